This design comes from an exercise in tuning for small area on the open sky130 flow, not from production work.
At most, simulation tests tie the RTL to the original design; equivalence was not proved.
Order is by start time. A run may have started before the one above it ended, and the first run may already hold edits.
Not every run is shown, and edits may drop behaviour that the tests do not exercise.
For runs 2 to 5, only the layout was checked, not whether the RTL still works.
In runs 7 to 14 and 16 to 26 the design's own scripts or RTL, not TritonCTS, make the clock network.
The clock port is modelled as an ideal driver, which makes a skipped or thinned clock tree look cheaper than it is; a real chip needs a root buffer or a tree.
Power is estimated from default activity; no workload was simulated.

==> design/flow/design.v <==
module timer #(
    parameter timerBaseAddr = 0,
    parameter timerbits = 16,
    parameter addrWidth = 32
) (
    input sel,
    enable,
    reset,
    clk,
    write,
    input logic [addrWidth-1:0] addr,
    input logic [timerbits-1:0] wdata,
    output logic [timerbits-1:0] rdata,
    output logic ready,
    slverr
);
  localparam STATE_IDLE = 0;
  localparam STATE_SETUP = 1;
  localparam STATE_WRITE = 2;
  localparam STATE_READ = 3;
  localparam CTR_STATUS_ADDR = timerBaseAddr;
  localparam CTR_GOAL_ADDR = timerBaseAddr + 1;
  localparam CTR_CURR_ADDR = timerBaseAddr + 2;
  localparam CTR_STATUS_START = 0;
  localparam CTR_STATUS_PAUSE = 1;
  localparam CTR_STATUS_STATE = 2;
  localparam CTR_STATE_LEN = 2;
  logic [1:0] apb_state;
  logic [timerbits-1:0] current_value;
  logic [timerbits-1:0] max_value;
  localparam CTR_IDLE = 2'b00;
  localparam CTR_RUNNING = 2'b01;
  localparam CTR_COMPLETE = 2'b10;
  logic [3:0] state_bits;
  always @(posedge clk) begin
    if (!reset) begin
      apb_state <= STATE_IDLE;
      current_value <= 0;
      max_value <= 0;
      state_bits <= 0;
      rdata <= 0;
      ready <= 0;
      slverr <= 0;
    end else begin
    if (state_bits[CTR_STATUS_STATE+:CTR_STATE_LEN] == CTR_RUNNING && current_value == max_value)
      state_bits[CTR_STATUS_STATE+:CTR_STATE_LEN] <= CTR_COMPLETE;
    if (state_bits[CTR_STATUS_STATE+:CTR_STATE_LEN] == CTR_RUNNING && !state_bits[CTR_STATUS_PAUSE])
      current_value <= current_value + 8'b00000001;
    if (addr >= timerBaseAddr && addr <= timerBaseAddr + 2) begin
      case (apb_state)
        STATE_IDLE: begin
          rdata  <= 0;
          slverr <= 0;
          ready  <= 0;
          if (sel) apb_state <= STATE_SETUP;
        end
        STATE_SETUP: begin
          if (sel && enable) begin
            if (write) begin
              apb_state <= STATE_WRITE;
            end else begin
              apb_state <= STATE_READ;
            end
          end
        end
        STATE_WRITE: begin
          ready <= 1;
          if (sel && enable) begin
            case (addr)
              CTR_STATUS_ADDR: begin
                state_bits[CTR_STATUS_START] <= wdata[0];
                state_bits[CTR_STATUS_PAUSE] <= wdata[1];
                if (wdata[CTR_STATUS_START] == 1)
                  state_bits[CTR_STATUS_STATE+:CTR_STATE_LEN] <= CTR_RUNNING;
                else begin
                  current_value <= 0;
                  state_bits[CTR_STATUS_STATE+:CTR_STATE_LEN] <= CTR_IDLE;
                end
              end
              CTR_GOAL_ADDR: begin
                max_value <= wdata;
              end
              CTR_CURR_ADDR: begin
                slverr <= 1;
              end
            endcase
          end else apb_state <= STATE_IDLE;
        end
        STATE_READ: begin
          ready <= 1;
          if (sel && enable) begin
            case (addr)
              CTR_STATUS_ADDR: begin
                rdata <= state_bits;
              end
              CTR_GOAL_ADDR: begin
                rdata <= max_value;
              end
              CTR_CURR_ADDR: begin
                rdata <= current_value;
              end
            endcase
          end else apb_state <= STATE_IDLE;
        end
        default: begin
          apb_state <= STATE_IDLE;
        end
      endcase
    end
    end
  end
endmodule
==> design/flow/run.sh <==
#!/bin/bash
# synth_recipe.tcl (not shown) runs the flow's synth.tcl, then flattens the netlist and writes it again
# the make line also repeats each setting of config.mk as NAME=value (left out here)
make -C /OpenROAD-flow-scripts/flow DESIGN_CONFIG=/design/flow/config.mk WORK_HOME=/design/flow/orfs CLKGATE_MAP_FILE= SYNTH_SCRIPT=/design/flow/synth_recipe.tcl finish
==> design/flow/config.mk <==
export PLATFORM = sky130hd
export DESIGN_NAME = timer
export DESIGN_NICKNAME = timer
export VERILOG_FILES = /design/flow/design.v
export SDC_FILE = /design/flow/constraint.sdc
export NUM_CORES = 4
export LEC_CHECK = 0
export CAP_MARGIN = 20
export CORE_MARGIN = 2
export CORE_UTILIZATION = 40
export SLEW_MARGIN = 20
==> design/flow/constraint.sdc <==
create_clock -name core_clock -period 4.0 [get_ports {clk}]
set_input_delay 0.8000 -clock core_clock [delete_from_list [all_inputs] [get_ports {clk}]]
set_output_delay 0.8000 -clock core_clock [all_outputs]
set_load 0.01 [all_outputs]
==> impl_metrics.py, run 1 <==
metrics = {
    "yosys": {
        "yosys-top-cells-area": "dfxtp_1 40%, nand2_1 6.7%, xnor2_1 4.7%",
        "synth_area_um2": 2820,
        "synth_area_per_cell_um2": 8.93,
        "async_reset_ff_share_pct": 0,
        "syn_inst": 316,
        "synth-seq-cells": 56,
        "ys_warn_count": 1,
        "seq_area_frac_synth_pct": 39.7,
        "ys.flop_type": "dfxtp_1",
        "synth_top_area_share_pct": 39.7,
        "syn_nets": 374,
        "synth-edff-count": 0,
        "synth_cell_types": 42,
        "netlist.top_cell.by_area": "dfxtp_1",
    },
    "power": {
        "total_power_mw": 0.936,
        "ir_worst_vdd_mv": 0.141,
        "combPwrFrac_pct": 9.7,
        "net-switching-power_mw": 0.205,
        "netSwitchingFraction_pct": 21.9,
        "p_int_mw": 0.731,
        "power_per_cell_area_nw_per_um2": 255,
        "power_frac_clock_pct": 30.8,
        "p_leak_nw": 1.29,
        "p_seq_share_pct": 59.5,
    },
    "setup_path": {
        "path_max_fanout": 16,
        "crit_path_end_kind": "flip-flop",
        "rr_endpoint": "rdata[3]$_SDFFE_PN0P_",
        "cp.arrival_ns": 3.07,
        "reg2reg_slack_ns": 1.83,
        "reg2reg_from": "apb_state[0]$_SDFFE_PN0P_",
        "reg2reg_depth": 5,
        "path_class": "input pin to flip-flop",
        "critical_path_required_ns": 4.21,
        "cp-start-kind": "input pin",
    },
    "final_layout": {
        "post_layout_nonfiller_instances": 476,
        "diodes": 0,
        "syn2layout_area_growth_pct": 30.3,
        "ff_latch_area_um2": 1120,
        "multi_input_area_um2": 1600,
        "fin_util_pct": 54.1,
        "nNetsFinal": 438,
        "n_fill_cell": 656,
        "finalInstanceArea_um2": 3680,
        "drive_above_1_share_pct": 8.95,
    },
    "clock_network": {
        "cts_root_buffer": "clkbuf_8",
        "hold_buffers": 0,
        "clk_pin_slew_worst_paths_ns": 0.09,
        "postCtsSetupBuffers": 0,
        "ctsResizeCount": 0,
        "cts-buffers-inserted": 5,
        "clkSinkCount": 56,
        "cts_max_path_buffers": 2,
        "cts_tree": "yes",
        "htreeDepth": 2,
        "clock_latency_ns": 0.30,
    },
    "timing": {
        "period_share_pct": 71.4,
        "fin_skew_ns": 0.00540,
        "whs_ns": 0.461,
        "period_needed_ns": 2.86,
        "worst_pin_slew_ns": 0.786,
        "rsz0062_at_grt": "false",
        "slew_violations": 0,
        "hold_violations": 0,
        "setup-tns-final_ns": 0,
        "setup_ws_ns": 1.14,
        "fmax_ghz": 0.350,
        "finalSetupViolCount": 0,
        "max_slew_margin_pct": 47.6,
    },
    "drt": {
        "wirelength_um": 6710,
        "final_antenna_net_count": 0,
        "route.detailed.drc": 0,
        "drt-vias-per-instance": 5.00,
        "vias": 2380,
        "dr.pass1.iters": 4,
        "wl_per_cell_um": 14.1,
        "drt_iter0_markers": 103,
    },
    "floorplanning": {
        "placementRows": 30,
        "fp.dieH_um": 88.0,
        "initial_core_util_pct": 41.5,
        "core_um2": 6790,
        "die_w_um": 88.0,
        "die_area_um2": 7740,
        "io_pins": 71,
    },
    "placed_design": {
        "place_inst": 469,
        "finalWeightedCongestion": 0.812,
        "port_buffers": 70,
        "dp_hpwl_um": 5150,
        "dpl_worst_slack_ns": 0.797,
        "placed_cell_area_um2": 3600,
    },
    "grt": {
        "grt-ovfl-total": 0,
        "grt_use_total_pct": 18.5,
        "grt_pass1_wl_um": 11100,
        "grt.busiest_layer": "met2",
        "antenna_found_initial": 0,
        "grtUsageMet3_pct": 2.92,
        "grt_util_met2_pct": 29.5,
        "grt_pass1_vias": 2286,
        "grt_max_degree": 45,
        "grt_util_met1_pct": 26.4,
    },
    "worst_hold_path": {
        "min_from": "rdata[7]$_SDFFE_PN0P_",
        "hp-class": "flip-flop to flip-flop",
        "whs_endpoint": "rdata[7]$_SDFFE_PN0P_",
        "whs_path_depth": 2,
    },
    "run": {
        "cap_violations": 0,
    },
    "outcome": {
        "status": "no timing/DRC/antenna violations",
    },
}
layout by cell type, fill, tap and decap left out, types with 2 or more instances in the layout:
| cell type | synthesis | routed |
|---|---|---|
| nor4_2 | 3 | 3 |
| nor3_1 | 2 | 2 |
| o21ai_0 | 21 | 21 |
| xnor2_1 | 15 | 15 |
| clkbuf_8 | 0 | 5 |
| a21oi_1 | 2 | 2 |
| buf_4 | 0 | 5 |
| inv_1 | 5 | 5 |
| nor4_4 | 4 | 4 |
| ha_1 | 5 | 5 |
| nor2_1 | 20 | 20 |
| nor4_1 | 4 | 4 |
| or3_1 | 2 | 2 |
| clkdlybuf4s50_1 | 0 | 70 |
| dfxtp_1 | 56 | 56 |
| a22oi_1 | 16 | 16 |
| o211ai_1 | 4 | 4 |
| mux2i_1 | 4 | 4 |
| and4_1 | 2 | 2 |
| nand4_4 | 2 | 2 |
| nand3_1 | 24 | 24 |
| nand4_1 | 5 | 5 |
| nand2_1 | 50 | 50 |
| nor2b_1 | 7 | 7 |
| xor2_1 | 14 | 14 |
| o21ai_2 | 10 | 10 |
| and3_1 | 6 | 6 |
synthesized netlist by cell type, types with 2 or more instances:
cell type   n
dfxtp_1    56
nand2_1    50
nand3_1    24
o21ai_0    21
nor2_1     20
a22oi_1    16
xnor2_1    15
xor2_1     14
clkbuf_1   12
o21ai_2    10
nor2b_1     7
and3_1      6
buf_2       5
ha_1        5
inv_1       5
nand4_1     5
mux2i_1     4
nor4_1      4
nor4_4      4
o211ai_1    4
nor4_2      3
a21oi_1     2
and4_1      2
nand4_4     2
nor3_1      2
or3_1       2
worst max-delay path: stages:
cell             delay, ns
clkdlybuf4s50_1       0.45
nor4_4                0.33
nand4_4               0.23
or4_1                 0.93
o211ai_1              0.32
flip-flops by register name (all words and copies together), names as in the netlist:
| signal | count |
|---|---|
| rdata | 16 |
| max_value | 16 |
| apb_state | 2 |
| slverr | 1 |
| ready | 1 |
| current_value | 16 |
| state_bits | 4 |
power by group through the flow:
| stage | Clock, mW | Combinational [mW] | Sequential, mW |
|---|---|---|---|
| 6_report | 0.288 | 0.0909 | 0.557 |
| 5_1_grt | 0.320 | 0.0977 | 0.557 |
| 3_3_place_gp | 0 | 0.0906 | 0.570 |
| 3_5_place_dp | 0 | 0.0915 | 0.570 |
| 2_1_floorplan | 0 | 0.0259 | 0.570 |
| 4_1_cts | 0.300 | 0.0917 | 0.557 |
worst max path at each step:
stage                   from                     end  slack, ns  cells after the start
floorplan            addr[8]  rdata[10]$_SDFFE_PN0P_       1.68                      6
global placement     addr[4]   rdata[3]$_SDFFE_PN0P_       0.88                      5
detailed placement   addr[7]   rdata[3]$_SDFFE_PN0P_       0.80                      5
CTS                  addr[7]   rdata[0]$_SDFFE_PN0P_       1.12                      5
global route        addr[18]   rdata[3]$_SDFFE_PN0P_       1.01                      5
finish               addr[4]   rdata[3]$_SDFFE_PN0P_       1.14                      5
cells by family after synthesis:
group	Yosys count	share of synthesized area, %
adder cells (fa/ha/maj)	5	2.22
flip-flops	56	39.7
AND/OR/NAND/NOR	136	27.8
AO/OA/AOI/OAI	63	16.3
buffers and inverters	23	3.55
XOR/XNOR	29	9.00
multiplexers	4	1.42
layout make-up:
class / count / area share [%]
multi-input cells: 237 / 43.5
repair buffers: 75 / 20.1
flip-flops and latches: 56 / 30.5
clock inverters: 1 / 0.136
inverters: 5 / 0.511
well taps: 96 / 3.27
clock buffers: 6 / 1.97
routing by layer:
metal	vias to the layer above	wire, um
met5	-	0
met4	0	70
met3	4	225
met2	33	3080
met1	1092	3340
li1	1251	-
==> run 2: changes to the inputs <==
==> design/flow/design.v (replaced) <==
module timer #(
    parameter timerBaseAddr = 0,
    parameter timerbits = 16,
    parameter addrWidth = 32
) (
    input sel,
    enable,
    reset,
    clk,
    write,
    input logic [addrWidth-1:0] addr,
    input logic [timerbits-1:0] wdata,
    output logic [timerbits-1:0] rdata,
    output logic ready,
    slverr
);
  logic [1:0] apb_state;
  logic [timerbits-1:0] current_value;
  logic [timerbits-1:0] max_value;
  logic pause;
  logic running;    
  logic complete;   
  wire [addrWidth-1:0] offs = addr - timerBaseAddr;
  wire in_range = (offs[addrWidth-1:2] == 0) && !(offs[1] && offs[0]);
  wire a_goal = offs[0];   
  wire a_curr = offs[1];   
  wire a_stat = !offs[1] && !offs[0];
  wire se = sel && enable;
  wire is_write = apb_state == 2'b10;
  wire is_read = apb_state == 2'b11;
  wire wr_cycle = reset && in_range && is_write && se;
  wire rd_cycle = reset && in_range && is_read && se;
  wire wr_stat = wr_cycle && a_stat;
  wire wr_goal = wr_cycle && a_goal;
  wire equal = current_value == max_value;
  wire goal_keep = reset && !wr_goal;
  wire [timerbits-1:0] goal_next = ({timerbits{wr_goal}} & wdata) |
                                   ({timerbits{goal_keep}} & max_value);
  wire cnt_keep = reset && !(wr_stat && !wdata[0]);
  wire [timerbits-1:0] carry;
  assign carry[0] = running && !pause;
  genvar i;
  generate
    for (i = 1; i < timerbits; i = i + 1) begin : g_carry
      assign carry[i] = carry[i-1] && current_value[i-1];
    end
  endgenerate
  wire [timerbits-1:0] cnt_next = {timerbits{cnt_keep}} & (current_value ^ carry);
  wire stat_keep = reset && !wr_stat;
  wire pause_next = (wr_stat && wdata[1]) || (stat_keep && pause);
  wire running_next = (wr_stat && wdata[0]) || (stat_keep && running && !equal);
  wire complete_next = stat_keep && (complete || (running && equal));
  wire bus_keep = reset && !in_range;
  wire bus_step = reset && in_range;
  logic [1:0] apb_next;
  always_comb begin
    case (apb_state)
      2'b00: apb_next = sel ? 2'b01 : 2'b00;
      2'b01: apb_next = se ? (write ? 2'b10 : 2'b11) : 2'b01;
      default: apb_next = se ? apb_state : 2'b00;
    endcase
    apb_next = ({2{bus_step}} & apb_next) | ({2{bus_keep}} & apb_state);
  end
  wire ready_next = (bus_step && apb_state[1]) || (bus_keep && ready);
  wire slverr_next = (bus_step && is_write && (slverr || (se && a_curr))) ||
                     (bus_keep && slverr);
  wire rd_keep = bus_keep || (bus_step && is_read && !se);
  wire rd_goal = rd_cycle && a_goal;
  wire rd_curr = rd_cycle && a_curr;
  wire rd_stat = rd_cycle && a_stat;
  wire [3:0] status = {complete, running, pause, running | complete};
  wire [timerbits-1:0] rdata_next = ({timerbits{rd_goal}} & max_value) |
                                    ({timerbits{rd_curr}} & current_value) |
                                    ({timerbits{rd_stat}} & {{(timerbits-4){1'b0}}, status}) |
                                    ({timerbits{rd_keep}} & rdata);
  always @(posedge clk) begin
    apb_state <= apb_next;
    current_value <= cnt_next;
    max_value <= goal_next;
    pause <= pause_next;
    running <= running_next;
    complete <= complete_next;
    rdata <= rdata_next;
    ready <= ready_next;
    slverr <= slverr_next;
  end
endmodule
==> design/flow/flow/run.sh (new file) <==
#!/bin/bash
# Standard layout, but with the smallest buffer on the ports.
export BUFFER_PORTS_ARGS="-buffer_cell sky130_fd_sc_hd__buf_1"
bash standard.sh > standard.log 2>&1
==> design/flow/standard.sh (new file) <==
#!/bin/bash
# synth_recipe.tcl (not shown) runs the flow's synth.tcl, then flattens the netlist and writes it again
# the make line also repeats each setting of config.mk as NAME=value (left out here)
make -C /OpenROAD-flow-scripts/flow DESIGN_CONFIG=/design/flow/config.mk WORK_HOME=/design/flow/orfs CLKGATE_MAP_FILE= SYNTH_SCRIPT=/design/flow/synth_recipe.tcl "${@:-finish}"
removed: design/flow/run.sh
==> run 2 against run 1 <==
Die area fell by 9.6%; combinational power fell by 48%; still clean on timing, DRC and antenna; sequential power fell by 2%; utilization fell by 6.7 points; register-to-register slack got worse by 1.5 ns; synthesized cell count fell by 19%.
==> impl_metrics.py, run 2 <==
metrics = {
    "clock_network": {
        "clock_latency_ns": 0.31,
        "clkSinkCount": 55,
        "cts-buffers-inserted": 5,
        "cts_tree": "yes",
        "hold_buffers": 0,
        "clk_pin_slew_worst_paths_ns": 0.10,
        "cts_max_path_buffers": 2,
        "postCtsSetupBuffers": 0,
        "cts_root_buffer": "clkbuf_8",
        "ctsResizeCount": 0,
        "htreeDepth": 2,
    },
    "timing": {
        "hold_violations": 0,
        "slew_violations": 0,
        "fmax_ghz": 0.276,
        "setup_ws_ns": 0.372,
        "worst_pin_slew_ns": 0.756,
        "period_needed_ns": 3.63,
        "finalSetupViolCount": 0,
        "fin_skew_ns": 0.00766,
        "period_share_pct": 90.7,
        "max_slew_margin_pct": 49.6,
        "rsz0062_at_grt": "false",
        "setup-tns-final_ns": 0,
    },
    "yosys": {
        "syn_nets": 324,
        "synth-edff-count": 0,
        "synth-seq-cells": 55,
        "ys.flop_type": "dfxtp_1",
        "synthTopCellsByCount": "55 x dfxtp_1, 28 x a22o_1, 28 x nand2_1, 18 x and2_1, 18 x inv_1",
        "ys_warn_count": 1,
        "async_reset_ff_share_pct": 0,
        "synth_area_per_cell_um2": 9.92,
        "yosys-top-cells-area": "dfxtp_1 43%, a22o_1 9.7%, ha_1 7.4%",
        "netlist.top_cell.by_area": "dfxtp_1",
        "synth_top_area_share_pct": 43.4,
        "yosysMostFrequentCell": "dfxtp_1",
        "synth_cell_types": 34,
        "seq_area_frac_synth_pct": 43.4,
        "synth_area_um2": 2540,
        "syn_inst": 256,
    },
    "final_layout": {
        "drive_above_1_share_pct": 4.89,
        "final_common_cell": "buf_1",
        "top_regs": "current_value (16), max_value (16), rdata (16)",
        "syn2layout_area_growth_pct": 16.7,
        "n_fill_cell": 635,
        "nNetsFinal": 394,
        "final_cell_mix": "70 x buf_1, 55 x dfxtp_1, 28 x nand2_1, 28 x a22o_1",
        "diodes": 0,
    },
    "power": {
        "netSwitchingFraction_pct": 23.1,
        "power_per_cell_area_nw_per_um2": 311,
        "net-switching-power_mw": 0.213,
        "power_frac_clock_pct": 35.4,
        "p_int_mw": 0.707,
        "p_seq_share_pct": 59.5,
        "p_leak_nw": 1.34,
        "combPwrFrac_pct": 5.1,
        "ir_worst_vdd_mv": 0.162,
    },
    "drt": {
        "route.detailed.drc": 0,
        "wirelength_um": 5220,
        "final_antenna_net_count": 0,
        "dr.pass1.iters": 4,
        "vias": 2019,
        "wl_per_cell_um": 12.9,
        "drt-vias-per-instance": 5.00,
        "drt_iter0_markers": 78,
    },
    "setup_path": {
        "crit_top_cell": "ha_1",
        "reg2reg_slack_ns": 0.37,
        "critical_path_required_ns": 4.21,
        "crit_path_end_kind": "flip-flop",
        "path_class": "flip-flop to flip-flop",
        "cp_slowest_stage_delay_ns": 0.35,
        "slowest_stage": "dfxtp_1",
        "cp.arrival_ns": 3.84,
        "cp-start-kind": "flip-flop",
        "path_max_fanout": 5,
        "cp_cell_sequence": "nor2b_1 > ha_1 > ha_1 > ha_1 > ha_1 > ha_1 > ha_1 > ha_1 > ha_1 > ha_1 > ha_1 > ha_1 > ha_1 > ha_1 > ha_1 > ha_1 > xor2_1 > and2_1",
    },
    "placed_design": {
        "dp_hpwl_um": 3970,
        "dpl_worst_slack_ns": 0.374,
        "finalWeightedCongestion": 0.745,
        "port_buffers": 70,
    },
    "run": {
        "cap_violations": 0,
    },
    "grt": {
        "grt-ovfl-total": 0,
        "grt_pass1_vias": 1871,
        "antenna_found_initial": 0,
        "grt_pass1_wl_um": 8810,
        "grt_use_total_pct": 15.3,
        "grt_max_degree": 21,
    },
    "worst_hold_path": {
        "hp-class": "flip-flop to flip-flop",
    },
    "floorplanning": {
        "io_pins": 71,
        "die_area_um2": 7000,
        "placementRows": 29,
        "initial_core_util_pct": 40.7,
        "core_um2": 6240,
        "fp.dieH_um": 83.7,
        "die_w_um": 83.7,
    },
    "outcome": {
        "status": "no timing/DRC/antenna violations",
    },
}
-- run 2: changes by cell type after synthesis, moves of 13 or more --
cell	delta
a22o_1	+28
and2_1	+17
inv_1	+13
mux2i_1	+13
nand2_1	-22
nand3_1	-21
nor2_1	-16
o21ai_0	-19
xor2_1	-13
-- run 2: cells by family (layout without fill, tap and decap cells) --
group           after synthesis  after routing  share of synthesized area, %
flops                        55             55                          43.4
xor+xnor                     17             17                          5.86
buf+inv                      29            100                          5.22
simple gates                 77             77                          16.6
compound gates               46             46                          14.8
mux                          17             17                          6.70
fa+ha+maj                    15             15                          7.39
-- run 2: worst paths after layout --
path,startpoint,endpoint,cells past startpoint
setup / recovery,running$_DFF_P_,current_value[15]$_DFF_P_,18
hold / removal,rdata[9]$_DFF_P_,rdata[9]$_DFF_P_,1
setup reg to reg,running$_DFF_P_,current_value[15]$_DFF_P_,18
hold reg to reg,rdata[9]$_DFF_P_,rdata[9]$_DFF_P_,1
-- run 2: critical path: cells and delay by family, from the launching register on --
family,cells,cell delay [ns]
flops,1,0.35
fa+ha+maj,15,2.69
simple gates,2,0.31
xor+xnor,1,0.16
-- run 2: area by class of cell --
class	count	area (um2)	share of cell area, %
clock buffer	6	82.6	2.79
clock inverter	2	16.3	0.549
inverter	18	67.6	2.28
multi-input combinational	172	1310	44.1
sequential	55	1100	37.2
tap	77	96.3	3.25
timing repair buffer	74	293	9.89
-- run 2: per-layer routing --
layer	up-vias	GRT usage [%]	routed length (um)
met2	63	23.9	2240
li1	1042	-	-
met3	4	2.77	248
met1	910	21.7	2690
met5	-	0	0
met4	0	3.96	40
-- run 2: power by group through the flow --
stage / clock (mW) / combinational [mW] / sequential (mW)
floorplan: 0 / 0.0200 / 0.560
global placement: 0 / 0.0471 / 0.560
detailed placement: 0 / 0.0475 / 0.560
CTS: 0.338 / 0.0477 / 0.547
global route: 0.353 / 0.0535 / 0.547
finish: 0.326 / 0.0472 / 0.547
-- run 2: through the flow --
stage	hold WS [ns]	util [%]	total power, mW	cells	instance area, um2
floorplan	0.461	-	0.580	256	2540
global placement	0.459	45.9	0.607	396	2860
detailed placement	0.466	45.9	0.607	396	2860
CTS	0.491	47.5	0.933	404	2960
global route	0.502	47.5	0.954	404	2960
finish	0.484	47.5	0.920	404	2960
==> run 3: changes to the inputs <==
==> design/flow/flow/run.sh (replaced) <==
#!/bin/bash
# Layout flow: the standard flow (standard.sh) with three changes:
#  - synthesis is ORFS's synthesis script with an area-oriented ABC script
#    (flow/area.abc) and without the half-adder extraction step;
#  - the ports are buffered with the smallest buffer (buf_1);
#  - CTS uses small clock buffers and no dummy loads.
# Each tool's full output is in the ORFS logs under orfs/logs/, and make's in
# the *.log files here.
set -euo pipefail
HERE=$(pwd)
FLOWDIR=$HERE/flow

# Synthesis script: ORFS's synth.tcl with ABC running flow/area.abc.
sed "s|  log_cmd abc {\*}\$abc_args|  set abc_args [lreplace \$abc_args 1 1 $FLOWDIR/area.abc]\n  log_cmd abc {*}\$abc_args|" \
  "$FLOW_HOME/scripts/synth.tcl" > "$HERE/area_synth.tcl"
grep -q "area.abc" "$HERE/area_synth.tcl"
sed "s|source \$::env(SCRIPTS_DIR)/synth.tcl|source $HERE/area_synth.tcl|" \
  "$HERE/synth_recipe.tcl" > "$HERE/area_synth_recipe.tcl"
grep -q "area_synth.tcl" "$HERE/area_synth_recipe.tcl"

# standard.sh with that synthesis script and no adder mapping.
sed -e "s|SYNTH_SCRIPT=[^ ]*|SYNTH_SCRIPT=$HERE/area_synth_recipe.tcl ADDER_MAP_FILE=|" \
  "$HERE/standard.sh" > "$HERE/area_standard.sh"
grep -q "area_synth_recipe.tcl" "$HERE/area_standard.sh"

export BUFFER_PORTS_ARGS="-buffer_cell sky130_fd_sc_hd__buf_1"
export CTS_ARGS="-sink_clustering_enable -repair_clock_nets -dont_use_dummy_load -buf_list {sky130_fd_sc_hd__clkbuf_4 sky130_fd_sc_hd__clkbuf_8}"

bash "$HERE/area_standard.sh" > "$HERE/flow_make.log" 2>&1
==> design/flow/flow/area.abc (new file) <==
strash
dch -f
amap
strash
dch -f
amap
topo
==> run 3 against run 2 <==
Clock power fell by 14%; sequential power barely moved; final area fell by 12%; sequential share of layout area rose by 5.0 points; die area fell by 14%; power fell by 6.3%; setup slack improved by 0.62 ns; critical path type unchanged; largest cell class is now registers; largest power group unchanged; highest routed layer unchanged.
==> impl_metrics.py, run 3 <==
metrics = {
    "drt": {
        "dr.pass1.iters": 4,
        "drt-vias-per-instance": 5.10,
        "final_antenna_net_count": 0,
        "route.detailed.drc": 0,
        "vias": 2121,
        "wl_per_cell_um": 12.9,
        "wirelength_um": 5360,
        "drt_iter0_markers": 102,
    },
    "worst_hold_path": {
        "whs_endpoint": "ready$_DFF_P_",
        "hp-class": "flip-flop to flip-flop",
        "min_from": "ready$_DFF_P_",
        "whs_path_depth": 1,
    },
    "setup_path": {
        "cp_slowest_stage_delay_ns": 0.34,
        "path_class": "flip-flop to flip-flop",
        "rr_endpoint": "current_value[15]$_DFF_P_",
        "critical_path_buf_inv_count": 1,
        "crit_family": "simple AND/OR/NAND/NOR gates",
        "reg2reg_from": "running$_DFF_P_",
        "cp-start-kind": "flip-flop",
        "reg2reg_depth": 18,
        "crit_path_end_kind": "flip-flop",
        "reg2reg_slack_ns": 0.99,
        "cp_cell_sequence": "clkinv_1 > nor2_1 > nand2_1 > nor2_1 > nand2_1 > nor2_1 > nand2_1 > nor2_1 > nand2_1 > nor2_1 > nand2_1 > nor2_1 > nand2_1 > nor2_1 > nand2_1 > nor2_1 > nand2_1 > a221oi_1",
        "slowest_stage": "dfxtp_1",
        "critical_path_required_ns": 4.22,
        "cp.arrival_ns": 3.23,
        "path_max_fanout": 3,
    },
    "timing": {
        "fin_skew_ns": 0.0131,
        "period_needed_ns": 3.01,
        "rsz0062_at_grt": "false",
        "period_share_pct": 75.3,
        "slew_violations": 0,
        "worst_pin_slew_ns": 0.694,
        "fmax_ghz": 0.332,
        "setup-tns-final_ns": 0,
        "finalSetupViolCount": 0,
        "whs_ns": 0.454,
        "setup_ws_ns": 0.989,
        "hold_violations": 0,
        "max_slew_margin_pct": 53.6,
    },
    "final_layout": {
        "final_common_cell": "buf_1",
        "drive_above_1_share_pct": 2.31,
        "ff_latch_area_um2": 1100,
        "n_fill_cell": 548,
        "diodes": 0,
        "top_regs": "current_value (16), max_value (16), rdata (16)",
        "nNetsFinal": 401,
        "final_cell_mix": "70 x buf_1, 55 x dfxtp_1, 40 x clkinv_1, 35 x nand2_1",
        "finalInstanceArea_um2": 2610,
        "syn2layout_area_growth_pct": 20.3,
        "multi_input_area_um2": 920,
    },
    "placed_design": {
        "port_buffers": 70,
        "finalWeightedCongestion": 0.802,
        "dpl_worst_slack_ns": 0.804,
        "placed_cell_area_um2": 2540,
        "dp_hpwl_um": 4000,
    },
    "clock_network": {
        "clk_pin_slew_worst_paths_ns": 0.09,
        "ctsResizeCount": 0,
        "postCtsSetupBuffers": 0,
        "cts_max_path_buffers": 2,
        "clock_latency_ns": 0.30,
        "htreeDepth": 2,
        "cts-buffers-inserted": 5,
        "clkSinkCount": 55,
        "hold_buffers": 0,
        "cts_tree": "yes",
        "cts_root_buffer": "clkbuf_8",
    },
    "floorplanning": {
        "die_area_um2": 6030,
        "placementRows": 26,
        "core_um2": 5170,
        "fp.dieH_um": 77.7,
        "initial_core_util_pct": 42.0,
        "io_pins": 71,
        "die_w_um": 77.7,
    },
    "yosys": {
        "yosysMostFrequentCell": "dfxtp_1",
        "ys_warn_count": 1,
        "syn_nets": 321,
        "netlist.top_cell.by_area": "dfxtp_1",
        "synth_top_area_share_pct": 50.7,
        "synth-edff-count": 0,
        "ys.flop_type": "dfxtp_1",
        "yosys-top-cells-area": "dfxtp_1 51%, o21ai_0 7.4%, clkinv_1 6.9%",
        "synth_area_um2": 2170,
        "syn_inst": 268,
        "synthTopCellsByCount": "55 x dfxtp_1, 40 x clkinv_1, 35 x nand2_1, 32 x o21ai_0, 31 x nor2_1",
        "synth_area_per_cell_um2": 8.10,
        "synth_cell_types": 21,
        "async_reset_ff_share_pct": 0,
        "synth-seq-cells": 55,
        "seq_area_frac_synth_pct": 50.7,
    },
    "power": {
        "power_per_cell_area_nw_per_um2": 330,
        "p_leak_nw": 0.818,
        "total_power_mw": 0.862,
        "ir_worst_vdd_mv": 0.125,
    },
    "grt": {
        "grt_pass1_wl_um": 9110,
        "grt_max_degree": 17,
        "grt_pass1_vias": 2029,
        "grt_use_total_pct": 19.0,
        "antenna_found_initial": 0,
        "grt-ovfl-total": 0,
    },
    "outcome": {
        "status": "no timing/DRC/antenna violations",
    },
    "run": {
        "cap_violations": 0,
    },
}
## run 3: layer usage
layer  track usage (%)  vias up  part of all wire, %
met5                 0        -                    0
met4              5.36        0                  1.2
met3              3.49        6                  5.3
met2              32.8       66                   47
met1              24.0      924                   46
li1                  -     1125                    -
## run 3: worst max-delay path by stage
stage	depth (start not counted)	endpoint	from	slack, ns
floorplan	10	current_value[15]$_DFF_P_	addr[6]	0.45
detailed placement	12	max_value[10]$_DFF_P_	addr[6]	0.80
CTS	18	current_value[15]$_DFF_P_	running$_DFF_P_	0.95
finish	18	current_value[15]$_DFF_P_	running$_DFF_P_	0.99
global route	18	current_value[15]$_DFF_P_	running$_DFF_P_	0.31
global placement	9	rdata[14]$_DFF_P_	addr[6]	0.84
## run 3: report_power, final
| part | leakage, nW | internal, mW | switching (mW) |
|---|---|---|---|
| Sequential | 0.443 | 0.547 | 0.0000000000102 |
| Clock | 0.0359 | 0.114 | 0.166 |
| Combinational | 0.339 | 0.0154 | 0.0203 |
## run 3: cell type report
cell class	instances	share of cell area, %
well taps	70	3.35
multi-input cells	173	35.2
clock buffers	5	2.63
inverters	40	5.75
repair buffers	73	10.9
flip-flops and latches	55	42.1
## run 3: cells by family (layout without fill, tap and decap cells)
group | Yosys count | in the layout | synth area share [%]
buffers and inverters | 40 | 118 | 6.92
AND/OR/NAND/NOR | 88 | 88 | 17.3
AO/OA/AOI/OAI | 85 | 85 | 25.0
flip-flops | 55 | 55 | 50.7
## run 3: through the flow
stage | util, % | std cells
3_3_place_gp | 49.2 | 411
6_report | 50.5 | 416
3_5_place_dp | 49.2 | 411
4_1_cts | 50.5 | 416
5_1_grt | 50.5 | 416
2_1_floorplan | - | 268
==> run 4: changes to the inputs <==
--- a/design/flow/flow/run.sh
+++ b/design/flow/flow/run.sh
@@ -24,6 +24,6 @@
 grep -q "area_synth_recipe.tcl" "$HERE/area_standard.sh"
 
 export BUFFER_PORTS_ARGS="-buffer_cell sky130_fd_sc_hd__buf_1"
-export CTS_ARGS="-sink_clustering_enable -repair_clock_nets -dont_use_dummy_load -buf_list {sky130_fd_sc_hd__clkbuf_4 sky130_fd_sc_hd__clkbuf_8}"
+export CTS_ARGS="-sink_clustering_enable -repair_clock_nets -dont_use_dummy_load -sink_clustering_size 60 -sink_clustering_max_diameter 500 -buf_list {sky130_fd_sc_hd__clkbuf_16}"
 
 bash "$HERE/area_standard.sh" > "$HERE/flow_make.log" 2>&1
==> run 4 against run 3 <==
Still clean; clock skew down 0.0051 ns; fmax fell by 1.8%; synthesized area unchanged; sequential cell count is the same; combinational power about the same; final area grew 2.2%; setup slack got worse by 0.055 ns; critical path type unchanged; critical endpoint unchanged.
==> impl_metrics.py, run 4 <==
metrics = {
    "outcome": {
        "status": "no timing/DRC/antenna violations",
    },
    "power": {
        "p_int_mw": 0.784,
        "netSwitchingFraction_pct": 19.8,
        "net-switching-power_mw": 0.193,
        "p_seq_share_pct": 56.0,
        "p_leak_nw": 0.843,
        "power_per_cell_area_nw_per_um2": 366,
        "power_frac_clock_pct": 40.3,
        "ir_worst_vdd_mv": 0.196,
        "combPwrFrac_pct": 3.7,
    },
    "yosys": {
        "netlist.top_cell.by_area": "dfxtp_1",
        "synth_compound_area_share_pct": 25.0,
        "synth_area_per_cell_um2": 8.10,
        "ys.flop_type": "dfxtp_1",
        "synth_cell_types": 21,
        "yosys.area_share.simple_pct": 17.3,
        "synth_area_um2": 2170,
        "synth_top_family_by_area": "compound AO/OA/AOI/OAI gates",
        "synth_xor_area_share_pct": 0,
        "synthTopCellsByCount": "55 x dfxtp_1, 40 x clkinv_1, 35 x nand2_1, 32 x o21ai_0, 31 x nor2_1",
        "synth_adder_area_share_pct": 0,
        "syn_nets": 321,
        "async_reset_ff_share_pct": 0,
        "ys_warn_count": 1,
        "syn_inst": 268,
        "seq_area_frac_synth_pct": 50.7,
        "synth-edff-count": 0,
        "muxShareOfSynthArea_pct": 0,
        "yosysMostFrequentCell": "dfxtp_1",
        "synth-seq-cells": 55,
        "yosys-top-cells-area": "dfxtp_1 51%, o21ai_0 7.4%, clkinv_1 6.9%",
        "synth_top_area_share_pct": 50.7,
    },
    "setup_path": {
        "rr_endpoint": "current_value[15]$_DFF_P_",
        "path_max_fanout": 3,
        "slowest_stage": "dfxtp_1",
        "cp_slowest_stage_delay_ns": 0.33,
        "cp_cell_sequence": "clkinv_1 > nor2_1 > nand2_1 > nor2_1 > nand2_1 > nor2_1 > nand2_1 > nor2_1 > nand2_1 > nor2_1 > nand2_1 > nor2_1 > nand2_1 > nor2_1 > nand2_1 > nor2_1 > nand2_1 > a221oi_1",
        "cp.arrival_ns": 3.26,
        "reg2reg_depth": 18,
        "reg2reg_slack_ns": 0.93,
        "cp_num_cells": 18,
        "cp-start-kind": "flip-flop",
        "cp-endpoint": "current_value[15]$_DFF_P_",
        "path_class": "flip-flop to flip-flop",
        "critical_path_buf_inv_count": 1,
        "critical_path.startpoint": "running$_DFF_P_",
        "critical_path_required_ns": 4.19,
        "crit_family": "simple AND/OR/NAND/NOR gates",
        "crit_path_end_kind": "flip-flop",
        "reg2reg_from": "running$_DFF_P_",
    },
    "timing": {
        "period_needed_ns": 3.07,
        "fmax_ghz": 0.326,
        "fin_skew_ns": 0.00804,
        "period_share_pct": 76.7,
        "rsz0062_at_grt": "false",
        "worst_pin_slew_ns": 0.704,
        "setup_ws_ns": 0.934,
        "finalSetupViolCount": 0,
        "setup-tns-final_ns": 0,
        "slew_violations": 0,
        "hold_violations": 0,
        "max_slew_margin_pct": 52.9,
    },
    "run": {
        "cap_violations": 0,
    },
    "worst_hold_path": {
        "hp-class": "flip-flop to flip-flop",
        "whs_path_depth": 1,
    },
    "floorplanning": {
        "io_pins": 71,
        "initial_core_util_pct": 42.0,
        "core_um2": 5170,
        "fp.dieH_um": 77.7,
        "placementRows": 26,
        "die_w_um": 77.7,
        "die_area_um2": 6030,
    },
    "grt": {
        "grt_use_total_pct": 19.1,
        "grt-ovfl-total": 0,
        "grt_max_degree": 17,
        "antenna_found_initial": 0,
        "grt_pass1_wl_um": 9140,
        "grt_pass1_vias": 2037,
    },
    "final_layout": {
        "finalInstanceArea_um2": 2670,
        "diodes": 0,
        "top_regs": "current_value (16), max_value (16), rdata (16)",
        "ff_latch_area_um2": 1100,
        "syn2layout_area_growth_pct": 22.9,
        "n_fill_cell": 544,
        "drive_above_1_share_pct": 2.31,
        "final_cell_mix": "70 x buf_1, 55 x dfxtp_1, 40 x clkinv_1, 35 x nand2_1",
        "multi_input_area_um2": 920,
        "final_common_cell": "buf_1",
        "nNetsFinal": 401,
    },
    "placed_design": {
        "dpl_worst_slack_ns": 0.804,
        "placed_cell_area_um2": 2540,
        "finalWeightedCongestion": 0.802,
        "port_buffers": 70,
        "dp_hpwl_um": 4000,
    },
    "clock_network": {
        "hold_buffers": 0,
        "cts_max_path_buffers": 2,
        "ctsResizeCount": 0,
        "clk_pin_slew_worst_paths_ns": 0.07,
        "cts_root_buffer": "clkbuf_16",
        "cts-buffers-inserted": 5,
        "clkSinkCount": 55,
        "htreeDepth": 2,
        "postCtsSetupBuffers": 0,
        "clock_latency_ns": 0.28,
        "cts_tree": "yes",
    },
    "drt": {
        "route.detailed.drc": 0,
        "drt-vias-per-instance": 5.15,
        "wl_per_cell_um": 12.9,
        "dr.pass1.iters": 4,
        "vias": 2143,
        "drt_iter0_markers": 109,
        "wirelength_um": 5380,
        "final_antenna_net_count": 0,
    },
}
==> run 4: cell counts after synthesis <==
Identical to the previous run, type by type.
==> run 4: how the worst min path moves through the flow <==
stage | start | slack, ns | end
2_1_floorplan | complete$_DFF_P_ | 0.43 | complete$_DFF_P_
3_3_place_gp | ready$_DFF_P_ | 0.45 | ready$_DFF_P_
3_5_place_dp | ready$_DFF_P_ | 0.44 | ready$_DFF_P_
4_1_cts | ready$_DFF_P_ | 0.46 | ready$_DFF_P_
5_1_grt | ready$_DFF_P_ | 0.47 | ready$_DFF_P_
6_report | ready$_DFF_P_ | 0.45 | ready$_DFF_P_
==> run 4: logic make-up after synthesis <==
kind of cell | Yosys count
DFF | 55
buffers and inverters | 40
and+or+nand+nor | 88
AOI/OAI and AO/OA | 85
==> run 4: routing by layer <==
metal  vias to the layer above  track usage, %  wire [um]
met5                         -               0          0
met4                         0            5.36         31
met3                         2            3.49        279
met2                        68            33.2       2580
met1                       948            24.2       2500
li1                       1125               -          -
==> run 4: metrics by stage <==
| stage | total power [mW] | cells | hold slack (ns) | util [%] |
|---|---|---|---|---|
| after global routing | 1.02 | 416 | 0.468 | 51.6 |
| after floorplan | 0.570 | 268 | 0.429 | - |
| after CTS | 0.987 | 416 | 0.456 | 51.6 |
| final | 0.978 | 416 | 0.450 | 51.6 |
| after detailed placement | 0.596 | 411 | 0.442 | 49.2 |
| after global placement | 0.596 | 411 | 0.450 | 49.2 |
==> run 4: layout make-up <==
class	instances	area share [%]
repair buffers	73	10.7
inverters	40	5.63
multi-input cells	173	34.5
well taps	70	3.28
clock buffers	5	4.69
flip-flops and latches	55	41.3
==> run 4: power groups by stage <==
stage / Clock [mW] / Sequential, mW / Combinational [mW]
floorplan: 0 / 0.560 / 0.0100
global placement: 0 / 0.560 / 0.0359
detailed placement: 0 / 0.560 / 0.0361
CTS: 0.403 / 0.547 / 0.0362
global route: 0.431 / 0.547 / 0.0406
finish: 0.394 / 0.547 / 0.0360
==> run 5: changes to the inputs <==
--- a/design/flow/flow/run.sh
+++ b/design/flow/flow/run.sh
@@ -24,6 +24,6 @@
 grep -q "area_synth_recipe.tcl" "$HERE/area_standard.sh"
 
 export BUFFER_PORTS_ARGS="-buffer_cell sky130_fd_sc_hd__buf_1"
-export CTS_ARGS="-sink_clustering_enable -repair_clock_nets -dont_use_dummy_load -sink_clustering_size 60 -sink_clustering_max_diameter 500 -buf_list {sky130_fd_sc_hd__clkbuf_16}"
+export CTS_ARGS="-sink_clustering_enable -repair_clock_nets -dont_use_dummy_load -sink_clustering_size 60 -sink_clustering_max_diameter 500 -buf_list {sky130_fd_sc_hd__clkbuf_8}"
 
 bash "$HERE/area_standard.sh" > "$HERE/flow_make.log" 2>&1
==> run 5 against run 4 <==
Largest cell class unchanged; register-to-register slack better by 0.05 ns; critical endpoint unchanged; synthesized area stayed put; sequential cell count stayed put; count of clock-buffer cells in the layout stayed put.
==> impl_metrics.py, run 5 <==
metrics = {
    "outcome": {
        "status": "no timing/DRC/antenna violations",
    },
    "floorplanning": {
        "core_um2": 5170,
        "initial_core_util_pct": 42.0,
        "fp.dieH_um": 77.7,
        "placementRows": 26,
        "die_area_um2": 6030,
        "io_pins": 71,
        "die_w_um": 77.7,
    },
    "final_layout": {
        "syn2layout_area_growth_pct": 20.3,
        "nNetsFinal": 401,
        "drive_above_1_share_pct": 2.31,
        "fin_util_pct": 50.5,
        "final_common_cell": "buf_1",
        "diodes": 0,
        "post_layout_nonfiller_instances": 416,
        "top_regs": "current_value (16), max_value (16), rdata (16)",
        "final_cell_mix": "70 x buf_1, 55 x dfxtp_1, 40 x clkinv_1, 35 x nand2_1",
    },
    "yosys": {
        "yosys-top-cells-area": "dfxtp_1 51%, o21ai_0 7.4%, clkinv_1 6.9%",
        "synth_area_um2": 2170,
        "synth_cell_types": 21,
        "synth-edff-count": 0,
        "synth_area_per_cell_um2": 8.10,
        "yosysMostFrequentCell": "dfxtp_1",
        "netlist.top_cell.by_area": "dfxtp_1",
        "ys.flop_type": "dfxtp_1",
        "ys_warn_count": 1,
        "synth-seq-cells": 55,
        "syn_nets": 321,
        "syn_inst": 268,
        "synthTopCellsByCount": "55 x dfxtp_1, 40 x clkinv_1, 35 x nand2_1, 32 x o21ai_0, 31 x nor2_1",
        "async_reset_ff_share_pct": 0,
        "seq_area_frac_synth_pct": 50.7,
        "synth_top_area_share_pct": 50.7,
    },
    "placed_design": {
        "port_buffers": 70,
        "dp_hpwl_um": 4000,
        "place_inst": 411,
        "finalWeightedCongestion": 0.802,
    },
    "grt": {
        "grt_use_total_pct": 19.0,
        "grt_pass1_vias": 2029,
        "antenna_found_initial": 0,
        "grt-ovfl-total": 0,
        "grt_pass1_wl_um": 9110,
        "grt_max_degree": 17,
    },
    "setup_path": {
        "reg2reg_from": "running$_DFF_P_",
        "rr_endpoint": "current_value[15]$_DFF_P_",
        "cp.arrival_ns": 3.23,
        "path_max_fanout": 3,
        "crit_path_end_kind": "flip-flop",
        "cp_cell_sequence": "clkinv_1 > nor2_1 > nand2_1 > nor2_1 > nand2_1 > nor2_1 > nand2_1 > nor2_1 > nand2_1 > nor2_1 > nand2_1 > nor2_1 > nand2_1 > nor2_1 > nand2_1 > nor2_1 > nand2_1 > a221oi_1",
        "cp_slowest_stage_delay_ns": 0.34,
        "slowest_stage": "dfxtp_1",
        "reg2reg_slack_ns": 0.99,
        "cp-start-kind": "flip-flop",
        "critical_path_required_ns": 4.22,
        "path_class": "flip-flop to flip-flop",
        "reg2reg_depth": 18,
    },
    "drt": {
        "wl_per_cell_um": 12.9,
        "final_antenna_net_count": 0,
        "drt-vias-per-instance": 5.10,
        "wirelength_um": 5360,
        "dr.pass1.iters": 4,
        "drt_iter0_markers": 102,
        "route.detailed.drc": 0,
        "vias": 2121,
    },
    "timing": {
        "slew_violations": 0,
        "setup-tns-final_ns": 0,
        "hold_violations": 0,
        "fmax_ghz": 0.332,
        "period_share_pct": 75.3,
        "fin_skew_ns": 0.0131,
        "worst_pin_slew_ns": 0.694,
        "max_slew_margin_pct": 53.6,
        "finalSetupViolCount": 0,
        "rsz0062_at_grt": "false",
        "period_needed_ns": 3.01,
        "whs_ns": 0.454,
    },
    "clock_network": {
        "htreeDepth": 2,
        "clock_latency_ns": 0.30,
        "postCtsSetupBuffers": 0,
        "clkSinkCount": 55,
        "cts_root_buffer": "clkbuf_8",
        "ctsResizeCount": 0,
        "clk_pin_slew_worst_paths_ns": 0.09,
        "hold_buffers": 0,
        "cts-buffers-inserted": 5,
        "cts_tree": "yes",
        "cts_max_path_buffers": 2,
    },
    "run": {
        "cap_violations": 0,
    },
    "power": {
        "ir_worst_vdd_mv": 0.125,
        "power_per_cell_area_nw_per_um2": 330,
        "p_leak_nw": 0.818,
    },
    "worst_hold_path": {
        "hp-class": "flip-flop to flip-flop",
        "min_from": "ready$_DFF_P_",
        "whs_endpoint": "ready$_DFF_P_",
        "whs_path_depth": 1,
    },
}
[run 5: kinds of logic (layout without fill, tap and decap cells)]
| family | Yosys count | count (layout) | share of synthesized area (%) |
|---|---|---|---|
| buf+inv | 40 | 118 | 6.92 |
| flops | 55 | 55 | 50.7 |
| compound gates | 85 | 85 | 25.0 |
| simple gates | 88 | 88 | 17.3 |
[run 5: cell type report]
type                            instances  area, um2
Timing Repair Buffer                   73        285
Inverter                               40        150
Fill cell                             548       2560
Tap cell                               70       87.6
Multi-Input combinational cell        173        920
Clock buffer                            5       68.8
Sequential cell                        55       1100
[run 5: routing by layer]
metal  track usage, %  wire [um]  up-vias
met3             3.49        285        6
met5                0          0        -
met1             24.0       2470      924
met2             32.8       2540       66
li1                 -          -     1125
met4             5.36         66        0
[run 5: worst max-delay path by stage]
stage | startpoint | to | slack, ns | cells past startpoint
2_1_floorplan | addr[6] | current_value[15]$_DFF_P_ | 0.45 | 10
3_3_place_gp | addr[6] | rdata[14]$_DFF_P_ | 0.84 | 9
3_5_place_dp | addr[6] | max_value[10]$_DFF_P_ | 0.80 | 12
4_1_cts | running$_DFF_P_ | current_value[15]$_DFF_P_ | 0.95 | 18
5_1_grt | running$_DFF_P_ | current_value[15]$_DFF_P_ | 0.31 | 18
6_report | running$_DFF_P_ | current_value[15]$_DFF_P_ | 0.99 | 18
[run 5: critical path, delay by kind of cell (launching register included)]
family | cells | cell delay, ns
simple gates | 16 | 2.23
flops | 1 | 0.34
compound gates | 1 | 0.27
buf+inv | 1 | 0.09
[run 5: report_power, final]
group / leakage, nW / switching (mW) / internal [mW]
combinational: 0.339 / 0.0203 / 0.0154
sequential: 0.443 / 0.0000000000102 / 0.547
clock: 0.0359 / 0.166 / 0.114
[run 5: through the flow]
step / area [um2] / power [mW] / setup WS [ns]
after global placement: 2540 / 0.596 / 0.839
final: 2610 / 0.862 / 0.989
after CTS: 2610 / 0.867 / 0.951
after global routing: 2610 / 0.895 / 0.307
after floorplan: 2170 / 0.570 / 0.448
after detailed placement: 2540 / 0.596 / 0.804
==> run 6: changes to the inputs <==
--- a/design/flow/design.v
+++ b/design/flow/design.v
@@ -16,7 +16,8 @@
 );
   logic [1:0] apb_state;
   logic [timerbits-1:0] current_value;
-  logic [timerbits-1:0] max_value;
+  logic [timerbits-1:0] max_value_n;   
+  wire [timerbits-1:0] max_value = ~max_value_n;
   logic pause;
   logic running;    
   logic complete;   
@@ -34,8 +35,8 @@
   wire wr_goal = wr_cycle && a_goal;
   wire equal = current_value == max_value;
   wire goal_keep = reset && !wr_goal;
-  wire [timerbits-1:0] goal_next = ({timerbits{wr_goal}} & wdata) |
-                                   ({timerbits{goal_keep}} & max_value);
+  wire [timerbits-1:0] goal_next_n = ~(({timerbits{wr_goal}} & wdata) |
+                                   ({timerbits{goal_keep}} & max_value));
   wire cnt_keep = reset && !(wr_stat && !wdata[0]);
   wire [timerbits-1:0] carry;
   assign carry[0] = running && !pause;
@@ -76,7 +77,7 @@
   always @(posedge clk) begin
     apb_state <= apb_next;
     current_value <= cnt_next;
-    max_value <= goal_next;
+    max_value_n <= goal_next_n;
     pause <= pause_next;
     running <= running_next;
     complete <= complete_next;
--- a/design/flow/flow/run.sh
+++ b/design/flow/flow/run.sh
@@ -24,6 +24,6 @@
 grep -q "area_synth_recipe.tcl" "$HERE/area_standard.sh"
 
 export BUFFER_PORTS_ARGS="-buffer_cell sky130_fd_sc_hd__buf_1"
-export CTS_ARGS="-sink_clustering_enable -repair_clock_nets -dont_use_dummy_load -sink_clustering_size 60 -sink_clustering_max_diameter 500 -buf_list {sky130_fd_sc_hd__clkbuf_8}"
+export CTS_ARGS="-sink_clustering_enable -repair_clock_nets -dont_use_dummy_load -buf_list {sky130_fd_sc_hd__clkbuf_4 sky130_fd_sc_hd__clkbuf_8}"
 
 bash "$HERE/area_standard.sh" > "$HERE/flow_make.log" 2>&1
==> run 6 against run 5 <==
Hold slack better by 0.0067 ns; synthesized cell count is 4.1% lower; critical endpoint unchanged; still clean on timing, DRC and antenna; fmax down 0.85%; highest routed layer unchanged; largest cell class unchanged; first-iteration DRC count rose by 22%; via count is 0.38% higher; non-clock buffer count grew 4; final area hardly changed.
==> impl_metrics.py, run 6 <==
metrics = {
    "final_layout": {
        "diodes": 0,
        "syn2layout_area_growth_pct": 22.1,
        "final_cell_mix": "70 x buf_1, 55 x dfxtp_1, 51 x nor2_1, 31 x nand2_1, 22 x a21oi_1",
        "drive_above_1_share_pct": 3.54,
        "nNetsFinal": 394,
        "final_common_cell": "buf_1",
        "top_regs": "current_value (16), max_value_n (16), rdata (16)",
    },
    "placed_design": {
        "dpl_worst_slack_ns": 0.863,
        "dp_hpwl_um": 3830,
        "finalWeightedCongestion": 0.844,
        "port_buffers": 70,
    },
    "clock_network": {
        "clkSinkCount": 55,
        "hold_buffers": 0,
        "cts_tree": "yes",
        "ctsResizeCount": 0,
        "htreeDepth": 2,
        "cts_root_buffer": "clkbuf_8",
        "cts_max_path_buffers": 2,
        "clock_latency_ns": 0.30,
        "clk_pin_slew_worst_paths_ns": 0.08,
        "postCtsSetupBuffers": 0,
        "cts-buffers-inserted": 5,
    },
    "yosys": {
        "synth_xor_area_share_pct": 0.410,
        "muxShareOfSynthArea_pct": 0,
        "synth-edff-count": 0,
        "yosysMostFrequentCell": "dfxtp_1",
        "synthTopCellsByCount": "55 x dfxtp_1, 51 x nor2_1, 31 x nand2_1, 22 x a21oi_1, 21 x clkinv_1",
        "yosys-top-cells-area": "dfxtp_1 51%, nor2_1 9.0%, nand2_1 5.4%",
        "seq_area_frac_synth_pct": 51.5,
        "netlist.top_cell.by_area": "dfxtp_1",
        "async_reset_ff_share_pct": 0,
        "synth-seq-cells": 55,
        "synth_top_family_by_area": "compound AO/OA/AOI/OAI gates",
        "ys_warn_count": 1,
        "yosys.area_share.simple_pct": 19.5,
        "syn_nets": 310,
        "synth_area_per_cell_um2": 8.32,
        "synth_cell_types": 22,
        "ys.flop_type": "dfxtp_1",
        "synth_adder_area_share_pct": 0,
        "synth_top_area_share_pct": 51.5,
        "synth_area_um2": 2140,
        "syn_inst": 257,
        "synth_compound_area_share_pct": 24.9,
    },
    "grt": {
        "grt_pass1_vias": 1988,
        "grtUsageMet3_pct": 3.65,
        "grt_use_total_pct": 18.8,
        "grt-ovfl-total": 0,
        "grt_pass1_wl_um": 9080,
        "grt.busiest_layer": "met2",
        "antenna_found_initial": 0,
        "grt_max_degree": 17,
        "grt_util_met2_pct": 29.9,
        "grt_util_met1_pct": 25.7,
    },
    "timing": {
        "fmax_ghz": 0.329,
        "slew_violations": 0,
        "rsz0062_at_grt": "false",
        "hold_violations": 0,
        "worst_pin_slew_ns": 0.754,
        "finalSetupViolCount": 0,
        "period_share_pct": 75.9,
        "period_needed_ns": 3.04,
        "setup_ws_ns": 0.963,
        "fin_skew_ns": 0.0191,
        "setup-tns-final_ns": 0,
        "max_slew_margin_pct": 49.6,
    },
    "setup_path": {
        "reg2reg_depth": 18,
        "rr_endpoint": "current_value[15]$_DFF_P_",
        "cp-start-kind": "flip-flop",
        "critical_path_required_ns": 4.21,
        "reg2reg_slack_ns": 0.96,
        "reg2reg_from": "running$_DFF_P_",
        "critical_path.startpoint": "running$_DFF_P_",
        "path_max_fanout": 4,
        "path_class": "flip-flop to flip-flop",
        "cp.arrival_ns": 3.24,
        "crit_path_end_kind": "flip-flop",
    },
    "floorplanning": {
        "placementRows": 26,
        "initial_core_util_pct": 41.6,
        "die_area_um2": 5950,
        "die_w_um": 77.1,
        "core_um2": 5140,
        "io_pins": 71,
        "fp.dieH_um": 77.1,
    },
    "worst_hold_path": {
        "whs_endpoint": "ready$_DFF_P_",
        "hp-class": "flip-flop to flip-flop",
        "whs_path_depth": 1,
        "min_from": "ready$_DFF_P_",
    },
    "outcome": {
        "status": "no timing/DRC/antenna violations",
    },
    "drt": {
        "drt-vias-per-instance": 5.21,
        "drt_iter0_markers": 124,
        "route.detailed.drc": 0,
        "vias": 2129,
        "final_antenna_net_count": 0,
        "wirelength_um": 5170,
        "dr.pass1.iters": 4,
        "wl_per_cell_um": 12.6,
    },
    "power": {
        "ir_worst_vdd_mv": 0.201,
        "power_per_cell_area_nw_per_um2": 329,
        "p_leak_nw": 0.862,
        "total_power_mw": 0.857,
    },
    "run": {
        "cap_violations": 0,
    },
}
-- run 6: cell types whose count changed in the layout (fill, tap and decap cells not counted), sizes merged, moves of 5 or more --
cell    before  now
a21oi        9   22
nor2        31   51
a221o        0    7
o22ai       12    3
a22oi        5    0
clkinv      40   21
o21ai       32   17
-- run 6: area by class of cell --
class	count	area [um2]
timing repair buffer	77	315
sequential	55	1100
fill	549	2530
multi-input combinational	181	958
clock buffer	5	68.8
tap	70	87.6
inverter	21	78.8
-- run 6: power by group --
part	total (mW)	internal, mW	switching [mW]
clock network	0.272	0.113	0.159
logic	0.0380	0.0168	0.0212
registers	0.547	0.547	0.00000000000747
total	0.857	0.677	0.180
-- run 6: critical path: stages (launching register included) --
cell      delay, ns
dfxtp_1        0.34
clkinv_1       0.13
nor2_1         0.16
nand2_1        0.09
nor2_1         0.17
nand2_1        0.11
nor2_1         0.17
nand2_1        0.10
nor2_1         0.18
nand2_1        0.12
nor2_1         0.17
nand2_1        0.11
nor2_1         0.16
nand2_1        0.10
nor2_1         0.16
nand2_1        0.11
nor2_1         0.19
nand2_1        0.10
a221oi_1       0.28
-- run 6: through the flow --
step	area (um2)	hold slack [ns]	util, %	instances
2_1_floorplan	2140	0.433	-	257
3_3_place_gp	2540	0.449	49.4	404
6_report	2610	0.461	50.8	409
5_1_grt	2610	0.495	50.8	409
4_1_cts	2610	0.466	50.8	409
3_5_place_dp	2540	0.449	49.4	404
-- run 6: logic make-up (layout without fill, tap and decap cells) --
group	count (synthesis)	in the layout
and+or+nand+nor	101	101
AOI/OAI and AO/OA	79	79
DFF	55	55
buffers and inverters	21	103
xor gates and xnor gates	1	1
-- run 6: worst max path at each step --
stage          slack (ns)                         to  depth (start not counted)
2_1_floorplan        0.62  current_value[15]$_DFF_P_                         10
6_report             0.96  current_value[15]$_DFF_P_                         18
4_1_cts              0.96  current_value[15]$_DFF_P_                         18
3_3_place_gp         0.84   current_value[3]$_DFF_P_                         12
3_5_place_dp         0.86   current_value[7]$_DFF_P_                         12
5_1_grt              0.35  current_value[15]$_DFF_P_                         18
-- run 6: routing by layer --
| layer | share of wire, % | wire length (um) |
|---|---|---|
| met5 | 0 | 0 |
| met4 | 1.6 | 85 |
| met3 | 4.6 | 240 |
| met2 | 46 | 2360 |
| met1 | 48 | 2480 |
==> run 7: changes to the inputs <==
--- a/design/flow/flow/run.sh
+++ b/design/flow/flow/run.sh
@@ -3,7 +3,8 @@
 #  - synthesis is ORFS's synthesis script with an area-oriented ABC script
 #    (flow/area.abc) and without the half-adder extraction step;
 #  - the ports are buffered with the smallest buffer (buf_1);
-#  - CTS uses small clock buffers and no dummy loads.
+#  - the clock is buffered by flow/cts_hook.tcl (three clkbuf_8, each driving
+#    a nearby group of flip-flops) instead of TritonCTS.
 # Each tool's full output is in the ORFS logs under orfs/logs/, and make's in
 # the *.log files here.
 set -euo pipefail
@@ -24,6 +25,6 @@
 grep -q "area_synth_recipe.tcl" "$HERE/area_standard.sh"
 
 export BUFFER_PORTS_ARGS="-buffer_cell sky130_fd_sc_hd__buf_1"
-export CTS_ARGS="-sink_clustering_enable -repair_clock_nets -dont_use_dummy_load -buf_list {sky130_fd_sc_hd__clkbuf_4 sky130_fd_sc_hd__clkbuf_8}"
+export PRE_CTS_TCL="$FLOWDIR/cts_hook.tcl"
 
 bash "$HERE/area_standard.sh" > "$HERE/flow_make.log" 2>&1
==> design/flow/flow/clkbuf.tcl (new file) <==
# Manual clock buffering: split the flip-flops on net clk into CLKB_N groups by
# k-means on their placed locations, and drive each group from its own
# CLKB_CELL buffer placed at the group's centre; the buffers' inputs are on clk.
proc manual_clock_buffers {n cell} {
  set db [ord::get_db]; set block [[$db getChip] getBlock]
  set net [$block findNet clk]
  set pts {}
  foreach it [$net getITerms] {
    set loc [[$it getInst] getLocation]
    lappend pts [list [lindex $loc 0] [lindex $loc 1] $it]
  }
  set pts [lsort -integer -index 0 $pts]
  set m [llength $pts]
  # initial centres: evenly spaced in x order
  set cs {}
  for {set g 0} {$g < $n} {incr g} {
    set e [lindex $pts [expr {int(($g + 0.5) * $m / $n)}]]
    lappend cs [list [lindex $e 0] [lindex $e 1]]
  }
  set cap [expr {int(ceil(double($m) / $n))}]
  for {set iter 0} {$iter < 30} {incr iter} {
    # balanced assignment: greedy by distance, each group at most cap sinks
    set pairs {}
    set i 0
    foreach p $pts {
      set g 0
      foreach c $cs {
        set d [expr {abs([lindex $p 0] - [lindex $c 0]) + abs([lindex $p 1] - [lindex $c 1])}]
        lappend pairs [list $d $i $g]
        incr g
      }
      incr i
    }
    set pairs [lsort -integer -index 0 $pairs]
    set asg [lrepeat $m -1]; set cnt [lrepeat $n 0]
    foreach pr $pairs {
      lassign $pr d i g
      if {[lindex $asg $i] >= 0} continue
      if {[lindex $cnt $g] >= $cap} continue
      lset asg $i $g; lset cnt $g [expr {[lindex $cnt $g] + 1}]
    }
    set ncs {}
    for {set g 0} {$g < $n} {incr g} {
      set sx 0; set sy 0; set k 0
      for {set i 0} {$i < $m} {incr i} {
        if {[lindex $asg $i] == $g} { set p [lindex $pts $i]; incr sx [lindex $p 0]; incr sy [lindex $p 1]; incr k }
      }
      if {$k > 0} { lappend ncs [list [expr {$sx / $k}] [expr {$sy / $k}]] } else { lappend ncs [lindex $cs $g] }
    }
    set cs $ncs
  }
  set master [$db findMaster $cell]
  for {set g 0} {$g < $n} {incr g} {
    set inst [odb::dbInst_create $block $master clkbuf_manual_$g]
    set nn [odb::dbNet_create $block clk_manual_$g]
    $nn setSigType CLOCK
    for {set i 0} {$i < $m} {incr i} {
      if {[lindex $asg $i] == $g} { set it [lindex [lindex $pts $i] 2]; $it disconnect; $it connect $nn }
    }
    [$inst findITerm A] connect $net
    [$inst findITerm X] connect $nn
    $inst setLocation [lindex [lindex $cs $g] 0] [lindex [lindex $cs $g] 1]
    $inst setPlacementStatus PLACED
    $inst setSourceType TIMING
  }
}
==> design/flow/flow/cts_hook.tcl (new file) <==
# PRE_CTS hook: buffer the clock by hand instead of TritonCTS. The clock port
# drives a few clock buffers; each drives a nearby group of flip-flops.
source [file join [file dirname [info script]] clkbuf.tcl]
manual_clock_buffers 3 sky130_fd_sc_hd__clkbuf_8
set_propagated_clock [all_clocks]
proc clock_tree_synthesis {args} {
  puts "clock_tree_synthesis skipped: the clock was buffered by cts_hook.tcl"
}
==> run 7 against run 6 <==
Via count down 0.75%; hold slack better by 0.012 ns; largest power group unchanged; sequential cell count unchanged; highest routed layer unchanged; sequential power about the same; register-to-register slack worse by 0.03 ns; fmax down 0.85%; synthesized cell count unchanged; final cell count down 0.49%.
==> impl_metrics.py, run 7 <==
metrics = {
    "grt": {
        "grt_use_total_pct": 17.8,
        "grt_max_degree": 20,
        "grt-ovfl-total": 0,
        "grt_pass1_wl_um": 9050,
        "grt_pass1_vias": 1974,
        "antenna_found_initial": 0,
    },
    "yosys": {
        "synth-edff-count": 0,
        "syn_inst": 257,
        "netlist.top_cell.by_area": "dfxtp_1",
        "ys_warn_count": 1,
        "async_reset_ff_share_pct": 0,
        "ys.flop_type": "dfxtp_1",
        "synthTopCellsByCount": "55 x dfxtp_1, 51 x nor2_1, 31 x nand2_1, 22 x a21oi_1, 21 x clkinv_1",
        "yosys-top-cells-area": "dfxtp_1 51%, nor2_1 9.0%, nand2_1 5.4%",
        "syn_nets": 310,
        "synth_top_area_share_pct": 51.5,
        "yosysMostFrequentCell": "dfxtp_1",
        "synth_area_um2": 2140,
        "seq_area_frac_synth_pct": 51.5,
        "synth_area_per_cell_um2": 8.32,
        "synth_cell_types": 22,
        "synth-seq-cells": 55,
    },
    "power": {
        "combPwrFrac_pct": 4.7,
        "power_frac_clock_pct": 26.6,
        "p_int_mw": 0.634,
        "ir_worst_vdd_mv": 0.292,
        "power_per_cell_area_nw_per_um2": 309,
        "netSwitchingFraction_pct": 20.4,
        "p_leak_nw": 0.848,
        "p_seq_share_pct": 68.7,
        "net-switching-power_mw": 0.163,
    },
    "drt": {
        "final_antenna_net_count": 0,
        "wirelength_um": 5130,
        "wl_per_cell_um": 12.6,
        "route.detailed.drc": 0,
        "vias": 2113,
        "drt-vias-per-instance": 5.19,
        "drt_iter0_markers": 131,
        "dr.pass1.iters": 4,
    },
    "timing": {
        "worst_pin_slew_ns": 0.751,
        "setup_ws_ns": 0.937,
        "hold_violations": 0,
        "fmax_ghz": 0.326,
        "period_needed_ns": 3.06,
        "fin_skew_ns": 0.0188,
        "max_slew_margin_pct": 49.8,
        "slew_violations": 0,
        "setup-tns-final_ns": 0,
        "period_share_pct": 76.6,
        "rsz0062_at_grt": "false",
        "finalSetupViolCount": 0,
    },
    "final_layout": {
        "final_cell_mix": "70 x buf_1, 55 x dfxtp_1, 51 x nor2_1, 31 x nand2_1, 22 x a21oi_1",
        "drive_above_1_share_pct": 2.97,
        "ff_latch_area_um2": 1100,
        "diodes": 0,
        "multi_input_area_um2": 958,
        "nNetsFinal": 392,
        "top_regs": "current_value (16), max_value_n (16), rdata (16)",
        "syn2layout_area_growth_pct": 20.8,
        "final_common_cell": "buf_1",
        "n_fill_cell": 554,
    },
    "floorplanning": {
        "placementRows": 26,
        "initial_core_util_pct": 41.6,
        "core_um2": 5140,
        "die_area_um2": 5950,
        "die_w_um": 77.1,
        "fp.dieH_um": 77.1,
        "io_pins": 71,
    },
    "setup_path": {
        "cp.arrival_ns": 3.15,
        "cp-start-kind": "flip-flop",
        "crit_path_end_kind": "flip-flop",
        "path_max_fanout": 4,
        "path_class": "flip-flop to flip-flop",
        "reg2reg_slack_ns": 0.94,
        "critical_path_required_ns": 4.08,
    },
    "worst_hold_path": {
        "hp-class": "flip-flop to flip-flop",
    },
    "clock_network": {
        "ctsResizeCount": 0,
        "clk_pin_slew_worst_paths_ns": 0.12,
        "postCtsSetupBuffers": 0,
        "clock_latency_ns": 0.17,
        "hold_buffers": 0,
    },
    "placed_design": {
        "port_buffers": 70,
        "finalWeightedCongestion": 0.844,
        "dp_hpwl_um": 3830,
        "dpl_worst_slack_ns": 0.863,
    },
    "run": {
        "cap_violations": 0,
    },
    "outcome": {
        "status": "no timing/DRC/antenna violations",
    },
}
## run 7: cell counts after synthesis
Identical to the previous run, type by type.
## run 7: cell type report, without the clock buffers
| class | count | area share, % |
|---|---|---|
| timing repair buffer | 77 | 12.2 |
| sequential | 55 | 42.6 |
| inverter | 21 | 3.05 |
| multi-input combinational | 181 | 37.1 |
| tap | 70 | 3.39 |
## run 7: worst paths after layout
path,startpoint,end,cells after the start
setup / recovery,running$_DFF_P_,current_value[15]$_DFF_P_,18
hold / removal,ready$_DFF_P_,ready$_DFF_P_,1
setup reg to reg,running$_DFF_P_,current_value[15]$_DFF_P_,18
hold reg to reg,ready$_DFF_P_,ready$_DFF_P_,1
## run 7: routing by layer
| layer | track usage [%] | part of all wire (%) | vias up |
|---|---|---|---|
| met5 | 0 | 0 | - |
| met4 | 2.86 | 1.4 | 0 |
| met3 | 0.941 | 4.8 | 6 |
| met2 | 30.0 | 46 | 55 |
| met1 | 25.7 | 48 | 959 |
| li1 | - | - | 1093 |
## run 7: through the flow
step | utilization (%) | hold WS (ns) | total power [mW] | cells | area [um2]
detailed placement | 49.4 | 0.449 | 0.598 | 404 | 2540
global placement | 49.4 | 0.449 | 0.597 | 404 | 2540
finish | 50.2 | 0.473 | 0.797 | 407 | 2580
floorplan | - | 0.433 | 0.570 | 257 | 2140
CTS | 50.2 | 0.476 | 0.803 | 407 | 2580
global route | 50.2 | 0.502 | 0.825 | 407 | 2580
## run 7: power by group through the flow
stage / combinational [mW] / sequential, mW / clock, mW
floorplan: 0.0105 / 0.560 / 0
detailed placement: 0.0381 / 0.560 / 0
CTS: 0.0383 / 0.547 / 0.217
global route: 0.0431 / 0.548 / 0.235
global placement: 0.0375 / 0.560 / 0
finish: 0.0378 / 0.547 / 0.212
## run 7: critical path: stages (launching register included)
cell and delay [ns]:
dfxtp_1 0.36, clkinv_1 0.13, nor2_1 0.16, nand2_1 0.09
nor2_1 0.17, nand2_1 0.11, nor2_1 0.17, nand2_1 0.10
nor2_1 0.17, nand2_1 0.11, nor2_1 0.17, nand2_1 0.11
nor2_1 0.16, nand2_1 0.11, nor2_1 0.16, nand2_1 0.11
nor2_1 0.19, nand2_1 0.10, a221oi_1 0.27
## run 7: cell families after synthesis
kind of cell    after synthesis  synth area share, %
buf+inv                      21                 3.69
compound gates               79                 24.9
xor+xnor                      1                0.410
simple gates                101                 19.5
flops                        55                 51.5
==> run 8: changes to the inputs <==
--- a/design/flow/config.mk
+++ b/design/flow/config.mk
@@ -5,7 +5,7 @@
 export SDC_FILE = /design/flow/constraint.sdc
 export NUM_CORES = 4
 export LEC_CHECK = 0
-export CAP_MARGIN = 20
+export CAP_MARGIN = 0
 export CORE_MARGIN = 2
 export CORE_UTILIZATION = 40
-export SLEW_MARGIN = 20
+export SLEW_MARGIN = 0
==> run 8 against run 7 <==
Clock skew stayed put; die area stayed put; synthesized cell count stayed put; still clean; largest power group unchanged; highest routed layer unchanged; clock power hardly changed; fmax stayed put.
==> impl_metrics.py, run 8 <==
metrics = {
    "outcome": {
        "status": "no timing/DRC/antenna violations",
    },
    "floorplanning": {
        "die_w_um": 77.1,
        "core_um2": 5140,
        "io_pins": 71,
        "die_area_um2": 5950,
        "placementRows": 26,
        "initial_core_util_pct": 41.6,
        "fp.dieH_um": 77.1,
    },
    "final_layout": {
        "n_fill_cell": 554,
        "multi_input_area_um2": 958,
        "finalInstanceArea_um2": 2580,
        "top_regs": "current_value (16), max_value_n (16), rdata (16)",
        "diodes": 0,
        "fin_util_pct": 50.2,
        "final_cell_mix": "70 x buf_1, 55 x dfxtp_1, 51 x nor2_1, 31 x nand2_1, 22 x a21oi_1",
        "final_common_cell": "buf_1",
        "nNetsFinal": 392,
        "post_layout_nonfiller_instances": 407,
        "drive_above_1_share_pct": 2.97,
        "ff_latch_area_um2": 1100,
        "syn2layout_area_growth_pct": 20.8,
    },
    "drt": {
        "wirelength_um": 5130,
        "dr.pass1.iters": 4,
        "final_antenna_net_count": 0,
        "drt-vias-per-instance": 5.19,
        "wl_per_cell_um": 12.6,
        "vias": 2113,
        "drt_iter0_markers": 131,
        "route.detailed.drc": 0,
    },
    "worst_hold_path": {
        "hp-class": "flip-flop to flip-flop",
        "min_from": "ready$_DFF_P_",
    },
    "grt": {
        "grt_pass1_wl_um": 9050,
        "antenna_found_initial": 0,
        "grt_pass1_vias": 1974,
        "grt_use_total_pct": 17.8,
        "grt-ovfl-total": 0,
        "grt_max_degree": 20,
    },
    "timing": {
        "rsz0062_at_grt": "false",
        "whs_ns": 0.473,
        "setup-tns-final_ns": 0,
        "fmax_ghz": 0.326,
        "worst_pin_slew_ns": 0.751,
        "max_slew_margin_pct": 49.8,
        "period_needed_ns": 3.06,
        "slew_violations": 0,
        "hold_violations": 0,
        "period_share_pct": 76.6,
        "finalSetupViolCount": 0,
        "setup_ws_ns": 0.937,
        "fin_skew_ns": 0.0188,
    },
    "setup_path": {
        "path_max_fanout": 4,
        "reg2reg_from": "running$_DFF_P_",
        "crit_path_end_kind": "flip-flop",
        "cp.arrival_ns": 3.15,
        "path_class": "flip-flop to flip-flop",
        "cp-start-kind": "flip-flop",
        "critical_path_required_ns": 4.08,
        "critical_path.startpoint": "running$_DFF_P_",
    },
    "power": {
        "power_per_cell_area_nw_per_um2": 309,
        "ir_worst_vdd_mv": 0.292,
        "p_leak_nw": 0.848,
        "total_power_mw": 0.797,
    },
    "yosys": {
        "synthTopCellsByCount": "55 x dfxtp_1, 51 x nor2_1, 31 x nand2_1, 22 x a21oi_1, 21 x clkinv_1",
        "yosysMostFrequentCell": "dfxtp_1",
        "seq_area_frac_synth_pct": 51.5,
        "synth_top_area_share_pct": 51.5,
        "synth_area_per_cell_um2": 8.32,
        "synth_cell_types": 22,
        "ys.flop_type": "dfxtp_1",
        "netlist.top_cell.by_area": "dfxtp_1",
        "synth_area_um2": 2140,
        "async_reset_ff_share_pct": 0,
        "synth-edff-count": 0,
        "ys_warn_count": 1,
        "yosys-top-cells-area": "dfxtp_1 51%, nor2_1 9.0%, nand2_1 5.4%",
        "syn_nets": 310,
        "syn_inst": 257,
        "synth-seq-cells": 55,
    },
    "clock_network": {
        "clk_pin_slew_worst_paths_ns": 0.12,
        "ctsResizeCount": 0,
        "hold_buffers": 0,
        "postCtsSetupBuffers": 0,
        "clock_latency_ns": 0.17,
    },
    "placed_design": {
        "port_buffers": 70,
        "place_inst": 404,
        "dp_hpwl_um": 3830,
        "placed_cell_area_um2": 2540,
        "dpl_worst_slack_ns": 0.863,
        "finalWeightedCongestion": 0.844,
    },
    "run": {
        "cap_violations": 0,
    },
}
run 8: worst max-delay path, stage by stage, from the launching register on:
cell	delay, ns
dfxtp_1	0.36
clkinv_1	0.13
nor2_1	0.16
nand2_1	0.09
nor2_1	0.17
nand2_1	0.11
nor2_1	0.17
nand2_1	0.10
nor2_1	0.17
nand2_1	0.11
nor2_1	0.17
nand2_1	0.11
nor2_1	0.16
nand2_1	0.11
nor2_1	0.16
nand2_1	0.11
nor2_1	0.19
nand2_1	0.10
a221oi_1	0.27
run 8: cell families after synthesis:
group | count (synthesis) | synth area share, %
AO/OA/AOI/OAI | 79 | 24.9
XOR/XNOR | 1 | 0.410
buffers and inverters | 21 | 3.69
AND/OR/NAND/NOR | 101 | 19.5
flip-flops | 55 | 51.5
run 8: worst paths after layout:
check / end / slack (ns) / cells after the start
max reg2reg: current_value[15]$_DFF_P_ / 0.94 / 18
min: ready$_DFF_P_ / 0.47 / 1
max: current_value[15]$_DFF_P_ / 0.94 / 18
min reg2reg: ready$_DFF_P_ / 0.47 / 1
run 8: power breakdown:
group / switching, mW / total (mW) / leakage (nW) / internal, mW
clock: 0.142 / 0.212 / 0.0216 / 0.0702
combinational: 0.0210 / 0.0378 / 0.383 / 0.0168
sequential: 0.00000000000727 / 0.547 / 0.443 / 0.547
total: 0.163 / 0.797 / 0.848 / 0.634
run 8: layout make-up, without the clock buffers:
class | count | area share [%]
Multi-Input combinational cell | 181 | 37.1
Inverter | 21 | 3.05
Sequential cell | 55 | 42.6
Tap cell | 70 | 3.39
Timing Repair Buffer | 77 | 12.2
run 8: metal layers:
| layer | share of wire, % | wire length (um) | vias to the layer above | track usage [%] |
|---|---|---|---|---|
| met5 | 0 | 0 | - | 0 |
| met4 | 1.4 | 73 | 0 | 2.86 |
| met3 | 4.8 | 244 | 6 | 0.941 |
| met2 | 46 | 2340 | 55 | 30.0 |
| met1 | 48 | 2470 | 959 | 25.7 |
| li1 | - | - | 1093 | - |
==> run 9: changes to the inputs <==
--- a/design/flow/config.mk
+++ b/design/flow/config.mk
@@ -8,4 +8,5 @@
 export CAP_MARGIN = 0
 export CORE_MARGIN = 2
 export CORE_UTILIZATION = 40
+export GPL_TIMING_DRIVEN = 0
 export SLEW_MARGIN = 0
==> run 9 against run 8 <==
Largest cell class unchanged; wire length grew 3.2%; sequential share of layout area up 0.12 points; global-route usage decreased by 0.13 points; utilization shrank 0.15 points; via count decreased by 0.90%; first-iteration DRC count decreased by 24%; sequential cell count is the same; die area unchanged; sequential power is essentially flat; final area fell by 0.29%; setup slack lost 0.21 ns.
==> impl_metrics.py, run 9 <==
metrics = {
    "grt": {
        "grt-ovfl-total": 0,
        "grt_pass1_wl_um": 8860,
        "antenna_found_initial": 0,
        "grt_use_total_pct": 17.6,
        "grt_max_degree": 20,
        "grt_pass1_vias": 1935,
    },
    "yosys": {
        "ys_warn_count": 1,
        "synth_top_area_share_pct": 51.5,
        "synth-seq-cells": 55,
        "seq_area_frac_synth_pct": 51.5,
        "muxShareOfSynthArea_pct": 0,
        "syn_nets": 310,
        "yosys-top-cells-area": "dfxtp_1 51%, nor2_1 9.0%, nand2_1 5.4%",
        "async_reset_ff_share_pct": 0,
        "synth_area_per_cell_um2": 8.32,
        "netlist.top_cell.by_area": "dfxtp_1",
        "yosysMostFrequentCell": "dfxtp_1",
        "ys.flop_type": "dfxtp_1",
        "synth_xor_area_share_pct": 0.410,
        "yosys.area_share.simple_pct": 19.5,
        "synth_cell_types": 22,
        "synth_compound_area_share_pct": 24.9,
        "synth_adder_area_share_pct": 0,
        "synthTopCellsByCount": "55 x dfxtp_1, 51 x nor2_1, 31 x nand2_1, 22 x a21oi_1, 21 x clkinv_1",
        "synth_area_um2": 2140,
        "syn_inst": 257,
        "synth_top_family_by_area": "compound AO/OA/AOI/OAI gates",
        "synth-edff-count": 0,
    },
    "drt": {
        "route.met2.wl_um": 2530,
        "dr_wl_met3_um": 244,
        "vias": 2094,
        "route.detailed.drc": 0,
        "highest_layer": "met4",
        "wirelength_um": 5300,
        "wl_met1_um": 2460,
        "drt-vias-per-instance": 5.18,
        "dr.pass1.iters": 4,
        "wl_per_cell_um": 13.1,
        "final_antenna_net_count": 0,
        "drt_iter0_markers": 100,
    },
    "final_layout": {
        "diodes": 0,
        "final_cell_mix": "70 x buf_1, 55 x dfxtp_1, 51 x nor2_1, 31 x nand2_1, 22 x a21oi_1",
        "n_fill_cell": 529,
        "post_layout_nonfiller_instances": 404,
        "top_regs": "current_value (16), max_value_n (16), rdata (16)",
        "drive_above_1_share_pct": 2.10,
        "syn2layout_area_growth_pct": 20.4,
        "nNetsFinal": 389,
        "final_common_cell": "buf_1",
    },
    "setup_path": {
        "cp-start-kind": "input pin",
        "critical_path_buf_inv_count": 3,
        "critical_path_required_ns": 4.06,
        "cp_cell_sequence": "buf_1 > nor4_1 > nand4_1 > a211oi_1 > nand2_1 > nor3_1 > nand2_1 > nor3_1 > clkinv_1 > o21ai_1 > buf_6 > a211oi_1",
        "path_max_fanout": 10,
        "slowest_stage": "o21ai_1",
        "crit_family": "simple AND/OR/NAND/NOR gates",
        "cp_slowest_stage_delay_ns": 0.51,
        "path_class": "input pin to flip-flop",
        "cp.arrival_ns": 3.33,
        "crit_path_end_kind": "flip-flop",
    },
    "timing": {
        "finalSetupViolCount": 0,
        "worst_pin_slew_ns": 0.751,
        "slew_violations": 0,
        "fin_skew_ns": 0.00777,
        "period_needed_ns": 3.27,
        "rsz0062_at_grt": "false",
        "hold_violations": 0,
        "period_share_pct": 81.7,
        "max_slew_margin_pct": 49.8,
        "setup-tns-final_ns": 0,
        "fmax_ghz": 0.306,
    },
    "run": {
        "cap_violations": 0,
    },
    "outcome": {
        "status": "no timing/DRC/antenna violations",
    },
    "floorplanning": {
        "die_area_um2": 5950,
        "die_w_um": 77.1,
        "core_um2": 5140,
        "initial_core_util_pct": 41.6,
        "io_pins": 71,
        "placementRows": 26,
        "fp.dieH_um": 77.1,
    },
    "clock_network": {
        "hold_buffers": 0,
        "postCtsSetupBuffers": 0,
        "ctsResizeCount": 0,
        "clock_latency_ns": 0.17,
        "clk_pin_slew_worst_paths_ns": 0.11,
    },
    "power": {
        "p_leak_nw": 0.838,
        "power_per_cell_area_nw_per_um2": 308,
        "ir_worst_vdd_mv": 0.286,
    },
    "placed_design": {
        "port_buffers": 70,
        "dp_hpwl_um": 3900,
        "finalWeightedCongestion": 0.749,
        "place_inst": 400,
    },
    "worst_hold_path": {
        "hp-class": "flip-flop to flip-flop",
    },
}
-- run 9: cell counts after synthesis --
No cell type changed its count.
-- run 9: where the power goes --
group | switching, mW | total, mW | leakage, nW | internal, mW
registers | 0.00000000000544 | 0.547 | 0.443 | 0.547
clock network | 0.136 | 0.206 | 0.0216 | 0.0701
logic | 0.0218 | 0.0390 | 0.373 | 0.0172
total | 0.158 | 0.793 | 0.838 | 0.635
-- run 9: worst paths after layout --
kind                                 startpoint                        end  slack, ns  depth (start not counted)
worst max-delay path                   addr[23]  current_value[11]$_DFF_P_       0.73                         12
worst min-delay path              ready$_DFF_P_              ready$_DFF_P_       0.47                          1
worst max register to register  running$_DFF_P_  current_value[15]$_DFF_P_       0.85                         18
worst min register to register    ready$_DFF_P_              ready$_DFF_P_       0.47                          1
-- run 9: layout make-up, without the clock buffers --
type | instances | area [um2] | share of cell area [%]
Sequential cell | 55 | 1100 | 42.8
Inverter | 21 | 78.8 | 3.06
Tap cell | 70 | 87.6 | 3.40
Timing Repair Buffer | 74 | 308 | 12.0
Multi-Input combinational cell | 181 | 958 | 37.2
-- run 9: through the flow --
stage               setup slack (ns)  instance area, um2  hold slack (ns)  util, %  power, mW
floorplan                      0.624                2140            0.433        -      0.570
global placement              -0.356                2490            0.437     48.4      0.595
detailed placement             0.447                2520            0.447     49.1      0.599
CTS                            0.644                2560            0.474     49.9      0.801
global route                   0.355                2570            0.501     50.1      0.823
finish                         0.730                2570            0.468     50.1      0.793
-- run 9: cells by family (layout without fill, tap and decap cells) --
family / count (synthesis) / after routing
compound gates: 79 / 79
buf+inv: 21 / 98
simple gates: 101 / 101
xor+xnor: 1 / 1
flops: 55 / 55
-- run 9: metal layers --
layer / vias to the layer above / global-route usage, %
li1: 1091 / -
met1: 951 / 25.0
met2: 46 / 31.0
met3: 6 / 0.824
met4: 0 / 1.79
met5: - / 0
==> run 10: changes to the inputs <==
--- a/design/flow/flow/run.sh
+++ b/design/flow/flow/run.sh
@@ -3,8 +3,9 @@
 #  - synthesis is ORFS's synthesis script with an area-oriented ABC script
 #    (flow/area.abc) and without the half-adder extraction step;
 #  - the ports are buffered with the smallest buffer (buf_1);
-#  - the clock is buffered by flow/cts_hook.tcl (three clkbuf_8, each driving
-#    a nearby group of flip-flops) instead of TritonCTS.
+#  - the clock is buffered by flow/cts_hook.tcl (four clock buffers, each
+#    driving a nearby group of flip-flops) instead of TritonCTS;
+#  - the repair steps may use only small buffers (flow/small_bufs.tcl).
 # Each tool's full output is in the ORFS logs under orfs/logs/, and make's in
 # the *.log files here.
 set -euo pipefail
@@ -26,5 +27,8 @@
 
 export BUFFER_PORTS_ARGS="-buffer_cell sky130_fd_sc_hd__buf_1"
 export PRE_CTS_TCL="$FLOWDIR/cts_hook.tcl"
+export PRE_GLOBAL_PLACE_TCL="$FLOWDIR/small_bufs.tcl"
+export PRE_RESIZE_TCL="$FLOWDIR/small_bufs.tcl"
+export PRE_GLOBAL_ROUTE_TCL="$FLOWDIR/small_bufs.tcl"
 
 bash "$HERE/area_standard.sh" > "$HERE/flow_make.log" 2>&1
--- a/design/flow/flow/clkbuf.tcl
+++ b/design/flow/flow/clkbuf.tcl
@@ -50,6 +50,7 @@
     set cs $ncs
   }
   set master [$db findMaster $cell]
+  set insts {}
   for {set g 0} {$g < $n} {incr g} {
     set inst [odb::dbInst_create $block $master clkbuf_manual_$g]
     set nn [odb::dbNet_create $block clk_manual_$g]
@@ -62,5 +63,37 @@
     $inst setLocation [lindex [lindex $cs $g] 0] [lindex [lindex $cs $g] 1]
     $inst setPlacementStatus PLACED
     $inst setSourceType TIMING
+    lappend insts $inst
+  }
+  return $insts
+}
+
+# Clock slew at the flip-flops each buffer drives, from placement parasitics.
+proc manual_clock_group_slew {inst} {
+  set mx 0
+  set nn [[$inst findITerm X] getNet]
+  foreach it [$nn getITerms] {
+    if {[$it isOutputSignal]} continue
+    set p [get_pins [[$it getInst] getName]/[[$it getMTerm] getName]]
+    set s [get_property $p slew_max]
+    if {$s > $mx} { set mx $s }
+  }
+  return $mx
+}
+
+# Size each clock buffer up, one step at a time, until the clock slew at its
+# flip-flops is at most max_slew (ns) by the placement estimate.
+proc manual_clock_buffer_sizes {insts sizes max_slew} {
+  foreach inst $insts {
+    set i 0
+    while {1} {
+      estimate_parasitics -placement
+      set s [manual_clock_group_slew $inst]
+      set m [[$inst getMaster] getName]
+      puts "clock buffer [$inst getName] $m: [llength [[[$inst findITerm X] getNet] getITerms]] pins, slew [format %.3f $s]"
+      set i [lsearch $sizes $m]
+      if {$s <= $max_slew || $i < 0 || $i + 1 >= [llength $sizes]} break
+      replace_cell [get_cells [$inst getName]] [lindex $sizes [expr {$i + 1}]]
+    }
   }
 }
==> design/flow/flow/cts_hook.tcl (replaced) <==
# PRE_CTS hook: buffer the clock by hand instead of TritonCTS. The clock port
# drives four clock buffers; each drives a nearby group of flip-flops, and is
# sized up if the clock slew at its flip-flops would be high.
source [file join [file dirname [info script]] small_bufs.tcl]
source [file join [file dirname [info script]] clkbuf.tcl]
set_propagated_clock [all_clocks]
set clock_buffers [manual_clock_buffers 4 sky130_fd_sc_hd__clkbuf_8]
manual_clock_buffer_sizes $clock_buffers \
  {sky130_fd_sc_hd__clkbuf_8 sky130_fd_sc_hd__clkbuf_16} 0.110
proc clock_tree_synthesis {args} {
  puts "clock_tree_synthesis skipped: the clock was buffered by cts_hook.tcl"
}
==> design/flow/flow/small_bufs.tcl (new file) <==
# Hook for the steps that repair slew, capacitance and timing: keep the
# resizer to small buffers, so that an overloaded net gets a small buffer or a
# stronger driver instead of a large buffer.
set_dont_use {sky130_fd_sc_hd__buf_4 sky130_fd_sc_hd__buf_6 sky130_fd_sc_hd__buf_8
  sky130_fd_sc_hd__buf_12 sky130_fd_sc_hd__buf_16 sky130_fd_sc_hd__bufbuf_8
  sky130_fd_sc_hd__bufbuf_16}
--- a/design/flow/config.mk
+++ b/design/flow/config.mk
@@ -5,8 +5,8 @@
 export SDC_FILE = /design/flow/constraint.sdc
 export NUM_CORES = 4
 export LEC_CHECK = 0
-export CAP_MARGIN = 0
+export CAP_MARGIN = 20
 export CORE_MARGIN = 2
 export CORE_UTILIZATION = 40
 export GPL_TIMING_DRIVEN = 0
-export SLEW_MARGIN = 0
+export SLEW_MARGIN = 20
==> run 10 against run 9 <==
Hold slack improved by 0.0022 ns; clock power up 15%; final area fell by 0.29%; highest routed layer unchanged; synthesized area unchanged; global-route usage decreased by 0.095 points; synthesized cell count is the same; largest cell class unchanged; setup slack worse by 0.029 ns; critical path depth shrank 1; die area unchanged; sequential power about the same; final cell count decreased by 0.25%; critical endpoint is now current_value[15]$_DFF_P_; first-iteration DRC count fell by 36%; critical path type unchanged.
==> impl_metrics.py, run 10 <==
metrics = {
    "outcome": {
        "status": "no timing/DRC/antenna violations",
    },
    "timing": {
        "setup-tns-final_ns": 0,
        "max_slew_margin_pct": 45.3,
        "fin_skew_ns": 0.0144,
        "setup_ws_ns": 0.701,
        "period_needed_ns": 3.30,
        "rsz0062_at_grt": "false",
        "slew_violations": 0,
        "period_share_pct": 82.5,
        "fmax_ghz": 0.303,
        "hold_violations": 0,
        "worst_pin_slew_ns": 0.818,
        "finalSetupViolCount": 0,
    },
    "setup_path": {
        "path_class": "input pin to flip-flop",
        "path_max_fanout": 16,
        "critical_path_required_ns": 3.99,
        "crit_path_end_kind": "flip-flop",
        "reg2reg_slack_ns": 0.89,
        "cp.arrival_ns": 3.29,
        "cp_slowest_stage_delay_ns": 0.59,
        "cp_cell_sequence": "buf_1 > nor4_1 > nand4_1 > a211oi_1 > nand2_1 > nor3_1 > nand2_1 > nor3_1 > clkinv_1 > o21ai_2 > a221oi_1",
        "slowest_stage": "o21ai_2",
        "cp-start-kind": "input pin",
    },
    "placed_design": {
        "dp_hpwl_um": 3860,
        "finalWeightedCongestion": 0.749,
        "dpl_worst_slack_ns": 0.517,
        "placed_cell_area_um2": 2510,
        "port_buffers": 70,
    },
    "final_layout": {
        "finalInstanceArea_um2": 2570,
        "syn2layout_area_growth_pct": 20.1,
        "top_regs": "current_value (16), max_value_n (16), rdata (16)",
        "drive_above_1_share_pct": 3.00,
        "final_cell_mix": "70 x buf_1, 55 x dfxtp_1, 50 x nor2_1, 31 x nand2_1, 22 x a21oi_1",
        "diodes": 0,
        "final_common_cell": "buf_1",
        "nNetsFinal": 388,
    },
    "drt": {
        "dr.pass1.iters": 4,
        "wirelength_um": 5310,
        "wl_per_cell_um": 13.2,
        "final_antenna_net_count": 0,
        "drt_iter0_markers": 64,
        "drt-vias-per-instance": 5.15,
        "route.detailed.drc": 0,
        "vias": 2077,
    },
    "yosys": {
        "netlist.top_cell.by_area": "dfxtp_1",
        "syn_inst": 257,
        "ys.flop_type": "dfxtp_1",
        "ys_warn_count": 1,
        "synth_area_um2": 2140,
        "syn_nets": 310,
        "synth-edff-count": 0,
        "async_reset_ff_share_pct": 0,
        "yosysMostFrequentCell": "dfxtp_1",
        "synth_area_per_cell_um2": 8.32,
        "synthTopCellsByCount": "55 x dfxtp_1, 51 x nor2_1, 31 x nand2_1, 22 x a21oi_1, 21 x clkinv_1",
        "synth-seq-cells": 55,
        "synth_cell_types": 22,
        "yosys-top-cells-area": "dfxtp_1 51%, nor2_1 9.0%, nand2_1 5.4%",
        "seq_area_frac_synth_pct": 51.5,
        "synth_top_area_share_pct": 51.5,
    },
    "power": {
        "netSwitchingFraction_pct": 20.2,
        "ir_worst_vdd_mv": 0.258,
        "p_int_mw": 0.655,
        "net-switching-power_mw": 0.166,
        "power_per_cell_area_nw_per_um2": 320,
        "p_leak_nw": 0.832,
        "p_seq_share_pct": 66.7,
        "combPwrFrac_pct": 4.5,
        "power_frac_clock_pct": 28.8,
    },
    "floorplanning": {
        "core_um2": 5140,
        "placementRows": 26,
        "initial_core_util_pct": 41.6,
        "io_pins": 71,
        "die_w_um": 77.1,
        "die_area_um2": 5950,
        "fp.dieH_um": 77.1,
    },
    "clock_network": {
        "clock_latency_ns": 0.16,
        "ctsResizeCount": 0,
        "postCtsSetupBuffers": 0,
        "hold_buffers": 0,
        "clk_pin_slew_worst_paths_ns": 0.10,
    },
    "grt": {
        "antenna_found_initial": 0,
        "grt.busiest_layer": "met2",
        "grtUsageMet3_pct": 1.06,
        "grt_use_total_pct": 17.6,
        "grt_util_met1_pct": 25.1,
        "grt-ovfl-total": 0,
        "grt_util_met2_pct": 30.0,
        "grt_max_degree": 17,
        "grt_pass1_vias": 1916,
        "grt_pass1_wl_um": 8740,
    },
    "worst_hold_path": {
        "hp-class": "flip-flop to flip-flop",
    },
    "run": {
        "cap_violations": 0,
    },
}
run 10: area by class of cell, without the clock buffers:
class,count,area (um2)
multi-input combinational,181,972
inverter,21,78.8
tap,70,87.6
sequential,55,1100
timing repair buffer,72,273
fill,539,2570
run 10: worst paths after layout:
check                                   end  cells past startpoint            start
setup / recovery  current_value[15]$_DFF_P_                     11         addr[23]
hold / removal                ready$_DFF_P_                      1    ready$_DFF_P_
setup reg to reg  current_value[15]$_DFF_P_                     18  running$_DFF_P_
hold reg to reg               ready$_DFF_P_                      1    ready$_DFF_P_
run 10: power groups by stage:
stage / logic (mW) / registers (mW) / clock network, mW
CTS: 0.0374 / 0.547 / 0.245
global route: 0.0415 / 0.547 / 0.266
detailed placement: 0.0372 / 0.560 / 0
global placement: 0.0347 / 0.560 / 0
floorplan: 0.0105 / 0.560 / 0
finish: 0.0370 / 0.547 / 0.237
run 10: cells by family (layout without fill, tap and decap cells):
group | Yosys count | in the layout | share of synthesized area [%]
DFF | 55 | 55 | 51.5
and+or+nand+nor | 101 | 101 | 19.5
xor gates and xnor gates | 1 | 1 | 0.410
AOI/OAI and AO/OA | 79 | 79 | 24.9
buffers and inverters | 21 | 97 | 3.69
run 10: per-stage QoR:
stage	power [mW]	hold WS [ns]	util, %	instances
2_1_floorplan	0.570	0.433	-	257
4_1_cts	0.829	0.475	50.0	403
6_report	0.820	0.470	50.0	403
5_1_grt	0.855	0.502	50.0	403
3_3_place_gp	0.595	0.437	48.4	397
3_5_place_dp	0.597	0.450	48.9	399
run 10: critical path: cells and delay by family:
kind,cells,cell delay [ns]
buffers and inverters,2,0.25
and+or+nand+nor,6,1.25
AOI/OAI and AO/OA,3,0.99
run 10: per-layer routing:
metal | vias up | routed length, um | share of wire (%)
met1 | 930 | 2470 | 47
met3 | 8 | 273 | 5.1
met2 | 49 | 2470 | 47
met5 | - | 0 | 0
li1 | 1090 | - | -
met4 | 0 | 87 | 1.6
==> run 11: changes to the inputs <==
--- a/design/flow/config.mk
+++ b/design/flow/config.mk
@@ -7,6 +7,6 @@
 export LEC_CHECK = 0
 export CAP_MARGIN = 20
 export CORE_MARGIN = 2
-export CORE_UTILIZATION = 40
+export CORE_UTILIZATION = 70
 export GPL_TIMING_DRIVEN = 0
 export SLEW_MARGIN = 20
==> run 11 against run 10 <==
Sequential share of layout area up 0.87 points; via count grew 3.4%; combinational power rose by 2%; global-route usage up 13 points; setup slack lost 0.16 ns; final area shrank 2.0%; clock power is 5% lower; first-iteration DRC count grew to 2.8 times the previous value; final cell count fell by 9.4%; synthesized area stayed put; largest power group unchanged.
==> impl_metrics.py, run 11 <==
metrics = {
    "outcome": {
        "status": "no timing/DRC/antenna violations",
    },
    "final_layout": {
        "syn2layout_area_growth_pct": 17.7,
        "n_fill_cell": 207,
        "diodes": 0,
        "drive_above_1_share_pct": 2.71,
        "top_regs": "current_value (16), max_value_n (16), rdata (16)",
        "final_cell_mix": "70 x buf_1, 55 x dfxtp_1, 50 x nor2_1, 31 x nand2_1, 22 x a21oi_1",
        "nNetsFinal": 387,
        "final_common_cell": "buf_1",
    },
    "timing": {
        "setup_ws_ns": 0.540,
        "worst_pin_slew_ns": 0.785,
        "fmax_ghz": 0.289,
        "hold_violations": 0,
        "finalSetupViolCount": 0,
        "period_needed_ns": 3.46,
        "max_slew_margin_pct": 47.6,
        "rsz0062_at_grt": "false",
        "fin_skew_ns": 0.00960,
        "period_share_pct": 86.5,
        "setup-tns-final_ns": 0,
        "slew_violations": 0,
    },
    "yosys": {
        "synth_area_per_cell_um2": 8.32,
        "seq_area_frac_synth_pct": 51.5,
        "synth_adder_area_share_pct": 0,
        "synth_top_area_share_pct": 51.5,
        "ys_warn_count": 1,
        "synthTopCellsByCount": "55 x dfxtp_1, 51 x nor2_1, 31 x nand2_1, 22 x a21oi_1, 21 x clkinv_1",
        "synth-edff-count": 0,
        "yosys-top-cells-area": "dfxtp_1 51%, nor2_1 9.0%, nand2_1 5.4%",
        "netlist.top_cell.by_area": "dfxtp_1",
        "syn_inst": 257,
        "yosysMostFrequentCell": "dfxtp_1",
        "synth_top_family_by_area": "compound AO/OA/AOI/OAI gates",
        "yosys.area_share.simple_pct": 19.5,
        "synth_area_um2": 2140,
        "muxShareOfSynthArea_pct": 0,
        "synth_xor_area_share_pct": 0.410,
        "synth_cell_types": 22,
        "synth-seq-cells": 55,
        "ys.flop_type": "dfxtp_1",
        "syn_nets": 310,
        "async_reset_ff_share_pct": 0,
        "synth_compound_area_share_pct": 24.9,
    },
    "setup_path": {
        "cp.arrival_ns": 3.50,
        "reg2reg_slack_ns": 0.83,
        "cp-start-kind": "input pin",
        "critical_path.startpoint": "addr[13]",
        "crit_path_end_kind": "flip-flop",
        "path_max_fanout": 10,
        "reg2reg_from": "running$_DFF_P_",
        "path_class": "input pin to flip-flop",
        "critical_path_required_ns": 4.04,
    },
    "grt": {
        "antenna_found_initial": 0,
        "grt_max_degree": 17,
        "grt_pass1_vias": 1911,
        "grt_use_total_pct": 30.1,
        "grt-ovfl-total": 0,
        "grt_pass1_wl_um": 8290,
    },
    "drt": {
        "drt_iter0_markers": 180,
        "final_antenna_net_count": 0,
        "drt-vias-per-instance": 5.88,
        "wirelength_um": 5270,
        "vias": 2148,
        "wl_per_cell_um": 14.4,
        "dr.pass1.iters": 4,
        "route.detailed.drc": 0,
    },
    "placed_design": {
        "dp_hpwl_um": 3820,
        "port_buffers": 70,
        "finalWeightedCongestion": 0.791,
        "dpl_worst_slack_ns": 0.194,
    },
    "floorplanning": {
        "io_pins": 71,
        "die_area_um2": 3510,
        "initial_core_util_pct": 71.8,
        "fp.dieH_um": 59.3,
        "placementRows": 20,
        "core_um2": 2980,
        "die_w_um": 59.3,
    },
    "worst_hold_path": {
        "hp-class": "flip-flop to flip-flop",
        "min_from": "ready$_DFF_P_",
    },
    "power": {
        "p_leak_nw": 0.828,
        "ir_worst_vdd_mv": 0.317,
        "power_per_cell_area_nw_per_um2": 322,
    },
    "clock_network": {
        "postCtsSetupBuffers": 0,
        "clock_latency_ns": 0.15,
        "clk_pin_slew_worst_paths_ns": 0.09,
    },
    "run": {
        "cap_violations": 0,
    },
}
-- run 11: per-layer routing --
| metal | track usage [%] | routed length (um) | up-vias |
|---|---|---|---|
| met5 | 0 | 0 | - |
| met4 | 5.19 | 45 | 0 |
| met3 | 2.40 | 317 | 5 |
| met2 | 56.2 | 2700 | 80 |
| met1 | 37.9 | 2200 | 970 |
| li1 | - | - | 1093 |
-- run 11: repair_timing --
action                     in CTS  in global routing
setup endpoints to repair       0                  6
gates resized for setup         0                  1
hold buffers                    0                  0
-- run 11: final cells by class, without the clock buffers --
cell class / count / area, um2 / area share (%)
Sequential cell: 55 / 1100 / 43.8
Multi-Input combinational cell: 181 / 972 / 38.6
Tap cell: 33 / 41.3 / 1.64
Inverter: 21 / 78.8 / 3.13
Timing Repair Buffer: 71 / 268 / 10.6
-- run 11: stage by stage --
stage	power (mW)	instances	area [um2]	hold slack (ns)	util (%)
3_5_place_dp	0.596	361	2460	0.442	82.5
4_1_cts	0.810	365	2510	0.461	84.4
5_1_grt	0.835	365	2520	0.488	84.5
2_1_floorplan	0.570	257	2140	0.433	-
6_report	0.810	365	2520	0.459	84.5
3_3_place_gp	0.593	360	2440	0.438	82.0
-- run 11: worst paths after layout --
check	endpoint	cells past startpoint
worst min register to register	ready$_DFF_P_	1
worst max-delay path	current_value[5]$_DFF_P_	12
worst min-delay path	ready$_DFF_P_	1
worst max register to register	current_value[15]$_DFF_P_	18
-- run 11: critical path, stage by stage --
cell      delay, ns
buf_1          0.09
nor4_1         0.38
nand4_1        0.13
a211oi_1       0.31
nand2_1        0.16
nor3_1         0.25
nand2_1        0.17
nor3_1         0.25
clkinv_1       0.18
o21ai_2        0.42
buf_2          0.28
a211oi_1       0.08
-- run 11: report_power, final --
| part | switching (mW) | total, mW | internal, mW |
|---|---|---|---|
| Sequential | 0.00000000000709 | 0.547 | 0.547 |
| Combinational | 0.0227 | 0.0377 | 0.0150 |
| Clock | 0.133 | 0.225 | 0.0920 |
-- run 11: kinds of logic (layout without fill, tap and decap cells) --
kind of cell	Yosys count	in the layout
flip-flops	55	55
AND/OR/NAND/NOR	101	101
buffers and inverters	21	96
XOR/XNOR	1	1
AO/OA/AOI/OAI	79	79
==> run 12: changes to the inputs <==
--- a/design/flow/flow/run.sh
+++ b/design/flow/flow/run.sh
@@ -1,7 +1,8 @@
 #!/bin/bash
-# Layout flow: the standard flow (standard.sh) with three changes:
-#  - synthesis is ORFS's synthesis script with an area-oriented ABC script
-#    (flow/area.abc) and without the half-adder extraction step;
+# Layout flow: the standard flow (standard.sh) with these changes:
+#  - synthesis is ORFS's synthesis script without the half-adder extraction
+#    step, and with ABC run with each area-oriented script in flow/abc/,
+#    keeping the smallest mapping (flow/abc_best.tcl);
 #  - the ports are buffered with the smallest buffer (buf_1);
 #  - the clock is buffered by flow/cts_hook.tcl (four clock buffers, each
 #    driving a nearby group of flip-flops) instead of TritonCTS;
@@ -12,10 +13,10 @@
 HERE=$(pwd)
 FLOWDIR=$HERE/flow
 
-# Synthesis script: ORFS's synth.tcl with ABC running flow/area.abc.
-sed "s|  log_cmd abc {\*}\$abc_args|  set abc_args [lreplace \$abc_args 1 1 $FLOWDIR/area.abc]\n  log_cmd abc {*}\$abc_args|" \
+# Synthesis script: ORFS's synth.tcl with ABC run by flow/abc_best.tcl.
+sed "s|  log_cmd abc {\*}\$abc_args|  set area_abc_scripts [lsort [glob $FLOWDIR/abc/*.abc]]\n  source $FLOWDIR/abc_best.tcl|" \
   "$FLOW_HOME/scripts/synth.tcl" > "$HERE/area_synth.tcl"
-grep -q "area.abc" "$HERE/area_synth.tcl"
+grep -q "abc_best.tcl" "$HERE/area_synth.tcl"
 sed "s|source \$::env(SCRIPTS_DIR)/synth.tcl|source $HERE/area_synth.tcl|" \
   "$HERE/synth_recipe.tcl" > "$HERE/area_synth_recipe.tcl"
 grep -q "area_synth.tcl" "$HERE/area_synth_recipe.tcl"
==> design/flow/flow/abc/b2.abc (new file) <==
strash
dch -f
amap
strash
dch -f
amap
topo
==> design/flow/flow/abc/b4.abc (new file) <==
strash
dc2
dch -f
amap
topo
==> design/flow/flow/abc/d1.abc (new file) <==
strash
dch -f
amap
strash
dch -f
amap
strash
dch -f
amap
topo
==> design/flow/flow/abc/d7.abc (new file) <==
strash
dch -f
map -a
strash
dch -f
amap
topo
==> design/flow/flow/abc/g3.abc (new file) <==
strash
dch -f
amap
strash
dch -f
amap
strash
balance; rewrite; refactor; balance; rewrite; rewrite -z; balance; refactor -z; rewrite -z; balance
dch -f
amap
topo
==> design/flow/flow/abc/g6.abc (new file) <==
strash
dch -f
map -a
strash
dch -f
map -a
strash
dch -f
amap
topo
==> design/flow/flow/abc/g8.abc (new file) <==
strash
fraig
balance -l
dch -f
amap
strash
balance -l
dch -f
amap
topo
==> design/flow/flow/abc_best.tcl (new file) <==
# Sourced by the synthesis script in place of its single ABC run: map the
# design with each ABC script in area_abc_scripts and keep the smallest result.
design -save area_pre_abc
set area_best ""
set area_best_val 0
set area_stat [file join $::env(RESULTS_DIR) area_abc_stat.txt]
foreach area_script $area_abc_scripts {
  design -load area_pre_abc
  log_cmd abc {*}[lreplace $abc_args 1 1 $area_script]
  tee -q -o $area_stat stat {*}$lib_args
  set fh [open $area_stat]
  set txt [read $fh]
  close $fh
  if {![regexp {Chip area for module '[^']*': ([0-9.]+)} $txt -> a]} {
    error "no area from stat after $area_script"
  }
  puts "ABC script $area_script: area $a"
  if {$area_best eq "" || $a < $area_best_val} {
    set area_best $area_script
    set area_best_val $a
    design -save area_best_abc
  }
}
design -load area_best_abc
puts "Chosen ABC script $area_best: area $area_best_val"
removed: design/flow/flow/area.abc
==> run 12 against run 11 <==
Synthesized cell count down 3.1%; wire length about the same; critical path depth unchanged; hold slack worse by 0.0023 ns; critical path type unchanged; critical endpoint is now current_value[15]$_DFF_P_; largest power group unchanged; highest routed layer unchanged.
==> impl_metrics.py, run 12 <==
metrics = {
    "outcome": {
        "status": "no timing/DRC/antenna violations",
    },
    "yosys": {
        "synth-seq-cells": 55,
        "synth_cell_types": 30,
        "ys_warn_count": 1,
        "ys.flop_type": "dfxtp_1",
        "syn_nets": 302,
        "synth-edff-count": 0,
        "syn_inst": 249,
        "async_reset_ff_share_pct": 0,
        "synth_top_area_share_pct": 51.6,
        "synth_area_um2": 2130,
        "synth_area_per_cell_um2": 8.57,
        "netlist.top_cell.by_area": "dfxtp_1",
        "yosys-top-cells-area": "dfxtp_1 52%, nor2_1 7.4%, a21oi_1 5.9%",
        "seq_area_frac_synth_pct": 51.6,
        "synthTopCellsByCount": "55 x dfxtp_1, 42 x nor2_1, 25 x a21oi_1, 25 x nand2_1, 20 x o21ai_0",
        "yosysMostFrequentCell": "dfxtp_1",
    },
    "final_layout": {
        "final_common_cell": "buf_1",
        "drive_above_1_share_pct": 2.77,
        "nNetsFinal": 380,
        "top_regs": "current_value (16), max_value_n (16), rdata (16)",
        "final_cell_mix": "70 x buf_1, 55 x dfxtp_1, 42 x nor2_1, 25 x nand2_1, 25 x a21oi_1",
        "diodes": 0,
        "n_fill_cell": 194,
        "post_layout_nonfiller_instances": 358,
        "fin_util_pct": 84.5,
        "syn2layout_area_growth_pct": 17.9,
    },
    "power": {
        "p_seq_share_pct": 67.6,
        "power_per_cell_area_nw_per_um2": 321,
        "power_frac_clock_pct": 27.8,
        "combPwrFrac_pct": 4.5,
        "p_int_mw": 0.654,
        "p_leak_nw": 0.798,
        "total_power_mw": 0.808,
        "net-switching-power_mw": 0.155,
        "netSwitchingFraction_pct": 19.1,
        "ir_worst_vdd_mv": 0.291,
    },
    "grt": {
        "grt.busiest_layer": "met2",
        "grtUsageMet3_pct": 2.40,
        "grt-ovfl-total": 0,
        "grt_pass1_wl_um": 8830,
        "antenna_found_initial": 0,
        "grt_util_met1_pct": 40.3,
        "grt_use_total_pct": 31.7,
        "grt_max_degree": 17,
        "grt_util_met2_pct": 57.6,
        "grt_pass1_vias": 2065,
    },
    "floorplanning": {
        "die_area_um2": 3510,
        "initial_core_util_pct": 71.6,
        "placementRows": 20,
        "fp.dieH_um": 59.2,
        "die_w_um": 59.2,
        "io_pins": 71,
        "core_um2": 2980,
    },
    "drt": {
        "drt-vias-per-instance": 5.97,
        "wl_per_cell_um": 14.7,
        "final_antenna_net_count": 0,
        "wirelength_um": 5270,
        "drt_iter0_markers": 191,
        "route.detailed.drc": 0,
        "dr.pass1.iters": 4,
        "vias": 2136,
    },
    "timing": {
        "setup-tns-final_ns": 0,
        "rsz0062_at_grt": "false",
        "max_slew_margin_pct": 44.5,
        "period_share_pct": 90.0,
        "hold_violations": 0,
        "period_needed_ns": 3.60,
        "fmax_ghz": 0.278,
        "worst_pin_slew_ns": 0.812,
        "finalSetupViolCount": 0,
        "fin_skew_ns": 0.00403,
        "slew_violations": 0,
    },
    "placed_design": {
        "place_inst": 354,
        "port_buffers": 70,
        "finalWeightedCongestion": 0.835,
        "dp_hpwl_um": 4060,
    },
    "setup_path": {
        "path_max_fanout": 12,
        "path_class": "input pin to flip-flop",
        "cp-start-kind": "input pin",
        "critical_path_required_ns": 4.03,
        "crit_path_end_kind": "flip-flop",
        "cp.arrival_ns": 3.63,
    },
    "clock_network": {
        "clock_latency_ns": 0.15,
        "postCtsSetupBuffers": 0,
        "clk_pin_slew_worst_paths_ns": 0.08,
    },
    "run": {
        "cap_violations": 0,
    },
    "worst_hold_path": {
        "hp-class": "flip-flop to flip-flop",
    },
}
[run 12: final cells by class, without the clock buffers]
cell class	count	area [um2]	share of cell area, %
Inverter	18	67.6	2.69
Multi-Input combinational cell	176	978	38.9
Sequential cell	55	1100	43.8
Tap cell	33	41.3	1.64
Timing Repair Buffer	72	273	10.8
[run 12: cell families after synthesis]
| family | count (synthesis) | share of synthesized area (%) |
|---|---|---|
| buf+inv | 18 | 3.17 |
| compound gates | 88 | 27.6 |
| simple gates | 88 | 17.6 |
| flops | 55 | 51.6 |
[run 12: path summary, 6_finish.rpt]
kind,slack [ns],from,cells after the start,end
min,0.46,ready$_DFF_P_,1,ready$_DFF_P_
min reg2reg,0.46,ready$_DFF_P_,1,ready$_DFF_P_
max,0.40,addr[4],12,current_value[15]$_DFF_P_
max reg2reg,0.85,running$_DFF_P_,18,current_value[15]$_DFF_P_
[run 12: stage by stage]
step                hold slack [ns]  area (um2)  setup WS [ns]
floorplan                     0.429        2130          0.181
global placement              0.436        2440         -0.519
detailed placement            0.442        2450         -0.257
CTS                           0.461        2510          0.284
global route                  0.481        2520          0.105
finish                        0.457        2520          0.399
[run 12: repair_timing]
item                                    CTS  global route
cloned                                    0             0
hold buffers                              0             0
resized for setup                         1             1
endpoints found under the setup margin    9            12
[run 12: worst max-delay path, stage by stage]
cell,delay [ns]
buf_1,0.07
or4_1,0.51
a2111o_1,0.31
nor3_2,0.28
nand2_1,0.12
nor3_1,0.24
nand3_1,0.18
nor2_1,0.20
clkinv_1,0.16
o21ai_1,0.36
buf_2,0.32
a221oi_1,0.08
[run 12: layer usage]
layer	vias up	wire length [um]
met3	4	258
met5	-	0
met4	0	29
met2	71	2820
met1	981	2150
li1	1080	-
[run 12: power groups by stage]
stage	Clock, mW	Sequential [mW]	Combinational (mW)
after floorplan	0	0.560	0.0106
after global placement	0	0.560	0.0341
after CTS	0.228	0.547	0.0363
final	0.225	0.547	0.0366
after detailed placement	0	0.560	0.0359
after global routing	0.246	0.547	0.0404
==> run 13: changes to the inputs <==
--- a/design/flow/flow/run.sh
+++ b/design/flow/flow/run.sh
@@ -6,7 +6,9 @@
 #  - the ports are buffered with the smallest buffer (buf_1);
 #  - the clock is buffered by flow/cts_hook.tcl (four clock buffers, each
 #    driving a nearby group of flip-flops) instead of TritonCTS;
-#  - the repair steps may use only small buffers (flow/small_bufs.tcl).
+#  - the repair steps may use only small buffers (flow/small_bufs.tcl), and
+#    cells whose *_1 size has the area of their *_0 size use the *_1 size
+#    (flow/pre_resize.tcl).
 # Each tool's full output is in the ORFS logs under orfs/logs/, and make's in
 # the *.log files here.
 set -euo pipefail
@@ -29,7 +31,7 @@
 export BUFFER_PORTS_ARGS="-buffer_cell sky130_fd_sc_hd__buf_1"
 export PRE_CTS_TCL="$FLOWDIR/cts_hook.tcl"
 export PRE_GLOBAL_PLACE_TCL="$FLOWDIR/small_bufs.tcl"
-export PRE_RESIZE_TCL="$FLOWDIR/small_bufs.tcl"
+export PRE_RESIZE_TCL="$FLOWDIR/pre_resize.tcl"
 export PRE_GLOBAL_ROUTE_TCL="$FLOWDIR/small_bufs.tcl"
 
 bash "$HERE/area_standard.sh" > "$HERE/flow_make.log" 2>&1
==> design/flow/flow/pre_resize.tcl (new file) <==
# PRE_RESIZE hook, before repair_design: the *_0 sizes of these cells have
# the same area as their *_1 sizes but drive less, so use the *_1 sizes, and
# keep the resizer to small buffers.
source [file join [file dirname [info script]] small_bufs.tcl]
foreach inst [get_cells *] {
  set m [get_property $inst ref_name]
  if {[regexp {^(sky130_fd_sc_hd__(o21ai|and2|or2|a21boi|o311ai))_0$} $m -> base]} {
    replace_cell $inst ${base}_1
  }
}
--- a/design/flow/config.mk
+++ b/design/flow/config.mk
@@ -5,8 +5,8 @@
 export SDC_FILE = /design/flow/constraint.sdc
 export NUM_CORES = 4
 export LEC_CHECK = 0
-export CAP_MARGIN = 20
+export CAP_MARGIN = 10
 export CORE_MARGIN = 2
 export CORE_UTILIZATION = 70
 export GPL_TIMING_DRIVEN = 0
-export SLEW_MARGIN = 20
+export SLEW_MARGIN = 10
==> run 13 against run 12 <==
Still clean on timing, DRC and antenna; synthesized area is the same; sequential cell count unchanged; global-route usage decreased by 1.4 points; register-to-register slack worse by 0.08 ns; synthesized cell count did not move; hold slack better by 0.0019 ns; fmax shrank 1.3%; die area stayed put; combinational power rose by 2%; highest routed layer unchanged.
==> impl_metrics.py, run 13 <==
metrics = {
    "floorplanning": {
        "io_pins": 71,
        "initial_core_util_pct": 71.6,
        "core_um2": 2980,
        "fp.dieH_um": 59.2,
        "placementRows": 20,
        "die_area_um2": 3510,
        "die_w_um": 59.2,
    },
    "setup_path": {
        "reg2reg_slack_ns": 0.77,
        "cp-endpoint": "rdata[13]$_DFF_P_",
        "cp.arrival_ns": 3.71,
        "rr_endpoint": "current_value[15]$_DFF_P_",
        "reg2reg_depth": 18,
        "critical_path.startpoint": "addr[4]",
        "critical_path_required_ns": 4.06,
        "path_class": "input pin to flip-flop",
        "path_max_fanout": 9,
        "crit_path_end_kind": "flip-flop",
        "cp-start-kind": "input pin",
        "reg2reg_from": "running$_DFF_P_",
    },
    "grt": {
        "grt-ovfl-total": 0,
        "antenna_found_initial": 0,
        "grt_use_total_pct": 30.3,
        "grt_pass1_vias": 1933,
        "grt_max_degree": 17,
        "grt_pass1_wl_um": 8470,
    },
    "clock_network": {
        "clk_pin_slew_worst_paths_ns": 0.08,
        "clock_latency_ns": 0.14,
        "postCtsSetupBuffers": 0,
    },
    "timing": {
        "fin_skew_ns": 0.00245,
        "period_needed_ns": 3.65,
        "rsz0062_at_grt": "false",
        "finalSetupViolCount": 0,
        "fmax_ghz": 0.274,
        "slew_violations": 0,
        "max_slew_margin_pct": 35.4,
        "setup-tns-final_ns": 0,
        "hold_violations": 0,
        "period_share_pct": 91.2,
        "worst_pin_slew_ns": 0.945,
    },
    "drt": {
        "wl_per_cell_um": 14.7,
        "drt_iter0_markers": 151,
        "final_antenna_net_count": 0,
        "dr.pass1.iters": 4,
        "drt-vias-per-instance": 6.05,
        "vias": 2155,
        "wirelength_um": 5240,
        "route.detailed.drc": 0,
    },
    "outcome": {
        "status": "no timing/DRC/antenna violations",
    },
    "yosys": {
        "netlist.top_cell.by_area": "dfxtp_1",
        "seq_area_frac_synth_pct": 51.6,
        "syn_nets": 302,
        "syn_inst": 249,
        "async_reset_ff_share_pct": 0,
        "synth_cell_types": 30,
        "synth_top_area_share_pct": 51.6,
        "ys_warn_count": 1,
        "synth-edff-count": 0,
        "synthTopCellsByCount": "55 x dfxtp_1, 42 x nor2_1, 25 x a21oi_1, 25 x nand2_1, 20 x o21ai_0",
        "synth-seq-cells": 55,
        "synth_area_um2": 2130,
        "ys.flop_type": "dfxtp_1",
        "yosysMostFrequentCell": "dfxtp_1",
        "synth_area_per_cell_um2": 8.57,
        "yosys-top-cells-area": "dfxtp_1 52%, nor2_1 7.4%, a21oi_1 5.9%",
    },
    "placed_design": {
        "placed_cell_area_um2": 2440,
        "dp_hpwl_um": 3820,
        "finalWeightedCongestion": 0.835,
        "port_buffers": 70,
        "place_inst": 352,
    },
    "final_layout": {
        "drive_above_1_share_pct": 2.48,
        "nNetsFinal": 378,
        "final_common_cell": "buf_1",
        "finalInstanceArea_um2": 2510,
        "post_layout_nonfiller_instances": 356,
        "top_regs": "current_value (16), max_value_n (16), rdata (16)",
        "diodes": 0,
        "final_cell_mix": "70 x buf_1, 55 x dfxtp_1, 41 x nor2_1, 25 x nand2_1, 25 x a21oi_1",
        "syn2layout_area_growth_pct": 17.9,
    },
    "power": {
        "net-switching-power_mw": 0.154,
        "combPwrFrac_pct": 4.6,
        "p_leak_nw": 0.789,
        "p_int_mw": 0.654,
        "netSwitchingFraction_pct": 19.1,
        "power_per_cell_area_nw_per_um2": 321,
        "power_frac_clock_pct": 27.7,
        "ir_worst_vdd_mv": 0.303,
        "p_seq_share_pct": 67.7,
    },
    "run": {
        "cap_violations": 0,
    },
    "worst_hold_path": {
        "hp-class": "flip-flop to flip-flop",
    },
}
[run 13: changes by cell type in the layout (fill, tap and decap cells not counted), sizes merged]
cell | before | now
buf | 72 | 70
[run 13: through the flow]
| stage | hold slack [ns] | total power [mW] | util [%] | setup slack [ns] |
|---|---|---|---|---|
| final | 0.459 | 0.808 | 84.5 | 0.351 |
| after global routing | 0.481 | 0.834 | 84.5 | 0.109 |
| after CTS | 0.459 | 0.807 | 84.0 | 0.119 |
| after detailed placement | 0.441 | 0.595 | 81.8 | -0.269 |
| after global placement | 0.436 | 0.594 | 81.8 | -0.519 |
| after floorplan | 0.429 | 0.570 | - | 0.181 |
[run 13: per-layer routing]
layer	track usage, %	up-vias	part of all wire (%)
met2	51.6	78	51
met1	41.2	995	42
met5	0	-	0
met4	8.77	0	1.4
met3	1.97	7	5.3
li1	-	1075	-
[run 13: kinds of logic after synthesis]
logic type      after synthesis  synth area share [%]
simple gates                 88                  17.6
buf+inv                      18                  3.17
compound gates               88                  27.6
flops                        55                  51.6
[run 13: area by class of cell, without the clock buffers]
class                   count  area (um2)
inverters                  18        67.6
flip-flops and latches     55        1100
multi-input cells         176         987
repair buffers             70         263
fillers                   184         463
well taps                  33        41.3
[run 13: power by group through the flow]
stage / registers (mW) / clock network, mW / logic (mW)
CTS: 0.547 / 0.224 / 0.0359
global placement: 0.560 / 0 / 0.0341
floorplan: 0.560 / 0 / 0.0106
finish: 0.547 / 0.223 / 0.0375
global route: 0.547 / 0.245 / 0.0414
detailed placement: 0.560 / 0 / 0.0353
[run 13: worst min path at each step]
stage	start	end	slack, ns	cells past startpoint
3_3_place_gp	ready$_DFF_P_	ready$_DFF_P_	0.44	1
6_report	ready$_DFF_P_	ready$_DFF_P_	0.46	1
3_5_place_dp	ready$_DFF_P_	ready$_DFF_P_	0.44	1
5_1_grt	ready$_DFF_P_	ready$_DFF_P_	0.48	1
4_1_cts	ready$_DFF_P_	ready$_DFF_P_	0.46	1
2_1_floorplan	complete$_DFF_P_	complete$_DFF_P_	0.43	2
[run 13: critical path, stage by stage]
cell	delay, ns
buf_1	0.07
or4_1	0.50
a2111o_1	0.30
nor3_1	0.40
nand3_1	0.24
nor3_2	0.58
clkinv_1	0.50
o221ai_1	0.32
[run 13: repair_timing]
item | in CTS | in global routing
setup endpoints to repair | 25 | 16
gates resized for setup | 2 | 1
hold buffers | 0 | 0
==> run 14: changes to the inputs <==
--- a/design/flow/config.mk
+++ b/design/flow/config.mk
@@ -5,8 +5,8 @@
 export SDC_FILE = /design/flow/constraint.sdc
 export NUM_CORES = 4
 export LEC_CHECK = 0
-export CAP_MARGIN = 10
+export CAP_MARGIN = 20
 export CORE_MARGIN = 2
 export CORE_UTILIZATION = 70
 export GPL_TIMING_DRIVEN = 0
-export SLEW_MARGIN = 10
+export SLEW_MARGIN = 20
==> run 14 against run 13 <==
Final cell count up 0.28%; sequential power hardly changed; first-iteration DRC count rose by 12%; synthesized area stayed put; sequential cell count did not move; sequential share of layout area is 0.087 points higher; die area stayed put; clock power rose by 2%; synthesized cell count stayed put; highest routed layer unchanged; still clean; utilization decreased by 0.17 points; final area is 0.20% lower; via count shrank 1.4%.
==> impl_metrics.py, run 14 <==
metrics = {
    "yosys": {
        "synthTopCellsByCount": "55 x dfxtp_1, 42 x nor2_1, 25 x a21oi_1, 25 x nand2_1, 20 x o21ai_0",
        "synth_area_per_cell_um2": 8.57,
        "seq_area_frac_synth_pct": 51.6,
        "netlist.top_cell.by_area": "dfxtp_1",
        "ys_warn_count": 1,
        "synth_area_um2": 2130,
        "syn_nets": 302,
        "synth-seq-cells": 55,
        "synth-edff-count": 0,
        "ys.flop_type": "dfxtp_1",
        "synth_cell_types": 30,
        "syn_inst": 249,
        "async_reset_ff_share_pct": 0,
        "yosysMostFrequentCell": "dfxtp_1",
        "yosys-top-cells-area": "dfxtp_1 52%, nor2_1 7.4%, a21oi_1 5.9%",
        "synth_top_area_share_pct": 51.6,
    },
    "setup_path": {
        "reg2reg_depth": 18,
        "cp.arrival_ns": 3.74,
        "critical_path.startpoint": "addr[4]",
        "crit_path_end_kind": "flip-flop",
        "cp-start-kind": "input pin",
        "reg2reg_from": "running$_DFF_P_",
        "critical_path_required_ns": 4.00,
        "path_class": "input pin to flip-flop",
        "rr_endpoint": "current_value[15]$_DFF_P_",
        "path_max_fanout": 16,
        "reg2reg_slack_ns": 0.74,
    },
    "floorplanning": {
        "die_area_um2": 3510,
        "io_pins": 71,
        "die_w_um": 59.2,
        "placementRows": 20,
        "fp.dieH_um": 59.2,
        "core_um2": 2980,
        "initial_core_util_pct": 71.6,
    },
    "final_layout": {
        "diodes": 0,
        "syn2layout_area_growth_pct": 17.7,
        "top_regs": "current_value (16), max_value_n (16), rdata (16)",
        "drive_above_1_share_pct": 2.47,
        "post_layout_nonfiller_instances": 357,
        "final_common_cell": "buf_1",
        "nNetsFinal": 379,
        "n_fill_cell": 200,
        "final_cell_mix": "70 x buf_1, 55 x dfxtp_1, 42 x nor2_1, 25 x nand2_1, 25 x a21oi_1",
        "finalInstanceArea_um2": 2510,
        "fin_util_pct": 84.3,
    },
    "run": {
        "cap_violations": 0,
    },
    "grt": {
        "grt.busiest_layer": "met2",
        "antenna_found_initial": 0,
        "grt_pass1_wl_um": 8490,
        "grt_util_met1_pct": 39.9,
        "grtUsageMet3_pct": 2.18,
        "grt_max_degree": 17,
        "grt_util_met2_pct": 53.4,
        "grt-ovfl-total": 0,
        "grt_use_total_pct": 30.4,
        "grt_pass1_vias": 2005,
    },
    "timing": {
        "setup-tns-final_ns": 0,
        "max_slew_margin_pct": 42.5,
        "rsz0062_at_grt": "false",
        "finalSetupViolCount": 0,
        "fin_skew_ns": 0.00369,
        "fmax_ghz": 0.267,
        "hold_violations": 0,
        "period_share_pct": 93.5,
        "period_needed_ns": 3.74,
        "slew_violations": 0,
        "worst_pin_slew_ns": 0.840,
    },
    "drt": {
        "dr.pass1.iters": 4,
        "drt_iter0_markers": 169,
        "vias": 2124,
        "wl_per_cell_um": 14.7,
        "final_antenna_net_count": 0,
        "drt-vias-per-instance": 5.95,
        "route.detailed.drc": 0,
        "wirelength_um": 5230,
    },
    "outcome": {
        "status": "no timing/DRC/antenna violations",
    },
    "worst_hold_path": {
        "whs_path_depth": 1,
        "min_from": "ready$_DFF_P_",
        "whs_endpoint": "ready$_DFF_P_",
        "hp-class": "flip-flop to flip-flop",
    },
    "power": {
        "p_leak_nw": 0.794,
        "power_per_cell_area_nw_per_um2": 323,
        "ir_worst_vdd_mv": 0.319,
    },
    "clock_network": {
        "clock_latency_ns": 0.15,
        "hold_buffers": 0,
        "clk_pin_slew_worst_paths_ns": 0.09,
    },
    "placed_design": {
        "port_buffers": 70,
        "finalWeightedCongestion": 0.835,
        "placed_cell_area_um2": 2450,
        "place_inst": 353,
        "dp_hpwl_um": 3900,
    },
}
==> run 14: repair_timing <==
item                                    CTS  global route
endpoints found under the setup margin   23             0
gates resized for setup                   2             0
buffers inserted                          0             0
==> run 14: final cells by class, without the clock buffers <==
cell class	instances	area, um2	share of cell area (%)
well taps	33	41.3	1.65
flip-flops and latches	55	1100	43.9
repair buffers	71	268	10.7
multi-input cells	176	977	38.9
inverters	18	67.6	2.69
==> run 14: worst max-delay path, cell delays in order <==
cell      delay, ns
buf_1          0.07
or4_1          0.51
a2111o_1       0.29
nor3_1         0.40
nand2_1        0.14
nor3_1         0.26
nand3_1        0.21
nor2_1         0.20
clkinv_1       0.16
o21ai_2        0.58
a211oi_1       0.11
==> run 14: how the worst max path moves through the flow <==
stage               slack (ns)  depth (start not counted)                   endpoint
global placement         -0.52                         11  current_value[15]$_DFF_P_
finish                    0.26                         11   current_value[1]$_DFF_P_
floorplan                 0.18                         10  current_value[15]$_DFF_P_
CTS                       0.31                         11   current_value[7]$_DFF_P_
detailed placement       -0.25                          8           rdata[9]$_DFF_P_
global route             0.008                         11   current_value[3]$_DFF_P_
==> run 14: cell families after synthesis <==
logic type | share of synthesized area (%)
flops | 51.6
simple gates | 17.6
buf+inv | 3.17
compound gates | 27.6
==> run 14: routing by layer <==
layer  vias to the layer above  part of all wire [%]
met4                         0                  0.88
li1                       1080                     -
met1                       971                    44
met5                         -                     0
met2                        68                    51
met3                         5                   4.0
==> run 14: where the power goes <==
group / internal [mW] / switching, mW / total [mW]
combinational: 0.0147 / 0.0216 / 0.0363
clock: 0.0921 / 0.136 / 0.228
sequential: 0.547 / 0.0000000000134 / 0.547
==> run 14: metrics by stage <==
stage / power (mW) / setup WS (ns) / hold slack [ns]
4_1_cts: 0.810 / 0.307 / 0.461
3_3_place_gp: 0.594 / -0.519 / 0.436
3_5_place_dp: 0.595 / -0.250 / 0.442
2_1_floorplan: 0.570 / 0.181 / 0.429
5_1_grt: 0.837 / 0.00848 / 0.481
6_report: 0.812 / 0.259 / 0.460
==> run 15: changes to the inputs <==
--- a/design/flow/config.mk
+++ b/design/flow/config.mk
@@ -7,6 +7,6 @@
 export LEC_CHECK = 0
 export CAP_MARGIN = 20
 export CORE_MARGIN = 2
-export CORE_UTILIZATION = 70
+export CORE_UTILIZATION = 80
 export GPL_TIMING_DRIVEN = 0
 export SLEW_MARGIN = 20
==> run 15 against run 14 <==
The flow now stops in 3_3_place_gp; synthesized area is the same; synthesized cell count is the same.
==> impl_metrics.py, run 15 <==
metrics = {
    "yosys": {
        "yosys-top-cells-area": "dfxtp_1 52%, nor2_1 7.4%, a21oi_1 5.9%",
        "synth_area_um2": 2130,
        "ys_warn_count": 1,
        "synthTopCellsByCount": "55 x dfxtp_1, 42 x nor2_1, 25 x a21oi_1, 25 x nand2_1, 20 x o21ai_0",
        "syn_inst": 249,
        "syn_nets": 302,
        "seq_area_frac_synth_pct": 51.6,
        "synth_area_per_cell_um2": 8.57,
        "synth-edff-count": 0,
        "yosysMostFrequentCell": "dfxtp_1",
        "synth_cell_types": 30,
        "synth_top_area_share_pct": 51.6,
        "async_reset_ff_share_pct": 0,
        "synth-seq-cells": 55,
        "netlist.top_cell.by_area": "dfxtp_1",
        "ys.flop_type": "dfxtp_1",
    },
    "outcome": {
        "lastStage": "3_3_place_gp",
        "status": "stopped before the end",
        "error": "[ERROR GPL-0301] Utilization 109.231 % exceeds 100%.",
    },
    "floorplanning": {
        "fp.dieH_um": 55.6,
        "die_w_um": 55.6,
        "io_pins": 71,
        "placementRows": 18,
        "initial_core_util_pct": 85.3,
    },
    "placed_design": {
        "port_buffers": 70,
    },
}
==> run 15: cell counts after synthesis <==
No cell type changed its count.
==> run 15: logic make-up after synthesis <==
group / after synthesis / share of synthesized area [%]
simple gates: 88 / 17.6
compound gates: 88 / 27.6
flops: 55 / 51.6
buf+inv: 18 / 3.17
==> run 16: changes to the inputs <==
==> design/flow/flow/abc/h2.abc (new file) <==
strash
dch -f
amap
strash
dch -f
amap
strash
&get -n
&deepsyn -T 20
&put
dch -f
amap
topo
--- a/design/flow/config.mk
+++ b/design/flow/config.mk
@@ -7,6 +7,6 @@
 export LEC_CHECK = 0
 export CAP_MARGIN = 20
 export CORE_MARGIN = 2
-export CORE_UTILIZATION = 80
+export CORE_UTILIZATION = 70
 export GPL_TIMING_DRIVEN = 0
 export SLEW_MARGIN = 20
==> run 16 against run 15 <==
Now clean on timing, DRC and antenna; synthesized cell count up 0.40%; synthesized area is 0.23% lower.
==> impl_metrics.py, run 16 <==
metrics = {
    "power": {
        "power_per_cell_area_nw_per_um2": 320,
        "combPwrFrac_pct": 4.8,
        "ir_worst_vdd_mv": 0.324,
        "netSwitchingFraction_pct": 19.3,
        "p_seq_share_pct": 67.4,
        "p_leak_nw": 0.803,
        "p_int_mw": 0.654,
        "net-switching-power_mw": 0.157,
        "power_frac_clock_pct": 27.8,
    },
    "floorplanning": {
        "core_um2": 2980,
        "fp.dieH_um": 59.1,
        "die_area_um2": 3500,
        "initial_core_util_pct": 71.5,
        "die_w_um": 59.1,
        "placementRows": 20,
        "io_pins": 71,
    },
    "setup_path": {
        "path_max_fanout": 10,
        "crit_family": "simple AND/OR/NAND/NOR gates",
        "path_class": "input pin to flip-flop",
        "critical_path_buf_inv_count": 3,
        "crit_path_end_kind": "flip-flop",
        "cp.arrival_ns": 3.63,
        "cp_cell_sequence": "buf_1 > or4_1 > nor2_1 > nand3_1 > a2111oi_4 > nand2_1 > nor3_1 > nand3_1 > nor3_2 > clkinv_1 > a22oi_2 > buf_2 > a211oi_1",
        "crit_top_cell": "nand3_1",
        "slowest_stage": "or4_1",
        "cp_slowest_stage_delay_ns": 0.50,
        "cp-start-kind": "input pin",
        "critical_path_required_ns": 4.03,
    },
    "timing": {
        "fmax_ghz": 0.278,
        "finalSetupViolCount": 0,
        "hold_violations": 0,
        "setup-tns-final_ns": 0,
        "setup_ws_ns": 0.399,
        "fin_skew_ns": 0.00826,
        "period_needed_ns": 3.60,
        "max_slew_margin_pct": 49.1,
        "slew_violations": 0,
        "worst_pin_slew_ns": 0.763,
        "period_share_pct": 90.0,
        "rsz0062_at_grt": "false",
    },
    "yosys": {
        "synth_area_um2": 2130,
        "seq_area_frac_synth_pct": 51.7,
        "synth-seq-cells": 55,
        "yosys-top-cells-area": "dfxtp_1 52%, nor2_1 7.9%, a21oi_1 5.2%",
        "synth-edff-count": 0,
        "syn_nets": 303,
        "ys.flop_type": "dfxtp_1",
        "ys_warn_count": 1,
        "netlist.top_cell.by_area": "dfxtp_1",
        "synth_cell_types": 30,
        "synthTopCellsByCount": "55 x dfxtp_1, 45 x nor2_1, 23 x nand2_1, 22 x a21oi_1, 20 x clkinv_1",
        "syn_inst": 250,
        "async_reset_ff_share_pct": 0,
        "yosysMostFrequentCell": "dfxtp_1",
        "synth_top_area_share_pct": 51.7,
        "synth_area_per_cell_um2": 8.51,
    },
    "grt": {
        "grt_max_degree": 17,
        "grt-ovfl-total": 0,
        "antenna_found_initial": 0,
        "grt_pass1_wl_um": 9310,
        "grt_use_total_pct": 33.9,
        "grt_pass1_vias": 2055,
    },
    "final_layout": {
        "final_cell_mix": "70 x buf_1, 55 x dfxtp_1, 44 x nor2_1, 23 x nand2_1, 22 x a21oi_1",
        "diodes": 0,
        "top_regs": "current_value (16), max_value_n (16), rdata (16)",
        "multi_input_area_um2": 987,
        "n_fill_cell": 196,
        "post_layout_nonfiller_instances": 359,
        "final_common_cell": "buf_1",
        "ff_latch_area_um2": 1100,
        "syn2layout_area_growth_pct": 19.0,
        "nNetsFinal": 381,
        "drive_above_1_share_pct": 3.37,
    },
    "drt": {
        "dr.pass1.iters": 4,
        "vias": 2195,
        "wirelength_um": 5680,
        "drt-vias-per-instance": 6.11,
        "final_antenna_net_count": 0,
        "route.detailed.drc": 0,
        "drt_iter0_markers": 142,
        "wl_per_cell_um": 15.8,
    },
    "outcome": {
        "status": "no timing/DRC/antenna violations",
    },
    "placed_design": {
        "place_inst": 353,
        "finalWeightedCongestion": 0.856,
        "port_buffers": 70,
        "dp_hpwl_um": 4050,
        "dpl_worst_slack_ns": -0.561,
    },
    "clock_network": {
        "hold_buffers": 0,
        "clock_latency_ns": 0.15,
        "clk_pin_slew_worst_paths_ns": 0.08,
    },
    "run": {
        "cap_violations": 0,
    },
    "worst_hold_path": {
        "hp-class": "flip-flop to flip-flop",
    },
}
[run 16: kinds of logic (layout without fill, tap and decap cells)]
group	count (synthesis)	after routing	share of synthesized area, %
simple gates	89	89	17.8
compound gates	86	86	26.9
flops	55	55	51.7
buf+inv	20	96	3.53
[run 16: power by group through the flow]
stage	Combinational, mW	Sequential, mW	Clock, mW
after floorplan	0.0101	0.560	0
after global placement	0.0339	0.560	0
after detailed placement	0.0357	0.560	0
after CTS	0.0370	0.547	0.224
after global routing	0.0427	0.547	0.249
final	0.0389	0.547	0.225
[run 16: repair_timing]
| action | 4_1_cts | 5_1_grt |
|---|---|---|
| endpoints found under the setup margin | 32 | 17 |
| pin swaps | 1 | 0 |
| resized for setup | 1 | 2 |
| setup buffers | 2 | 0 |
[run 16: final timing paths]
path | start | to | slack (ns) | cells past startpoint
setup reg to reg | running$_DFF_P_ | current_value[15]$_DFF_P_ | 0.56 | 18
hold reg to reg | ready$_DFF_P_ | ready$_DFF_P_ | 0.48 | 1
setup / recovery | addr[4] | current_value[1]$_DFF_P_ | 0.40 | 13
hold / removal | ready$_DFF_P_ | ready$_DFF_P_ | 0.48 | 1
[run 16: through the flow]
step	cell area [um2]	util (%)	hold slack [ns]	total power, mW
3_5_place_dp	2440	82.0	0.438	0.596
4_1_cts	2510	84.4	0.467	0.808
6_report	2530	85.0	0.478	0.811
2_1_floorplan	2130	-	0.429	0.570
5_1_grt	2530	85.0	0.509	0.839
3_3_place_gp	2440	81.8	0.443	0.594
[run 16: layout make-up, without the clock buffers]
type / count / area share [%]
timing repair buffer: 72 / 10.8
inverter: 20 / 2.96
tap: 33 / 1.63
multi-input combinational: 175 / 39.0
sequential: 55 / 43.5
[run 16: metal layers]
metal	vias up	global-route usage [%]	wire length (um)
li1	1080	-	-
met1	1002	43.8	2300
met2	107	63.0	2960
met3	6	2.18	378
met4	0	4.87	47
met5	-	0	0
==> run 17: changes to the inputs <==
--- a/design/flow/flow/run.sh
+++ b/design/flow/flow/run.sh
@@ -4,7 +4,7 @@
 #    step, and with ABC run with each area-oriented script in flow/abc/,
 #    keeping the smallest mapping (flow/abc_best.tcl);
 #  - the ports are buffered with the smallest buffer (buf_1);
-#  - the clock is buffered by flow/cts_hook.tcl (four clock buffers, each
+#  - the clock is buffered by flow/cts_hook.tcl (three or four clock buffers, each
 #    driving a nearby group of flip-flops) instead of TritonCTS;
 #  - the repair steps may use only small buffers (flow/small_bufs.tcl), and
 #    cells whose *_1 size has the area of their *_0 size use the *_1 size
--- a/design/flow/flow/clkbuf.tcl
+++ b/design/flow/flow/clkbuf.tcl
@@ -97,3 +97,65 @@
     }
   }
 }
+
+# Undo manual_clock_buffers: put the flip-flops back on clk and delete the
+# buffers and their nets.
+proc manual_clock_undo {insts} {
+  set block [[[ord::get_db] getChip] getBlock]
+  set net [$block findNet clk]
+  foreach inst $insts {
+    set nn [[$inst findITerm X] getNet]
+    foreach it [$nn getITerms] {
+      if {[$it getInst] eq $inst} continue
+      $it disconnect
+      $it connect $net
+    }
+    odb::dbInst_destroy $inst
+    odb::dbNet_destroy $nn
+  }
+}
+
+proc manual_clock_area {insts} {
+  set a 0
+  foreach inst $insts {
+    set m [$inst getMaster]
+    set a [expr {$a + [$m getWidth] * [$m getHeight]}]
+  }
+  return $a
+}
+
+proc manual_clock_max_slew {insts} {
+  estimate_parasitics -placement
+  set mx 0
+  foreach inst $insts {
+    set s [manual_clock_group_slew $inst]
+    if {$s > $mx} { set mx $s }
+  }
+  return $mx
+}
+
+# Try each {groups first_cell} configuration, sizing buffers up as needed to
+# meet max_slew, and keep the one with the least buffer area.
+proc manual_clock_tree {configs sizes max_slew} {
+  set best ""
+  set best_area 0
+  foreach cfg $configs {
+    lassign $cfg n cell
+    set insts [manual_clock_buffers $n $cell]
+    manual_clock_buffer_sizes $insts $sizes $max_slew
+    set a [manual_clock_area $insts]
+    set s [manual_clock_max_slew $insts]
+    puts "clock configuration $n x $cell: buffer area [expr {$a / 1e6}] um2, slew [format %.3f $s]"
+    manual_clock_undo $insts
+    if {$s <= $max_slew && ($best eq "" || $a < $best_area)} {
+      set best $cfg
+      set best_area $a
+    }
+  }
+  if {$best eq ""} { set best [lindex $configs end] }
+  lassign $best n cell
+  puts "clock configuration chosen: $n x $cell"
+  set insts [manual_clock_buffers $n $cell]
+  manual_clock_buffer_sizes $insts $sizes $max_slew
+  return $insts
+}
==> design/flow/flow/cts_hook.tcl (replaced) <==
# PRE_CTS hook: buffer the clock by hand instead of TritonCTS. The clock port
# drives three or four clock buffers; each drives a nearby group of
# flip-flops. Three buffers are used if the clock slew at the flip-flops
# stays low enough by the placement estimate, else four; a buffer is sized
# up if its flip-flops' clock slew would be high.
source [file join [file dirname [info script]] small_bufs.tcl]
source [file join [file dirname [info script]] clkbuf.tcl]
set_propagated_clock [all_clocks]
set clock_buffers [manual_clock_tree \
  {{3 sky130_fd_sc_hd__clkbuf_8} {4 sky130_fd_sc_hd__clkbuf_8}} \
  {sky130_fd_sc_hd__clkbuf_8 sky130_fd_sc_hd__clkbuf_16} 0.110]
proc clock_tree_synthesis {args} {
  puts "clock_tree_synthesis skipped: the clock was buffered by cts_hook.tcl"
}
removed: design/flow/flow/abc/h2.abc
==> run 17 against run 16 <==
Still clean on timing, DRC and antenna; register-to-register slack better by 0.23 ns; first-iteration DRC count is 6.3% higher; sequential share of layout area grew 0.26 points; via count down 3.5%; synthesized cell count is 0.40% lower; global-route usage is 4.0 points lower; fmax fell by 2.3%; sequential cell count stayed put; clock skew decreased by 0.0019 ns; utilization decreased by 0.50 points; hold slack worse by 0.019 ns; power hardly changed; highest routed layer unchanged.
==> impl_metrics.py, run 17 <==
metrics = {
    "outcome": {
        "status": "no timing/DRC/antenna violations",
    },
    "yosys": {
        "synth_cell_types": 30,
        "synth-seq-cells": 55,
        "ys_warn_count": 1,
        "syn_nets": 302,
        "seq_area_frac_synth_pct": 51.6,
        "yosys-top-cells-area": "dfxtp_1 52%, nor2_1 7.4%, a21oi_1 5.9%",
        "synth_area_per_cell_um2": 8.57,
        "async_reset_ff_share_pct": 0,
        "synthTopCellsByCount": "55 x dfxtp_1, 42 x nor2_1, 25 x a21oi_1, 25 x nand2_1, 20 x o21ai_0",
        "synth_area_um2": 2130,
        "yosysMostFrequentCell": "dfxtp_1",
        "ys.flop_type": "dfxtp_1",
        "syn_inst": 249,
        "netlist.top_cell.by_area": "dfxtp_1",
        "synth-edff-count": 0,
        "synth_top_area_share_pct": 51.6,
    },
    "power": {
        "p_leak_nw": 0.795,
        "power_per_cell_area_nw_per_um2": 322,
        "combPwrFrac_pct": 4.6,
        "p_seq_share_pct": 67.5,
        "power_frac_clock_pct": 27.9,
        "netSwitchingFraction_pct": 19.3,
        "net-switching-power_mw": 0.156,
        "ir_worst_vdd_mv": 0.343,
        "p_int_mw": 0.654,
    },
    "final_layout": {
        "nNetsFinal": 379,
        "drive_above_1_share_pct": 2.47,
        "final_cell_mix": "70 x buf_1, 55 x dfxtp_1, 42 x nor2_1, 25 x nand2_1, 25 x a21oi_1",
        "syn2layout_area_growth_pct": 18.0,
        "ff_latch_area_um2": 1100,
        "final_common_cell": "buf_1",
        "n_fill_cell": 194,
        "finalInstanceArea_um2": 2520,
        "multi_input_area_um2": 985,
        "fin_util_pct": 84.5,
        "diodes": 0,
        "top_regs": "current_value (16), max_value_n (16), rdata (16)",
    },
    "drt": {
        "wirelength_um": 5200,
        "highest_layer": "met4",
        "wl_met1_um": 2320,
        "wl_per_cell_um": 14.6,
        "dr_wl_met3_um": 198,
        "drt_iter0_markers": 151,
        "route.detailed.drc": 0,
        "vias": 2119,
        "route.met2.wl_um": 2650,
        "final_antenna_net_count": 0,
        "drt-vias-per-instance": 5.94,
        "dr.pass1.iters": 4,
    },
    "timing": {
        "period_share_pct": 92.2,
        "finalSetupViolCount": 0,
        "fin_skew_ns": 0.00639,
        "slew_violations": 0,
        "hold_violations": 0,
        "worst_pin_slew_ns": 0.822,
        "fmax_ghz": 0.271,
        "period_needed_ns": 3.69,
        "rsz0062_at_grt": "false",
        "max_slew_margin_pct": 43.8,
    },
    "grt": {
        "antenna_found_initial": 0,
        "grt_max_degree": 17,
        "grt-ovfl-total": 0,
        "grt_use_total_pct": 29.9,
        "grt_pass1_wl_um": 8360,
        "grt_pass1_vias": 1927,
    },
    "floorplanning": {
        "die_w_um": 59.2,
        "die_area_um2": 3510,
        "initial_core_util_pct": 71.6,
        "core_um2": 2980,
        "fp.dieH_um": 59.2,
        "io_pins": 71,
        "placementRows": 20,
    },
    "placed_design": {
        "finalWeightedCongestion": 0.835,
        "dp_hpwl_um": 3900,
        "placed_cell_area_um2": 2450,
        "port_buffers": 70,
    },
    "setup_path": {
        "cp.arrival_ns": 3.74,
        "path_max_fanout": 9,
        "crit_path_end_kind": "flip-flop",
        "cp-start-kind": "input pin",
        "critical_path_required_ns": 4.05,
        "path_class": "input pin to flip-flop",
    },
    "clock_network": {
        "hold_buffers": 0,
        "clock_latency_ns": 0.15,
        "clk_pin_slew_worst_paths_ns": 0.09,
    },
    "worst_hold_path": {
        "hp-class": "flip-flop to flip-flop",
    },
    "run": {
        "cap_violations": 0,
    },
}
## run 17: changes by cell type in the layout (fill, tap and decap cells not counted), sizes merged, moves of 3 or more
cell    delta
a221o      -5
a21oi      +3
nand3      -3
nor2       -3
o221ai     +3
o22ai      -3
## run 17: worst paths after layout
path	start	slack, ns	endpoint	depth (start not counted)
setup / recovery	addr[4]	0.31	rdata[2]$_DFF_P_	8
hold / removal	ready$_DFF_P_	0.46	ready$_DFF_P_	1
setup reg to reg	running$_DFF_P_	0.79	current_value[15]$_DFF_P_	18
hold reg to reg	ready$_DFF_P_	0.46	ready$_DFF_P_	1
## run 17: repair_timing
| action | CTS | global route |
|---|---|---|
| endpoints found under the setup margin | 25 | 9 |
| pin swaps | 0 | 0 |
| setup buffers | 0 | 0 |
| gates resized for setup | 2 | 1 |
## run 17: cells by family (layout without fill, tap and decap cells)
group,count (synthesis),count (layout),share of synthesized area (%)
simple gates,88,88,17.6
flops,55,55,51.6
buf+inv,18,93,3.17
compound gates,88,88,27.6
## run 17: final cells by class, without the clock buffers
class / count / area share, %
multi-input combinational: 176 / 39.1
timing repair buffer: 71 / 10.6
tap: 33 / 1.64
sequential: 55 / 43.7
inverter: 18 / 2.68
## run 17: power by group through the flow
stage | Combinational (mW) | Clock [mW] | Sequential [mW]
floorplan | 0.0106 | 0 | 0.560
global placement | 0.0341 | 0 | 0.560
detailed placement | 0.0357 | 0 | 0.560
CTS | 0.0361 | 0.225 | 0.547
global route | 0.0413 | 0.247 | 0.547
finish | 0.0371 | 0.226 | 0.547
## run 17: layer usage
metal  global-route usage, %  vias to the layer above
li1                        -                     1083
met1                    40.2                      968
met2                    51.8                       64
met3                    2.40                        4
met4                    7.14                        0
met5                       0                        -
## run 17: critical path: stages
cell and delay (ns):
buf_1 0.07, or4_1 0.51, a2111o_1 0.30, nor3_1 0.40
nand3_1 0.24, nor3_2 0.60, clkinv_1 0.51, o221ai_1 0.31
## run 17: per-stage QoR
| stage | hold WS (ns) | total power [mW] | cells | setup TNS (ns) | setup slack (ns) |
|---|---|---|---|---|---|
| 2_1_floorplan | 0.429 | 0.570 | 249 | 0 | 0.181 |
| 3_3_place_gp | 0.436 | 0.594 | 352 | -16.05 | -0.519 |
| 3_5_place_dp | 0.442 | 0.595 | 353 | -4.77 | -0.250 |
| 4_1_cts | 0.461 | 0.808 | 357 | 0 | 0.271 |
| 5_1_grt | 0.482 | 0.835 | 357 | 0 | 0.0876 |
| 6_report | 0.459 | 0.810 | 357 | 0 | 0.314 |
==> run 18: changes to the inputs <==
--- a/design/flow/design.v
+++ b/design/flow/design.v
@@ -19,8 +19,9 @@
   logic [timerbits-1:0] max_value_n;   
   wire [timerbits-1:0] max_value = ~max_value_n;
   logic pause;
-  logic running;    
+  logic start;
   logic complete;   
+  wire running = start && !complete;   
   wire [addrWidth-1:0] offs = addr - timerBaseAddr;
   wire in_range = (offs[addrWidth-1:2] == 0) && !(offs[1] && offs[0]);
   wire a_goal = offs[0];   
@@ -49,8 +50,8 @@
   wire [timerbits-1:0] cnt_next = {timerbits{cnt_keep}} & (current_value ^ carry);
   wire stat_keep = reset && !wr_stat;
   wire pause_next = (wr_stat && wdata[1]) || (stat_keep && pause);
-  wire running_next = (wr_stat && wdata[0]) || (stat_keep && running && !equal);
-  wire complete_next = stat_keep && (complete || (running && equal));
+  wire start_next = (wr_stat && wdata[0]) || (stat_keep && start);
+  wire complete_next = stat_keep && (complete || (start && equal));
   wire bus_keep = reset && !in_range;
   wire bus_step = reset && in_range;
   logic [1:0] apb_next;
@@ -69,7 +70,7 @@
   wire rd_goal = rd_cycle && a_goal;
   wire rd_curr = rd_cycle && a_curr;
   wire rd_stat = rd_cycle && a_stat;
-  wire [3:0] status = {complete, running, pause, running | complete};
+  wire [3:0] status = {complete, running, pause, start};
   wire [timerbits-1:0] rdata_next = ({timerbits{rd_goal}} & max_value) |
                                     ({timerbits{rd_curr}} & current_value) |
                                     ({timerbits{rd_stat}} & {{(timerbits-4){1'b0}}, status}) |
@@ -79,7 +80,7 @@
     current_value <= cnt_next;
     max_value_n <= goal_next_n;
     pause <= pause_next;
-    running <= running_next;
+    start <= start_next;
     complete <= complete_next;
     rdata <= rdata_next;
     ready <= ready_next;
--- a/design/flow/flow/run.sh
+++ b/design/flow/flow/run.sh
@@ -4,7 +4,7 @@
 #    step, and with ABC run with each area-oriented script in flow/abc/,
 #    keeping the smallest mapping (flow/abc_best.tcl);
 #  - the ports are buffered with the smallest buffer (buf_1);
-#  - the clock is buffered by flow/cts_hook.tcl (three or four clock buffers, each
+#  - the clock is buffered by flow/cts_hook.tcl (four clock buffers, each
 #    driving a nearby group of flip-flops) instead of TritonCTS;
 #  - the repair steps may use only small buffers (flow/small_bufs.tcl), and
 #    cells whose *_1 size has the area of their *_0 size use the *_1 size
--- a/design/flow/flow/clkbuf.tcl
+++ b/design/flow/flow/clkbuf.tcl
@@ -97,65 +97,3 @@
     }
   }
 }
-
-# Undo manual_clock_buffers: put the flip-flops back on clk and delete the
-# buffers and their nets.
-proc manual_clock_undo {insts} {
-  set block [[[ord::get_db] getChip] getBlock]
-  set net [$block findNet clk]
-  foreach inst $insts {
-    set nn [[$inst findITerm X] getNet]
-    foreach it [$nn getITerms] {
-      if {[$it getInst] eq $inst} continue
-      $it disconnect
-      $it connect $net
-    }
-    odb::dbInst_destroy $inst
-    odb::dbNet_destroy $nn
-  }
-}
-
-proc manual_clock_area {insts} {
-  set a 0
-  foreach inst $insts {
-    set m [$inst getMaster]
-    set a [expr {$a + [$m getWidth] * [$m getHeight]}]
-  }
-  return $a
-}
-
-proc manual_clock_max_slew {insts} {
-  estimate_parasitics -placement
-  set mx 0
-  foreach inst $insts {
-    set s [manual_clock_group_slew $inst]
-    if {$s > $mx} { set mx $s }
-  }
-  return $mx
-}
-
-# Try each {groups first_cell} configuration, sizing buffers up as needed to
-# meet max_slew, and keep the one with the least buffer area.
-proc manual_clock_tree {configs sizes max_slew} {
-  set best ""
-  set best_area 0
-  foreach cfg $configs {
-    lassign $cfg n cell
-    set insts [manual_clock_buffers $n $cell]
-    manual_clock_buffer_sizes $insts $sizes $max_slew
-    set a [manual_clock_area $insts]
-    set s [manual_clock_max_slew $insts]
-    puts "clock configuration $n x $cell: buffer area [expr {$a / 1e6}] um2, slew [format %.3f $s]"
-    manual_clock_undo $insts
-    if {$s <= $max_slew && ($best eq "" || $a < $best_area)} {
-      set best $cfg
-      set best_area $a
-    }
-  }
-  if {$best eq ""} { set best [lindex $configs end] }
-  lassign $best n cell
-  puts "clock configuration chosen: $n x $cell"
-  set insts [manual_clock_buffers $n $cell]
-  manual_clock_buffer_sizes $insts $sizes $max_slew
-  return $insts
-}
==> design/flow/flow/cts_hook.tcl (replaced) <==
# PRE_CTS hook: buffer the clock by hand instead of TritonCTS. The clock port
# drives four clock buffers; each drives a nearby group of flip-flops, and is
# sized up if the clock slew at its flip-flops would be high.
source [file join [file dirname [info script]] small_bufs.tcl]
source [file join [file dirname [info script]] clkbuf.tcl]
set_propagated_clock [all_clocks]
set clock_buffers [manual_clock_buffers 4 sky130_fd_sc_hd__clkbuf_8]
manual_clock_buffer_sizes $clock_buffers \
  {sky130_fd_sc_hd__clkbuf_8 sky130_fd_sc_hd__clkbuf_16} 0.110
proc clock_tree_synthesis {args} {
  puts "clock_tree_synthesis skipped: the clock was buffered by cts_hook.tcl"
}
--- a/design/flow/config.mk
+++ b/design/flow/config.mk
@@ -7,6 +7,6 @@
 export LEC_CHECK = 0
 export CAP_MARGIN = 20
 export CORE_MARGIN = 2
-export CORE_UTILIZATION = 70
+export CORE_UTILIZATION = 50
 export GPL_TIMING_DRIVEN = 0
 export SLEW_MARGIN = 20
==> run 18 against run 17 <==
Still clean on timing, DRC and antenna; global-route usage decreased by 6.5 points; combinational power rose by 2%; critical path depth rose by 4; hold slack got worse by 0.00087 ns; wire length increased by 3.6%; sequential power about the same; final area shrank 0.15%; clock skew up 0.0030 ns; sequential share of layout area is 0.065 points higher; sequential cell count did not move; final cell count up 4.2%; fmax increased by 6.8%; largest power group unchanged.
==> impl_metrics.py, run 18 <==
metrics = {
    "outcome": {
        "status": "no timing/DRC/antenna violations",
    },
    "yosys": {
        "synth_top_area_share_pct": 52.1,
        "async_reset_ff_share_pct": 0,
        "ys.flop_type": "dfxtp_1",
        "synth-edff-count": 0,
        "seq_area_frac_synth_pct": 52.1,
        "synthTopCellsByCount": "55 x dfxtp_1, 46 x nor2_1, 24 x a21oi_1, 22 x o21ai_0, 18 x clkinv_1",
        "ys_warn_count": 1,
        "netlist.top_cell.by_area": "dfxtp_1",
        "synth_area_per_cell_um2": 8.52,
        "yosys-top-cells-area": "dfxtp_1 52%, nor2_1 8.2%, a21oi_1 5.7%",
        "synth_cell_types": 26,
        "yosysMostFrequentCell": "dfxtp_1",
        "syn_inst": 248,
        "syn_nets": 301,
        "synth-seq-cells": 55,
        "synth_area_um2": 2110,
    },
    "grt": {
        "grt_max_degree": 17,
        "grt_pass1_wl_um": 8520,
        "grt_pass1_vias": 1854,
        "grt_use_total_pct": 23.3,
        "grt-ovfl-total": 0,
        "antenna_found_initial": 0,
    },
    "drt": {
        "final_antenna_net_count": 0,
        "route.detailed.drc": 0,
        "dr.pass1.iters": 4,
        "drt-vias-per-instance": 5.61,
        "vias": 2086,
        "drt_iter0_markers": 107,
        "wl_per_cell_um": 14.5,
        "wirelength_um": 5390,
    },
    "setup_path": {
        "critical_path_required_ns": 4.02,
        "slowest_stage": "a21oi_4",
        "path_max_fanout": 16,
        "cp.arrival_ns": 3.47,
        "crit_family": "simple AND/OR/NAND/NOR gates",
        "cp_cell_sequence": "buf_1 > nor4_1 > nand4_1 > a21oi_1 > nand4_1 > or2_1 > nor3_1 > nand3_1 > nor3_1 > nor2_1 > a21oi_4 > nor2_1",
        "crit_path_end_kind": "flip-flop",
        "critical_path_buf_inv_count": 1,
        "cp-start-kind": "input pin",
        "path_class": "input pin to flip-flop",
        "cp_slowest_stage_delay_ns": 0.41,
    },
    "timing": {
        "slew_violations": 0,
        "period_share_pct": 86.3,
        "fin_skew_ns": 0.00940,
        "hold_violations": 0,
        "worst_pin_slew_ns": 0.808,
        "finalSetupViolCount": 0,
        "rsz0062_at_grt": "false",
        "setup_ws_ns": 0.547,
        "max_slew_margin_pct": 46.1,
        "fmax_ghz": 0.290,
        "period_needed_ns": 3.45,
    },
    "floorplanning": {
        "placementRows": 23,
        "initial_core_util_pct": 52.4,
        "die_area_um2": 4760,
        "io_pins": 71,
        "fp.dieH_um": 69.0,
        "die_w_um": 69.0,
        "core_um2": 4030,
    },
    "power": {
        "p_leak_nw": 0.786,
        "p_int_mw": 0.654,
        "combPwrFrac_pct": 4.7,
        "p_seq_share_pct": 67.0,
        "total_power_mw": 0.816,
        "netSwitchingFraction_pct": 19.9,
        "ir_worst_vdd_mv": 0.231,
        "net-switching-power_mw": 0.162,
        "power_per_cell_area_nw_per_um2": 325,
        "power_frac_clock_pct": 28.3,
    },
    "placed_design": {
        "place_inst": 368,
        "finalWeightedCongestion": 0.840,
        "port_buffers": 70,
        "dp_hpwl_um": 3960,
        "dpl_worst_slack_ns": 0.184,
    },
    "worst_hold_path": {
        "hp-class": "flip-flop to flip-flop",
    },
    "run": {
        "cap_violations": 0,
    },
    "final_layout": {
        "top_regs": "current_value (16), max_value_n (16), rdata (16)",
        "final_cell_mix": "70 x buf_1, 55 x dfxtp_1, 45 x nor2_1, 23 x a21oi_1, 20 x o21ai_1",
        "syn2layout_area_growth_pct": 19.0,
        "diodes": 0,
        "post_layout_nonfiller_instances": 372,
        "drive_above_1_share_pct": 2.48,
        "nNetsFinal": 377,
        "final_common_cell": "buf_1",
    },
    "clock_network": {
        "hold_buffers": 0,
        "clock_latency_ns": 0.15,
        "clk_pin_slew_worst_paths_ns": 0.09,
        "ctsResizeCount": 0,
        "postCtsSetupBuffers": 0,
    },
}
[run 18: worst paths after layout]
check / from / endpoint / slack (ns) / cells past startpoint
setup / recovery: addr[9] / current_value[0]$_DFF_P_ / 0.55 / 12
hold / removal: ready$_DFF_P_ / ready$_DFF_P_ / 0.46 / 1
setup reg to reg: start$_DFF_P_ / current_value[15]$_DFF_P_ / 0.66 / 19
hold reg to reg: ready$_DFF_P_ / ready$_DFF_P_ / 0.46 / 1
[run 18: layout make-up, without the clock buffers]
class                           count  area, um2
Timing Repair Buffer               70        263
Sequential cell                    55       1100
Multi-Input combinational cell    175        965
Tap cell                           50       62.6
Fill cell                         392       1520
Inverter                           18       67.6
[run 18: routing by layer]
metal	share of wire [%]	track usage, %
met5	0	0
met4	1.0	3.43
met3	7.5	2.27
met2	46	39.7
met1	46	32.8
[run 18: kinds of logic after synthesis]
group | share of synthesized area, %
AO/OA/AOI/OAI | 27.1
AND/OR/NAND/NOR | 17.6
flip-flops | 52.1
buffers and inverters | 3.20
[run 18: power groups by stage]
| stage | combinational [mW] | clock (mW) | sequential [mW] |
|---|---|---|---|
| after global placement | 0.0354 | 0 | 0.560 |
| after global routing | 0.0421 | 0.254 | 0.547 |
| after detailed placement | 0.0371 | 0 | 0.560 |
| after CTS | 0.0371 | 0.233 | 0.547 |
| after floorplan | 0.0105 | 0 | 0.560 |
| final | 0.0380 | 0.231 | 0.547 |
[run 18: worst reg2reg max path: cells and delay by family (launching register included)]
| family | cells | cell delay, ns |
|---|---|---|
| AOI/OAI and AO/OA | 1 | 0.15 |
| and+or+nand+nor | 17 | 2.63 |
| DFF | 1 | 0.35 |
| buffers and inverters | 1 | 0.16 |
[run 18: per-stage QoR]
step | area [um2] | util (%) | setup TNS (ns) | hold WS [ns]
6_report | 2510 | 62.4 | 0 | 0.458
5_1_grt | 2510 | 62.4 | 0 | 0.489
4_1_cts | 2510 | 62.2 | 0 | 0.463
3_5_place_dp | 2450 | 60.8 | 0 | 0.442
3_3_place_gp | 2440 | 60.5 | -7.73 | 0.437
2_1_floorplan | 2110 | - | 0 | 0.458
==> run 19: changes to the inputs <==
--- a/design/flow/config.mk
+++ b/design/flow/config.mk
@@ -7,6 +7,6 @@
 export LEC_CHECK = 0
 export CAP_MARGIN = 20
 export CORE_MARGIN = 2
-export CORE_UTILIZATION = 50
+export CORE_UTILIZATION = 60
 export GPL_TIMING_DRIVEN = 0
 export SLEW_MARGIN = 20
==> run 19 against run 18 <==
Sequential power hardly changed; synthesized cell count unchanged; first-iteration DRC count did not move; final cell count shrank 1.1%; die area shrank 16%; setup slack worse by 0.096 ns; power fell by 0.60%; final area is 0.50% lower; sequential share of layout area is 0.22 points higher; clock skew is 0.0019 ns lower.
==> impl_metrics.py, run 19 <==
metrics = {
    "grt": {
        "antenna_found_initial": 0,
        "grt_pass1_wl_um": 8570,
        "grt_pass1_vias": 1885,
        "grt-ovfl-total": 0,
        "grt_max_degree": 17,
        "grt_use_total_pct": 25.8,
    },
    "yosys": {
        "async_reset_ff_share_pct": 0,
        "synth_top_area_share_pct": 52.1,
        "seq_area_frac_synth_pct": 52.1,
        "synth_area_per_cell_um2": 8.52,
        "ys.flop_type": "dfxtp_1",
        "yosysMostFrequentCell": "dfxtp_1",
        "synthTopCellsByCount": "55 x dfxtp_1, 46 x nor2_1, 24 x a21oi_1, 22 x o21ai_0, 18 x clkinv_1",
        "synth-seq-cells": 55,
        "yosys-top-cells-area": "dfxtp_1 52%, nor2_1 8.2%, a21oi_1 5.7%",
        "syn_nets": 301,
        "synth_area_um2": 2110,
        "syn_inst": 248,
        "synth_cell_types": 26,
        "netlist.top_cell.by_area": "dfxtp_1",
        "synth-edff-count": 0,
        "ys_warn_count": 1,
    },
    "clock_network": {
        "clk_pin_slew_worst_paths_ns": 0.09,
        "ctsResizeCount": 0,
        "clock_latency_ns": 0.15,
        "hold_buffers": 0,
        "postCtsSetupBuffers": 0,
    },
    "timing": {
        "setup-tns-final_ns": 0,
        "period_share_pct": 88.7,
        "finalSetupViolCount": 0,
        "worst_pin_slew_ns": 0.767,
        "slew_violations": 0,
        "fin_skew_ns": 0.00749,
        "max_slew_margin_pct": 48.9,
        "whs_ns": 0.459,
        "fmax_ghz": 0.282,
        "hold_violations": 0,
        "rsz0062_at_grt": "false",
        "period_needed_ns": 3.55,
    },
    "setup_path": {
        "critical_path_required_ns": 4.00,
        "cp-start-kind": "input pin",
        "cp.arrival_ns": 3.55,
        "path_max_fanout": 16,
        "path_class": "input pin to flip-flop",
        "reg2reg_from": "start$_DFF_P_",
        "reg2reg_depth": 19,
        "cp_cell_sequence": "buf_1 > nor4_1 > nand4_1 > a21oi_1 > nand4_1 > or2_1 > nor3_1 > nand3_1 > nor3_1 > nor2_1 > a21oi_2 > a211oi_1",
        "crit_path_end_kind": "flip-flop",
        "cp_slowest_stage_delay_ns": 0.57,
        "rr_endpoint": "current_value[15]$_DFF_P_",
        "reg2reg_slack_ns": 0.53,
        "critical_path_buf_inv_count": 1,
        "crit_family": "simple AND/OR/NAND/NOR gates",
        "slowest_stage": "a21oi_2",
    },
    "power": {
        "total_power_mw": 0.811,
        "power_per_cell_area_nw_per_um2": 324,
        "p_leak_nw": 0.785,
        "ir_worst_vdd_mv": 0.291,
    },
    "floorplanning": {
        "initial_core_util_pct": 62.8,
        "placementRows": 21,
        "core_um2": 3360,
        "fp.dieH_um": 63.3,
        "die_area_um2": 4010,
        "io_pins": 71,
        "die_w_um": 63.3,
    },
    "drt": {
        "final_antenna_net_count": 0,
        "route.detailed.drc": 0,
        "drt-vias-per-instance": 5.78,
        "dr.pass1.iters": 4,
        "vias": 2127,
        "drt_iter0_markers": 107,
        "wl_per_cell_um": 14.0,
        "wirelength_um": 5150,
    },
    "final_layout": {
        "drive_above_1_share_pct": 2.48,
        "fin_util_pct": 74.4,
        "nNetsFinal": 377,
        "diodes": 0,
        "n_fill_cell": 290,
        "final_common_cell": "buf_1",
        "syn2layout_area_growth_pct": 18.4,
        "top_regs": "current_value (16), max_value_n (16), rdata (16)",
        "final_cell_mix": "70 x buf_1, 55 x dfxtp_1, 45 x nor2_1, 23 x a21oi_1, 20 x o21ai_1",
    },
    "worst_hold_path": {
        "whs_endpoint": "ready$_DFF_P_",
        "whs_path_depth": 1,
        "min_from": "ready$_DFF_P_",
        "hp-class": "flip-flop to flip-flop",
    },
    "outcome": {
        "status": "no timing/DRC/antenna violations",
    },
    "placed_design": {
        "finalWeightedCongestion": 0.886,
        "dp_hpwl_um": 3830,
        "port_buffers": 70,
    },
    "run": {
        "cap_violations": 0,
    },
}
==> run 19: cell counts after synthesis <==
No cell type changed its count.
==> run 19: worst max path at each step <==
stage	startpoint	endpoint	slack, ns	depth (start not counted)
2_1_floorplan	addr[5]	current_value[15]$_DFF_P_	0.76	11
3_3_place_gp	addr[9]	rdata[2]$_DFF_P_	-0.17	11
3_5_place_dp	addr[9]	current_value[10]$_DFF_P_	0.28	12
4_1_cts	addr[9]	current_value[1]$_DFF_P_	0.43	12
5_1_grt	start$_DFF_P_	current_value[15]$_DFF_P_	0.04	19
6_report	addr[9]	current_value[1]$_DFF_P_	0.45	12
==> run 19: through the flow <==
step / setup WS, ns / area, um2 / instances
floorplan: 0.760 / 2110 / 248
global placement: -0.166 / 2430 / 364
detailed placement: 0.279 / 2450 / 364
CTS: 0.435 / 2500 / 368
global route: 0.0435 / 2500 / 368
finish: 0.451 / 2500 / 368
==> run 19: kinds of logic (layout without fill, tap and decap cells) <==
group / count (synthesis) / in the layout / synth area share, %
buffers and inverters: 18 / 92 / 3.20
AND/OR/NAND/NOR: 86 / 86 / 17.6
flip-flops: 55 / 55 / 52.1
AO/OA/AOI/OAI: 89 / 89 / 27.1
==> run 19: cell type report, without the clock buffers <==
class	instances	area, um2	share of cell area (%)
inverters	18	67.6	2.70
well taps	46	57.6	2.30
multi-input cells	175	957	38.3
repair buffers	70	263	10.5
flip-flops and latches	55	1100	44.0
==> run 19: where the power goes <==
part	internal (mW)	total [mW]	switching, mW
Clock	0.0921	0.228	0.136
Sequential	0.547	0.547	0.00000000180
Combinational	0.0144	0.0364	0.0219
==> run 19: worst reg2reg max path, delay by kind of cell (launching register included) <==
kind,cells,cell delay (ns)
buf+inv,1,0.14
compound gates,1,0.17
simple gates,17,2.72
flops,1,0.34
==> run 19: metal layers <==
metal / vias up / GRT usage, % / wire [um]
li1: 1080 / - / -
met1: 963 / 34.8 / 2390
met2: 80 / 47.4 / 2420
met3: 4 / 1.43 / 283
met4: 0 / 2.17 / 51
met5: - / 0 / 0
==> run 20: changes to the inputs <==
--- a/design/flow/config.mk
+++ b/design/flow/config.mk
@@ -5,8 +5,8 @@
 export SDC_FILE = /design/flow/constraint.sdc
 export NUM_CORES = 4
 export LEC_CHECK = 0
-export CAP_MARGIN = 20
+export CAP_MARGIN = 5
 export CORE_MARGIN = 2
 export CORE_UTILIZATION = 60
 export GPL_TIMING_DRIVEN = 0
-export SLEW_MARGIN = 20
+export SLEW_MARGIN = 5
==> run 20 against run 19 <==
Utilization hardly changed; final area about the same; sequential power about the same; still clean on timing, DRC and antenna.
==> impl_metrics.py, run 20 <==
metrics = {
    "setup_path": {
        "critical_path_required_ns": 3.99,
        "reg2reg_slack_ns": 0.50,
        "crit_family": "simple AND/OR/NAND/NOR gates",
        "crit_path_end_kind": "flip-flop",
        "cp_cell_sequence": "buf_1 > nor4_1 > nand4_1 > a21oi_1 > nand4_1 > or2_1 > nor3_1 > nand3_1 > nor2_1 > a21oi_1",
        "slowest_stage": "nor2_1",
        "reg2reg_from": "start$_DFF_P_",
        "critical_path_buf_inv_count": 1,
        "cp_slowest_stage_delay_ns": 0.97,
        "path_max_fanout": 16,
        "reg2reg_depth": 19,
        "cp-start-kind": "input pin",
        "rr_endpoint": "current_value[15]$_DFF_P_",
        "path_class": "input pin to flip-flop",
        "cp.arrival_ns": 3.52,
    },
    "floorplanning": {
        "io_pins": 71,
        "fp.dieH_um": 63.3,
        "placementRows": 21,
        "core_um2": 3360,
        "die_area_um2": 4010,
        "die_w_um": 63.3,
        "initial_core_util_pct": 62.8,
    },
    "grt": {
        "antenna_found_initial": 0,
        "grt_use_total_pct": 26.1,
        "grt-ovfl-total": 0,
        "grt_pass1_wl_um": 8630,
        "grt_max_degree": 17,
        "grt_pass1_vias": 1905,
    },
    "yosys": {
        "async_reset_ff_share_pct": 0,
        "ys.flop_type": "dfxtp_1",
        "muxShareOfSynthArea_pct": 0,
        "synth-edff-count": 0,
        "yosysMostFrequentCell": "dfxtp_1",
        "synth-seq-cells": 55,
        "netlist.top_cell.by_area": "dfxtp_1",
        "synth_compound_area_share_pct": 27.1,
        "synthTopCellsByCount": "55 x dfxtp_1, 46 x nor2_1, 24 x a21oi_1, 22 x o21ai_0, 18 x clkinv_1",
        "yosys-top-cells-area": "dfxtp_1 52%, nor2_1 8.2%, a21oi_1 5.7%",
        "synth_top_area_share_pct": 52.1,
        "syn_nets": 301,
        "yosys.area_share.simple_pct": 17.6,
        "synth_top_family_by_area": "compound AO/OA/AOI/OAI gates",
        "synth_adder_area_share_pct": 0,
        "synth_area_um2": 2110,
        "synth_area_per_cell_um2": 8.52,
        "seq_area_frac_synth_pct": 52.1,
        "ys_warn_count": 1,
        "synth_xor_area_share_pct": 0,
        "synth_cell_types": 26,
        "syn_inst": 248,
    },
    "timing": {
        "slew_violations": 0,
        "max_slew_margin_pct": 17.4,
        "rsz0062_at_grt": "false",
        "period_share_pct": 88.3,
        "setup-tns-final_ns": 0,
        "fin_skew_ns": 0.00523,
        "fmax_ghz": 0.283,
        "finalSetupViolCount": 0,
        "period_needed_ns": 3.53,
        "worst_pin_slew_ns": 1.24,
        "hold_violations": 0,
    },
    "drt": {
        "wl_per_cell_um": 14.2,
        "drt_iter0_markers": 94,
        "route.met2.wl_um": 2500,
        "drt-vias-per-instance": 5.79,
        "dr.pass1.iters": 4,
        "final_antenna_net_count": 0,
        "dr_wl_met3_um": 400,
        "route.detailed.drc": 0,
        "wirelength_um": 5230,
        "highest_layer": "met4",
        "wl_met1_um": 2280,
        "vias": 2129,
    },
    "final_layout": {
        "finalInstanceArea_um2": 2500,
        "n_fill_cell": 290,
        "syn2layout_area_growth_pct": 18.5,
        "diodes": 0,
        "post_layout_nonfiller_instances": 368,
        "fin_util_pct": 74.4,
        "final_common_cell": "buf_1",
        "drive_above_1_share_pct": 1.86,
        "ff_latch_area_um2": 1100,
        "multi_input_area_um2": 958,
        "top_regs": "current_value (16), max_value_n (16), rdata (16)",
        "final_cell_mix": "70 x buf_1, 55 x dfxtp_1, 46 x nor2_1, 23 x a21oi_1, 21 x o21ai_1",
        "nNetsFinal": 377,
    },
    "placed_design": {
        "port_buffers": 70,
        "dp_hpwl_um": 3870,
        "placed_cell_area_um2": 2430,
        "place_inst": 364,
        "finalWeightedCongestion": 0.886,
    },
    "clock_network": {
        "postCtsSetupBuffers": 0,
        "clock_latency_ns": 0.15,
        "clk_pin_slew_worst_paths_ns": 0.09,
    },
    "outcome": {
        "status": "no timing/DRC/antenna violations",
    },
    "worst_hold_path": {
        "whs_endpoint": "ready$_DFF_P_",
        "whs_path_depth": 1,
        "hp-class": "flip-flop to flip-flop",
        "min_from": "ready$_DFF_P_",
    },
    "power": {
        "power_per_cell_area_nw_per_um2": 324,
        "total_power_mw": 0.810,
        "ir_worst_vdd_mv": 0.269,
        "p_leak_nw": 0.785,
    },
    "run": {
        "cap_violations": 0,
    },
}
-- run 20: power breakdown --
| part | total (mW) | switching [mW] | internal [mW] |
|---|---|---|---|
| Combinational | 0.0371 | 0.0225 | 0.0146 |
| Sequential | 0.547 | 0.00000000177 | 0.547 |
| Clock | 0.226 | 0.134 | 0.0920 |
-- run 20: worst max-delay path by stage --
stage,from,endpoint,slack [ns],cells past startpoint
floorplan,addr[5],current_value[15]$_DFF_P_,0.76,11
global placement,addr[9],rdata[2]$_DFF_P_,-0.17,11
detailed placement,addr[9],current_value[10]$_DFF_P_,-0.12,12
CTS,addr[9],current_value[10]$_DFF_P_,0.04,12
global route,start$_DFF_P_,current_value[15]$_DFF_P_,0.03,19
finish,addr[9],max_value_n[15]$_DFF_P_,0.47,10
-- run 20: kinds of logic after synthesis --
kind of cell / after synthesis
buffers and inverters: 18
DFF: 55
AOI/OAI and AO/OA: 89
and+or+nand+nor: 86
-- run 20: what timing repair did --
item | in CTS | in global routing
hold buffers | 0 | 0
hold endpoints to repair | 0 | 0
setup endpoints to repair | 0 | 16
resized for setup | 0 | 2
-- run 20: through the flow --
step | worst slack (ns) | hold slack, ns
global route | 0.0323 | 0.497
CTS | 0.0443 | 0.466
global placement | -0.166 | 0.437
detailed placement | -0.123 | 0.443
finish | 0.467 | 0.459
floorplan | 0.760 | 0.458
-- run 20: area by class of cell, without the clock buffers --
cell class,count,area share [%]
tap,46,2.30
sequential,55,44.0
multi-input combinational,175,38.3
inverter,18,2.70
timing repair buffer,70,10.5
-- run 20: routing by layer --
metal  vias to the layer above  track usage [%]
met4                         0             1.90
met2                        86             47.8
met5                         -                0
li1                       1074                -
met1                       963             35.2
met3                         6             1.79
==> run 21: changes to the inputs <==
--- a/design/flow/flow/run.sh
+++ b/design/flow/flow/run.sh
@@ -4,7 +4,7 @@
 #    step, and with ABC run with each area-oriented script in flow/abc/,
 #    keeping the smallest mapping (flow/abc_best.tcl);
 #  - the ports are buffered with the smallest buffer (buf_1);
-#  - the clock is buffered by flow/cts_hook.tcl (four clock buffers, each
+#  - the clock is buffered by flow/cts_hook.tcl (three or four clock buffers, each
 #    driving a nearby group of flip-flops) instead of TritonCTS;
 #  - the repair steps may use only small buffers (flow/small_bufs.tcl), and
 #    cells whose *_1 size has the area of their *_0 size use the *_1 size
--- a/design/flow/flow/clkbuf.tcl
+++ b/design/flow/flow/clkbuf.tcl
@@ -97,3 +97,65 @@
     }
   }
 }
+
+# Undo manual_clock_buffers: put the flip-flops back on clk and delete the
+# buffers and their nets.
+proc manual_clock_undo {insts} {
+  set block [[[ord::get_db] getChip] getBlock]
+  set net [$block findNet clk]
+  foreach inst $insts {
+    set nn [[$inst findITerm X] getNet]
+    foreach it [$nn getITerms] {
+      if {[$it getInst] eq $inst} continue
+      $it disconnect
+      $it connect $net
+    }
+    odb::dbInst_destroy $inst
+    odb::dbNet_destroy $nn
+  }
+}
+
+proc manual_clock_area {insts} {
+  set a 0
+  foreach inst $insts {
+    set m [$inst getMaster]
+    set a [expr {$a + [$m getWidth] * [$m getHeight]}]
+  }
+  return $a
+}
+
+proc manual_clock_max_slew {insts} {
+  estimate_parasitics -placement
+  set mx 0
+  foreach inst $insts {
+    set s [manual_clock_group_slew $inst]
+    if {$s > $mx} { set mx $s }
+  }
+  return $mx
+}
+
+# Try each {groups first_cell} configuration, sizing buffers up as needed to
+# meet max_slew, and keep the one with the least buffer area.
+proc manual_clock_tree {configs sizes max_slew} {
+  set best ""
+  set best_area 0
+  foreach cfg $configs {
+    lassign $cfg n cell
+    set insts [manual_clock_buffers $n $cell]
+    manual_clock_buffer_sizes $insts $sizes $max_slew
+    set a [manual_clock_area $insts]
+    set s [manual_clock_max_slew $insts]
+    puts "clock configuration $n x $cell: buffer area [expr {$a / 1e6}] um2, slew [format %.3f $s]"
+    manual_clock_undo $insts
+    if {$s <= $max_slew && ($best eq "" || $a < $best_area)} {
+      set best $cfg
+      set best_area $a
+    }
+  }
+  if {$best eq ""} { set best [lindex $configs end] }
+  lassign $best n cell
+  puts "clock configuration chosen: $n x $cell"
+  set insts [manual_clock_buffers $n $cell]
+  manual_clock_buffer_sizes $insts $sizes $max_slew
+  return $insts
+}
==> design/flow/flow/cts_hook.tcl (replaced) <==
# PRE_CTS hook: buffer the clock by hand instead of TritonCTS. The clock port
# drives three or four clock buffers; each drives a nearby group of
# flip-flops. Three buffers are used if the clock slew at the flip-flops
# stays low enough by the placement estimate, else four; a buffer is sized
# up if its flip-flops' clock slew would be high.
source [file join [file dirname [info script]] small_bufs.tcl]
source [file join [file dirname [info script]] clkbuf.tcl]
set_propagated_clock [all_clocks]
set clock_buffers [manual_clock_tree \
  {{3 sky130_fd_sc_hd__clkbuf_8} {4 sky130_fd_sc_hd__clkbuf_8}} \
  {sky130_fd_sc_hd__clkbuf_8 sky130_fd_sc_hd__clkbuf_16} 0.118]
proc clock_tree_synthesis {args} {
  puts "clock_tree_synthesis skipped: the clock was buffered by cts_hook.tcl"
}
--- a/design/flow/config.mk
+++ b/design/flow/config.mk
@@ -5,8 +5,8 @@
 export SDC_FILE = /design/flow/constraint.sdc
 export NUM_CORES = 4
 export LEC_CHECK = 0
-export CAP_MARGIN = 5
+export CAP_MARGIN = 20
 export CORE_MARGIN = 2
 export CORE_UTILIZATION = 60
 export GPL_TIMING_DRIVEN = 0
-export SLEW_MARGIN = 5
+export SLEW_MARGIN = 20
==> run 21 against run 20 <==
Utilization fell by 0.45 points; still clean; largest power group unchanged; die area stayed put; critical path depth increased by 2; highest routed layer unchanged; critical path type unchanged; sequential share of layout area is 0.27 points higher; global-route usage shrank 0.71 points; register-to-register slack hardly changed.
==> impl_metrics.py, run 21 <==
metrics = {
    "outcome": {
        "status": "no timing/DRC/antenna violations",
    },
    "yosys": {
        "syn_inst": 248,
        "synth-edff-count": 0,
        "ys.flop_type": "dfxtp_1",
        "synth_cell_types": 26,
        "synth_area_per_cell_um2": 8.52,
        "synthTopCellsByCount": "55 x dfxtp_1, 46 x nor2_1, 24 x a21oi_1, 22 x o21ai_0, 18 x clkinv_1",
        "syn_nets": 301,
        "ys_warn_count": 1,
        "yosysMostFrequentCell": "dfxtp_1",
        "async_reset_ff_share_pct": 0,
        "synth-seq-cells": 55,
        "netlist.top_cell.by_area": "dfxtp_1",
        "synth_area_um2": 2110,
        "synth_top_area_share_pct": 52.1,
        "yosys-top-cells-area": "dfxtp_1 52%, nor2_1 8.2%, a21oi_1 5.7%",
        "seq_area_frac_synth_pct": 52.1,
    },
    "timing": {
        "fmax_ghz": 0.282,
        "worst_pin_slew_ns": 0.758,
        "whs_ns": 0.467,
        "period_needed_ns": 3.54,
        "period_share_pct": 88.6,
        "finalSetupViolCount": 0,
        "slew_violations": 0,
        "fin_skew_ns": 0.00908,
        "rsz0062_at_grt": "false",
        "max_slew_margin_pct": 49.5,
        "hold_violations": 0,
    },
    "clock_network": {
        "postCtsSetupBuffers": 0,
        "ctsResizeCount": 0,
        "hold_buffers": 0,
        "clock_latency_ns": 0.17,
        "clk_pin_slew_worst_paths_ns": 0.11,
    },
    "final_layout": {
        "nNetsFinal": 376,
        "syn2layout_area_growth_pct": 17.8,
        "diodes": 0,
        "final_common_cell": "buf_1",
        "drive_above_1_share_pct": 2.18,
        "final_cell_mix": "70 x buf_1, 55 x dfxtp_1, 45 x nor2_1, 23 x a21oi_1, 20 x o21ai_1",
        "fin_util_pct": 74.0,
        "top_regs": "current_value (16), max_value_n (16), rdata (16)",
        "post_layout_nonfiller_instances": 367,
        "finalInstanceArea_um2": 2490,
    },
    "setup_path": {
        "critical_path_required_ns": 4.02,
        "path_max_fanout": 16,
        "cp.arrival_ns": 3.57,
        "crit_path_end_kind": "flip-flop",
        "path_class": "input pin to flip-flop",
        "cp-start-kind": "input pin",
    },
    "placed_design": {
        "finalWeightedCongestion": 0.886,
        "dp_hpwl_um": 3830,
        "port_buffers": 70,
        "place_inst": 364,
        "placed_cell_area_um2": 2450,
    },
    "grt": {
        "grt_use_total_pct": 25.4,
        "grt-ovfl-total": 0,
        "grt_max_degree": 20,
        "grt_pass1_vias": 1876,
        "antenna_found_initial": 0,
        "grt_pass1_wl_um": 8450,
    },
    "drt": {
        "final_antenna_net_count": 0,
        "drt-vias-per-instance": 5.78,
        "vias": 2123,
        "wl_per_cell_um": 13.8,
        "dr.pass1.iters": 4,
        "route.detailed.drc": 0,
        "wirelength_um": 5070,
        "drt_iter0_markers": 99,
    },
    "run": {
        "cap_violations": 0,
    },
    "floorplanning": {
        "placementRows": 21,
        "die_w_um": 63.3,
        "initial_core_util_pct": 62.8,
        "core_um2": 3360,
        "die_area_um2": 4010,
        "fp.dieH_um": 63.3,
        "io_pins": 71,
    },
    "worst_hold_path": {
        "hp-class": "flip-flop to flip-flop",
    },
    "power": {
        "p_leak_nw": 0.778,
        "ir_worst_vdd_mv": 0.271,
        "power_per_cell_area_nw_per_um2": 317,
    },
}
[run 21: report_power, final]
group / internal [mW] / switching, mW
registers: 0.547 / 0.00000000181
clock network: 0.0700 / 0.134
logic: 0.0144 / 0.0220
total: 0.632 / 0.156
[run 21: worst paths after layout]
kind | start | endpoint | slack [ns] | cells past startpoint
max | addr[9] | current_value[15]$_DFF_P_ | 0.46 | 12
min | ready$_DFF_P_ | ready$_DFF_P_ | 0.47 | 1
max reg2reg | start$_DFF_P_ | current_value[15]$_DFF_P_ | 0.51 | 19
min reg2reg | ready$_DFF_P_ | ready$_DFF_P_ | 0.47 | 1
[run 21: per-layer routing]
metal	share of wire, %	track usage, %
met1	47	34.6
met2	46	46.6
met3	6.1	1.25
met4	0.79	1.63
met5	0	0
[run 21: worst max-delay path: stages]
cell and delay, ns:
buf_1 0.07, nor4_1 0.32, nand4_1 0.15, a21oi_1 0.14, nand4_1 0.12, or2_1 0.28, nor3_1 0.26, nand3_1 0.21
nor3_1 0.36, nor2_1 0.17, a21oi_2 0.57, a211oi_1 0.11
[run 21: cells by family after synthesis]
logic type	Yosys count	share of synthesized area (%)
AOI/OAI and AO/OA	89	27.1
buffers and inverters	18	3.20
DFF	55	52.1
and+or+nand+nor	86	17.6
[run 21: final cells by class, without the clock buffers]
cell class,count,area (um2)
Inverter,18,67.6
Multi-Input combinational cell,175,957
Timing Repair Buffer,70,263
Sequential cell,55,1100
Tap cell,46,57.6
Fill cell,297,876
[run 21: metrics by stage]
stage / setup slack (ns) / total power [mW] / setup TNS, ns
final: 0.456 / 0.788 / 0
after global routing: 0.0377 / 0.805 / 0
after CTS: 0.457 / 0.787 / 0
after detailed placement: 0.279 / 0.596 / 0
after global placement: -0.166 / 0.594 / -3.69
after floorplan: 0.760 / 0.570 / 0
==> run 22: changes to the inputs <==
==> design/flow/flow/abc/d5.abc (new file) <==
strash
dch -f
amap
strash
dch -f
amap
strash
dch -f
amap
strash
dch -f
amap
topo
==> design/flow/flow/abc/k1.abc (new file) <==
strash
dch -f
amap
strash
dch -f
amap
strash
dch -f
amap
strash
dch -f
amap
strash
dch -f
amap
topo
==> design/flow/flow/abc/k3.abc (new file) <==
strash
dch -f
amap
strash
dch -f
amap
strash
dch -f
map -a
strash
dch -f
amap
topo
==> design/flow/flow/abc/r12.abc (new file) <==
strash
dch -f
amap
strash
dch -f
amap
strash
dch -f
amap
strash
dch -f
amap
strash
dch -f
amap
strash
dch -f
amap
strash
dch -f
amap
strash
dch -f
amap
strash
dch -f
amap
strash
dch -f
amap
strash
dch -f
amap
strash
dch -f
amap
strash
dch -f
amap
topo
==> run 22 against run 21 <==
Fmax up 4.5%; highest routed layer unchanged; global-route usage up 0.30 points; utilization about the same; sequential power barely moved; final cell count shrank 0.54%; power up 0.52%; still clean; critical path type is now flip-flop to flip-flop; synthesized area decreased by 0.41%; clock power about the same; clock skew is 0.0056 ns higher.
==> impl_metrics.py, run 22 <==
metrics = {
    "outcome": {
        "status": "no timing/DRC/antenna violations",
    },
    "drt": {
        "vias": 2085,
        "dr.pass1.iters": 4,
        "wirelength_um": 5090,
        "drt-vias-per-instance": 5.71,
        "route.detailed.drc": 0,
        "drt_iter0_markers": 204,
        "wl_per_cell_um": 13.9,
        "final_antenna_net_count": 0,
    },
    "grt": {
        "grt_pass1_vias": 1902,
        "grt_util_met2_pct": 44.7,
        "grt-ovfl-total": 0,
        "grt_util_met1_pct": 36.0,
        "antenna_found_initial": 0,
        "grt_pass1_wl_um": 8510,
        "grtUsageMet3_pct": 1.96,
        "grt_max_degree": 20,
        "grt_use_total_pct": 25.7,
        "grt.busiest_layer": "met2",
    },
    "yosys": {
        "muxShareOfSynthArea_pct": 0,
        "synth_cell_types": 25,
        "netlist.top_cell.by_area": "dfxtp_1",
        "synth_xor_area_share_pct": 0,
        "ys.flop_type": "dfxtp_1",
        "yosys.area_share.simple_pct": 17.0,
        "syn_inst": 246,
        "synth-seq-cells": 55,
        "ys_warn_count": 1,
        "synth-edff-count": 0,
        "seq_area_frac_synth_pct": 52.3,
        "syn_nets": 299,
        "synth_area_um2": 2100,
        "yosysMostFrequentCell": "dfxtp_1",
        "synthTopCellsByCount": "55 x dfxtp_1, 43 x nor2_1, 24 x nand2_1, 21 x a21oi_1, 20 x clkinv_1",
        "yosys-top-cells-area": "dfxtp_1 52%, nor2_1 7.7%, a21oi_1 5.0%",
        "synth_adder_area_share_pct": 0,
        "synth_area_per_cell_um2": 8.55,
        "synth_top_family_by_area": "compound AO/OA/AOI/OAI gates",
        "synth_top_area_share_pct": 52.3,
        "synth_compound_area_share_pct": 27.1,
        "async_reset_ff_share_pct": 0,
    },
    "power": {
        "ir_worst_vdd_mv": 0.321,
        "power_per_cell_area_nw_per_um2": 318,
        "total_power_mw": 0.792,
        "p_leak_nw": 0.778,
    },
    "final_layout": {
        "ff_latch_area_um2": 1100,
        "multi_input_area_um2": 951,
        "diodes": 0,
        "syn2layout_area_growth_pct": 18.3,
        "n_fill_cell": 275,
        "final_cell_mix": "70 x buf_1, 55 x dfxtp_1, 42 x nor2_1, 24 x nand2_1",
        "nNetsFinal": 374,
        "final_common_cell": "buf_1",
        "drive_above_1_share_pct": 2.19,
        "top_regs": "current_value (16), max_value_n (16), rdata (16)",
    },
    "floorplanning": {
        "die_w_um": 63.2,
        "io_pins": 71,
        "die_area_um2": 3990,
        "initial_core_util_pct": 62.5,
        "core_um2": 3360,
        "fp.dieH_um": 63.2,
        "placementRows": 21,
    },
    "worst_hold_path": {
        "hp-class": "flip-flop to flip-flop",
    },
    "clock_network": {
        "postCtsSetupBuffers": 0,
        "ctsResizeCount": 0,
        "clock_latency_ns": 0.17,
        "clk_pin_slew_worst_paths_ns": 0.12,
        "hold_buffers": 0,
    },
    "setup_path": {
        "crit_path_end_kind": "flip-flop",
        "reg2reg_from": "start$_DFF_P_",
        "critical_path.startpoint": "start$_DFF_P_",
        "path_max_fanout": 3,
        "reg2reg_slack_ns": 0.61,
        "path_class": "flip-flop to flip-flop",
        "cp.arrival_ns": 3.48,
        "reg2reg_depth": 18,
        "cp-endpoint": "current_value[15]$_DFF_P_",
        "critical_path_required_ns": 4.08,
        "rr_endpoint": "current_value[15]$_DFF_P_",
        "cp-start-kind": "flip-flop",
    },
    "timing": {
        "finalSetupViolCount": 0,
        "setup-tns-final_ns": 0,
        "period_needed_ns": 3.39,
        "period_share_pct": 84.8,
        "max_slew_margin_pct": 47.9,
        "fin_skew_ns": 0.0147,
        "worst_pin_slew_ns": 0.781,
        "hold_violations": 0,
        "rsz0062_at_grt": "false",
        "slew_violations": 0,
        "fmax_ghz": 0.295,
    },
    "placed_design": {
        "dp_hpwl_um": 3810,
        "port_buffers": 70,
        "finalWeightedCongestion": 0.867,
    },
    "run": {
        "cap_violations": 0,
    },
}
[run 22: worst max-delay path, stage by stage, from the launching register on]
cell	delay [ns]
dfxtp_1	0.39
clkinv_1	0.13
nor3_1	0.24
nand2_1	0.12
nor2_1	0.17
nand2_1	0.11
nor2_1	0.23
nand2_1	0.12
nor2_1	0.18
nand2_1	0.12
nor2_1	0.19
nand2_1	0.13
nor2_1	0.19
nand2_1	0.12
nor2_1	0.17
nand2_1	0.12
nor2_1	0.19
nand2_1	0.10
a221oi_1	0.29
[run 22: cell families (layout without fill, tap and decap cells)]
family                 after synthesis  in the layout
flip-flops                          55             55
AND/OR/NAND/NOR                     86             86
buffers and inverters               20             93
AO/OA/AOI/OAI                       85             85
[run 22: worst min path at each step]
stage,start,end,cells after the start
final,ready$_DFF_P_,ready$_DFF_P_,2
after global routing,ready$_DFF_P_,ready$_DFF_P_,2
after global placement,ready$_DFF_P_,ready$_DFF_P_,2
after detailed placement,ready$_DFF_P_,ready$_DFF_P_,2
after CTS,ready$_DFF_P_,ready$_DFF_P_,2
after floorplan,max_value_n[14]$_DFF_P_,rdata[14]$_DFF_P_,1
[run 22: where the power goes]
| part | total [mW] | internal (mW) | switching, mW |
|---|---|---|---|
| clock | 0.207 | 0.0701 | 0.137 |
| sequential | 0.547 | 0.547 | 0.00000000188 |
| combinational | 0.0374 | 0.0149 | 0.0226 |
| total | 0.792 | 0.632 | 0.160 |
[run 22: routing by layer]
layer / part of all wire, % / vias to the layer above
met1: 46 / 932
met3: 7.2 / 7
li1: - / 1065
met2: 46 / 81
met4: 1.2 / 0
met5: 0 / -
[run 22: cell type report, without the clock buffers]
class,count,share of cell area [%]
well taps,46,2.31
inverters,20,3.02
repair buffers,70,10.6
flip-flops and latches,55,44.2
multi-input cells,171,38.2
[run 22: metrics by stage]
step	cell area, um2	setup slack (ns)	cells	util (%)	hold slack, ns
after CTS	2490	0.610	365	74.0	0.455
after global placement	2420	0.0305	362	72.1	0.435
after global routing	2490	0.0623	365	74.0	0.495
after detailed placement	2450	0.450	362	72.8	0.436
final	2490	0.607	365	74.0	0.451
after floorplan	2100	0.877	246	-	0.465
==> run 23: changes to the inputs <==
--- a/design/flow/config.mk
+++ b/design/flow/config.mk
@@ -5,8 +5,8 @@
 export SDC_FILE = /design/flow/constraint.sdc
 export NUM_CORES = 4
 export LEC_CHECK = 0
-export CAP_MARGIN = 20
+export CAP_MARGIN = 10
 export CORE_MARGIN = 2
 export CORE_UTILIZATION = 60
 export GPL_TIMING_DRIVEN = 0
-export SLEW_MARGIN = 20
+export SLEW_MARGIN = 10
==> run 23 against run 22 <==
Global-route usage fell by 0.63 points; sequential cell count did not move; sequential share of layout area barely moved; still clean on timing, DRC and antenna; highest routed layer unchanged; final area fell by 0.10%; sequential power barely moved.
==> impl_metrics.py, run 23 <==
metrics = {
    "grt": {
        "antenna_found_initial": 0,
        "grt_pass1_wl_um": 8330,
        "grt_pass1_vias": 1873,
        "grt_use_total_pct": 25.1,
        "grt_max_degree": 20,
        "grt-ovfl-total": 0,
    },
    "yosys": {
        "syn_nets": 299,
        "yosys.area_share.simple_pct": 17.0,
        "ys.flop_type": "dfxtp_1",
        "synth_top_area_share_pct": 52.3,
        "synth_adder_area_share_pct": 0,
        "syn_inst": 246,
        "synth_area_um2": 2100,
        "synth_cell_types": 25,
        "yosys-top-cells-area": "dfxtp_1 52%, nor2_1 7.7%, a21oi_1 5.0%",
        "synth_area_per_cell_um2": 8.55,
        "seq_area_frac_synth_pct": 52.3,
        "synth_top_family_by_area": "compound AO/OA/AOI/OAI gates",
        "yosysMostFrequentCell": "dfxtp_1",
        "synth_xor_area_share_pct": 0,
        "synth-seq-cells": 55,
        "synth_compound_area_share_pct": 27.1,
        "synthTopCellsByCount": "55 x dfxtp_1, 43 x nor2_1, 24 x nand2_1, 21 x a21oi_1, 20 x clkinv_1",
        "muxShareOfSynthArea_pct": 0,
        "ys_warn_count": 1,
        "async_reset_ff_share_pct": 0,
        "netlist.top_cell.by_area": "dfxtp_1",
        "synth-edff-count": 0,
    },
    "placed_design": {
        "dp_hpwl_um": 3810,
        "finalWeightedCongestion": 0.867,
        "port_buffers": 70,
        "dpl_worst_slack_ns": 0.152,
        "placed_cell_area_um2": 2430,
    },
    "floorplanning": {
        "placementRows": 21,
        "fp.dieH_um": 63.2,
        "die_area_um2": 3990,
        "die_w_um": 63.2,
        "io_pins": 71,
        "initial_core_util_pct": 62.5,
        "core_um2": 3360,
    },
    "clock_network": {
        "clock_latency_ns": 0.16,
        "hold_buffers": 0,
        "clk_pin_slew_worst_paths_ns": 0.11,
        "ctsResizeCount": 0,
        "postCtsSetupBuffers": 0,
    },
    "power": {
        "total_power_mw": 0.790,
        "p_leak_nw": 0.785,
        "power_per_cell_area_nw_per_um2": 318,
        "ir_worst_vdd_mv": 0.349,
    },
    "drt": {
        "vias": 2085,
        "drt_iter0_markers": 157,
        "final_antenna_net_count": 0,
        "wirelength_um": 5080,
        "drt-vias-per-instance": 5.68,
        "dr.pass1.iters": 4,
        "wl_per_cell_um": 13.9,
        "route.detailed.drc": 0,
    },
    "timing": {
        "period_needed_ns": 3.57,
        "hold_violations": 0,
        "whs_ns": 0.453,
        "period_share_pct": 89.2,
        "fin_skew_ns": 0.00452,
        "setup-tns-final_ns": 0,
        "finalSetupViolCount": 0,
        "setup_ws_ns": 0.431,
        "worst_pin_slew_ns": 0.768,
        "rsz0062_at_grt": "false",
        "slew_violations": 0,
        "max_slew_margin_pct": 48.8,
        "fmax_ghz": 0.280,
    },
    "worst_hold_path": {
        "hp-class": "flip-flop to flip-flop",
    },
    "setup_path": {
        "slowest_stage": "a21oi_1",
        "crit_family": "simple AND/OR/NAND/NOR gates",
        "critical_path_buf_inv_count": 2,
        "cp_cell_sequence": "buf_1 > nor4_1 > nand4_1 > a211oi_1 > nand3_1 > nor2_1 > nand2_1 > nor3_1 > nor2_1 > a21oi_1 > clkbuf_2 > a211oi_1",
        "cp-start-kind": "input pin",
        "cp.arrival_ns": 3.63,
        "crit_path_end_kind": "flip-flop",
        "cp_slowest_stage_delay_ns": 0.54,
        "critical_path_required_ns": 4.06,
        "path_class": "input pin to flip-flop",
        "path_max_fanout": 10,
    },
    "final_layout": {
        "final_cell_mix": "70 x buf_1, 55 x dfxtp_1, 42 x nor2_1, 24 x nand2_1, 21 x a21oi_1",
        "nNetsFinal": 376,
        "n_fill_cell": 282,
        "final_common_cell": "buf_1",
        "drive_above_1_share_pct": 2.49,
        "diodes": 0,
        "finalInstanceArea_um2": 2490,
        "syn2layout_area_growth_pct": 18.2,
        "top_regs": "current_value (16), max_value_n (16), rdata (16)",
    },
    "outcome": {
        "status": "no timing/DRC/antenna violations",
    },
    "run": {
        "cap_violations": 0,
    },
}
-- run 23: cell count changes in the layout (fill, tap and decap cells not counted) --
| cell | change |
|---|---|
| a21oi_1 | +1 |
| a21oi_2 | -1 |
| buf_2 | +1 |
| clkbuf_2 | +1 |
| o31ai_2 | +1 |
| o31ai_4 | -1 |
-- run 23: where the power goes --
group	total, mW	switching [mW]	internal (mW)
clock	0.206	0.135	0.0700
combinational	0.0375	0.0223	0.0152
sequential	0.547	0.00000000189	0.547
-- run 23: kinds of logic after synthesis --
kind of cell           after synthesis
AO/OA/AOI/OAI                       85
buffers and inverters               20
AND/OR/NAND/NOR                     86
flip-flops                          55
-- run 23: per-layer routing --
| metal | vias up | part of all wire [%] | global-route usage (%) |
|---|---|---|---|
| li1 | 1067 | - | - |
| met4 | 0 | 0.83 | 3.26 |
| met1 | 953 | 47 | 36.1 |
| met2 | 60 | 47 | 43.0 |
| met5 | - | 0 | 0 |
| met3 | 5 | 4.6 | 1.43 |
-- run 23: worst register-to-register path: stages, from the launching register on --
cell and delay, ns:
dfxtp_1 0.38, clkinv_1 0.13, nor3_1 0.24, nand2_1 0.12
nor2_1 0.17, nand2_1 0.11, nor2_1 0.22, nand2_1 0.12
nor2_1 0.18, nand2_1 0.13, nor2_1 0.19, nand2_1 0.12
nor2_1 0.19, nand2_1 0.13, nor2_1 0.17, nand2_1 0.12
nor2_1 0.19, nand2_1 0.10, a221oi_1 0.29
-- run 23: metrics by stage --
stage / std cells / utilization [%]
2_1_floorplan: 246 / -
3_3_place_gp: 362 / 72.1
3_5_place_dp: 363 / 72.4
4_1_cts: 366 / 73.6
5_1_grt: 367 / 73.9
6_report: 367 / 73.9
-- run 23: worst paths after layout --
path	from	to	slack, ns	cells past startpoint
max	addr[13]	current_value[1]$_DFF_P_	0.43	12
min	ready$_DFF_P_	ready$_DFF_P_	0.45	2
max reg2reg	start$_DFF_P_	current_value[15]$_DFF_P_	0.61	18
min reg2reg	ready$_DFF_P_	ready$_DFF_P_	0.45	2
-- run 23: layout make-up, without the clock buffers --
class / instances / area (um2) / share of cell area [%]
repair buffers: 72 / 273 / 11.0
well taps: 46 / 57.6 / 2.32
multi-input cells: 171 / 938 / 37.7
flip-flops and latches: 55 / 1100 / 44.3
inverters: 20 / 75.1 / 3.02
==> run 24: changes to the inputs <==
==> design/flow/config.mk (replaced) <==
export PLATFORM = sky130hd
export DESIGN_NAME = timer
export DESIGN_NICKNAME = timer
export VERILOG_FILES = /design/flow/design.v
export SDC_FILE = /design/flow/constraint.sdc
export NUM_CORES = 4
export LEC_CHECK = 0
export CAP_MARGIN = 20
export CORE_MARGIN = 2
export CORE_UTILIZATION = 55
export GPL_TIMING_DRIVEN = 0
export SLEW_MARGIN = 20
==> run 24 against run 23 <==
Still clean; fmax rose by 2.3%; final area up 0.20%; wire length is 3.9% higher; critical endpoint is now current_value[5]$_DFF_P_; largest cell class unchanged.
==> impl_metrics.py, run 24 <==
metrics = {
    "grt": {
        "grt_pass1_vias": 1808,
        "grt_max_degree": 20,
        "grt_use_total_pct": 23.8,
        "grt-ovfl-total": 0,
        "antenna_found_initial": 0,
        "grt_pass1_wl_um": 8220,
    },
    "clock_network": {
        "ctsResizeCount": 0,
        "postCtsSetupBuffers": 0,
        "clk_pin_slew_worst_paths_ns": 0.11,
        "clock_latency_ns": 0.16,
        "hold_buffers": 0,
    },
    "placed_design": {
        "place_inst": 364,
        "finalWeightedCongestion": 0.840,
        "placed_cell_area_um2": 2450,
        "dp_hpwl_um": 3850,
        "port_buffers": 70,
    },
    "power": {
        "ir_worst_vdd_mv": 0.366,
        "p_seq_share_pct": 69.1,
        "power_frac_clock_pct": 26.1,
        "power_per_cell_area_nw_per_um2": 318,
        "combPwrFrac_pct": 4.8,
        "total_power_mw": 0.792,
        "netSwitchingFraction_pct": 20.2,
        "p_leak_nw": 0.778,
        "p_int_mw": 0.632,
        "net-switching-power_mw": 0.160,
    },
    "setup_path": {
        "reg2reg_slack_ns": 0.63,
        "critical_path.startpoint": "addr[9]",
        "reg2reg_from": "start$_DFF_P_",
        "path_class": "input pin to flip-flop",
        "cp.arrival_ns": 3.51,
        "path_max_fanout": 16,
        "crit_path_end_kind": "flip-flop",
        "rr_endpoint": "current_value[15]$_DFF_P_",
        "cp-start-kind": "input pin",
        "reg2reg_depth": 18,
        "cp-endpoint": "current_value[5]$_DFF_P_",
        "critical_path_required_ns": 4.02,
    },
    "timing": {
        "hold_violations": 0,
        "finalSetupViolCount": 0,
        "worst_pin_slew_ns": 0.791,
        "rsz0062_at_grt": "false",
        "period_share_pct": 87.2,
        "period_needed_ns": 3.49,
        "fmax_ghz": 0.287,
        "max_slew_margin_pct": 47.3,
        "fin_skew_ns": 0.00533,
        "slew_violations": 0,
    },
    "yosys": {
        "seq_area_frac_synth_pct": 52.3,
        "synth_top_area_share_pct": 52.3,
        "synth_area_per_cell_um2": 8.55,
        "synthTopCellsByCount": "55 x dfxtp_1, 43 x nor2_1, 24 x nand2_1, 21 x a21oi_1, 20 x clkinv_1",
        "syn_nets": 299,
        "synth-seq-cells": 55,
        "synth-edff-count": 0,
        "ys_warn_count": 1,
        "netlist.top_cell.by_area": "dfxtp_1",
        "synth_area_um2": 2100,
        "ys.flop_type": "dfxtp_1",
        "synth_cell_types": 25,
        "yosys-top-cells-area": "dfxtp_1 52%, nor2_1 7.7%, a21oi_1 5.0%",
        "yosysMostFrequentCell": "dfxtp_1",
        "syn_inst": 246,
        "async_reset_ff_share_pct": 0,
    },
    "drt": {
        "drt-vias-per-instance": 5.73,
        "drt_iter0_markers": 103,
        "dr.pass1.iters": 5,
        "route.detailed.drc": 0,
        "wirelength_um": 5280,
        "final_antenna_net_count": 0,
        "wl_per_cell_um": 14.4,
        "vias": 2104,
    },
    "floorplanning": {
        "die_area_um2": 4330,
        "die_w_um": 65.8,
        "placementRows": 22,
        "initial_core_util_pct": 57.5,
        "fp.dieH_um": 65.8,
        "core_um2": 3660,
        "io_pins": 71,
    },
    "final_layout": {
        "post_layout_nonfiller_instances": 367,
        "n_fill_cell": 328,
        "top_regs": "current_value (16), max_value_n (16), rdata (16)",
        "drive_above_1_share_pct": 2.19,
        "final_common_cell": "buf_1",
        "syn2layout_area_growth_pct": 18.4,
        "final_cell_mix": "70 x buf_1, 55 x dfxtp_1, 42 x nor2_1, 24 x nand2_1",
        "fin_util_pct": 68.0,
        "nNetsFinal": 374,
        "diodes": 0,
        "finalInstanceArea_um2": 2490,
    },
    "outcome": {
        "status": "no timing/DRC/antenna violations",
    },
    "run": {
        "cap_violations": 0,
    },
    "worst_hold_path": {
        "min_from": "ready$_DFF_P_",
        "hp-class": "flip-flop to flip-flop",
    },
}
run 24: cell counts after synthesis:
Identical to the previous run, type by type.
run 24: logic make-up after synthesis:
group / count (synthesis) / share of synthesized area, %
AND/OR/NAND/NOR: 86 / 17.0
flip-flops: 55 / 52.3
AO/OA/AOI/OAI: 85 / 27.1
buffers and inverters: 20 / 3.57
run 24: cell type report, without the clock buffers:
class | count | area [um2] | share of cell area [%]
Timing Repair Buffer | 70 | 263 | 10.5
Tap cell | 48 | 60.1 | 2.41
Inverter | 20 | 75.1 | 3.01
Sequential cell | 55 | 1100 | 44.2
Multi-Input combinational cell | 171 | 951 | 38.2
run 24: worst min-delay path by stage:
stage / end / slack, ns / cells past startpoint
2_1_floorplan: rdata[14]$_DFF_P_ / 0.46 / 1
3_3_place_gp: ready$_DFF_P_ / 0.43 / 2
3_5_place_dp: rdata[9]$_DFF_P_ / 0.45 / 2
4_1_cts: ready$_DFF_P_ / 0.48 / 2
5_1_grt: rdata[9]$_DFF_P_ / 0.50 / 2
6_report: ready$_DFF_P_ / 0.46 / 2
run 24: metal layers:
layer  vias up  routed length (um)  global-route usage [%]
met3         7                 236                   0.852
met2        66                2550                    43.1
met4         0                  65                    2.86
li1       1067                   -                       -
met5         -                   0                       0
met1       964                2430                    32.5
run 24: power by group through the flow:
stage               logic (mW)  registers, mW  clock network, mW
detailed placement      0.0380          0.560                  0
global placement        0.0349          0.560                  0
finish                  0.0378          0.547              0.207
floorplan               0.0110          0.560                  0
global route            0.0423          0.548              0.233
CTS                     0.0382          0.547              0.208
run 24: critical path, stage by stage:
cell and delay (ns):
buf_1 0.07, nor4_1 0.29, nand4_1 0.18, a211oi_1 0.34, nand3_1 0.26, nor2_1 0.19
nand2_1 0.15, nor3_1 0.34, nor2_1 0.18, a21oi_2 0.59, a211oi_1 0.12
run 24: per-stage QoR:
stage / setup WS (ns) / hold WS [ns] / TNS, ns
floorplan: 0.877 / 0.465 / 0
global placement: -0.164 / 0.430 / -0.290
detailed placement: 0.310 / 0.454 / 0
CTS: 0.488 / 0.477 / 0
global route: 0.0834 / 0.498 / 0
finish: 0.510 / 0.465 / 0
==> run 25: changes to the inputs <==
--- a/design/flow/config.mk
+++ b/design/flow/config.mk
@@ -7,6 +7,6 @@
 export LEC_CHECK = 0
 export CAP_MARGIN = 20
 export CORE_MARGIN = 2
-export CORE_UTILIZATION = 55
+export CORE_UTILIZATION = 65
 export GPL_TIMING_DRIVEN = 0
 export SLEW_MARGIN = 20
==> run 25 against run 24 <==
Synthesized cell count unchanged; sequential share of layout area barely moved; combinational power about the same; sequential power is essentially flat; die area shrank 14%; global-route usage increased by 4.7 points; clock skew grew 0.0086 ns; highest routed layer unchanged; wire length up 1.6%; via count increased by 2.6%; final cell count down 0.82%; fmax is 1.7% lower; register-to-register slack got worse by 0.18 ns.
==> impl_metrics.py, run 25 <==
metrics = {
    "timing": {
        "hold_violations": 0,
        "fmax_ghz": 0.282,
        "setup-tns-final_ns": 0,
        "worst_pin_slew_ns": 0.796,
        "period_needed_ns": 3.55,
        "period_share_pct": 88.8,
        "fin_skew_ns": 0.0139,
        "rsz0062_at_grt": "false",
        "max_slew_margin_pct": 46.9,
        "slew_violations": 0,
        "finalSetupViolCount": 0,
    },
    "outcome": {
        "status": "no timing/DRC/antenna violations",
    },
    "drt": {
        "dr.pass1.iters": 4,
        "drt-vias-per-instance": 5.93,
        "wirelength_um": 5370,
        "final_antenna_net_count": 0,
        "drt_iter0_markers": 153,
        "wl_per_cell_um": 14.7,
        "route.detailed.drc": 0,
        "vias": 2159,
    },
    "yosys": {
        "synthTopCellsByCount": "55 x dfxtp_1, 43 x nor2_1, 24 x nand2_1, 21 x a21oi_1, 20 x clkinv_1",
        "seq_area_frac_synth_pct": 52.3,
        "syn_nets": 299,
        "synth_cell_types": 25,
        "ys.flop_type": "dfxtp_1",
        "synth_top_area_share_pct": 52.3,
        "async_reset_ff_share_pct": 0,
        "synth_area_um2": 2100,
        "netlist.top_cell.by_area": "dfxtp_1",
        "synth-seq-cells": 55,
        "syn_inst": 246,
        "synth_area_per_cell_um2": 8.55,
        "synth-edff-count": 0,
        "yosysMostFrequentCell": "dfxtp_1",
        "ys_warn_count": 1,
        "yosys-top-cells-area": "dfxtp_1 52%, nor2_1 7.7%, a21oi_1 5.0%",
    },
    "power": {
        "net-switching-power_mw": 0.161,
        "power_per_cell_area_nw_per_um2": 319,
        "p_int_mw": 0.632,
        "ir_worst_vdd_mv": 0.356,
        "combPwrFrac_pct": 4.7,
        "netSwitchingFraction_pct": 20.3,
        "p_leak_nw": 0.783,
        "power_frac_clock_pct": 26.3,
        "p_seq_share_pct": 69.0,
    },
    "final_layout": {
        "final_common_cell": "buf_1",
        "nNetsFinal": 375,
        "post_layout_nonfiller_instances": 364,
        "syn2layout_area_growth_pct": 18.3,
        "top_regs": "current_value (16), max_value_n (16), rdata (16)",
        "final_cell_mix": "70 x buf_1, 55 x dfxtp_1, 43 x nor2_1, 24 x nand2_1",
        "n_fill_cell": 233,
        "diodes": 0,
        "drive_above_1_share_pct": 2.19,
    },
    "clock_network": {
        "hold_buffers": 0,
        "ctsResizeCount": 0,
        "clk_pin_slew_worst_paths_ns": 0.12,
        "postCtsSetupBuffers": 0,
        "clock_latency_ns": 0.17,
    },
    "placed_design": {
        "port_buffers": 70,
        "finalWeightedCongestion": 0.873,
        "dp_hpwl_um": 3990,
        "place_inst": 361,
    },
    "floorplanning": {
        "die_w_um": 60.9,
        "fp.dieH_um": 60.9,
        "initial_core_util_pct": 68.3,
        "placementRows": 20,
        "core_um2": 3080,
        "io_pins": 71,
        "die_area_um2": 3710,
    },
    "grt": {
        "grt_use_total_pct": 28.5,
        "grt_max_degree": 20,
        "antenna_found_initial": 0,
        "grt_pass1_wl_um": 8200,
        "grt.busiest_layer": "met2",
        "grt_util_met1_pct": 35.2,
        "grt_pass1_vias": 1869,
        "grt_util_met2_pct": 52.7,
        "grt-ovfl-total": 0,
        "grtUsageMet3_pct": 2.99,
    },
    "run": {
        "cap_violations": 0,
    },
    "setup_path": {
        "crit_top_cell": "nand2_1",
        "crit_path_end_kind": "flip-flop",
        "slowest_stage": "dfxtp_1",
        "cp-start-kind": "flip-flop",
        "path_max_fanout": 3,
        "path_class": "flip-flop to flip-flop",
        "cp_slowest_stage_delay_ns": 0.37,
        "cp_cell_sequence": "clkinv_1 > nor3_1 > nand2_1 > nor2_1 > nand2_1 > nor2_1 > nand2_1 > nor2_1 > nand2_1 > nor2_1 > nand2_1 > nor2_1 > nand2_1 > nor2_1 > nand2_1 > nor2_1 > nand2_1 > a221oi_1",
        "cp.arrival_ns": 3.63,
        "critical_path_required_ns": 4.08,
    },
    "worst_hold_path": {
        "hp-class": "flip-flop to flip-flop",
    },
}
## run 25: final timing paths
check / startpoint / to / slack, ns / depth (start not counted)
worst min-delay path: ready$_DFF_P_ / ready$_DFF_P_ / 0.46 / 2
worst min register to register: ready$_DFF_P_ / ready$_DFF_P_ / 0.46 / 2
worst max register to register: start$_DFF_P_ / current_value[15]$_DFF_P_ / 0.45 / 18
worst max-delay path: start$_DFF_P_ / current_value[15]$_DFF_P_ / 0.45 / 18
## run 25: through the flow
stage	utilization (%)	worst slack (ns)	power (mW)	area (um2)	hold slack [ns]
5_1_grt	80.9	0.00357	0.814	2490	0.480
6_report	80.9	0.450	0.794	2490	0.458
2_1_floorplan	-	0.877	0.571	2100	0.465
4_1_cts	80.9	0.480	0.791	2490	0.462
3_5_place_dp	79.5	0.357	0.597	2450	0.444
3_3_place_gp	78.7	-0.00639	0.594	2420	0.432
## run 25: area by class of cell, without the clock buffers
| class | count | area (um2) | share of cell area, % |
|---|---|---|---|
| Timing Repair Buffer | 71 | 268 | 10.8 |
| Multi-Input combinational cell | 171 | 948 | 38.1 |
| Inverter | 20 | 75.1 | 3.02 |
| Tap cell | 44 | 55.1 | 2.21 |
| Sequential cell | 55 | 1100 | 44.2 |
## run 25: per-layer routing
| metal | wire length (um) | part of all wire, % | vias up |
|---|---|---|---|
| met5 | 0 | 0 | - |
| met1 | 2270 | 42 | 996 |
| met2 | 2660 | 50 | 87 |
| li1 | - | - | 1063 |
| met4 | 105 | 2.0 | 0 |
| met3 | 328 | 6.1 | 13 |
## run 25: cells by family (layout without fill, tap and decap cells)
| group | Yosys count | after routing | synth area share, % |
|---|---|---|---|
| and+or+nand+nor | 86 | 86 | 17.0 |
| AOI/OAI and AO/OA | 85 | 85 | 27.1 |
| DFF | 55 | 55 | 52.3 |
| buffers and inverters | 20 | 94 | 3.57 |
## run 25: power groups by stage
stage               registers (mW)  clock network (mW)  logic [mW]
finish                       0.547               0.209      0.0375
global route                 0.547               0.225      0.0421
global placement             0.560                   0      0.0345
floorplan                    0.560                   0      0.0110
CTS                          0.547               0.206      0.0374
detailed placement           0.560                   0      0.0372
## run 25: worst max-delay path, delay by kind of cell, from the launching register on
family,cells,cell delay [ns]
AOI/OAI and AO/OA,1,0.31
buffers and inverters,1,0.13
DFF,1,0.37
and+or+nand+nor,16,2.64
==> run 26: changes to the inputs <==
==> design/flow/config.mk (replaced) <==
export PLATFORM = sky130hd
export DESIGN_NAME = timer
export DESIGN_NICKNAME = timer
export VERILOG_FILES = /design/flow/design.v
export SDC_FILE = /design/flow/constraint.sdc
export NUM_CORES = 4
export LEC_CHECK = 0
export CAP_MARGIN = 15
export CORE_MARGIN = 2
export CORE_UTILIZATION = 60
export GPL_TIMING_DRIVEN = 0
export SLEW_MARGIN = 15
==> run 26 against run 25 <==
Still clean; via count down 2.2%; final area down 0.10%; critical path depth down 6; setup slack worse by 0.16 ns; global-route usage down 2.9 points; synthesized area unchanged; clock skew down 0.0076 ns; sequential power about the same; first-iteration DRC count up 9.2%; sequential share of layout area about the same; combinational power about the same; power down 1.1%; critical path type is now input pin to flip-flop; largest cell class unchanged.
==> impl_metrics.py, run 26 <==
metrics = {
    "outcome": {
        "status": "no timing/DRC/antenna violations",
    },
    "floorplanning": {
        "initial_core_util_pct": 62.5,
        "io_pins": 71,
        "fp.dieH_um": 63.2,
        "core_um2": 3360,
        "placementRows": 21,
        "die_area_um2": 3990,
        "die_w_um": 63.2,
    },
    "setup_path": {
        "cp-start-kind": "input pin",
        "critical_path_required_ns": 4.05,
        "path_class": "input pin to flip-flop",
        "reg2reg_from": "start$_DFF_P_",
        "cp.arrival_ns": 3.76,
        "crit_path_end_kind": "flip-flop",
        "critical_path.startpoint": "addr[13]",
        "path_max_fanout": 10,
    },
    "timing": {
        "period_share_pct": 92.8,
        "setup_ws_ns": 0.289,
        "worst_pin_slew_ns": 0.830,
        "hold_violations": 0,
        "fin_skew_ns": 0.00635,
        "max_slew_margin_pct": 44.6,
        "period_needed_ns": 3.71,
        "fmax_ghz": 0.269,
        "slew_violations": 0,
        "finalSetupViolCount": 0,
        "setup-tns-final_ns": 0,
        "rsz0062_at_grt": "false",
    },
    "final_layout": {
        "syn2layout_area_growth_pct": 18.2,
        "diodes": 0,
        "final_cell_mix": "70 x buf_1, 55 x dfxtp_1, 42 x nor2_1, 24 x nand2_1, 21 x a21oi_1",
        "top_regs": "current_value (16), max_value_n (16), rdata (16)",
        "final_common_cell": "buf_1",
        "nNetsFinal": 376,
        "drive_above_1_share_pct": 2.49,
    },
    "yosys": {
        "synth_area_um2": 2100,
        "syn_nets": 299,
        "ys.flop_type": "dfxtp_1",
        "netlist.top_cell.by_area": "dfxtp_1",
        "syn_inst": 246,
        "synth_cell_types": 25,
        "async_reset_ff_share_pct": 0,
        "synthTopCellsByCount": "55 x dfxtp_1, 43 x nor2_1, 24 x nand2_1, 21 x a21oi_1, 20 x clkinv_1",
        "seq_area_frac_synth_pct": 52.3,
        "yosys-top-cells-area": "dfxtp_1 52%, nor2_1 7.7%, a21oi_1 5.0%",
        "synth_area_per_cell_um2": 8.55,
        "synth_top_area_share_pct": 52.3,
        "ys_warn_count": 1,
        "synth-edff-count": 0,
        "synth-seq-cells": 55,
        "yosysMostFrequentCell": "dfxtp_1",
    },
    "placed_design": {
        "port_buffers": 70,
        "dp_hpwl_um": 3860,
        "finalWeightedCongestion": 0.867,
        "dpl_worst_slack_ns": 0.224,
    },
    "grt": {
        "grt-ovfl-total": 0,
        "grt_pass1_wl_um": 8470,
        "antenna_found_initial": 0,
        "grt_use_total_pct": 25.5,
        "grt_max_degree": 20,
        "grt_pass1_vias": 1894,
    },
    "drt": {
        "final_antenna_net_count": 0,
        "route.detailed.drc": 0,
        "wl_per_cell_um": 13.9,
        "drt_iter0_markers": 167,
        "dr.pass1.iters": 4,
        "drt-vias-per-instance": 5.75,
        "vias": 2111,
        "wirelength_um": 5090,
    },
    "clock_network": {
        "clk_pin_slew_worst_paths_ns": 0.11,
        "clock_latency_ns": 0.16,
        "hold_buffers": 0,
        "postCtsSetupBuffers": 0,
        "ctsResizeCount": 0,
    },
    "worst_hold_path": {
        "hp-class": "flip-flop to flip-flop",
        "min_from": "ready$_DFF_P_",
    },
    "power": {
        "power_per_cell_area_nw_per_um2": 316,
        "p_leak_nw": 0.785,
        "ir_worst_vdd_mv": 0.349,
    },
    "run": {
        "cap_violations": 0,
    },
}
## run 26: cell counts after synthesis
Identical to the previous run, type by type.
## run 26: path summary, 6_finish.rpt
path | slack (ns) | depth (start not counted) | end
worst max register to register | 0.59 | 18 | current_value[15]$_DFF_P_
worst max-delay path | 0.29 | 12 | current_value[3]$_DFF_P_
worst min register to register | 0.45 | 2 | ready$_DFF_P_
worst min-delay path | 0.45 | 2 | ready$_DFF_P_
## run 26: logic make-up after synthesis
| kind of cell | Yosys count | share of synthesized area [%] |
|---|---|---|
| simple gates | 86 | 17.0 |
| compound gates | 85 | 27.1 |
| flops | 55 | 52.3 |
| buf+inv | 20 | 3.57 |
## run 26: layout make-up, without the clock buffers
type	count	area [um2]
tap	46	57.6
multi-input combinational	171	938
sequential	55	1100
fill	289	877
inverter	20	75.1
timing repair buffer	72	273
## run 26: layer usage
metal	GRT usage (%)	vias up	wire length, um
met2	45.3	77	2440
li1	-	1064	-
met4	2.72	0	28
met1	34.9	965	2250
met3	2.68	5	366
met5	0	-	0
## run 26: report_power, final
part / switching, mW / leakage [nW] / internal, mW / total (mW)
combinational: 0.0222 / 0.320 / 0.0152 / 0.0374
clock: 0.130 / 0.0216 / 0.0699 / 0.200
sequential: 0.00000000191 / 0.443 / 0.547 / 0.547
total: 0.153 / 0.785 / 0.632 / 0.785
## run 26: worst max-delay path, cell delays in order
cell and delay [ns]:
buf_1 0.07, nor4_1 0.32, nand4_1 0.13, a211oi_1 0.36
nand3_1 0.25, nor2_1 0.18, nand2_1 0.15, nor3_1 0.30
nor2_1 0.15, a21oi_1 0.67, buf_2 0.31, a211oi_1 0.06
## run 26: stage by stage
step / util [%] / hold slack [ns] / instance area [um2] / power (mW) / instances
2_1_floorplan: - / 0.465 / 2100 / 0.571 / 246
3_3_place_gp: 72.1 / 0.435 / 2420 / 0.595 / 362
3_5_place_dp: 72.6 / 0.436 / 2440 / 0.597 / 364
4_1_cts: 73.8 / 0.454 / 2480 / 0.788 / 367
5_1_grt: 73.9 / 0.498 / 2490 / 0.813 / 367
6_report: 73.9 / 0.452 / 2490 / 0.785 / 367

[separate check: timing with driven ports]
Ports are ideal in the flow. The routed layouts listed here were re-timed in OpenROAD. Step 1, drivers: a clkbuf_16 drives clk and a buf_2 each remaining input, both assumed. Step 2 adds t to the input delays and takes it off the output delays; t is the mean of the earliest and latest rising clock arrival at the registers after step 1. Input paths then give back, and output paths get back, about the clock's delay inside the block. a / b / c = no drivers / after step 1 / after step 2; a / b = the first two.
run | shift t [ns] | setup WS [ns] | worst setup path at the end | latest minus earliest clock arrival (ns) | worst slew at a driven data input, ns
run 1 | 0.324 | 1.144 / 1.153 / 0.829 | input to register | 0.007 / 0.006 | 0.05
run 2 | 0.330 | 0.372 / 0.372 / 0.372 | register to register | 0.008 / 0.009 | 0.03
run 3 | 0.328 | 0.989 / 0.989 / 0.826 | input to register | 0.013 / 0.013 | 0.04
run 4 | 0.311 | 0.934 / 0.934 / 0.811 | input to register | 0.008 / 0.008 | 0.04
run 5 | 0.328 | 0.989 / 0.989 / 0.826 | input to register | 0.013 / 0.013 | 0.04
run 6 | 0.322 | 0.963 / 0.963 / 0.844 | input to register | 0.019 / 0.019 | 0.03
run 7 | 0.212 | 0.937 / 0.937 / 0.845 | input to register | 0.019 / 0.019 | 0.03
run 8 | 0.212 | 0.937 / 0.937 / 0.845 | input to register | 0.019 / 0.019 | 0.03
run 9 | 0.206 | 0.730 / 0.754 / 0.548 | input to register | 0.008 / 0.008 | 0.03
run 10 | 0.204 | 0.701 / 0.735 / 0.531 | input to register | 0.015 / 0.015 | 0.03
run 11 | 0.190 | 0.540 / 0.562 / 0.372 | input to register | 0.010 / 0.009 | 0.05
run 12 | 0.196 | 0.399 / 0.426 / 0.231 | input to register | 0.004 / 0.005 | 0.03
run 13 | 0.200 | 0.351 / 0.383 / 0.183 | input to register | 0.002 / 0.003 | 0.04
run 14 | 0.198 | 0.259 / 0.289 / 0.091 | input to register | 0.004 / 0.004 | 0.04
run 16 | 0.198 | 0.399 / 0.429 / 0.231 | input to register | 0.009 / 0.009 | 0.04
run 17 | 0.198 | 0.314 / 0.343 / 0.145 | input to register | 0.007 / 0.007 | 0.04
run 18 | 0.200 | 0.547 / 0.580 / 0.380 | input to register | 0.010 / 0.010 | 0.03
run 19 | 0.196 | 0.451 / 0.482 / 0.286 | input to register | 0.008 / 0.008 | 0.03
run 20 | 0.198 | 0.467 / 0.501 / 0.303 | input to register | 0.005 / 0.006 | 0.03
run 21 | 0.208 | 0.456 / 0.480 / 0.272 | input to register | 0.010 / 0.009 | 0.03
run 22 | 0.209 | 0.607 / 0.607 / 0.466 | input to register | 0.016 / 0.016 | 0.03
run 23 | 0.206 | 0.431 / 0.453 / 0.247 | input to register | 0.005 / 0.005 | 0.04
run 24 | 0.207 | 0.510 / 0.530 / 0.323 | input to register | 0.005 / 0.006 | 0.03
run 25 | 0.207 | 0.450 / 0.450 / 0.275 | input to register | 0.014 / 0.014 | 0.04
run 26 | 0.203 | 0.289 / 0.311 / 0.108 | input to register | 0.006 / 0.006 | 0.04
After both steps every run listed still meets setup and hold. The setup slack of run 1, which loses most, moves by +0.009 ns with the drivers and by -0.315 ns with both steps.
